Background: an optimization exercise with open tools, aiming at small area. Do not read the settings as production practice. At most, simulation tests tie the RTL to the original design; equivalence was not proved. Order is by start time. A run may have started before the one above it ended, and the first run may already hold edits. Some runs may be left out. An edit can pass the tests and still lose a function that they never use. Function not checked in run 2: the RTL went through the layout flow alone. No driver is modelled on the clock port, so clocking that relies on it looks cheaper here than on a real chip. Power and IR drop assume default switching activity.

==> config.mk <==
export PLATFORM = sky130hd
export DESIGN_NAME = rgblcd_top
export DESIGN_NICKNAME = rgblcd_top
export VERILOG_FILES = /design/flow/design.v
export SDC_FILE = /design/flow/constraint.sdc
export NUM_CORES = 4
export LEC_CHECK = 0
export CAP_MARGIN = 20
export CORE_MARGIN = 2
export CORE_UTILIZATION = 40
export SLEW_MARGIN = 20
==> constraint.sdc <==
create_clock -name core_clock -period 10.0 [get_ports {clk}]
set_input_delay 2.0000 -clock core_clock [delete_from_list [all_inputs] [get_ports {clk}]]
set_output_delay 2.0000 -clock core_clock [all_outputs]
set_load 0.01 [all_outputs]
==> design.v <==
`timescale 1ns/1ns
module lcd_ctrl
(
	input  wire			clk,			 
	input  wire			rst_n,     		 
	input  wire	[23:0]	lcd_data,		 
	output wire			lcd_clk,   		 
	output wire			lcd_hs,	    	 
	output wire			lcd_vs,	    	 
	output wire			lcd_de,			 
	output wire	[23:0]	lcd_rgb,		 
	output wire	[11:0]	lcd_xpos,		 
	output wire	[11:0]	lcd_ypos		 
);
	parameter H_SYNC = 10	; 		 
	parameter H_BACK = 46	; 		 
	parameter H_DISP = 800	; 		 
	parameter H_FRONT = 210 ; 		 
	parameter H_TOTAL = 1066; 		 
	parameter V_SYNC = 4	; 		 
	parameter V_BACK = 23	; 		 
	parameter V_DISP = 480	; 		 
	parameter V_FRONT = 13	; 		 
	parameter V_TOTAL = 520 ;  		 
localparam	H_AHEAD = 	12'd1;
reg [11:0] hcnt; 
reg [11:0] vcnt;
wire lcd_request;
always @ (posedge clk or negedge rst_n)
begin
	if (!rst_n)
		hcnt <= 12'd0;
	else
	begin
        if(hcnt < H_TOTAL - 1'b1)		 
            hcnt <= hcnt + 1'b1;
        else
            hcnt <= 12'd0;
	end
end 
assign	lcd_hs = (hcnt <= H_SYNC - 1'b1) ? 1'b0 : 1'b1;  
always@(posedge clk or negedge rst_n)
begin
	if (!rst_n)
		vcnt <= 12'b0;
	else if(hcnt == H_TOTAL - 1'b1)	 
		begin
		if(vcnt == V_TOTAL - 1'b1)		 
			vcnt <= 12'd0;
		else
			vcnt <= vcnt + 1'b1;
		end
end
assign	lcd_vs = (vcnt <= V_SYNC - 1'b1) ? 1'b0 : 1'b1;  
assign	lcd_de		=	(hcnt >= H_SYNC + H_BACK  && hcnt < H_SYNC + H_BACK + H_DISP) &&
						(vcnt >= V_SYNC + V_BACK  && vcnt < V_SYNC + V_BACK + V_DISP) 
						? 1'b1 : 1'b0;                    
assign	lcd_rgb 	= 	lcd_de ? lcd_data : 24'h000000;	
assign	lcd_request	=	(hcnt >= H_SYNC + H_BACK - H_AHEAD && hcnt < H_SYNC + H_BACK + H_DISP - H_AHEAD) &&
						(vcnt >= V_SYNC + V_BACK && vcnt < V_SYNC + V_BACK + V_DISP) 
						? 1'b1 : 1'b0;
assign	lcd_xpos	= 	lcd_request ? (hcnt - (H_SYNC + H_BACK - H_AHEAD)) : 12'd0;
assign	lcd_ypos	= 	lcd_request ? (vcnt - (V_SYNC + V_BACK)) : 12'd0;
assign lcd_clk = clk ;
endmodule
`timescale 1ns/1ns
module lcd_data
#(
	parameter H_DISP = 800,
	parameter V_DISP = 480,
	parameter PHASE  = 600_000	 
)
( 
	input  wire	 		clk,	
	input  wire			rst_n,	
	input  wire	[11:0]	lcd_xpos,	 
	input  wire	[11:0]	lcd_ypos,	 
	output reg  [23:0]	lcd_data	 
);
reg [28:0] clk50M_CNT;
always @(posedge clk or negedge rst_n) begin
	if(!rst_n) begin
		clk50M_CNT <= 0;
	end
	else begin
		if (clk50M_CNT==PHASE*8) begin
			clk50M_CNT<=0;
		end
		else 
		clk50M_CNT <= clk50M_CNT+1'b1;
	end
end
always@(posedge clk or negedge rst_n)
begin
	if(!rst_n)
		lcd_data <= 24'h0;
	else
		begin
		if	(clk50M_CNT>PHASE*7)
			lcd_data <= 24'hFF0000;
		else if(clk50M_CNT>PHASE*6)
			lcd_data <= 24'h00FF00;
		else if(clk50M_CNT>PHASE*5)
			lcd_data <= 24'h0000FF;
		else if(clk50M_CNT>PHASE*4)
		begin
		if	(lcd_ypos >= 0 && lcd_ypos < (V_DISP/8)*1  && lcd_xpos < (H_DISP/8)*4)
			lcd_data <= 24'hFF0000;
		else if(lcd_ypos >= (V_DISP/8)*1 && lcd_ypos < (V_DISP/8)*2  && lcd_xpos < (H_DISP/8)*4)
			lcd_data <= 24'h00FF00;
		else if(lcd_ypos >= (V_DISP/8)*2 && lcd_ypos < (V_DISP/8)*3  && lcd_xpos < (H_DISP/8)*4)
			lcd_data <= 24'h0000FF;
		else if(lcd_ypos >= (V_DISP/8)*3 && lcd_ypos < (V_DISP/8)*4  && lcd_xpos < (H_DISP/8)*4)
			lcd_data <= 24'hFFFFFF;
		else if(lcd_ypos >= (V_DISP/8)*4 && lcd_ypos < (V_DISP/8)*5  && lcd_xpos < (H_DISP/8)*4)
			lcd_data <= 24'h000000;
		else if(lcd_ypos >= (V_DISP/8)*5 && lcd_ypos < (V_DISP/8)*6 && lcd_xpos < (H_DISP/8)*4 )
			lcd_data <= 24'hFFFF00;
		else if(lcd_ypos >= (V_DISP/8)*6 && lcd_ypos < (V_DISP/8)*7  && lcd_xpos < (H_DISP/8)*4)
			lcd_data <= 24'hFF00FF;
		else
			lcd_data <= 24'h00FFFF;
		end
		else if(clk50M_CNT>PHASE*3)
		begin begin
		if	(lcd_xpos >= 0 && lcd_xpos < (H_DISP/8)*1)
			lcd_data <= 24'hFF0000;
		else if(lcd_xpos >= (H_DISP/8)*1 && lcd_xpos < (H_DISP/8)*2)
			lcd_data <= 24'h00FF00;
		else if(lcd_xpos >= (H_DISP/8)*2 && lcd_xpos < (H_DISP/8)*3)
			lcd_data <= 24'h0000FF;
		else if(lcd_xpos >= (H_DISP/8)*3 && lcd_xpos < (H_DISP/8)*4)
			lcd_data <= 24'hFFFFFF;
		else if(lcd_xpos >= (H_DISP/8)*4 && lcd_xpos < (H_DISP/8)*5)
			lcd_data <= 24'h000000;
		else if(lcd_xpos >= (H_DISP/8)*5 && lcd_xpos < (H_DISP/8)*6)
			lcd_data <= 24'hFFFF00;
		else if(lcd_xpos >= (H_DISP/8)*6 && lcd_xpos < (H_DISP/8)*7)
			lcd_data <= 24'hFF00FF;
		else
			lcd_data <= 24'h00FFFF;
		end end
		else if(clk50M_CNT>PHASE*2 )
			lcd_data <= {lcd_ypos[7:0], lcd_ypos[7:0], lcd_ypos[7:0]};
		else if(clk50M_CNT>PHASE*1)
			lcd_data <= lcd_xpos * lcd_ypos;
		else
			lcd_data <= 24'h00FFFF;
		end
end
endmodule
module rgblcd_top (
        input           clk,
        input           rst_n,
        output [4:0]  	LCD_R,
        output [5:0]  	LCD_G,
        output [4:0]  	LCD_B,
        output          lcd_de,
        output          lcd_hsync,
        output          lcd_vsync,
        output			lcd_bl
    );
    reg [31:0] bl_cnt;
    always @(posedge clk or negedge rst_n) begin
        if(!rst_n)
            bl_cnt<=0;
        else if(bl_cnt>250000)
            bl_cnt<=0;
        else begin
            bl_cnt<=bl_cnt+1;
        end
    end
   assign lcd_bl = bl_cnt>(250000/10)*4 ;
    wire clk_out = clk;
    parameter para = 8 ;
    wire [23:0] lcd_rgb  ;
    wire [23:0] lcd_data ;
    assign LCD_R[4:0] = lcd_rgb[4+ para*2:para*2];
    assign LCD_G[5:0] = lcd_rgb[5+ para*1:para*1];
    assign LCD_B[4:0] = lcd_rgb[4+ para*0:para*0];
    wire	[11:0]	lcd_xpos;
    wire	[11:0]	lcd_ypos;
    lcd_ctrl lcd_ctrl_inst (
                 .clk        (clk_out)    ,       
                 .rst_n      (rst_n)      ,       
                 .lcd_data   (lcd_data)   ,       
                 .lcd_clk    ()           ,       
                 .lcd_hs     (lcd_hsync)  ,	     
                 .lcd_vs     (lcd_vsync)  ,	     
                 .lcd_de     (lcd_de)     ,	     
                 .lcd_rgb    (lcd_rgb)    ,       
                 .lcd_xpos   (lcd_xpos)   ,       
                 .lcd_ypos   (lcd_ypos)		     
             );
    lcd_data lcd_data_inst(
                 .clk(clk),
                 .rst_n(rst_n),
                 .lcd_xpos(lcd_xpos),	 
                 .lcd_ypos(lcd_ypos),	 
                 .lcd_data(lcd_data)	     
             );
endmodule
==> run.sh <==
#!/bin/bash
# synth_recipe.tcl (not shown) runs the flow's synth.tcl, then flattens the netlist and writes it again
# the make line also repeats each setting of config.mk as NAME=value (left out here)
make -C /OpenROAD-flow-scripts/flow DESIGN_CONFIG=/design/flow/config.mk WORK_HOME=/design/flow/orfs CLKGATE_MAP_FILE= SYNTH_SCRIPT=/design/flow/synth_recipe.tcl finish
==> results of run 1 <==
## metal layers
metal / global-route usage (%) / part of all wire [%] / vias up
met1: 28.7 / 46 / 4305
met2: 32.4 / 46 / 263
met5: 0 / 0 / -
li1: - / - / 4191
met4: 5.67 / 2.6 / 0
met3: 3.12 / 5.5 / 64
## state kept, by name (all words and copies together), names as in the netlist
signal / count
lcd_data_inst.clk50M_CNT: 29
lcd_ctrl_inst.hcnt: 12
bl_cnt: 32
lcd_ctrl_inst.vcnt: 12
lcd_data_inst.lcd_data: 16
## power by group through the flow
stage               sequential, mW  combinational (mW)  clock [mW]
CTS                          0.417              0.0981       0.381
global route                 0.417               0.112       0.395
finish                       0.417              0.0959       0.373
detailed placement           0.425              0.0967           0
global placement             0.424              0.0957           0
floorplan                    0.423              0.0626           0
## path summary, 6_finish.rpt
check | slack, ns | to | start | cells past startpoint
max in group asynchronous | 7.20 | lcd_ctrl_inst.hcnt[11] | rst_n | 2
hold reg to reg | 0.48 | lcd_data_inst.clk50M_CNT[28] | lcd_data_inst.clk50M_CNT[28] | 1
hold / removal | 0.48 | lcd_data_inst.clk50M_CNT[28] | lcd_data_inst.clk50M_CNT[28] | 1
setup reg to reg | 1.68 | lcd_data_inst.lcd_data[19] | lcd_ctrl_inst.hcnt[0] | 23
setup / recovery | 1.68 | lcd_data_inst.lcd_data[19] | lcd_ctrl_inst.hcnt[0] | 23
min in group asynchronous | 1.54 | lcd_data_inst.clk50M_CNT[4] | rst_n | 1
## stage by stage
step / area [um2] / total power [mW] / cells / setup slack [ns] / util, %
floorplan: 10800 / 0.485 / 1288 / 3.24 / -
global placement: 11300 / 0.520 / 1586 / 2.10 / 42.9
detailed placement: 11300 / 0.521 / 1586 / 1.75 / 42.9
CTS: 11600 / 0.896 / 1602 / 1.71 / 44.1
global route: 11600 / 0.924 / 1603 / 1.11 / 44.2
finish: 11600 / 0.885 / 1603 / 1.68 / 44.2
## cells in the mapped netlist, types with 9 or more instances
cell type,count,share of area (%)
and3_1,16,0.93
buf_2,13,0.61
nand4_1,21,1.2
a21oi_1,32,1.5
ha_1,56,6.5
o21ai_0,24,1.1
nor3_1,34,1.6
or3_1,9,0.53
o21a_1,9,0.63
and2_1,26,1.5
nor4_1,9,0.53
nor2_1,137,4.8
o211ai_1,9,0.63
o31ai_1,9,0.63
o21ai_1,12,0.56
nand2_1,136,4.8
inv_1,151,5.3
fa_1,97,18
clkbuf_1,46,1.6
xnor2_1,56,4.6
nand3_1,39,1.8
xor2_1,32,2.6
dfrtp_1,101,24
a31oi_1,12,0.70
a211oi_1,12,0.84
## logic make-up (layout without fill, tap and decap cells)
group	count (synthesis)	count (layout)
buffers and inverters	220	200
AND/OR/NAND/NOR	484	484
AO/OA/AOI/OAI	201	201
adder cells (fa/ha/maj)	153	153
XOR/XNOR	90	90
other	2	35
flip-flops	101	101
multiplexers	4	4
## final cells by class
type | instances | area (um2)
well taps | 335 | 419
repair buffers | 31 | 283
fillers | 2549 | 14600
multi-input cells | 967 | 7450
clock buffers | 10 | 239
flip-flops and latches | 101 | 2530
clock inverters | 6 | 77.6
inverters | 153 | 574
## layout by cell type (no fill, tap or decap), types with 6 or more instances in the layout
| master | instances |
|---|---|
| inv_1 | 151 |
| nor2_1 | 137 |
| nand2_1 | 136 |
| dfrtp_1 | 101 |
| fa_1 | 97 |
| xnor2_1 | 56 |
| ha_1 | 56 |
| nand3_1 | 39 |
| conb_1 | 35 |
| nor3_1 | 34 |
| a21oi_1 | 32 |
| xor2_1 | 32 |
| and2_1 | 26 |
| o21ai_0 | 24 |
| nand4_1 | 21 |
| clkdlybuf4s50_1 | 20 |
| and3_1 | 16 |
| o21ai_1 | 12 |
| a31oi_1 | 12 |
| a211oi_1 | 12 |
| buf_4 | 10 |
| o211ai_1 | 9 |
| nor4_1 | 9 |
| o21a_1 | 9 |
| or3_1 | 9 |
| o31ai_1 | 9 |
| clkbuf_16 | 9 |
| or4_1 | 8 |
| nand2b_1 | 8 |
| nor2b_1 | 8 |
| a21o_1 | 7 |
| nand3b_1 | 7 |
| o221ai_1 | 7 |
| o2111ai_1 | 6 |
==> flow_metrics.tcl, run 1 <==
set metrics [dict create \
    outcome "complete, no violations" \
    cts_max_path_buffers 2 \
    synth-xor-area-share_pct 7.50 \
    drv_cap 0 \
    skew_ns 0.00872 \
    ant_nets 0 \
    power.leakage_nw 5.13 \
    worstPathMaxFanout 22 \
    drive_above_1_share_pct 4.26 \
    synth_top_family_by_area "adder cells" \
    path_cells "ha_1 > a21oi_1 > or4_1 > nand4_2 > nor2_1 > nand2_1 > fa_1 > fa_1 > inv_1 > fa_1 > fa_1 > inv_1 > fa_1 > inv_1 > ha_1 > and2_1 > and3_1 > and3_1 > o2111ai_1 > a21boi_0 > o21a_1 > o311a_1 > o221ai_1" \
    hold_ws_ns 0.477 \
    synth_compound_area_share_pct 13.7 \
    synthArstFlopShare_pct 100 \
    grt_pass1_vias 8852 \
    intPower_mw 0.652 \
    drtPass1Iterations 8 \
    grt_max_degree 76 \
    path_common_cell "fa_1" \
    min_path_type "flop to flop" \
    synth_mux_area_share_pct 0.397 \
    power_switching_share_pct 26.4 \
    crit_path_max_incr_delay_ns 0.87 \
    slowest_stage "nor2_1" \
    core_um2 26200 \
    slew_headroom_pct 30.6 \
    port_buffers 21 \
    synthCells 1255 \
    synth-simple-area-share_pct 22.0 \
    grt_usage_pct 20.3 \
    vdd_drop_max_mv 0.0769 \
    post_cts_buffers 0 \
    grt_overflow 0 \
    synth-edff-count 0 \
    yosys_warnings 3 \
    syn-cell-area_um2 10700 \
    hpwl_um 21000 \
    comb_power_share_pct 10.8 \
    cp_num_buf_inv 3 \
    timing.final.crit_share_pct 83.2 \
    postCtsResizedCells 0 \
    switching_power_mw 0.233 \
    post_synth_fa_ha_maj_area_fraction_pct 24.7 \
    holdBufCountCts 0 \
    rsz0062_at_grt "false" \
    fp.dieW_um 168 \
    synth_cell_types 87 \
    seqPwrFrac_pct 47.1 \
    cp_data_required_time_ns 10.26 \
    drcViolationCount 0 \
    avgViaCountPerCell 5.50 \
    ys.flop_type "dfrtp_1" \
    avgSynthCellArea_um2 8.54 \
    tightest_slew_ns 1.04 \
    ys_seq_area_share_pct 23.6 \
    critical_path_arrival_ns 8.58 \
    clkPwrFrac_pct 42.1 \
    cp-end-kind "flop" \
    power_density_nw_per_um2 76.5 \
    io_pins 22 \
    die-area_um2 28100 \
    area_growth_pct 8.01 \
    wl_per_cell_um 16.8 \
    rows 59 \
    cp-start-kind "flop" \
    wl_um 27000 \
    globalplace.congestion 0.898 \
    clk_latency_ns 0.35 \
    cts_root_buffer "clkbuf_16" \
    hold_violations 0 \
    setup_tns_ns 0 \
    cts_buffers 9 \
    report.final.slew_viol_count 0 \
    grt_first_pass_wirelength_um 46300 \
    fmax_mhz 120 \
    period_needed_ns 8.32 \
    cts.sinks 101 \
    nNetsFinal 1418 \
    start_util_pct 40.9 \
    critical_path_class "flop to flop" \
    postSynthRegisterBits 101 \
    setup_viol 0 \
    antenna_found_initial 0 \
    first_iter_violations 732 \
    cts_tree "yes" \
    chipHeight_um 168 \
    path_clk_slew_ns 0.07 \
    crit_family "adder cells" \
    diodes 0 \
    vias 8823 \
    htreeDepth 3 \
]
==> inputs of run 2 (changes only) <==
==> design.v (replaced) <==
module lcd_ctrl (
    input  wire       clk,
    input  wire       rst_n,
    output reg  [3:0] xhi,
    output reg  [6:0] xlo,
    output reg  [9:0] y,
    output wire       de,
    output wire       hs,
    output wire       vs
);
    wire xlo_end  = xlo[6] & xlo[5] & xlo[1] & xlo[0];           
    wire line_end = xhi[3] & xhi[1] & xlo[6] & xlo[0];           
    always @(posedge clk or negedge rst_n) begin
        if (!rst_n) begin
            xhi <= 4'd10;                                         
            xlo <= 7'd10;
        end else if (line_end) begin
            xhi <= 4'd0;
            xlo <= 7'd0;
        end else if (xlo_end) begin
            xhi <= xhi + 4'd1;
            xlo <= 7'd0;
        end else begin
            xlo <= xlo + 7'd1;
        end
    end
    wire h_end = xhi[3] & xhi[1] & (xlo[6:0] == 7'd9);
    wire frame_end = y[9] & y[2] & y[1] & y[0];                   
    always @(posedge clk or negedge rst_n) begin
        if (!rst_n)
            y <= 10'd493;                                         
        else if (h_end)
            y <= frame_end ? 10'd0 : y + 10'd1;
    end
    wire h_sync = xhi[3] & xhi[1] & ~xlo[6] & ~xlo[5] &
                  ((~xlo[4] & xlo[3] & (xlo[2] | xlo[1])) | (xlo[4] & ~xlo[3] & ~xlo[2]));
    wire v_sync = (y >= 10'd493) & (y <= 10'd496);
    assign hs = ~h_sync;
    assign vs = ~v_sync;
    assign de = ~xhi[3] & (y < 10'd480);
endmodule
module lcd_data (
    input  wire        clk,
    input  wire        rst_n,
    input  wire [3:0]  xhi,
    input  wire [9:0]  y,
    input  wire        de,
    output wire [4:0]  r,
    output wire [5:0]  g,
    output wire [4:0]  b
);
    localparam [19:0] S_LAST  = 20'b10001111111110000001;
    localparam [19:0] S_JUMP  = 20'b00100000000100000010;
    localparam [19:0] S_JUMP0 = 20'b00000000000000000010;
    reg [2:0]  ph;
    reg [19:0] s;
    wire s_last = (s == S_LAST);
    wire s_fb   = ~(s[19] ^ s[16]);
    always @(posedge clk or negedge rst_n) begin
        if (!rst_n) begin
            ph <= 3'd7;                                          
            s  <= S_LAST;
        end else begin
            if (s_last)
                ph <= ph + 3'd1;
            s <= {s[18:0], s_fb} ^ (s_last ? ((ph == 3'd7) ? S_JUMP0 : S_JUMP) : 20'd0);
        end
    end
    reg [18:0] acc;
    always @(posedge clk) begin
        if (xhi[3])
            acc <= 19'd0;
        else
            acc <= acc + {10'd0, y[8:0]};
    end
    wire [2:0] yq = (y >= 10'd420) ? 3'd7 :
                    (y >= 10'd360) ? 3'd6 :
                    (y >= 10'd300) ? 3'd5 :
                    (y >= 10'd240) ? 3'd4 :
                    (y >= 10'd180) ? 3'd3 :
                    (y >= 10'd120) ? 3'd2 :
                    (y >= 10'd60)  ? 3'd1 : 3'd0;
    wire ph0 = (ph == 3'd0);
    wire ph1 = (ph == 3'd1);
    wire ph2 = (ph == 3'd2);
    wire ph3 = (ph == 3'd3);
    wire ph4 = (ph == 3'd4);
    wire ph5 = (ph == 3'd5);
    wire ph6 = (ph == 3'd6);
    wire ph7 = (ph == 3'd7);
    wire [2:0] idx  = ph3 ? xhi[2:0] : (xhi[2] ? 3'd7 : yq);
    wire       bars = ph3 | ph4;
    wire ir = (idx == 3'd0) | (idx == 3'd3) | (idx == 3'd5) | (idx == 3'd6);
    wire ig = (idx == 3'd1) | (idx == 3'd3) | (idx == 3'd5) | (idx == 3'd7);
    wire ib = (idx == 3'd2) | (idx == 3'd3) | (idx == 3'd6) | (idx == 3'd7);
    wire cr = ph7 | (bars & ir);
    wire cg = ph0 | ph6 | (bars & ig);
    wire cb = ph0 | ph5 | (bars & ib);
    wire mul  = de & ph1;
    wire gray = de & ph2;
    assign r = ({5{mul}} & {2'b00, acc[18:16]}) | ({5{gray}} & y[4:0]) | {5{de & cr}};
    assign g = ({6{mul}} & acc[13:8])          | ({6{gray}} & y[5:0]) | {6{de & cg}};
    assign b = ({5{mul}} & acc[4:0])           | ({5{gray}} & y[4:0]) | {5{de & cb}};
endmodule
module rgblcd_top (
        input           clk,
        input           rst_n,
        output [4:0]    LCD_R,
        output [5:0]    LCD_G,
        output [4:0]    LCD_B,
        output          lcd_de,
        output          lcd_hsync,
        output          lcd_vsync,
        output          lcd_bl
    );
    localparam [17:0] R_START  = 18'b101001010110111110;
    localparam [17:0] R_END_LO = 18'b011100001011111111;
    localparam [17:0] R_END_HI = 18'b010100101011011111;
    localparam [17:0] R_JUMP   = 18'b000000010010000000;
    reg        bl;
    reg [17:0] rs;
    wire r_end = (rs == (bl ? R_END_HI : R_END_LO));
    wire r_fb  = ~(rs[17] ^ rs[6]);
    always @(posedge clk or negedge rst_n) begin
        if (!rst_n) begin
            bl <= 1'b0;
            rs <= R_START;
        end else begin
            bl <= bl ^ r_end;
            rs <= {rs[16:0], r_fb} ^ ((r_end & ~bl) ? R_JUMP : 18'd0);
        end
    end
    assign lcd_bl = bl;
    wire [3:0] xhi;
    wire [6:0] xlo;
    wire [9:0] y;
    lcd_ctrl lcd_ctrl_inst (
        .clk   (clk),
        .rst_n (rst_n),
        .xhi   (xhi),
        .xlo   (xlo),
        .y     (y),
        .de    (lcd_de),
        .hs    (lcd_hsync),
        .vs    (lcd_vsync)
    );
    lcd_data lcd_data_inst (
        .clk   (clk),
        .rst_n (rst_n),
        .xhi   (xhi),
        .y     (y),
        .de    (lcd_de),
        .r     (LCD_R),
        .g     (LCD_G),
        .b     (LCD_B)
    );
endmodule
==> run 2 against run 1 <==
Still clean on timing, DRC and antenna. Hold slack worse by 0.11 ns. Count of clock-buffer cells in the layout did not move. Synthesized area shrank 61%. Non-clock buffer count shrank 9. Global-route usage is 4.6 points lower. Sequential share of layout area rose by 21 points. Sequential cell count is 19 lower. Utilization increased by 1.3 points. Critical endpoint is now LCD_R[4].
==> flow_metrics.tcl, run 2 <==
set metrics [dict create \
    setup_tns_ns 0 \
    cts_max_path_buffers 2 \
    place_area_um2 4440 \
    critical_path_class "flop to output pin" \
    cts.sinks 82 \
    cp_data_required_time_ns 8.00 \
    post_cts_buffers 0 \
    r2r-start "lcd_ctrl_inst.y[0]" \
    regMostFlops "lcd_data_inst.s" \
    hold_depth 0 \
    synth-edff-count 0 \
    post_synth_fa_ha_maj_area_fraction_pct 7.08 \
    final_cell_mix "nand2_1, dfstp_2, nor2_1" \
    clk_latency_ns 0.37 \
    holdBufCountCts 0 \
    synth_cell_types 70 \
    skew_ns 0.0147 \
    grt_usage_pct 15.7 \
    outcome "complete, no violations" \
    cp-end-kind "output pin" \
    syn-cell-area_um2 4170 \
    nNetsFinal 445 \
    hold_ws_ns 0.370 \
    tightest_slew_ns 0.743 \
    postCtsResizedCells 0 \
    worstPathMaxFanout 7 \
    core_um2 10200 \
    first_iter_violations 155 \
    vias 2998 \
    io_pins 22 \
    start_util_pct 40.8 \
    path_clk_slew_ns 0.08 \
    critical_path_arrival_ns 3.18 \
    hpwl_um 5770 \
    grt_max_degree 64 \
    setup_viol 0 \
    regArea_um2 2000 \
    synthCells 405 \
    rsz0062_at_grt "false" \
    timing.final.crit_share_pct 51.8 \
    grt_overflow 0 \
    drv_cap 0 \
    synth_top_area_cell "dfstp_2" \
    multi_input_area_um2 1980 \
    largest_registers "lcd_data_inst.s: 20 flops, lcd_data_inst.acc: 19 flops, rs: 18 flops" \
    rows 37 \
    crit_start "lcd_data_inst.ph[2]" \
    cts_root_buffer "clkbuf_8" \
    wl_per_cell_um 14.8 \
    drtPass1Iterations 4 \
    synth_top_family_by_area "simple AND/OR/NAND/NOR gates" \
    fill_cells 950 \
    cts_buffers 9 \
    synthArstFlopShare_pct 76.8 \
    synth_mux_area_share_pct 1.95 \
    ys.flop_type "dfstp_2" \
    netlist_top_cells_count "dfstp_2, nand2_1, nor2_1" \
    synth-xor-area-share_pct 4.41 \
    cts_tree "yes" \
    report.final.slew_viol_count 0 \
    ys_seq_area_share_pct 48.0 \
    postSynthRegisterBits 82 \
    synth_area_leaders "dfstp_2, dfrtp_1, dfxtp_1, ha_1, nand2_1" \
    fp.dieW_um 106 \
    area_growth_pct 11.5 \
    cp-start-kind "flop" \
    avgSynthCellArea_um2 10.3 \
    drive_above_1_share_pct 16.9 \
    globalplace.congestion 0.850 \
    synth-simple-area-share_pct 19.0 \
    worstReg2RegEnd "lcd_data_inst.acc[18]" \
    min_from "lcd_data_inst.s[13]" \
    hold_violations 0 \
    grt_first_pass_wirelength_um 13900 \
    min_path_type "flop to flop" \
    chipHeight_um 106 \
    reg2reg_depth 9 \
    avgViaCountPerCell 5.34 \
    fmax_mhz 193 \
    min_to "lcd_data_inst.s[14]" \
    r2r_setup_slack_ns 7.13 \
    slew_headroom_pct 50.4 \
    htreeDepth 3 \
    largest_reg_flops 20 \
    diodes 0 \
    ant_nets 0 \
    period_needed_ns 5.18 \
    drcViolationCount 0 \
    port_buffers 21 \
    yosys_warnings 3 \
    final_area_um2 4650 \
    grt_pass1_vias 2793 \
    yosysTopAreaCellShare_pct 22.7 \
    wl_um 8310 \
    synth_compound_area_share_pct 15.1 \
    antenna_found_initial 0 \
    die-area_um2 11300 \
]
[run 2: cell types whose count changed in the layout (fill, tap and decap cells not counted), moves of 23 or more]
cell / previous run / this run
nor2_1: 137 / 33
inv_1: 151 / 18
nand3_1: 39 / 7
conb_1: 35 / 0
dfrtp_1: 101 / 27
and2_1: 26 / 3
nand2_1: 136 / 36
fa_1: 97 / 1
xnor2_1: 56 / 11
ha_1: 56 / 22
dfstp_2: 0 / 36
[run 2: metal layers]
layer	wire, um	GRT usage (%)
met1	4220	22.7
met4	172	7.24
met5	0	0
met2	3660	22.8
met3	263	2.82
[run 2: worst max-delay path by stage]
stage	end	slack, ns	cells past startpoint
2_1_floorplan	LCD_R[0]	5.87	8
4_1_cts	LCD_R[4]	4.84	9
6_report	LCD_R[4]	4.82	9
3_5_place_dp	LCD_R[4]	5.23	9
3_3_place_gp	LCD_G[5]	5.32	9
5_1_grt	LCD_R[2]	4.56	9
[run 2: area by class of cell]
class	instances	area share, %
clock buffers	10	2.96
multi-input cells	286	42.6
flip-flops and latches	82	43.1
clock inverters	6	1.59
inverters	19	1.53
repair buffers	22	4.57
well taps	136	3.66
[run 2: worst max-delay path, cell delays in order (launching register included)]
cell and delay (ns):
dfstp_2 0.59, inv_1 0.10, ha_1 0.26, nor3_1 0.21
a21boi_0 0.39, a221o_1 0.25, o211ai_2 0.11, mux2i_2 0.31
nand2_1 0.12, clkdlybuf4s50_1 0.49
[run 2: logic make-up (layout without fill, tap and decap cells)]
logic type,Yosys count,after routing
AND/OR/NAND/NOR,149,149
AO/OA/AOI/OAI,86,86
flip-flops,82,82
buffers and inverters,37,57
adder cells (fa/ha/maj),23,23
XOR/XNOR,21,21
multiplexers,7,7
[run 2: stage by stage]
stage | setup slack [ns] | std cells | util, %
CTS | 4.84 | 561 | 45.4
global placement | 5.32 | 545 | 43.4
floorplan | 5.87 | 405 | -
finish | 4.82 | 561 | 45.4
detailed placement | 5.23 | 545 | 43.4
global route | 4.56 | 561 | 45.4
Power of run 2 is not shown: the default activity estimate is doubtful for this run.
==> inputs of run 3 (changes only) <==
--- a/design.v
+++ b/design.v
@@ -12,2 +12,19 @@
     wire line_end = xhi[3] & xhi[1] & xlo[6] & xlo[0];           
+    wire [7:0] xlo_c;
+    wire [6:0] xlo_inc;
+    wire [4:0] xhi_c;
+    wire [3:0] xhi_inc;
+    assign xlo_c[0] = 1'b1;
+    assign xhi_c[0] = xlo_end;
+    genvar i;
+    generate
+        for (i = 0; i < 7; i = i + 1) begin : g_xlo
+            assign xlo_inc[i]  = xlo[i] ^ xlo_c[i];
+            assign xlo_c[i+1]  = xlo[i] & xlo_c[i];
+        end
+        for (i = 0; i < 4; i = i + 1) begin : g_xhi
+            assign xhi_inc[i]  = xhi[i] ^ xhi_c[i];
+            assign xhi_c[i+1]  = xhi[i] & xhi_c[i];
+        end
+    endgenerate
     always @(posedge clk or negedge rst_n) begin
@@ -16,14 +33,18 @@
             xlo <= 7'd10;
-        end else if (line_end) begin
-            xhi <= 4'd0;
-            xlo <= 7'd0;
-        end else if (xlo_end) begin
-            xhi <= xhi + 4'd1;
-            xlo <= 7'd0;
         end else begin
-            xlo <= xlo + 7'd1;
+            xhi <= xhi_inc & {4{~line_end}};
+            xlo <= xlo_inc & {7{~(line_end | xlo_end)}};
         end
     end
-    wire h_end = xhi[3] & xhi[1] & (xlo[6:0] == 7'd9);
+    wire h_end     = xhi[3] & xhi[1] & (xlo[6:0] == 7'd9);
     wire frame_end = y[9] & y[2] & y[1] & y[0];                   
+    wire [10:0] y_c;
+    wire [9:0]  y_inc;
+    assign y_c[0] = h_end;
+    generate
+        for (i = 0; i < 10; i = i + 1) begin : g_y
+            assign y_inc[i] = y[i] ^ y_c[i];
+            assign y_c[i+1] = y[i] & y_c[i];
+        end
+    endgenerate
     always @(posedge clk or negedge rst_n) begin
@@ -31,4 +52,4 @@
             y <= 10'd493;                                         
-        else if (h_end)
-            y <= frame_end ? 10'd0 : y + 10'd1;
+        else
+            y <= y_inc & {10{~(h_end & frame_end)}};
     end
@@ -58,2 +79,12 @@
     wire s_fb   = ~(s[19] ^ s[16]);
+    wire [3:0] ph_c;
+    wire [2:0] ph_inc;
+    assign ph_c[0] = s_last;
+    genvar i;
+    generate
+        for (i = 0; i < 3; i = i + 1) begin : g_ph
+            assign ph_inc[i] = ph[i] ^ ph_c[i];
+            assign ph_c[i+1] = ph[i] & ph_c[i];
+        end
+    endgenerate
     always @(posedge clk or negedge rst_n) begin
@@ -63,4 +94,3 @@
         end else begin
-            if (s_last)
-                ph <= ph + 3'd1;
+            ph <= ph_inc;
             s <= {s[18:0], s_fb} ^ (s_last ? ((ph == 3'd7) ? S_JUMP0 : S_JUMP) : 20'd0);
@@ -68,9 +98,18 @@
     end
-    reg [18:0] acc;
-    always @(posedge clk) begin
-        if (xhi[3])
-            acc <= 19'd0;
-        else
-            acc <= acc + {10'd0, y[8:0]};
-    end
+    reg  [18:0] acc;
+    wire [19:0] acc_c;
+    wire [18:0] acc_sum;
+    assign acc_c[0] = 1'b0;
+    generate
+        for (i = 0; i < 9; i = i + 1) begin : g_acc_fa
+            assign acc_sum[i]  = acc[i] ^ y[i] ^ acc_c[i];
+            assign acc_c[i+1]  = (acc[i] & y[i]) | (acc_c[i] & (acc[i] ^ y[i]));
+        end
+        for (i = 9; i < 19; i = i + 1) begin : g_acc_ha
+            assign acc_sum[i]  = acc[i] ^ acc_c[i];
+            assign acc_c[i+1]  = acc[i] & acc_c[i];
+        end
+    endgenerate
+    always @(posedge clk)
+        acc <= acc_sum & {19{~xhi[3]}};
     wire [2:0] yq = (y >= 10'd420) ? 3'd7 :
--- a/config.mk
+++ b/config.mk
@@ -7,2 +7,3 @@
 export LEC_CHECK = 0
+export ABC_AREA = 1
 export CAP_MARGIN = 20
==> run 3 against run 2 <==
Hold slack lost 0.0074 ns. Final cell count increased by 1.4%. Sequential share of layout area is 2.7 points higher. Maximum frequency grew 0.82%. Sequential cell count is the same. Worst setup slack better by 0.042 ns. Critical path type is now flop to flop.
==> flow_metrics.tcl, run 3 <==
set metrics [dict create \
    path_common_cell "ha_1" \
    core_um2 9240 \
    cp-start-kind "flop" \
    yosysTopAreaCellShare_pct 24.7 \
    ant_nets 0 \
    cts_buffers 9 \
    die-area_um2 10400 \
    final_area_um2 4370 \
    grt_usage_pct 14.2 \
    syn-cell-area_um2 3820 \
    antenna_found_initial 0 \
    use_met3_pct 3.80 \
    fp.dieW_um 102 \
    ys.flop_type "dfstp_2" \
    grt_overflow 0 \
    nNetsFinal 476 \
    wl_per_cell_um 11.3 \
    cts_max_path_buffers 2 \
    cts_root_buffer "clkbuf_8" \
    cp-end-kind "flop" \
    min_path_type "flop to flop" \
    regArea_um2 2000 \
    wl_um 6460 \
    netlist_top_cells_count "nand2_1, inv_1, nor2_1" \
    final_cell_mix "nand2_1, inv_1, nor2_1" \
    htreeDepth 3 \
    start_util_pct 41.4 \
    first_iter_violations 132 \
    post_cts_buffers 0 \
    drive_above_1_share_pct 14.8 \
    outcome "complete, no violations" \
    synth_top_area_cell "dfstp_2" \
    postSynthRegisterBits 82 \
    fmax_mhz 195 \
    port_buffers 21 \
    avgSynthCellArea_um2 9.42 \
    globalRouteMet1Util_pct 19.9 \
    globalplace.congestion 0.842 \
    layout_commonest_cell "nand2_1" \
    vias 2554 \
    report.final.slew_viol_count 0 \
    slew_headroom_pct 43.5 \
    synth_cell_types 31 \
    regMostFlops "lcd_data_inst.s" \
    cts_tree "yes" \
    ys_seq_area_share_pct 52.3 \
    crit_path_max_incr_delay_ns 0.58 \
    fill_cells 876 \
    rsz0062_at_grt "false" \
    largest_registers "lcd_data_inst.s: 20 flops, lcd_data_inst.acc: 19 flops, rs: 18 flops" \
    diodes 0 \
    yosys_warnings 3 \
    cts.sinks 82 \
    setup_tns_ns 0 \
    rows 35 \
    chipHeight_um 102 \
    drcViolationCount 0 \
    grt_max_degree 64 \
    tightest_slew_ns 0.840 \
    synthCells 406 \
    holdBufCountCts 0 \
    slowest_stage "dfstp_2" \
    worstPathMaxFanout 5 \
    drtPass1Iterations 4 \
    grt_busiest_layer "met2" \
    critical_path_class "flop to flop" \
    path_cells "ha_1 > inv_1 > fa_1 > fa_1 > fa_1 > inv_1 > fa_1 > fa_1 > inv_1 > fa_1 > fa_1 > inv_1 > fa_1 > ha_1 > ha_1 > ha_1 > ha_1 > ha_1 > ha_1 > ha_1 > ha_1 > ha_1 > xnor2_1 > nor2_1" \
    synth_area_leaders "dfstp_2, dfrtp_1, ha_1, dfxtp_1, nand2_1" \
    utilization_pct 47.3 \
    synthArstFlopShare_pct 76.8 \
    yosysMostFrequentCell "nand2_1" \
    path_clk_slew_ns 0.08 \
    setup_viol 0 \
    timing.final.crit_share_pct 51.4 \
    multi_input_area_um2 1510 \
    io_pins 22 \
    final_cells 569 \
    area_growth_pct 14.3 \
    met2_usage_pct 20.9 \
    grt_first_pass_wirelength_um 11500 \
    period_needed_ns 5.14 \
    cp_data_required_time_ns 10.22 \
    grt_pass1_vias 2470 \
    synth-edff-count 0 \
    postCtsResizedCells 0 \
    place_inst 553 \
    hpwl_um 4700 \
    drv_cap 0 \
    skew_ns 0.00857 \
    clk_latency_ns 0.34 \
    critical_path_arrival_ns 5.36 \
    avgViaCountPerCell 4.49 \
    largest_reg_flops 20 \
    place_area_um2 4180 \
    hold_violations 0 \
]
-- run 3: changes by cell type in the layout (fill, tap and decap cells not counted), sizes merged, moves of 7 or more --
cell | before | now
a21oi | 19 | 2
and3 | 7 | 0
fa | 1 | 8
ha | 22 | 31
inv | 21 | 77
nand2 | 37 | 84
nand3 | 7 | 19
nor2 | 33 | 48
nor2b | 14 | 0
nor3 | 12 | 5
-- run 3: metal layers --
layer,part of all wire (%),vias to the layer above
li1,-,1324
met1,52,1186
met2,43,40
met3,3.4,4
met4,0.96,0
met5,0,-
-- run 3: layout make-up --
type	count	area share (%)
sequential	82	45.8
multi-input combinational	243	34.6
inverter	77	6.61
timing repair buffer	22	4.87
tap	129	3.69
clock buffer	10	2.92
clock inverter	6	1.52
-- run 3: worst paths after layout --
| path | start | endpoint | slack [ns] | cells past startpoint |
|---|---|---|---|---|
| worst min register to register | rs[3] | rs[4] | 0.36 | 0 |
| worst min-delay path | rs[3] | rs[4] | 0.36 | 0 |
| worst max register to register | lcd_ctrl_inst.y[0] | lcd_data_inst.acc[18] | 4.86 | 24 |
| worst max-delay path | lcd_ctrl_inst.y[0] | lcd_data_inst.acc[18] | 4.86 | 24 |
| min in group asynchronous | rst_n | lcd_ctrl_inst.y[4] | 1.80 | 2 |
| max in group asynchronous | rst_n | lcd_data_inst.s[18] | 7.69 | 2 |
-- run 3: stage by stage --
step	worst slack, ns	hold WS [ns]
after detailed placement	4.87	0.355
final	4.86	0.363
after floorplan	5.11	0.346
after global placement	4.97	0.355
after CTS	4.83	0.358
after global routing	4.53	0.363
-- run 3: cell families (layout without fill, tap and decap cells) --
family / after synthesis / after routing / share of synthesized area, %
AND/OR/NAND/NOR: 176 / 176 / 20.4
flip-flops: 82 / 82 / 52.3
buffers and inverters: 81 / 115 / 8.15
adder cells (fa/ha/maj): 39 / 39 / 14.3
AO/OA/AOI/OAI: 19 / 19 / 2.68
XOR/XNOR: 9 / 9 / 2.06
-- run 3: critical path, delay by kind of cell (launching register included) --
kind	cells	cell delay (ns)
xor+xnor	1	0.11
buf+inv	4	0.26
fa+ha+maj	18	4.00
simple gates	1	0.05
flops	1	0.58
Power of run 3 is not shown: the default activity estimate is doubtful for this run.
==> inputs of run 4 (changes only) <==
--- a/design.v
+++ b/design.v
@@ -34,8 +34,16 @@
         end else begin
-            xhi <= xhi_inc & {4{~line_end}};
-            xlo <= xlo_inc & {7{~(line_end | xlo_end)}};
+            xhi <= {xhi_inc[3] & ~line_end, xhi_inc[2],
+                    xhi_inc[1] & ~line_end, xhi_inc[0]};
+            xlo <= {xlo_inc[6] & ~(xlo_end | line_end),
+                    xlo_inc[5] & ~xlo_end,
+                    xlo_inc[4:3],
+                    xlo_inc[2] & ~xlo_end,
+                    xlo_inc[1] & ~line_end,
+                    xlo_inc[0]};
         end
     end
-    wire h_end     = xhi[3] & xhi[1] & (xlo[6:0] == 7'd9);
+    wire h_end     = xhi[3] & xhi[1] & ~xlo[6] & ~xlo[5] & ~xlo[4] &
+                     xlo[3] & ~xlo[2] & ~xlo[1] & xlo[0];          
     wire frame_end = y[9] & y[2] & y[1] & y[0];                   
+    wire y_wrap    = h_end & frame_end;
     wire [10:0] y_c;
@@ -53,3 +61,3 @@
         else
-            y <= y_inc & {10{~(h_end & frame_end)}};
+            y <= {y_inc[9] & ~y_wrap, y_inc[8:4], y_inc[3] & ~y_wrap, y_inc[2:0]};
     end
@@ -57,6 +65,8 @@
                   ((~xlo[4] & xlo[3] & (xlo[2] | xlo[1])) | (xlo[4] & ~xlo[3] & ~xlo[2]));
-    wire v_sync = (y >= 10'd493) & (y <= 10'd496);
+    wire v_sync = ~y[9] & y[8] & y[7] & y[6] & y[5] &
+                  ((~y[4] & y[3] & y[2] & (y[1] | y[0])) |
+                   (y[4] & ~y[3] & ~y[2] & ~y[1] & ~y[0]));
     assign hs = ~h_sync;
     assign vs = ~v_sync;
-    assign de = ~xhi[3] & (y < 10'd480);
+    assign de = ~xhi[3] & ~y[9] & ~(y[8] & y[7] & y[6] & y[5]);
 endmodule
@@ -95,3 +105,3 @@
             ph <= ph_inc;
-            s <= {s[18:0], s_fb} ^ (s_last ? ((ph == 3'd7) ? S_JUMP0 : S_JUMP) : 20'd0);
+            s  <= {s[18:0], s_fb} ^ (s_last ? ((ph == 3'd7) ? S_JUMP0 : S_JUMP) : 20'd0);
         end
@@ -114,9 +124,7 @@
         acc <= acc_sum & {19{~xhi[3]}};
-    wire [2:0] yq = (y >= 10'd420) ? 3'd7 :
-                    (y >= 10'd360) ? 3'd6 :
-                    (y >= 10'd300) ? 3'd5 :
-                    (y >= 10'd240) ? 3'd4 :
-                    (y >= 10'd180) ? 3'd3 :
-                    (y >= 10'd120) ? 3'd2 :
-                    (y >= 10'd60)  ? 3'd1 : 3'd0;
+    wire [6:0] yy = y[8:2];
+    wire hr = (yy < 7'd15) | ((yy >= 7'd45) & (yy < 7'd60)) | ((yy >= 7'd75) & (yy < 7'd105));
+    wire hg = ((yy >= 7'd15) & (yy < 7'd30)) | ((yy >= 7'd45) & (yy < 7'd60)) |
+              ((yy >= 7'd75) & (yy < 7'd90)) | (yy >= 7'd105);
+    wire hb = ((yy >= 7'd30) & (yy < 7'd60)) | (yy >= 7'd90);
     wire ph0 = (ph == 3'd0);
@@ -129,10 +137,5 @@
     wire ph7 = (ph == 3'd7);
-    wire [2:0] idx  = ph3 ? xhi[2:0] : (xhi[2] ? 3'd7 : yq);
-    wire       bars = ph3 | ph4;
-    wire ir = (idx == 3'd0) | (idx == 3'd3) | (idx == 3'd5) | (idx == 3'd6);
-    wire ig = (idx == 3'd1) | (idx == 3'd3) | (idx == 3'd5) | (idx == 3'd7);
-    wire ib = (idx == 3'd2) | (idx == 3'd3) | (idx == 3'd6) | (idx == 3'd7);
-    wire cr = ph7 | (bars & ir);
-    wire cg = ph0 | ph6 | (bars & ig);
-    wire cb = ph0 | ph5 | (bars & ib);
+    wire cr = ph7 | (ph3 & ~(xhi[2] ^ xhi[1] ^ xhi[0])) | (ph4 & ~xhi[2] & hr);
+    wire cg = ph0 | ph6 | (ph3 & xhi[0]) | (ph4 & (xhi[2] | hg));
+    wire cb = ph0 | ph5 | (ph3 & xhi[1]) | (ph4 & (xhi[2] | hb));
     wire mul  = de & ph1;
==> flow/run.sh (new file) <==
#!/bin/bash
# Standard ORFS layout, with three changes to how cells are chosen:
#  - synthesis maps logic with an area-oriented ABC script (abc_area.script
#    here) and without the full/half-adder extraction;
#  - input and output ports are buffered with buf_1;
#  - clock tree synthesis uses small clock buffers and no dummy loads.
set -euo pipefail
W=$PWD
rm -rf "$W/scripts_mod"
cp -r "$FLOW_HOME/scripts" "$W/scripts_mod"
cp "$W/flow/abc_area.script" "$W/scripts_mod/abc_area.script"
export SCRIPTS_DIR="$W/scripts_mod"
export ADDER_MAP_FILE=
export BUFFER_PORTS_ARGS="-buffer_cell sky130_fd_sc_hd__buf_1"
export CTS_ARGS="-sink_clustering_enable -repair_clock_nets -dont_use_dummy_load -buf_list {sky130_fd_sc_hd__clkbuf_2 sky130_fd_sc_hd__clkbuf_4 sky130_fd_sc_hd__clkbuf_8}"
bash standard.sh > "$W/standard.log" 2>&1
==> flow/abc_area.script (new file) <==
strash
&get -n
&deepsyn -T 30
&put
amap -m
topo
==> standard.sh (new file) <==
#!/bin/bash
# synth_recipe.tcl (not shown) runs the flow's synth.tcl, then flattens the netlist and writes it again
# the make line also repeats each setting of config.mk as NAME=value (left out here)
make -C /OpenROAD-flow-scripts/flow DESIGN_CONFIG=/design/flow/config.mk WORK_HOME=/design/flow/orfs CLKGATE_MAP_FILE= SYNTH_SCRIPT=/design/flow/synth_recipe.tcl "${@:-finish}"
removed: run.sh
==> run 4 against run 3 <==
Wire length up 2.9%. First-iteration DRC count is 2.3% higher. Register-to-register slack gained 0.67 ns. Hold slack got worse by 0.0067 ns. Synthesized cell count is 15% lower. Count of clock-buffer cells in the layout fell by 1. Final cell count shrank 16%. Critical path type is now flop to output pin. Critical endpoint is now LCD_R[4]. Largest cell class unchanged.
==> flow_metrics.tcl, run 4 <==
set metrics [dict create \
    outcome "complete, no violations" \
    wl_um 6640 \
    port_buffers 21 \
    drive_above_1_share_pct 12.5 \
    antenna_found_initial 0 \
    skew_ns 0.0338 \
    globalplace.congestion 0.850 \
    worstPathMaxFanout 9 \
    netlist_top_cells_count "nor2_1, clkinv_1, dfstp_2" \
    final_cells 480 \
    fmax_mhz 199 \
    clk_latency_ns 0.34 \
    avgSynthCellArea_um2 9.73 \
    grt_pass1_vias 2391 \
    largest_reg_flops 20 \
    rows 33 \
    drcViolationCount 0 \
    hold_violations 0 \
    timing.final.crit_share_pct 50.3 \
    place_area_um2 3570 \
    layout_commonest_cell "nor2_1" \
    nNetsFinal 379 \
    vias 2494 \
    hpwl_um 4810 \
    cts_max_path_buffers 2 \
    place_inst 471 \
    io_pins 22 \
    holdBufCountCts 0 \
    hold_ws_ns 0.356 \
    synth_area_leaders "dfstp_2, dfrtp_1, dfxtp_1, nor2_1, clkinv_1" \
    report.final.slew_viol_count 0 \
    min_path_type "flop to flop" \
    htreeDepth 3 \
    critical_path_arrival_ns 3.03 \
    postSynthRegisterBits 82 \
    post_cts_buffers 0 \
    path_clk_slew_ns 0.07 \
    grt_usage_pct 16.0 \
    ys_seq_area_share_pct 59.8 \
    drtPass1Iterations 4 \
    wl_per_cell_um 13.8 \
    grt_first_pass_wirelength_um 11200 \
    grt_overflow 0 \
    synth_top_area_cell "dfstp_2" \
    core_um2 8180 \
    ys.flop_type "dfstp_2" \
    regMostFlops "lcd_data_inst.s" \
    die-area_um2 9120 \
    fp.dieW_um 95.5 \
    period_needed_ns 5.03 \
    synth-edff-count 0 \
    avgViaCountPerCell 5.20 \
    cp-end-kind "output pin" \
    setup_viol 0 \
    cts_root_buffer "clkbuf_8" \
    postCtsResizedCells 0 \
    first_iter_violations 135 \
    final_cell_mix "nor2_1, clkinv_1, dfstp_2" \
    fill_cells 798 \
    setup_tns_ns 0 \
    cts_buffers 9 \
    largest_registers "lcd_data_inst.s: 20 flops, lcd_data_inst.acc: 19 flops, rs: 18 flops" \
    rsz0062_at_grt "false" \
    chipHeight_um 95.5 \
    yosysMostFrequentCell "nor2_1" \
    slew_headroom_pct 48.5 \
    diodes 0 \
    ant_nets 0 \
    r2r_setup_slack_ns 5.53 \
    drv_cap 0 \
    cts_tree "yes" \
    start_util_pct 41.0 \
    synthCells 344 \
    yosys_warnings 3 \
    final_area_um2 3690 \
    yosysTopAreaCellShare_pct 28.3 \
    cp-start-kind "flop" \
    tightest_slew_ns 0.773 \
    synth_cell_types 31 \
    critical_path_class "flop to output pin" \
    cp_data_required_time_ns 8.00 \
    synthArstFlopShare_pct 76.8 \
    area_growth_pct 10.2 \
    syn-cell-area_um2 3350 \
    grt_max_degree 64 \
    cts.sinks 82 \
]
-- run 4: cell types whose count changed after synthesis, moves of 13 or more --
cell and delta:
clkinv_1 +52, nand2_1 -53, a21oi_1 +15, nand3_1 -13, ha_1 -31, inv_1 -73
-- run 4: final timing paths --
kind                                    start               endpoint  cells after the start
setup / recovery           lcd_ctrl_inst.y[3]               LCD_R[4]                     12
hold / removal             lcd_data_inst.s[9]    lcd_data_inst.s[10]                      0
setup reg to reg           lcd_ctrl_inst.y[0]  lcd_data_inst.acc[18]                     26
hold reg to reg            lcd_data_inst.s[9]    lcd_data_inst.s[10]                      0
max in group asynchronous               rst_n     lcd_ctrl_inst.y[4]                      2
min in group asynchronous               rst_n                     bl                      2
-- run 4: per-layer routing --
metal | track usage [%] | vias up | routed length, um
li1 | - | 1270 | -
met1 | 21.5 | 1175 | 3280
met2 | 25.8 | 44 | 3020
met3 | 3.87 | 5 | 291
met4 | 4.76 | 0 | 45
met5 | 0 | - | 0
-- run 4: area by class of cell --
cell class	instances	area [um2]	share of cell area, %
flip-flops and latches	82	2000	54.2
multi-input cells	209	1150	31.1
inverters	53	199	5.39
well taps	105	131	3.56
clock buffers	9	124	3.36
repair buffers	22	87.6	2.37
-- run 4: cells by family (layout without fill, tap and decap cells) --
group,count (synthesis),after routing,share of synthesized area [%]
flops,82,82,59.8
buf+inv,53,84,5.94
simple gates,120,120,16.2
compound gates,89,89,18.1
-- run 4: worst max-delay path: stages (launching register included) --
cell      delay [ns]
dfstp_2         0.55
clkinv_1        0.19
o21ai_0         0.24
a21oi_1         0.09
nor2_1          0.09
nor2_1          0.06
nor2_1          0.17
o22ai_1         0.11
a21oi_1         0.20
nor3_1          0.06
o21ai_0         0.48
o21ai_0         0.28
buf_1           0.19
-- run 4: per-stage QoR --
stage | setup slack (ns) | util, %
after detailed placement | 5.41 | 43.6
after global routing | 4.67 | 45.1
after floorplan | 5.84 | -
after CTS | 5.05 | 45.1
after global placement | 5.50 | 43.6
final | 4.97 | 45.1
Power of run 4 is not shown: the default activity estimate is doubtful for this run.
==> inputs of run 5 (changes only) <==
--- a/flow/run.sh
+++ b/flow/run.sh
@@ -14,3 +14,3 @@
 export BUFFER_PORTS_ARGS="-buffer_cell sky130_fd_sc_hd__buf_1"
-export CTS_ARGS="-sink_clustering_enable -repair_clock_nets -dont_use_dummy_load -buf_list {sky130_fd_sc_hd__clkbuf_2 sky130_fd_sc_hd__clkbuf_4 sky130_fd_sc_hd__clkbuf_8}"
+export CTS_ARGS="-sink_clustering_enable -repair_clock_nets -dont_use_dummy_load -root_buf sky130_fd_sc_hd__clkbuf_8 -buf_list {sky130_fd_sc_hd__clkbuf_8} -sink_clustering_size 25 -sink_clustering_max_diameter 200"
 bash standard.sh > "$W/standard.log" 2>&1
==> run 5 against run 4 <==
Count of clock-buffer cells in the layout unchanged. Worst setup slack unchanged. Critical path depth unchanged. Highest routed layer unchanged. Synthesized area unchanged. Die area unchanged. Still clean on timing, DRC and antenna.
==> flow_metrics.tcl, run 5 <==
set metrics [dict create \
    globalplace.congestion 0.850 \
    nNetsFinal 379 \
    post_cts_buffers 0 \
    grt_usage_pct 16.0 \
    dpl_worst_slack_ns 5.41 \
    vias 2494 \
    chipHeight_um 95.5 \
    holdBufCountCts 0 \
    diodes 0 \
    fmax_mhz 199 \
    ys_seq_area_share_pct 59.8 \
    drv_cap 0 \
    ant_nets 0 \
    critical_path_arrival_ns 3.03 \
    die-area_um2 9120 \
    antenna_found_initial 0 \
    yosysTopAreaCellShare_pct 28.3 \
    yosysMostFrequentCell "nor2_1" \
    cts_buffers 9 \
    wl_per_cell_um 13.8 \
    postCtsResizedCells 0 \
    report.final.slew_viol_count 0 \
    synth_top_area_cell "dfstp_2" \
    grt_first_pass_wirelength_um 11200 \
    area_growth_pct 10.2 \
    drcViolationCount 0 \
    tightest_slew_ns 0.773 \
    grt_pass1_vias 2391 \
    wl_um 6640 \
    slew_headroom_pct 48.5 \
    cts.sinks 82 \
    fp.dieW_um 95.5 \
    synth_cell_types 31 \
    regMostFlops "lcd_data_inst.s" \
    drtPass1Iterations 4 \
    cts_tree "yes" \
    port_buffers 21 \
    ys.flop_type "dfstp_2" \
    final_cell_mix "nor2_1, clkinv_1, dfstp_2" \
    start_util_pct 41.0 \
    clk_latency_ns 0.34 \
    setup_tns_ns 0 \
    outcome "complete, no violations" \
    hold_violations 0 \
    cp_data_required_time_ns 8.00 \
    setup_viol 0 \
    core_um2 8180 \
    io_pins 22 \
    drive_above_1_share_pct 12.5 \
    skew_ns 0.0338 \
    critical_path_class "flop to output pin" \
    postSynthRegisterBits 82 \
    period_needed_ns 5.03 \
    fill_cells 798 \
    hpwl_um 4810 \
    layout_commonest_cell "nor2_1" \
    synthCells 344 \
    rows 33 \
    min_path_type "flop to flop" \
    synth_area_leaders "dfstp_2, dfrtp_1, dfxtp_1, nor2_1, clkinv_1" \
    largest_reg_flops 20 \
    cp-start-kind "flop" \
    place_inst 471 \
    setup_ws_ns 4.97 \
    rsz0062_at_grt "false" \
    largest_registers "lcd_data_inst.s: 20 flops, lcd_data_inst.acc: 19 flops, rs: 18 flops" \
    synth-edff-count 0 \
    timing.final.crit_share_pct 50.3 \
    r2r_setup_slack_ns 5.53 \
    synthArstFlopShare_pct 76.8 \
    cts_max_path_buffers 2 \
    cts_root_buffer "clkbuf_8" \
    avgViaCountPerCell 5.20 \
    multi_input_area_um2 1150 \
    netlist_top_cells_count "nor2_1, clkinv_1, dfstp_2" \
    worstPathMaxFanout 9 \
    htreeDepth 3 \
    syn-cell-area_um2 3350 \
    path_clk_slew_ns 0.07 \
    grt_overflow 0 \
    first_iter_violations 135 \
    cp-end-kind "output pin" \
    regArea_um2 2000 \
    final_cells 480 \
    avgSynthCellArea_um2 9.73 \
    yosys_warnings 3 \
    grt_max_degree 64 \
]
[run 5: cell counts after synthesis]
No cell type changed its count.
[run 5: path summary, 6_finish.rpt]
kind | startpoint | to | cells after the start
setup / recovery | lcd_ctrl_inst.y[3] | LCD_R[4] | 12
min in group asynchronous | rst_n | bl | 2
max in group asynchronous | rst_n | lcd_ctrl_inst.y[4] | 2
setup reg to reg | lcd_ctrl_inst.y[0] | lcd_data_inst.acc[18] | 26
hold reg to reg | lcd_data_inst.s[9] | lcd_data_inst.s[10] | 0
hold / removal | lcd_data_inst.s[9] | lcd_data_inst.s[10] | 0
[run 5: area by class of cell]
type                            count  area share (%)
Clock buffer                        9            3.36
Tap cell                          105            3.56
Inverter                           53            5.39
Sequential cell                    82            54.2
Timing Repair Buffer               22            2.37
Multi-Input combinational cell    209            31.1
[run 5: metrics by stage]
step           area [um2]  hold WS [ns]  util, %
6_report             3690         0.356     45.1
5_1_grt              3690         0.366     45.1
4_1_cts              3690         0.358     45.1
3_5_place_dp         3570         0.357     43.6
3_3_place_gp         3570         0.353     43.6
2_1_floorplan        3350         0.346        -
[run 5: logic make-up after synthesis]
kind of cell | share of synthesized area (%)
and+or+nand+nor | 16.2
AOI/OAI and AO/OA | 18.1
DFF | 59.8
buffers and inverters | 5.94
[run 5: layer usage]
layer	track usage, %	up-vias	share of wire, %
met2	25.8	44	46
li1	-	1270	-
met3	3.87	5	4.4
met4	4.76	0	0.68
met1	21.5	1175	49
met5	0	-	0
[run 5: worst max-delay path: stages (launching register included)]
cell	delay, ns
dfstp_2	0.55
clkinv_1	0.19
o21ai_0	0.24
a21oi_1	0.09
nor2_1	0.09
nor2_1	0.06
nor2_1	0.17
o22ai_1	0.11
a21oi_1	0.20
nor3_1	0.06
o21ai_0	0.48
o21ai_0	0.28
buf_1	0.19
Power of run 5 is not shown: the default activity estimate is doubtful for this run.
==> inputs of run 6 (changes only) <==
--- a/flow/run.sh
+++ b/flow/run.sh
@@ -14,3 +14,3 @@
 export BUFFER_PORTS_ARGS="-buffer_cell sky130_fd_sc_hd__buf_1"
-export CTS_ARGS="-sink_clustering_enable -repair_clock_nets -dont_use_dummy_load -root_buf sky130_fd_sc_hd__clkbuf_8 -buf_list {sky130_fd_sc_hd__clkbuf_8} -sink_clustering_size 25 -sink_clustering_max_diameter 200"
+export CTS_ARGS="-repair_clock_nets -dont_use_dummy_load -root_buf sky130_fd_sc_hd__clkbuf_16 -buf_list {sky130_fd_sc_hd__clkbuf_16}"
 bash standard.sh > "$W/standard.log" 2>&1
==> run 6 against run 5 <==
Worst setup slack gained 0.0050 ns. Sequential share of layout area is 1.4 points lower. Still clean. Count of clock-buffer cells in the layout is the same. Die area unchanged. Critical path depth did not move. Via count grew 0.88%. Global-route usage increased by 0.44 points. Maximum frequency increased by 0.10%. Non-clock buffer count unchanged.
==> flow_metrics.tcl, run 6 <==
set metrics [dict create \
    outcome "complete, no violations" \
    ys.flop_type "dfstp_2" \
    area_growth_pct 13.3 \
    cts_tree "yes" \
    place_area_um2 3570 \
    die-area_um2 9120 \
    crit_family "compound AO/OA/AOI/OAI gates" \
    yosysMostFrequentCell "nor2_1" \
    start_util_pct 41.0 \
    grt_overflow 0 \
    timing.final.crit_share_pct 50.3 \
    period_needed_ns 5.03 \
    cts.sinks 82 \
    postSynthRegisterBits 82 \
    layout_commonest_cell "nor2_1" \
    final_area_um2 3790 \
    chipHeight_um 95.5 \
    report.final.slew_viol_count 0 \
    fmax_mhz 199 \
    setup_tns_ns 0 \
    drcViolationCount 0 \
    globalplace.congestion 0.850 \
    cts_max_path_buffers 2 \
    skew_ns 0.0226 \
    ys_seq_area_share_pct 59.8 \
    synth_top_area_cell "dfstp_2" \
    diodes 0 \
    hold_ws_ns 0.358 \
    wl_per_cell_um 14.1 \
    synth-edff-count 0 \
    nNetsFinal 379 \
    min_path_type "flop to flop" \
    cp_data_required_time_ns 8.00 \
    grt_pass1_vias 2409 \
    largest_registers "lcd_data_inst.s: 20 flops, lcd_data_inst.acc: 19 flops, rs: 18 flops" \
    clk_latency_ns 0.33 \
    grt_first_pass_wirelength_um 11400 \
    hpwl_um 4810 \
    fill_cells 789 \
    largest_reg_flops 20 \
    holdBufCountCts 0 \
    drtPass1Iterations 4 \
    first_iter_violations 135 \
    place_inst 471 \
    critical_path_class "flop to output pin" \
    worstPathMaxFanout 9 \
    postCtsResizedCells 0 \
    regMostFlops "lcd_data_inst.s" \
    slowest_stage "dfstp_2" \
    post_cts_buffers 0 \
    port_buffers 21 \
    drv_cap 0 \
    regArea_um2 2000 \
    fp.dieW_um 95.5 \
    final_cell_mix "nor2_1, clkinv_1, dfstp_2" \
    synthArstFlopShare_pct 76.8 \
    yosysTopAreaCellShare_pct 28.3 \
    netlist_top_cells_count "nor2_1, clkinv_1, dfstp_2" \
    multi_input_area_um2 1150 \
    vias 2516 \
    synthCells 344 \
    avgViaCountPerCell 5.24 \
    drive_above_1_share_pct 12.5 \
    critical_path_arrival_ns 3.03 \
    io_pins 22 \
    final_cells 480 \
    grt_usage_pct 16.4 \
    crit_path_max_incr_delay_ns 0.55 \
    tightest_slew_ns 0.775 \
    cp-end-kind "output pin" \
    antenna_found_initial 0 \
    cts_root_buffer "clkbuf_16" \
    synth_cell_types 31 \
    cts_buffers 9 \
    path_cells "clkinv_1 > o21ai_0 > a21oi_1 > nor2_1 > nor2_1 > nor2_1 > o22ai_1 > a21oi_1 > nor3_1 > o21ai_0 > o21ai_0 > buf_1" \
    setup_viol 0 \
    slew_headroom_pct 48.4 \
    core_um2 8180 \
    rows 33 \
    path_clk_slew_ns 0.05 \
    syn-cell-area_um2 3350 \
    yosys_warnings 3 \
    avgSynthCellArea_um2 9.73 \
    grt_max_degree 64 \
    hold_violations 0 \
    ant_nets 0 \
    htreeDepth 3 \
    cp_num_buf_inv 2 \
    synth_area_leaders "dfstp_2, dfrtp_1, dfxtp_1, nor2_1, clkinv_1" \
    wl_um 6790 \
    rsz0062_at_grt "false" \
    cp-start-kind "flop" \
]
==> run 6: kinds of logic after synthesis <==
logic type	count (synthesis)	share of synthesized area, %
compound gates	89	18.1
flops	82	59.8
buf+inv	53	5.94
simple gates	120	16.2
==> run 6: cell type report <==
| type | instances | area share, % |
|---|---|---|
| timing repair buffer | 22 | 2.31 |
| tap | 105 | 3.46 |
| multi-input combinational | 209 | 30.3 |
| sequential | 82 | 52.8 |
| inverter | 53 | 5.25 |
| clock buffer | 9 | 5.94 |
==> run 6: per-stage QoR <==
step                setup slack, ns  util (%)
floorplan                      5.84         -
global placement               5.50      43.6
detailed placement             5.41      43.6
CTS                            5.07      46.4
global route                   4.68      46.4
finish                         4.97      46.4
==> run 6: final timing paths <==
check | start | slack, ns | end | depth (start not counted)
hold reg to reg | lcd_data_inst.s[9] | 0.36 | lcd_data_inst.s[10] | 0
min in group asynchronous | rst_n | 1.81 | bl | 2
max in group asynchronous | rst_n | 7.64 | lcd_ctrl_inst.y[4] | 2
hold / removal | lcd_data_inst.s[9] | 0.36 | lcd_data_inst.s[10] | 0
setup / recovery | lcd_ctrl_inst.y[3] | 4.97 | LCD_R[4] | 12
setup reg to reg | lcd_ctrl_inst.y[0] | 5.51 | lcd_data_inst.acc[18] | 26
==> run 6: layer usage <==
layer	vias to the layer above	global-route usage, %	wire (um)
met2	44	26.2	3090
met1	1198	21.7	3370
li1	1268	-	-
met3	6	3.40	253
met5	-	0	0
met4	0	7.26	76
Power of run 6 is not shown: the default activity estimate is doubtful for this run.
==> inputs of run 7 (changes only) <==
--- a/flow/run.sh
+++ b/flow/run.sh
@@ -14,3 +14,3 @@
 export BUFFER_PORTS_ARGS="-buffer_cell sky130_fd_sc_hd__buf_1"
-export CTS_ARGS="-repair_clock_nets -dont_use_dummy_load -root_buf sky130_fd_sc_hd__clkbuf_16 -buf_list {sky130_fd_sc_hd__clkbuf_16}"
+export CTS_ARGS="-sink_clustering_enable -repair_clock_nets -dont_use_dummy_load -root_buf sky130_fd_sc_hd__clkbuf_8 -buf_list {sky130_fd_sc_hd__clkbuf_8} -sink_clustering_size 50 -sink_clustering_max_diameter 300"
 bash standard.sh > "$W/standard.log" 2>&1
==> run 7 against run 6 <==
Non-clock buffer count unchanged. Hold slack got worse by 0.0026 ns. Critical path type unchanged. Still clean on timing, DRC and antenna. Clock skew up 0.011 ns. Utilization decreased by 1.2 points. Synthesized area stayed put.
==> flow_metrics.tcl, run 7 <==
set metrics [dict create \
    cts_tree "yes" \
    skew_ns 0.0338 \
    postCtsResizedCells 0 \
    report.final.slew_viol_count 0 \
    antenna_found_initial 0 \
    hold_violations 0 \
    grt_pass1_vias 2391 \
    setup_tns_ns 0 \
    cts_max_path_buffers 2 \
    grt_first_pass_wirelength_um 11200 \
    wl_um 6640 \
    first_iter_violations 135 \
    yosys_warnings 3 \
    crit_path_max_incr_delay_ns 0.55 \
    synth-xor-area-share_pct 0 \
    critical_path_arrival_ns 3.03 \
    avgSynthCellArea_um2 9.73 \
    layout_commonest_cell "nor2_1" \
    yosysMostFrequentCell "nor2_1" \
    final_cell_mix "nor2_1, clkinv_1, dfstp_2" \
    use_met3_pct 3.87 \
    nNetsFinal 379 \
    drcViolationCount 0 \
    outcome "complete, no violations" \
    postSynthRegisterBits 82 \
    synth_mux_area_share_pct 0 \
    grt_max_degree 64 \
    grt_usage_pct 16.0 \
    synth-simple-area-share_pct 16.2 \
    syn-cell-area_um2 3350 \
    ys_seq_area_share_pct 59.8 \
    synth_compound_area_share_pct 18.1 \
    grt_busiest_layer "met2" \
    r2r-start "lcd_ctrl_inst.y[0]" \
    grt_overflow 0 \
    post_cts_buffers 0 \
    timing.final.crit_share_pct 50.3 \
    synthCells 344 \
    worstPathMaxFanout 9 \
    cp_data_required_time_ns 8.00 \
    start_util_pct 41.0 \
    yosysTopAreaCellShare_pct 28.3 \
    drive_above_1_share_pct 12.5 \
    min_path_type "flop to flop" \
    setup_viol 0 \
    rows 33 \
    cp-start-kind "flop" \
    crit_end "LCD_R[4]" \
    fmax_mhz 199 \
    globalplace.congestion 0.850 \
    period_needed_ns 5.03 \
    hpwl_um 4810 \
    met2_usage_pct 25.8 \
    holdBufCountCts 0 \
    htreeDepth 3 \
    io_pins 22 \
    cts_buffers 9 \
    slowest_stage "dfstp_2" \
    port_buffers 21 \
    synth-edff-count 0 \
    slew_headroom_pct 48.5 \
    ant_nets 0 \
    netlist_top_cells_count "nor2_1, clkinv_1, dfstp_2" \
    cp-end-kind "output pin" \
    place_inst 471 \
    largest_reg_flops 20 \
    diodes 0 \
    core_um2 8180 \
    vias 2494 \
    rsz0062_at_grt "false" \
    reg2reg_depth 26 \
    regMostFlops "lcd_data_inst.s" \
    fill_cells 798 \
    worstReg2RegEnd "lcd_data_inst.acc[18]" \
    post_synth_fa_ha_maj_area_fraction_pct 0 \
    die-area_um2 9120 \
    r2r_setup_slack_ns 5.53 \
    synth_top_area_cell "dfstp_2" \
    area_growth_pct 10.2 \
    drtPass1Iterations 4 \
    fp.dieW_um 95.5 \
    avgViaCountPerCell 5.20 \
    path_cells "clkinv_1 > o21ai_0 > a21oi_1 > nor2_1 > nor2_1 > nor2_1 > o22ai_1 > a21oi_1 > nor3_1 > o21ai_0 > o21ai_0 > buf_1" \
    synth_cell_types 31 \
    largest_registers "lcd_data_inst.s: 20 flops, lcd_data_inst.acc: 19 flops, rs: 18 flops" \
    drv_cap 0 \
    critical_path_class "flop to output pin" \
    synthArstFlopShare_pct 76.8 \
    synth_area_leaders "dfstp_2, dfrtp_1, dfxtp_1, nor2_1, clkinv_1" \
    ys.flop_type "dfstp_2" \
    tightest_slew_ns 0.773 \
    crit_start "lcd_ctrl_inst.y[3]" \
    wl_per_cell_um 13.8 \
    synth_top_family_by_area "compound AO/OA/AOI/OAI gates" \
    cts_root_buffer "clkbuf_8" \
    chipHeight_um 95.5 \
    path_clk_slew_ns 0.07 \
    globalRouteMet1Util_pct 21.5 \
    final_cells 480 \
    clk_latency_ns 0.34 \
    cts.sinks 82 \
]
==> run 7: kinds of logic (layout without fill, tap and decap cells) <==
group | Yosys count | in the layout
compound gates | 89 | 89
simple gates | 120 | 120
flops | 82 | 82
buf+inv | 53 | 84
==> run 7: through the flow <==
step / util [%] / instance area (um2) / worst slack (ns) / hold WS (ns)
after global placement: 43.6 / 3570 / 5.50 / 0.353
after floorplan: - / 3350 / 5.84 / 0.346
after global routing: 45.1 / 3690 / 4.67 / 0.366
final: 45.1 / 3690 / 4.97 / 0.356
after detailed placement: 43.6 / 3570 / 5.41 / 0.357
after CTS: 45.1 / 3690 / 5.05 / 0.358
==> run 7: layout make-up <==
class	instances	area, um2	share of cell area (%)
well taps	105	131	3.56
flip-flops and latches	82	2000	54.2
repair buffers	22	87.6	2.37
clock buffers	9	124	3.36
inverters	53	199	5.39
multi-input cells	209	1150	31.1
==> run 7: per-layer routing <==
metal  share of wire, %  vias to the layer above
li1                   -                     1270
met1                 49                     1175
met2                 46                       44
met3                4.4                        5
met4               0.68                        0
met5                  0                        -
==> run 7: worst min path at each step <==
stage                          endpoint  cells past startpoint  slack, ns               start
detailed placement                rs[3]                      0       0.36               rs[2]
global placement                 rs[14]                      0       0.35              rs[13]
floorplan            lcd_data_inst.s[5]                      0       0.35  lcd_data_inst.s[4]
finish              lcd_data_inst.s[10]                      0       0.36  lcd_data_inst.s[9]
CTS                 lcd_data_inst.s[10]                      0       0.36  lcd_data_inst.s[9]
global route        lcd_data_inst.s[10]                      0       0.37  lcd_data_inst.s[9]
==> run 7: critical path: cells and delay by family (launching register included) <==
kind | cells | cell delay (ns)
buf+inv | 2 | 0.38
compound gates | 6 | 1.40
flops | 1 | 0.55
simple gates | 4 | 0.38
Power of run 7 is not shown: the default activity estimate is doubtful for this run.
==> inputs of run 8 (changes only) <==
--- a/flow/run.sh
+++ b/flow/run.sh
@@ -14,3 +14,3 @@
 export BUFFER_PORTS_ARGS="-buffer_cell sky130_fd_sc_hd__buf_1"
-export CTS_ARGS="-sink_clustering_enable -repair_clock_nets -dont_use_dummy_load -root_buf sky130_fd_sc_hd__clkbuf_8 -buf_list {sky130_fd_sc_hd__clkbuf_8} -sink_clustering_size 50 -sink_clustering_max_diameter 300"
+export CTS_ARGS="-sink_clustering_enable -repair_clock_nets -dont_use_dummy_load -root_buf sky130_fd_sc_hd__clkbuf_8 -buf_list {sky130_fd_sc_hd__clkbuf_16} -sink_clustering_size 50 -sink_clustering_max_diameter 300"
 bash standard.sh > "$W/standard.log" 2>&1
==> run 8 against run 7 <==
Still clean on timing, DRC and antenna. Utilization is the same. Hold slack is the same. Critical path depth is the same. Wire length is the same. Count of clock-buffer cells in the layout is the same.
==> flow_metrics.tcl, run 8 <==
set metrics [dict create \
    outcome "complete, no violations" \
    setup_tns_ns 0 \
    synthArstFlopShare_pct 76.8 \
    drive_above_1_share_pct 12.5 \
    fmax_mhz 199 \
    drv_cap 0 \
    cts_tree "yes" \
    cts_max_path_buffers 2 \
    drtPass1Iterations 4 \
    yosys_warnings 3 \
    path_cells "clkinv_1 > o21ai_0 > a21oi_1 > nor2_1 > nor2_1 > nor2_1 > o22ai_1 > a21oi_1 > nor3_1 > o21ai_0 > o21ai_0 > buf_1" \
    synth-edff-count 0 \
    synth_compound_area_share_pct 18.1 \
    netlist_top_cells_count "nor2_1, clkinv_1, dfstp_2" \
    first_iter_violations 135 \
    start_util_pct 41.0 \
    cts.sinks 82 \
    vias 2494 \
    cts_buffers 9 \
    ys_seq_area_share_pct 59.8 \
    cp_data_required_time_ns 8.00 \
    postSynthRegisterBits 82 \
    critical_path_class "flop to output pin" \
    yosysMostFrequentCell "nor2_1" \
    setup_viol 0 \
    critical_path_arrival_ns 3.03 \
    avgSynthCellArea_um2 9.73 \
    report.final.slew_viol_count 0 \
    largest_registers "lcd_data_inst.s: 20 flops, lcd_data_inst.acc: 19 flops, rs: 18 flops" \
    cp_num_buf_inv 2 \
    grt_first_pass_wirelength_um 11200 \
    hold_violations 0 \
    setup_ws_ns 4.97 \
    clk_latency_ns 0.34 \
    ant_nets 0 \
    ys.flop_type "dfstp_2" \
    cp-end-kind "output pin" \
    min_path_type "flop to flop" \
    diodes 0 \
    avgViaCountPerCell 5.20 \
    fill_cells 798 \
    crit_family "compound AO/OA/AOI/OAI gates" \
    area_growth_pct 10.2 \
    nNetsFinal 379 \
    period_needed_ns 5.03 \
    io_pins 22 \
    path_clk_slew_ns 0.07 \
    rows 33 \
    synthCells 344 \
    syn-cell-area_um2 3350 \
    port_buffers 21 \
    htreeDepth 3 \
    synth_top_area_cell "dfstp_2" \
    antenna_found_initial 0 \
    synth_cell_types 31 \
    drcViolationCount 0 \
    synth-simple-area-share_pct 16.2 \
    wl_um 6640 \
    chipHeight_um 95.5 \
    tightest_slew_ns 0.773 \
    yosysTopAreaCellShare_pct 28.3 \
    worstPathMaxFanout 9 \
    grt_usage_pct 16.0 \
    grt_pass1_vias 2391 \
    post_synth_fa_ha_maj_area_fraction_pct 0 \
    grt_overflow 0 \
    layout_commonest_cell "nor2_1" \
    crit_path_max_incr_delay_ns 0.55 \
    core_um2 8180 \
    dpl_worst_slack_ns 5.41 \
    globalplace.congestion 0.850 \
    post_cts_buffers 0 \
    slew_headroom_pct 48.5 \
    wl_per_cell_um 13.8 \
    skew_ns 0.0338 \
    postCtsResizedCells 0 \
    hpwl_um 4810 \
    final_cell_mix "nor2_1, clkinv_1, dfstp_2" \
    synth_top_family_by_area "compound AO/OA/AOI/OAI gates" \
    die-area_um2 9120 \
    largest_reg_flops 20 \
    timing.final.crit_share_pct 50.3 \
    regMostFlops "lcd_data_inst.s" \
    fp.dieW_um 95.5 \
    grt_max_degree 64 \
    holdBufCountCts 0 \
    synth_area_leaders "dfstp_2, dfrtp_1, dfxtp_1, nor2_1, clkinv_1" \
    rsz0062_at_grt "false" \
    cp-start-kind "flop" \
    synth_mux_area_share_pct 0 \
    synth-xor-area-share_pct 0 \
    cts_root_buffer "clkbuf_8" \
    slowest_stage "dfstp_2" \
]
run 8: cell counts in the layout (fill, tap and decap cells not counted):
Identical to the previous run, type by type.
run 8: logic make-up (layout without fill, tap and decap cells):
logic type	Yosys count	in the layout
and+or+nand+nor	120	120
AOI/OAI and AO/OA	89	89
buffers and inverters	53	84
DFF	82	82
run 8: metal layers:
metal | wire length [um] | track usage (%) | up-vias
met5 | 0 | 0 | -
met4 | 45 | 4.76 | 0
met3 | 291 | 3.87 | 5
met2 | 3020 | 25.8 | 44
met1 | 3280 | 21.5 | 1175
li1 | - | - | 1270
run 8: final cells by class:
class	count	area [um2]	share of cell area (%)
Inverter	53	199	5.39
Sequential cell	82	2000	54.2
Clock buffer	9	124	3.36
Multi-Input combinational cell	209	1150	31.1
Tap cell	105	131	3.56
Timing Repair Buffer	22	87.6	2.37
run 8: final timing paths:
check,from,end,slack [ns],cells past startpoint
worst min-delay path,lcd_data_inst.s[9],lcd_data_inst.s[10],0.36,0
min in group asynchronous,rst_n,bl,1.79,2
worst max-delay path,lcd_ctrl_inst.y[3],LCD_R[4],4.97,12
max in group asynchronous,rst_n,lcd_ctrl_inst.y[4],7.65,2
worst max register to register,lcd_ctrl_inst.y[0],lcd_data_inst.acc[18],5.53,26
worst min register to register,lcd_data_inst.s[9],lcd_data_inst.s[10],0.36,0
run 8: worst register-to-register path, delay by kind of cell (launching register included):
kind            cells  cell delay (ns)
simple gates       17             2.44
compound gates      9             1.36
flops               1             0.59
run 8: through the flow:
stage / instance area (um2) / utilization [%] / hold WS (ns) / cells
6_report: 3690 / 45.1 / 0.356 / 480
4_1_cts: 3690 / 45.1 / 0.358 / 480
3_3_place_gp: 3570 / 43.6 / 0.353 / 471
5_1_grt: 3690 / 45.1 / 0.366 / 480
3_5_place_dp: 3570 / 43.6 / 0.357 / 471
2_1_floorplan: 3350 / - / 0.346 / 344
Power of run 8 is not shown: the default activity estimate is doubtful for this run.
==> inputs of run 9 (changes only) <==
--- a/design.v
+++ b/design.v
@@ -1,7 +1,11 @@
-module lcd_ctrl (
+module lcd_ctrl #(
+    parameter [3:0] XHI_P = 4'd0,
+    parameter [6:0] XLO_P = 7'd0,
+    parameter [9:0] Y_P   = 10'd0
+) (
     input  wire       clk,
     input  wire       rst_n,
-    output reg  [3:0] xhi,
-    output reg  [6:0] xlo,
-    output reg  [9:0] y,
+    output wire [3:0] xhi,
+    output wire [6:0] xlo,
+    output wire [9:0] y,
     output wire       de,
@@ -10,2 +14,8 @@
 );
+    reg [3:0] xhi_q;
+    reg [6:0] xlo_q;
+    reg [9:0] y_q;
+    assign xhi = xhi_q ^ XHI_P;
+    assign xlo = xlo_q ^ XLO_P;
+    assign y   = y_q ^ Y_P;
     wire xlo_end  = xlo[6] & xlo[5] & xlo[1] & xlo[0];           
@@ -31,8 +41,8 @@
         if (!rst_n) begin
-            xhi <= 4'd10;                                         
-            xlo <= 7'd10;
+            xhi_q <= 4'd10 ^ XHI_P;                               
+            xlo_q <= 7'd10 ^ XLO_P;
         end else begin
-            xhi <= {xhi_inc[3] & ~line_end, xhi_inc[2],
+            xhi_q <= XHI_P ^ {xhi_inc[3] & ~line_end, xhi_inc[2],
                     xhi_inc[1] & ~line_end, xhi_inc[0]};
-            xlo <= {xlo_inc[6] & ~(xlo_end | line_end),
+            xlo_q <= XLO_P ^ {xlo_inc[6] & ~(xlo_end | line_end),
                     xlo_inc[5] & ~xlo_end,
@@ -59,5 +69,5 @@
         if (!rst_n)
-            y <= 10'd493;                                         
+            y_q <= 10'd493 ^ Y_P;                                 
         else
-            y <= {y_inc[9] & ~y_wrap, y_inc[8:4], y_inc[3] & ~y_wrap, y_inc[2:0]};
+            y_q <= Y_P ^ {y_inc[9] & ~y_wrap, y_inc[8:4], y_inc[3] & ~y_wrap, y_inc[2:0]};
     end
@@ -72,3 +82,7 @@
 endmodule
-module lcd_data (
+module lcd_data #(
+    parameter [2:0]  PH_P  = 3'd0,
+    parameter [19:0] S_P   = 20'd0,
+    parameter [18:1] ACC_P = 18'd0
+) (
     input  wire        clk,
@@ -76,2 +90,3 @@
     input  wire [3:0]  xhi,
+    input  wire        x0,
     input  wire [9:0]  y,
@@ -85,4 +100,6 @@
     localparam [19:0] S_JUMP0 = 20'b00000000000000000010;
-    reg [2:0]  ph;
-    reg [19:0] s;
+    reg  [2:0]  ph_q;
+    reg  [19:0] s_q;
+    wire [2:0]  ph = ph_q ^ PH_P;
+    wire [19:0] s  = s_q ^ S_P;
     wire s_last = (s == S_LAST);
@@ -101,15 +118,18 @@
         if (!rst_n) begin
-            ph <= 3'd7;                                          
-            s  <= S_LAST;
+            ph_q <= 3'd7 ^ PH_P;                                 
+            s_q  <= S_LAST ^ S_P;
         end else begin
-            ph <= ph_inc;
-            s  <= {s[18:0], s_fb} ^ (s_last ? ((ph == 3'd7) ? S_JUMP0 : S_JUMP) : 20'd0);
-        end
-    end
-    reg  [18:0] acc;
-    wire [19:0] acc_c;
-    wire [18:0] acc_sum;
-    assign acc_c[0] = 1'b0;
-    generate
-        for (i = 0; i < 9; i = i + 1) begin : g_acc_fa
+            ph_q <= ph_inc ^ PH_P;
+            s_q  <= S_P ^ {s[18:0], s_fb} ^ (s_last ? ((ph == 3'd7) ? S_JUMP0 : S_JUMP) : 20'd0);
+        end
+    end
+    wire        p0 = x0 & y[0];
+    reg  [18:1] acc_q;
+    wire [18:1] acc_r = acc_q ^ ACC_P;
+    wire [18:0] acc = {acc_r, p0};
+    wire [19:1] acc_c;
+    wire [18:1] acc_sum;
+    assign acc_c[1] = p0;
+    generate
+        for (i = 1; i < 9; i = i + 1) begin : g_acc_fa
             assign acc_sum[i]  = acc[i] ^ y[i] ^ acc_c[i];
@@ -123,3 +143,3 @@
     always @(posedge clk)
-        acc <= acc_sum & {19{~xhi[3]}};
+        acc_q <= ACC_P ^ (acc_sum & {18{~xhi[3]}});
     wire [6:0] yy = y[8:2];
@@ -140,7 +160,30 @@
     wire cb = ph0 | ph5 | (ph3 & xhi[1]) | (ph4 & (xhi[2] | hb));
-    wire mul  = de & ph1;
-    wire gray = de & ph2;
-    assign r = ({5{mul}} & {2'b00, acc[18:16]}) | ({5{gray}} & y[4:0]) | {5{de & cr}};
-    assign g = ({6{mul}} & acc[13:8])          | ({6{gray}} & y[5:0]) | {6{de & cg}};
-    assign b = ({5{mul}} & acc[4:0])           | ({5{gray}} & y[4:0]) | {5{de & cb}};
+    lcd_out lcd_out_inst (
+        .mul  (de & ph1),
+        .gray (de & ph2),
+        .cr   (de & cr),
+        .cg   (de & cg),
+        .cb   (de & cb),
+        .acc  (acc),
+        .y    (y[5:0]),
+        .r    (r),
+        .g    (g),
+        .b    (b)
+    );
+endmodule
+module lcd_out (
+    input  wire        mul,
+    input  wire        gray,
+    input  wire        cr,
+    input  wire        cg,
+    input  wire        cb,
+    input  wire [18:0] acc,
+    input  wire [5:0]  y,
+    output wire [4:0]  r,
+    output wire [5:0]  g,
+    output wire [4:0]  b
+);
+    assign r = ({5{mul}} & {2'b00, acc[18:16]}) | ({5{gray}} & y[4:0]) | {5{cr}};
+    assign g = ({6{mul}} & acc[13:8])          | ({6{gray}} & y[5:0]) | {6{cg}};
+    assign b = ({5{mul}} & acc[4:0])           | ({5{gray}} & y[4:0]) | {5{cb}};
 endmodule
@@ -161,4 +204,6 @@
     localparam [17:0] R_JUMP   = 18'b000000010010000000;
-    reg        bl;
-    reg [17:0] rs;
+    localparam [17:0] RS_P = 18'd0;
+    reg         bl;
+    reg  [17:0] rs_q;
+    wire [17:0] rs = rs_q ^ RS_P;
     wire r_end = (rs == (bl ? R_END_HI : R_END_LO));
@@ -168,6 +213,6 @@
             bl <= 1'b0;
-            rs <= R_START;
+            rs_q <= R_START ^ RS_P;
         end else begin
             bl <= bl ^ r_end;
-            rs <= {rs[16:0], r_fb} ^ ((r_end & ~bl) ? R_JUMP : 18'd0);
+            rs_q <= RS_P ^ {rs[16:0], r_fb} ^ ((r_end & ~bl) ? R_JUMP : 18'd0);
         end
@@ -178,3 +223,7 @@
     wire [9:0] y;
-    lcd_ctrl lcd_ctrl_inst (
+    lcd_ctrl #(
+        .XHI_P (4'd0),
+        .XLO_P (7'd0),
+        .Y_P   (10'd0)
+    ) lcd_ctrl_inst (
         .clk   (clk),
@@ -188,3 +237,7 @@
     );
-    lcd_data lcd_data_inst (
+    lcd_data #(
+        .PH_P  (3'd0),
+        .S_P   (20'd0),
+        .ACC_P (18'd0)
+    ) lcd_data_inst (
         .clk   (clk),
@@ -192,2 +245,3 @@
         .xhi   (xhi),
+        .x0    (xlo[0]),
         .y     (y),
--- a/flow/run.sh
+++ b/flow/run.sh
@@ -14,3 +14,3 @@
 export BUFFER_PORTS_ARGS="-buffer_cell sky130_fd_sc_hd__buf_1"
-export CTS_ARGS="-sink_clustering_enable -repair_clock_nets -dont_use_dummy_load -root_buf sky130_fd_sc_hd__clkbuf_8 -buf_list {sky130_fd_sc_hd__clkbuf_16} -sink_clustering_size 50 -sink_clustering_max_diameter 300"
+export CTS_ARGS="-sink_clustering_enable -repair_clock_nets -dont_use_dummy_load -buf_list {sky130_fd_sc_hd__clkbuf_2 sky130_fd_sc_hd__clkbuf_4 sky130_fd_sc_hd__clkbuf_8}"
 bash standard.sh > "$W/standard.log" 2>&1
==> flow/abc_area.script (replaced) <==
strash
&get -n
&deepsyn -J 100 -T 300
&put
dch -f
amap -m
topo
==> run 9 against run 8 <==
Count of clock-buffer cells in the layout unchanged. Non-clock buffer count increased by 1. Register-to-register slack improved by 0.33 ns. Via count is 3.8% lower. Die area is 1.8% lower. Critical path depth is 2 lower. Synthesized area fell by 1.9%. Critical endpoint is now LCD_R[2]. Largest cell class unchanged.
==> flow_metrics.tcl, run 9 <==
set metrics [dict create \
    outcome "complete, no violations" \
    worstReg2RegEnd "lcd_data_inst.acc_q[18]" \
    chipHeight_um 94.6 \
    post_synth_fa_ha_maj_area_fraction_pct 0 \
    setup_viol 0 \
    synth_mux_area_share_pct 0 \
    dpl_worst_slack_ns 5.53 \
    drv_cap 0 \
    final_cells 476 \
    drcViolationCount 0 \
    synth-edff-count 0 \
    synth_area_leaders "dfstp_2, dfrtp_1, dfxtp_1, nor2_1, clkinv_1" \
    globalplace.congestion 0.798 \
    cts_tree "yes" \
    critical_path_arrival_ns 2.89 \
    cp_data_required_time_ns 8.00 \
    postSynthRegisterBits 81 \
    synth_compound_area_share_pct 17.8 \
    io_pins 22 \
    cp-end-kind "output pin" \
    grt_pass1_vias 2225 \
    crit_start "lcd_ctrl_inst.y_q[7]" \
    period_needed_ns 4.89 \
    avgSynthCellArea_um2 9.69 \
    skew_ns 0.0207 \
    cts_root_buffer "clkbuf_8" \
    first_iter_violations 100 \
    use_met3_pct 2.87 \
    worstPathMaxFanout 7 \
    hold_violations 0 \
    cts.sinks 81 \
    layout_commonest_cell "nor2_1" \
    largest_registers "lcd_data_inst.s_q: 20 flops, lcd_data_inst.acc_q: 18 flops, rs_q: 18 flops" \
    wl_per_cell_um 12.7 \
    vias 2400 \
    regMostFlops "lcd_data_inst.s_q" \
    hpwl_um 4390 \
    netlist_top_cells_count "nor2_1, clkinv_1, dfstp_2" \
    start_util_pct 40.6 \
    core_um2 8090 \
    met2_usage_pct 21.9 \
    fill_cells 833 \
    min_from "rs_q[7]" \
    path_clk_slew_ns 0.08 \
    synth_cell_types 33 \
    report.final.slew_viol_count 0 \
    final_cell_mix "nor2_1, clkinv_1, dfstp_2" \
    ys_seq_area_share_pct 60.3 \
    grt_first_pass_wirelength_um 10400 \
    fp.dieW_um 94.6 \
    r2r-start "lcd_ctrl_inst.y_q[0]" \
    antenna_found_initial 0 \
    grt_max_degree 64 \
    die-area_um2 8950 \
    drtPass1Iterations 4 \
    postCtsResizedCells 0 \
    drive_above_1_share_pct 12.9 \
    ant_nets 0 \
    synth-simple-area-share_pct 16.5 \
    synth_top_family_by_area "compound AO/OA/AOI/OAI gates" \
    setup_ws_ns 5.11 \
    holdBufCountCts 0 \
    grt_overflow 0 \
    rsz0062_at_grt "false" \
    port_buffers 21 \
    syn-cell-area_um2 3290 \
    yosysTopAreaCellShare_pct 28.8 \
    synthCells 339 \
    avgViaCountPerCell 5.04 \
    reg2reg_depth 27 \
    setup_tns_ns 0 \
    rows 33 \
    timing.final.crit_share_pct 48.9 \
    diodes 0 \
    yosysMostFrequentCell "nor2_1" \
    yosys_warnings 3 \
    place_inst 467 \
    globalRouteMet1Util_pct 21.6 \
    slew_headroom_pct 45.3 \
    cp-start-kind "flop" \
    post_cts_buffers 0 \
    grt_busiest_layer "met2" \
    htreeDepth 3 \
    largest_reg_flops 20 \
    fmax_mhz 205 \
    r2r_setup_slack_ns 5.86 \
    hold_depth 0 \
    ys.flop_type "dfstp_2" \
    cts_buffers 9 \
    wl_um 6030 \
    min_to "rs_q[8]" \
    synth-xor-area-share_pct 0 \
    cts_max_path_buffers 2 \
    nNetsFinal 375 \
    area_growth_pct 10.7 \
    min_path_type "flop to flop" \
    synthArstFlopShare_pct 77.8 \
    clk_latency_ns 0.35 \
    tightest_slew_ns 0.814 \
    synth_top_area_cell "dfstp_2" \
    critical_path_class "flop to output pin" \
    grt_usage_pct 15.2 \
]
run 9: worst max-delay path by stage:
| stage | to | slack [ns] | depth (start not counted) |
|---|---|---|---|
| after floorplan | LCD_R[0] | 5.46 | 7 |
| final | LCD_R[2] | 5.11 | 10 |
| after CTS | LCD_R[3] | 5.16 | 12 |
| after global placement | LCD_R[0] | 5.63 | 13 |
| after global routing | LCD_R[0] | 4.76 | 10 |
| after detailed placement | LCD_R[3] | 5.53 | 12 |
run 9: cell type report:
class                           instances  area, um2  area share, %
Inverter                               47        176           4.85
Timing Repair Buffer                   23       95.1           2.62
Clock buffer                            9        124           3.41
Multi-Input combinational cell        211       1130           31.0
Tap cell                              105        131           3.61
Sequential cell                        81       1980           54.5
run 9: worst max-delay path, stage by stage (launching register included):
cell      delay [ns]
dfstp_2         0.40
clkinv_1        0.11
nor4_1          0.08
nor3_1          0.67
nand3_1         0.21
nor4_1          0.30
a31oi_1         0.07
a31oi_1         0.39
nor2_1          0.07
o21ai_0         0.08
buf_1           0.16
run 9: per-stage QoR:
stage,hold slack [ns],instance area (um2),util [%]
global route,0.354,3640,44.9
finish,0.355,3640,44.9
floorplan,0.346,3290,-
detailed placement,0.355,3510,43.4
CTS,0.350,3640,44.9
global placement,0.356,3510,43.4
run 9: cell families (layout without fill, tap and decap cells):
kind of cell,count (synthesis),count (layout)
AOI/OAI and AO/OA,88,88
DFF,81,81
buffers and inverters,47,79
and+or+nand+nor,123,123
run 9: metal layers:
metal  vias to the layer above  part of all wire, %
met4                         0                  2.9
li1                       1243                    -
met1                      1120                   51
met3                        14                  2.1
met2                        23                   44
met5                         -                    0
Power of run 9 is not shown: the default activity estimate is doubtful for this run.
==> inputs of run 10 (changes only) <==
--- a/design.v
+++ b/design.v
@@ -204,3 +204,3 @@
     localparam [17:0] R_JUMP   = 18'b000000010010000000;
-    localparam [17:0] RS_P = 18'd0;
+    localparam [17:0] RS_P = 18'b101001010110111110;
     reg         bl;
@@ -224,5 +224,5 @@
     lcd_ctrl #(
-        .XHI_P (4'd0),
-        .XLO_P (7'd0),
-        .Y_P   (10'd0)
+        .XHI_P (4'd10),
+        .XLO_P (7'd10),
+        .Y_P   (10'd493)
     ) lcd_ctrl_inst (
@@ -238,4 +238,4 @@
     lcd_data #(
-        .PH_P  (3'd0),
-        .S_P   (20'd0),
+        .PH_P  (3'd7),
+        .S_P   (20'b10001111111110000001),
         .ACC_P (18'd0)
--- a/flow/run.sh
+++ b/flow/run.sh
@@ -14,3 +14,3 @@
 export BUFFER_PORTS_ARGS="-buffer_cell sky130_fd_sc_hd__buf_1"
-export CTS_ARGS="-sink_clustering_enable -repair_clock_nets -dont_use_dummy_load -buf_list {sky130_fd_sc_hd__clkbuf_2 sky130_fd_sc_hd__clkbuf_4 sky130_fd_sc_hd__clkbuf_8}"
+export CTS_ARGS="-sink_clustering_enable -repair_clock_nets -dont_use_dummy_load -root_buf sky130_fd_sc_hd__clkbuf_8 -buf_list {sky130_fd_sc_hd__clkbuf_8} -sink_clustering_size 40 -sink_clustering_max_diameter 300 -sink_clustering_levels 1"
 bash standard.sh > "$W/standard.log" 2>&1
==> run 10 against run 9 <==
Sequential cell count stayed put. Synthesized area is 0.61% lower. Clock skew is 0.0052 ns lower. Maximum frequency is 3.4% lower. Critical path type unchanged. Cell area is 0.65% lower. Highest routed layer unchanged.
==> flow_metrics.tcl, run 10 <==
set metrics [dict create \
    postCtsResizedCells 0 \
    path_cells "clkinv_1 > nor3_1 > nand2_1 > o32ai_1 > a211o_1 > buf_1" \
    drive_above_1_share_pct 3.18 \
    nNetsFinal 381 \
    ys.flop_type "dfrtp_1" \
    hpwl_um 4490 \
    grt_first_pass_wirelength_um 10800 \
    place_inst 470 \
    fp.dieW_um 94.4 \
    hold_violations 0 \
    ys_seq_area_share_pct 59.3 \
    crit_family "compound AO/OA/AOI/OAI gates" \
    cp_data_required_time_ns 8.00 \
    synth_area_leaders "dfrtp_1, dfxtp_1, clkinv_1, nor2_1, o21ai_0" \
    slowest_stage "o32ai_1" \
    io_pins 22 \
    cts.sinks 81 \
    cp-start-kind "flop" \
    critical_path_arrival_ns 3.06 \
    yosys_warnings 3 \
    report.final.slew_viol_count 0 \
    first_iter_violations 88 \
    final_cells 479 \
    regMostFlops "lcd_data_inst.s_q" \
    wl_um 6180 \
    clk_latency_ns 0.35 \
    wl_per_cell_um 12.9 \
    cp_num_buf_inv 2 \
    globalplace.congestion 0.836 \
    holdBufCountCts 0 \
    place_area_um2 3490 \
    largest_registers "lcd_data_inst.s_q: 20 flops, lcd_data_inst.acc_q: 18 flops, rs_q: 18 flops" \
    grt_usage_pct 15.7 \
    start_util_pct 41.8 \
    worstPathMaxFanout 17 \
    setup_viol 0 \
    fmax_mhz 198 \
    synth_top_area_cell "dfrtp_1" \
    synth_cell_types 31 \
    rsz0062_at_grt "false" \
    post_cts_buffers 0 \
    vias 2443 \
    yosysMostFrequentCell "dfrtp_1" \
    die-area_um2 8900 \
    critical_path_class "flop to output pin" \
    chipHeight_um 94.4 \
    cts_root_buffer "clkbuf_8" \
    ant_nets 0 \
    avgViaCountPerCell 5.10 \
    grt_pass1_vias 2335 \
    cts_max_path_buffers 2 \
    largest_reg_flops 20 \
    area_growth_pct 10.6 \
    timing.final.crit_share_pct 50.6 \
    crit_path_max_incr_delay_ns 0.72 \
    setup_tns_ns 0 \
    synthCells 345 \
    path_clk_slew_ns 0.08 \
    antenna_found_initial 0 \
    diodes 0 \
    netlist_top_cells_count "dfrtp_1, clkinv_1, nor2_1" \
    port_buffers 21 \
    cp-end-kind "output pin" \
    postSynthRegisterBits 81 \
    drv_cap 0 \
    synthArstFlopShare_pct 77.8 \
    outcome "complete, no violations" \
    drtPass1Iterations 4 \
    cts_tree "yes" \
    final_cell_mix "dfrtp_1, clkinv_1, nor2_1" \
    skew_ns 0.0156 \
    slew_headroom_pct 48.0 \
    grt_overflow 0 \
    rows 32 \
    layout_commonest_cell "dfrtp_1" \
    syn-cell-area_um2 3270 \
    final_area_um2 3610 \
    htreeDepth 3 \
    period_needed_ns 5.06 \
    grt_max_degree 64 \
    cts_buffers 9 \
    synth-edff-count 0 \
    avgSynthCellArea_um2 9.47 \
    core_um2 7810 \
    tightest_slew_ns 0.780 \
    min_path_type "flop to flop" \
    yosysTopAreaCellShare_pct 48.3 \
    drcViolationCount 0 \
]
## run 10: changes by cell type after synthesis, sizes merged, moves of 3 or more
cell    before  now
nor3        10   14
o21ai       15   25
clkinv      47   52
a211o       10   13
nor2        58   48
or2          4    7
nand3        6    2
dfstp       36    0
nand4        5    2
dfrtp       27   63
o21a         7    3
## run 10: worst paths after layout
path / from / to / slack (ns) / cells after the start
min in group asynchronous: rst_n / bl / 1.81 / 2
hold / removal: lcd_data_inst.s_q[2] / lcd_data_inst.s_q[3] / 0.37 / 0
max in group asynchronous: rst_n / lcd_ctrl_inst.y_q[4] / 7.65 / 2
setup / recovery: lcd_ctrl_inst.xhi_q[3] / LCD_B[1] / 4.94 / 6
setup reg to reg: lcd_ctrl_inst.xlo_q[0] / lcd_data_inst.acc_q[18] / 5.63 / 28
hold reg to reg: lcd_data_inst.s_q[2] / lcd_data_inst.s_q[3] / 0.37 / 0
## run 10: cell families (layout without fill, tap and decap cells)
kind of cell           count (synthesis)  count (layout)  share of synthesized area (%)
AND/OR/NAND/NOR                      120             120                           16.7
buffers and inverters                 52              84                           5.98
AO/OA/AOI/OAI                         92              92                           18.0
flip-flops                            81              81                           59.3
## run 10: routing by layer
layer	vias to the layer above	share of wire [%]	global-route usage (%)
li1	1251	-	-
met1	1157	52	22.0
met2	23	44	23.3
met3	12	2.3	3.19
met4	0	1.9	7.61
met5	-	0	0
## run 10: stage by stage
stage          utilization, %  hold slack [ns]  setup slack, ns
2_1_floorplan               -            0.346             5.47
3_3_place_gp             44.7            0.352             5.47
3_5_place_dp             44.7            0.355             5.29
4_1_cts                  46.3            0.374             4.91
5_1_grt                  46.3            0.385             4.73
6_report                 46.3            0.371             4.94
## run 10: cell type report
type | count | area [um2]
repair buffers | 23 | 95.1
inverters | 52 | 195
flip-flops and latches | 81 | 1940
well taps | 102 | 128
fillers | 758 | 4200
clock buffers | 9 | 124
multi-input cells | 212 | 1130
Power of run 10 is not shown: the default activity estimate is doubtful for this run.
==> inputs of run 11 (changes only) <==
--- a/flow/run.sh
+++ b/flow/run.sh
@@ -14,3 +14,3 @@
 export BUFFER_PORTS_ARGS="-buffer_cell sky130_fd_sc_hd__buf_1"
-export CTS_ARGS="-sink_clustering_enable -repair_clock_nets -dont_use_dummy_load -root_buf sky130_fd_sc_hd__clkbuf_8 -buf_list {sky130_fd_sc_hd__clkbuf_8} -sink_clustering_size 40 -sink_clustering_max_diameter 300 -sink_clustering_levels 1"
+export CTS_ARGS="-repair_clock_nets -dont_use_dummy_load -root_buf sky130_fd_sc_hd__clkbuf_8 -buf_list {sky130_fd_sc_hd__clkbuf_8} -distance_between_buffers 400 -branching_point_buffers_distance 400"
 bash standard.sh > "$W/standard.log" 2>&1
==> run 11 against run 10 <==
Still clean. Critical path depth is the same. Non-clock buffer count unchanged. Final cell count is the same. Largest cell class unchanged.
==> flow_metrics.tcl, run 11 <==
set metrics [dict create \
    crit_family "compound AO/OA/AOI/OAI gates" \
    cts_max_path_buffers 2 \
    io_pins 22 \
    grt_first_pass_wirelength_um 10800 \
    reg2reg_depth 28 \
    drive_above_1_share_pct 3.18 \
    hold_depth 0 \
    crit_path_max_incr_delay_ns 0.72 \
    post_cts_buffers 0 \
    drtPass1Iterations 4 \
    min_to "lcd_data_inst.s_q[3]" \
    holdBufCountCts 0 \
    min_path_type "flop to flop" \
    cts.sinks 81 \
    cp_num_buf_inv 2 \
    synthCells 345 \
    r2r-start "lcd_ctrl_inst.xlo_q[0]" \
    syn-cell-area_um2 3270 \
    slowest_stage "o32ai_1" \
    regMostFlops "lcd_data_inst.s_q" \
    cts_buffers 9 \
    path_clk_slew_ns 0.08 \
    timing.final.crit_share_pct 50.6 \
    diodes 0 \
    setup_viol 0 \
    synth-edff-count 0 \
    chipHeight_um 94.4 \
    start_util_pct 41.8 \
    core_um2 7810 \
    cp_data_required_time_ns 8.00 \
    critical_path_arrival_ns 3.06 \
    grt_max_degree 64 \
    drcViolationCount 0 \
    synth_cell_types 31 \
    vias 2443 \
    final_area_um2 3610 \
    synthArstFlopShare_pct 77.8 \
    clk_latency_ns 0.35 \
    htreeDepth 3 \
    ys_seq_area_share_pct 59.3 \
    synth_area_leaders "dfrtp_1, dfxtp_1, clkinv_1, nor2_1, o21ai_0" \
    outcome "complete, no violations" \
    hold_violations 0 \
    port_buffers 21 \
    largest_reg_flops 20 \
    netlist_top_cells_count "dfrtp_1, clkinv_1, nor2_1" \
    yosysTopAreaCellShare_pct 48.3 \
    wl_per_cell_um 12.9 \
    ant_nets 0 \
    antenna_found_initial 0 \
    yosys_warnings 3 \
    report.final.slew_viol_count 0 \
    tightest_slew_ns 0.780 \
    postCtsResizedCells 0 \
    min_from "lcd_data_inst.s_q[2]" \
    path_cells "clkinv_1 > nor3_1 > nand2_1 > o32ai_1 > a211o_1 > buf_1" \
    fmax_mhz 198 \
    area_growth_pct 10.6 \
    nNetsFinal 381 \
    grt_overflow 0 \
    cts_tree "yes" \
    globalplace.congestion 0.836 \
    grt_usage_pct 15.7 \
    largest_registers "lcd_data_inst.s_q: 20 flops, lcd_data_inst.acc_q: 18 flops, rs_q: 18 flops" \
    synth_top_area_cell "dfrtp_1" \
    cp-end-kind "output pin" \
    rsz0062_at_grt "false" \
    postSynthRegisterBits 81 \
    worstPathMaxFanout 17 \
    period_needed_ns 5.06 \
    cts_root_buffer "clkbuf_8" \
    fp.dieW_um 94.4 \
    first_iter_violations 88 \
    wl_um 6180 \
    final_cell_mix "dfrtp_1, clkinv_1, nor2_1" \
    setup_tns_ns 0 \
    avgViaCountPerCell 5.10 \
    place_area_um2 3490 \
    slew_headroom_pct 48.0 \
    cp-start-kind "flop" \
    drv_cap 0 \
    critical_path_class "flop to output pin" \
    avgSynthCellArea_um2 9.47 \
    hpwl_um 4490 \
    r2r_setup_slack_ns 5.63 \
    grt_pass1_vias 2335 \
    ys.flop_type "dfrtp_1" \
    layout_commonest_cell "dfrtp_1" \
    skew_ns 0.0156 \
    worstReg2RegEnd "lcd_data_inst.acc_q[18]" \
    yosysMostFrequentCell "dfrtp_1" \
    rows 32 \
    die-area_um2 8900 \
]
run 11: cell counts in the layout (fill, tap and decap cells not counted):
No cell type changed its count.
run 11: worst reg2reg max path: cells and delay by family (launching register included):
| kind | cells | cell delay (ns) |
|---|---|---|
| buffers and inverters | 1 | 0.17 |
| DFF | 1 | 0.39 |
| and+or+nand+nor | 18 | 2.85 |
| AOI/OAI and AO/OA | 9 | 0.87 |
run 11: how the worst max path moves through the flow:
stage,from,depth (start not counted),slack [ns],to
finish,lcd_ctrl_inst.xhi_q[3],6,4.94,LCD_B[1]
global route,lcd_ctrl_inst.xhi_q[3],6,4.73,LCD_B[2]
CTS,lcd_ctrl_inst.xhi_q[3],6,4.91,LCD_B[1]
detailed placement,lcd_ctrl_inst.xhi_q[3],6,5.29,LCD_B[1]
global placement,lcd_ctrl_inst.xhi_q[3],6,5.47,LCD_B[1]
floorplan,lcd_ctrl_inst.xhi_q[3],6,5.47,LCD_G[5]
run 11: cell type report:
class,instances,area (um2)
Clock buffer,9,124
Fill cell,758,4200
Inverter,52,195
Multi-Input combinational cell,212,1130
Sequential cell,81,1940
Tap cell,102,128
Timing Repair Buffer,23,95.1
run 11: metrics by stage:
stage	setup slack (ns)	std cells	util [%]	hold WS (ns)
after floorplan	5.47	345	-	0.346
after global placement	5.47	470	44.7	0.352
after detailed placement	5.29	470	44.7	0.355
after CTS	4.91	479	46.3	0.374
after global routing	4.73	479	46.3	0.385
final	4.94	479	46.3	0.371
run 11: cells by family after synthesis:
group,after synthesis,share of synthesized area (%)
AOI/OAI and AO/OA,92,18.0
buffers and inverters,52,5.98
DFF,81,59.3
and+or+nand+nor,120,16.7
run 11: per-layer routing:
metal	vias to the layer above	track usage, %	part of all wire [%]
li1	1251	-	-
met1	1157	22.0	52
met2	23	23.3	44
met3	12	3.19	2.3
met4	0	7.61	1.9
met5	-	0	0
Power of run 11 is not shown: the default activity estimate is doubtful for this run.
==> inputs of run 12 (changes only) <==
--- a/flow/run.sh
+++ b/flow/run.sh
@@ -5,3 +5,4 @@
 #  - input and output ports are buffered with buf_1;
-#  - clock tree synthesis uses small clock buffers and no dummy loads.
+#  - clock tree synthesis uses no dummy loads, and afterwards each clock
+#    buffer is made as small as the clock pins' slew allows (cts_down.tcl).
 set -euo pipefail
@@ -14,3 +15,5 @@
 export BUFFER_PORTS_ARGS="-buffer_cell sky130_fd_sc_hd__buf_1"
-export CTS_ARGS="-repair_clock_nets -dont_use_dummy_load -root_buf sky130_fd_sc_hd__clkbuf_8 -buf_list {sky130_fd_sc_hd__clkbuf_8} -distance_between_buffers 400 -branching_point_buffers_distance 400"
+export CTS_ARGS="-sink_clustering_enable -repair_clock_nets -dont_use_dummy_load -buf_list {sky130_fd_sc_hd__clkbuf_8}"
+export FLOW_WORK="$W"
+export POST_CTS_TCL="$W/flow/cts_down.tcl"
 bash standard.sh > "$W/standard.log" 2>&1
==> flow/cts_down.tcl (new file) <==
# After clock tree synthesis: give each clock buffer the smallest clock
# buffer that keeps every clock pin's slew under CLK_SLEW_TARGET (ns).
set target 0.095
if { [info exists ::env(CLK_SLEW_TARGET)] } { set target $::env(CLK_SLEW_TARGET) }
set log [open $::env(FLOW_WORK)/cts_down.log w]

proc clock_pin_max_slew {} {
  set worst 0.0
  foreach net [get_nets -hierarchical *clk*] {
    foreach pin [get_pins -of_objects $net -filter "direction == input"] {
      foreach prop {slew_max_rise slew_max_fall} {
        set s [get_property $pin $prop]
        if { $s > $worst } { set worst $s }
      }
    }
  }
  return $worst
}

estimate_parasitics -placement
puts $log "start: worst clock pin slew [clock_pin_max_slew]"
foreach cell [get_cells -filter "ref_name =~ sky130_fd_sc_hd__clkbuf_*"] {
  set name [get_full_name $cell]
  if { ![string match "clkbuf_*" $name] } { continue }
  set orig [get_property $cell ref_name]
  foreach smaller {sky130_fd_sc_hd__clkbuf_2 sky130_fd_sc_hd__clkbuf_4} {
    if { $smaller == $orig } { break }
    replace_cell $cell $smaller
    estimate_parasitics -placement
    set s [clock_pin_max_slew]
    if { $s <= $target } {
      puts $log "$name: $orig -> $smaller (worst slew $s)"
      set orig $smaller
      break
    }
    replace_cell $cell $orig
    estimate_parasitics -placement
  }
}
puts $log "end: worst clock pin slew [clock_pin_max_slew]"
close $log
detailed_placement
check_placement -verbose
==> run 12 against run 11 <==
First-iteration DRC count unchanged. Register-to-register slack barely moved. Via count unchanged. Maximum frequency is the same. Count of clock-buffer cells in the layout stayed put. Wire length did not move. Hold slack unchanged. Largest cell class unchanged. Highest routed layer unchanged.
==> flow_metrics.tcl, run 12 <==
set metrics [dict create \
    netlist_top_cells_count "dfrtp_1, clkinv_1, nor2_1" \
    cp-end-kind "output pin" \
    nNetsFinal 381 \
    largest_registers "lcd_data_inst.s_q: 20 flops, lcd_data_inst.acc_q: 18 flops, rs_q: 18 flops" \
    regMostFlops "lcd_data_inst.s_q" \
    fmax_mhz 198 \
    yosysTopAreaCellShare_pct 48.3 \
    drcViolationCount 0 \
    min_path_type "flop to flop" \
    chipHeight_um 94.4 \
    cp_data_required_time_ns 8.00 \
    antenna_found_initial 0 \
    synth-edff-count 0 \
    fp.dieW_um 94.4 \
    setup_viol 0 \
    timing.final.crit_share_pct 50.6 \
    period_needed_ns 5.06 \
    outcome "complete, no violations" \
    io_pins 22 \
    yosysMostFrequentCell "dfrtp_1" \
    rows 32 \
    synth_top_area_cell "dfrtp_1" \
    hold_ws_ns 0.371 \
    critical_path_class "flop to output pin" \
    grt_max_degree 64 \
    grt_overflow 0 \
    largest_reg_flops 20 \
    skew_ns 0.0156 \
    cp-start-kind "flop" \
    slew_headroom_pct 48.0 \
    synth_cell_types 31 \
    die-area_um2 8900 \
    core_um2 7810 \
    drv_cap 0 \
    rsz0062_at_grt "false" \
    syn-cell-area_um2 3270 \
    cts_tree "yes" \
    setup_tns_ns 0 \
    layout_commonest_cell "dfrtp_1" \
    report.final.slew_viol_count 0 \
    clk_latency_ns 0.35 \
    grt_first_pass_wirelength_um 10800 \
    critical_path_arrival_ns 3.06 \
    wl_um 6180 \
    diodes 0 \
    cts.sinks 81 \
    grt_pass1_vias 2335 \
    worstPathMaxFanout 17 \
    drive_above_1_share_pct 3.18 \
    synth_area_leaders "dfrtp_1, dfxtp_1, clkinv_1, nor2_1, o21ai_0" \
    avgSynthCellArea_um2 9.47 \
    hpwl_um 4490 \
    area_growth_pct 10.6 \
    ys.flop_type "dfrtp_1" \
    globalplace.congestion 0.836 \
    wl_per_cell_um 12.9 \
    hold_violations 0 \
    start_util_pct 41.8 \
    avgViaCountPerCell 5.10 \
    yosys_warnings 3 \
    synthCells 345 \
    grt_usage_pct 15.7 \
    synthArstFlopShare_pct 77.8 \
    place_area_um2 3490 \
    port_buffers 21 \
    vias 2443 \
    drtPass1Iterations 4 \
    path_clk_slew_ns 0.08 \
    ant_nets 0 \
    ys_seq_area_share_pct 59.3 \
    final_area_um2 3610 \
    final_cell_mix "dfrtp_1, clkinv_1, nor2_1" \
    tightest_slew_ns 0.780 \
    first_iter_violations 88 \
    postSynthRegisterBits 81 \
]
-- run 12: cell counts in the layout (fill, tap and decap cells not counted) --
Identical to the previous run, type by type.
-- run 12: logic make-up (layout without fill, tap and decap cells) --
logic type             Yosys count  in the layout  synth area share (%)
buffers and inverters           52             84                  5.98
DFF                             81             81                  59.3
and+or+nand+nor                120            120                  16.7
AOI/OAI and AO/OA               92             92                  18.0
-- run 12: worst paths after layout --
path,cells after the start,end,startpoint,slack (ns)
max in group asynchronous,2,lcd_ctrl_inst.y_q[4],rst_n,7.65
min in group asynchronous,2,bl,rst_n,1.81
hold / removal,0,lcd_data_inst.s_q[3],lcd_data_inst.s_q[2],0.37
hold reg to reg,0,lcd_data_inst.s_q[3],lcd_data_inst.s_q[2],0.37
setup / recovery,6,LCD_B[1],lcd_ctrl_inst.xhi_q[3],4.94
setup reg to reg,28,lcd_data_inst.acc_q[18],lcd_ctrl_inst.xlo_q[0],5.63
-- run 12: layout make-up --
type / instances / area (um2)
well taps: 102 / 128
multi-input cells: 212 / 1130
fillers: 758 / 4200
clock buffers: 9 / 124
repair buffers: 23 / 95.1
inverters: 52 / 195
flip-flops and latches: 81 / 1940
-- run 12: critical path: stages (launching register included) --
cell and delay (ns):
dfrtp_1 0.39, clkinv_1 0.45, nor3_1 0.62, nand2_1 0.21
o32ai_1 0.72, a211o_1 0.19, buf_1 0.15
-- run 12: per-layer routing --
metal	global-route usage (%)	part of all wire (%)	wire length (um)
met1	22.0	52	3210
met2	23.3	44	2700
met3	3.19	2.3	143
met4	7.61	1.9	119
met5	0	0	0
-- run 12: metrics by stage --
| stage | setup slack, ns | instances | util [%] |
|---|---|---|---|
| 2_1_floorplan | 5.47 | 345 | - |
| 3_3_place_gp | 5.47 | 470 | 44.7 |
| 3_5_place_dp | 5.29 | 470 | 44.7 |
| 5_1_grt | 4.73 | 479 | 46.3 |
| 6_report | 4.94 | 479 | 46.3 |
Power of run 12 is not shown: the default activity estimate is doubtful for this run.
==> inputs of run 13 (changes only) <==
==> flow/cts_down.tcl (replaced) <==
# After clock tree synthesis: give each clock buffer the smallest clock
# buffer that keeps every clock pin's slew under CLK_SLEW_TARGET (ns).
set target 0.110
if { [info exists ::env(CLK_SLEW_TARGET)] } { set target $::env(CLK_SLEW_TARGET) }
set log [open $::env(FLOW_WORK)/cts_down.log w]

# worst slew at the flip-flops' clock pins, and at the clock buffers' inputs
proc clock_slews {} {
  set ff 0.0
  set buf 0.0
  foreach net [get_nets -hierarchical clk*] {
    foreach pin [get_pins -of_objects $net -filter "direction == input"] {
      foreach prop {slew_max_rise slew_max_fall} {
        set s [get_property $pin $prop]
        if { [get_property $pin lib_pin_name] == "CLK" } {
          if { $s > $ff } { set ff $s }
        } elseif { $s > $buf } { set buf $s }
      }
    }
  }
  return [list $ff $buf]
}

proc slews_ok { target } {
  lassign [clock_slews] ff buf
  return [expr { $ff <= $target && $buf <= 0.25 }]
}

estimate_parasitics -placement
puts $log "start: worst clock slews (flip-flop, buffer) [clock_slews]"
# leaf buffers (driving the flip-flops) first, the root last
set cells [lsort -decreasing -command {apply {{a b} {
  string compare [get_full_name $a] [get_full_name $b] }}} \
  [get_cells -filter "ref_name =~ sky130_fd_sc_hd__clkbuf_*"]]
foreach cell $cells {
  set name [get_full_name $cell]
  if { ![string match "clkbuf_*" $name] } { continue }
  set orig [get_property $cell ref_name]
  foreach smaller {sky130_fd_sc_hd__clkbuf_1 sky130_fd_sc_hd__clkbuf_2 sky130_fd_sc_hd__clkbuf_4} {
    if { $smaller == $orig } { break }
    replace_cell $cell $smaller
    estimate_parasitics -placement
    if { [slews_ok $target] } {
      puts $log "$name: $orig -> $smaller, slews [clock_slews]"
      set orig $smaller
      break
    }
    replace_cell $cell $orig
    estimate_parasitics -placement
  }
}
puts $log "end: worst clock slews (flip-flop, buffer) [clock_slews]"
close $log
detailed_placement
check_placement -verbose
==> run 13 against run 12 <==
Still clean on timing, DRC and antenna. Die area is the same. First-iteration DRC count down 11%. Synthesized cell count did not move. Cell area is 1.0% lower. Wire length decreased by 0.45%. Count of clock-buffer cells in the layout unchanged. Maximum frequency decreased by 1.1%. Highest routed layer unchanged.
==> flow_metrics.tcl, run 13 <==
set metrics [dict create \
    fill_cells 768 \
    rows 32 \
    crit_start "lcd_ctrl_inst.xhi_q[3]" \
    netlist_top_cells_count "dfrtp_1, clkinv_1, nor2_1" \
    ant_nets 0 \
    yosysTopAreaCellShare_pct 48.3 \
    hpwl_um 4490 \
    grt_pass1_vias 2322 \
    fp.dieW_um 94.4 \
    postSynthRegisterBits 81 \
    slew_headroom_pct 48.2 \
    diodes 0 \
    setup_tns_ns 0 \
    start_util_pct 41.8 \
    grt_usage_pct 15.7 \
    yosysMostFrequentCell "dfrtp_1" \
    outcome "complete, no violations" \
    nNetsFinal 381 \
    cp-end-kind "output pin" \
    yosys_warnings 3 \
    tightest_slew_ns 0.777 \
    grt_first_pass_wirelength_um 10800 \
    place_area_um2 3490 \
    antenna_found_initial 0 \
    worstPathMaxFanout 17 \
    synthCells 345 \
    layout_commonest_cell "dfrtp_1" \
    synth_area_leaders "dfrtp_1, dfxtp_1, clkinv_1, nor2_1, o21ai_0" \
    chipHeight_um 94.4 \
    wl_per_cell_um 12.8 \
    drcViolationCount 0 \
    r2r_setup_slack_ns 5.63 \
    drive_above_1_share_pct 3.18 \
    port_buffers 21 \
    ys_seq_area_share_pct 59.3 \
    avgViaCountPerCell 5.09 \
    largest_registers "lcd_data_inst.s_q: 20 flops, lcd_data_inst.acc_q: 18 flops, rs_q: 18 flops" \
    rsz0062_at_grt "false" \
    path_clk_slew_ns 0.10 \
    regMostFlops "lcd_data_inst.s_q" \
    clk_latency_ns 0.41 \
    synth_top_area_cell "dfrtp_1" \
    fmax_mhz 195 \
    crit_end "LCD_B[1]" \
    cp_data_required_time_ns 8.00 \
    final_cell_mix "dfrtp_1, clkinv_1, nor2_1" \
    setup_viol 0 \
    ys.flop_type "dfrtp_1" \
    cp-start-kind "flop" \
    final_area_um2 3570 \
    vias 2437 \
    synth_cell_types 31 \
    drtPass1Iterations 4 \
    globalplace.congestion 0.836 \
    core_um2 7810 \
    grt_max_degree 64 \
    cts.sinks 81 \
    synthArstFlopShare_pct 77.8 \
    avgSynthCellArea_um2 9.47 \
    report.final.slew_viol_count 0 \
    first_iter_violations 78 \
    largest_reg_flops 20 \
    area_growth_pct 9.46 \
    synth-edff-count 0 \
    grt_overflow 0 \
    syn-cell-area_um2 3270 \
    io_pins 22 \
    critical_path_class "flop to output pin" \
    reg2reg_depth 28 \
    critical_path_arrival_ns 3.12 \
    skew_ns 0.0247 \
    drv_cap 0 \
    min_path_type "flop to flop" \
    regArea_um2 1940 \
    wl_um 6150 \
    period_needed_ns 5.12 \
    multi_input_area_um2 1130 \
    hold_violations 0 \
    die-area_um2 8900 \
    worstReg2RegEnd "lcd_data_inst.acc_q[18]" \
    cts_tree "yes" \
    timing.final.crit_share_pct 51.2 \
    r2r-start "lcd_ctrl_inst.xlo_q[0]" \
]
run 13: worst max-delay path, cell delays in order (launching register included):
cell and delay [ns]:
dfrtp_1 0.40, clkinv_1 0.45, nor3_1 0.60, nand2_1 0.21
o32ai_1 0.71, a211o_1 0.19, buf_1 0.15
run 13: worst min-delay path by stage:
stage / slack (ns) / cells past startpoint / start / end
finish: 0.36 / 0 / rs_q[7] / rs_q[8]
global route: 0.36 / 0 / rs_q[7] / rs_q[8]
detailed placement: 0.35 / 0 / rs_q[4] / rs_q[5]
global placement: 0.35 / 0 / rs_q[2] / rs_q[3]
floorplan: 0.35 / 0 / lcd_data_inst.s_q[5] / lcd_data_inst.s_q[6]
run 13: area by class of cell:
class / instances / share of cell area [%]
flip-flops and latches: 81 / 54.2
multi-input cells: 212 / 31.7
inverters: 52 / 5.46
well taps: 102 / 3.57
repair buffers: 23 / 2.66
clock buffers: 9 / 2.42
run 13: cell families after synthesis:
kind of cell	after synthesis	synth area share (%)
buf+inv	52	5.98
simple gates	120	16.7
compound gates	92	18.0
flops	81	59.3
run 13: through the flow:
stage                     worst slack (ns)  utilization [%]  instances  hold slack (ns)
after floorplan                       5.47                -        345            0.346
final                                 4.88             45.8        479            0.359
after global routing                  4.64             45.8        479            0.359
after global placement                5.47             44.7        470            0.352
after detailed placement              5.29             44.7        470            0.355
run 13: per-layer routing:
layer	track usage, %	wire [um]	up-vias
met4	7.49	99	0
met2	23.3	2740	15
met3	2.95	115	8
met5	0	0	-
li1	-	-	1254
met1	22.2	3200	1160
Power of run 13 is not shown: the default activity estimate is doubtful for this run.
==> inputs of run 14 (changes only) <==
==> flow/run.sh (replaced) <==
#!/bin/bash
# Standard ORFS layout, with three changes to how cells are chosen:
#  - synthesis maps logic without the full/half-adder extraction, with
#    several area-oriented ABC recipes (abc_recipe_*.script here), keeping
#    the smallest result (abc_best.tcl);
#  - input and output ports are buffered with buf_1;
#  - clock tree synthesis uses no dummy loads, and afterwards each clock
#    buffer is made as small as the clock pins' slew allows (cts_down.tcl).
set -euo pipefail
W=$PWD
rm -rf "$W/scripts_mod"
cp -r "$FLOW_HOME/scripts" "$W/scripts_mod"
sed -i 's|^\( *\)log_cmd abc {\*}\$abc_args$|\1source $::env(FLOW_WORK)/flow/abc_best.tcl|' "$W/scripts_mod/synth.tcl"
grep -q 'abc_best.tcl' "$W/scripts_mod/synth.tcl"
export SCRIPTS_DIR="$W/scripts_mod"
export FLOW_WORK="$W"
export ADDER_MAP_FILE=
export BUFFER_PORTS_ARGS="-buffer_cell sky130_fd_sc_hd__buf_1"
export CTS_ARGS="-sink_clustering_enable -repair_clock_nets -dont_use_dummy_load -buf_list {sky130_fd_sc_hd__clkbuf_8}"
export POST_CTS_TCL="$W/flow/cts_down.tcl"
bash standard.sh > "$W/standard.log" 2>&1
==> flow/abc_best.tcl (new file) <==
# Technology mapping: map the logic with each ABC recipe
# (abc_recipe_*.script beside this file) and keep the one whose netlist has
# the smallest cell area. Sourced by synth.tcl in place of its abc call.
set my_abc_rest [lrange $abc_args 2 end]
design -save my_pre_abc
set my_best_area 1e18
set my_best ""
foreach my_recipe [lsort [glob $::env(FLOW_WORK)/flow/abc_recipe_*.script]] {
  design -load my_pre_abc
  abc -script $my_recipe {*}$my_abc_rest
  set my_stat [tee -q -s result.string stat {*}$lib_args]
  if { [regexp {Chip area for module [^:]*: ([0-9.]+)} $my_stat -> my_area] } {
    puts "abc recipe [file tail $my_recipe]: area $my_area"
    if { $my_area < $my_best_area } {
      set my_best_area $my_area
      set my_best $my_recipe
    }
  }
}
puts "abc recipe chosen: [file tail $my_best] (area $my_best_area)"
design -load my_pre_abc
log_cmd abc -script $my_best {*}$my_abc_rest
==> flow/abc_recipe_1.script (new file) <==
strash
&get -n
&deepsyn -J 100 -T 300
&put
dch -f
amap -m
topo
==> flow/abc_recipe_3.script (new file) <==
strash
&get -n
&deepsyn -J 100 -T 300
&put
dch -f
amap -m -A 8
topo
==> flow/abc_recipe_4.script (new file) <==
strash
&get -n
&deepsyn -J 100 -T 300
&put
dch -f
amap -m
topo
&get -n
&deepsyn -J 100 -T 300
&put
dch -f
amap -m
topo
removed: flow/abc_area.script
==> run 14 against run 13 <==
Global-route usage is the same. Sequential cell count is the same. Register-to-register slack is essentially flat. Sequential share of layout area is the same. Critical path type unchanged. Critical endpoint unchanged.
==> flow_metrics.tcl, run 14 <==
set metrics [dict create \
    outcome "complete, no violations" \
    skew_ns 0.0247 \
    yosysMostFrequentCell "dfrtp_1" \
    worstPathMaxFanout 17 \
    final_area_um2 3570 \
    start_util_pct 41.8 \
    hold_ws_ns 0.359 \
    grt_max_degree 64 \
    area_growth_pct 9.46 \
    drv_cap 0 \
    cp-start-kind "flop" \
    place_area_um2 3490 \
    setup_tns_ns 0 \
    core_um2 7810 \
    yosys_warnings 3 \
    tightest_slew_ns 0.777 \
    chipHeight_um 94.4 \
    grt_pass1_vias 2322 \
    fill_cells 768 \
    port_buffers 21 \
    drtPass1Iterations 4 \
    final_cells 479 \
    vias 2437 \
    diodes 0 \
    synthArstFlopShare_pct 77.8 \
    synth_area_leaders "dfrtp_1, dfxtp_1, clkinv_1, nor2_1, o21ai_0" \
    syn-cell-area_um2 3270 \
    period_needed_ns 5.12 \
    drive_above_1_share_pct 3.18 \
    min_path_type "flop to flop" \
    cts.sinks 81 \
    wl_per_cell_um 12.8 \
    postSynthRegisterBits 81 \
    ant_nets 0 \
    first_iter_violations 78 \
    wl_um 6150 \
    yosysTopAreaCellShare_pct 48.3 \
    hold_violations 0 \
    setup_viol 0 \
    rsz0062_at_grt "false" \
    fp.dieW_um 94.4 \
    layout_commonest_cell "dfrtp_1" \
    largest_reg_flops 20 \
    critical_path_class "flop to output pin" \
    synth-edff-count 0 \
    path_clk_slew_ns 0.10 \
    cts_tree "yes" \
    cp-end-kind "output pin" \
    antenna_found_initial 0 \
    place_inst 470 \
    io_pins 22 \
    globalplace.congestion 0.836 \
    die-area_um2 8900 \
    fmax_mhz 195 \
    cp_data_required_time_ns 8.00 \
    drcViolationCount 0 \
    avgSynthCellArea_um2 9.47 \
    hpwl_um 4490 \
    rows 32 \
    regMostFlops "lcd_data_inst.s_q" \
    slew_headroom_pct 48.2 \
    report.final.slew_viol_count 0 \
    critical_path_arrival_ns 3.12 \
    synth_top_area_cell "dfrtp_1" \
    timing.final.crit_share_pct 51.2 \
    grt_overflow 0 \
    grt_usage_pct 15.7 \
    final_cell_mix "dfrtp_1, clkinv_1, nor2_1" \
    nNetsFinal 381 \
    synthCells 345 \
    largest_registers "lcd_data_inst.s_q: 20 flops, lcd_data_inst.acc_q: 18 flops, rs_q: 18 flops" \
    grt_first_pass_wirelength_um 10800 \
    ys_seq_area_share_pct 59.3 \
    clk_latency_ns 0.41 \
    avgViaCountPerCell 5.09 \
    ys.flop_type "dfrtp_1" \
    synth_cell_types 31 \
    netlist_top_cells_count "dfrtp_1, clkinv_1, nor2_1" \
]
[run 14: cell counts after synthesis]
Identical to the previous run, type by type.
[run 14: through the flow]
step                      utilization, %  setup WS [ns]
final                               45.8           4.88
after global placement              44.7           5.47
after detailed placement            44.7           5.29
after floorplan                        -           5.47
after global routing                45.8           4.64
[run 14: logic make-up after synthesis]
logic type             share of synthesized area, %
AOI/OAI and AO/OA                              18.0
buffers and inverters                          5.98
DFF                                            59.3
and+or+nand+nor                                16.7
[run 14: final cells by class]
cell class	instances	area (um2)	share of cell area, %
multi-input combinational	212	1130	31.7
clock buffer	9	86.3	2.42
tap	102	128	3.57
inverter	52	195	5.46
sequential	81	1940	54.2
timing repair buffer	23	95.1	2.66
[run 14: layer usage]
metal	vias to the layer above	routed length (um)	track usage [%]
met5	-	0	0
met4	0	99	7.49
li1	1254	-	-
met3	8	115	2.95
met1	1160	3200	22.2
met2	15	2740	23.3
[run 14: worst paths after layout]
path | slack (ns) | start | cells after the start | endpoint
min | 0.36 | rs_q[7] | 0 | rs_q[8]
min in group asynchronous | 1.75 | rst_n | 2 | rs_q[1]
max reg2reg | 5.63 | lcd_ctrl_inst.xlo_q[0] | 28 | lcd_data_inst.acc_q[18]
min reg2reg | 0.36 | rs_q[7] | 0 | rs_q[8]
max | 4.88 | lcd_ctrl_inst.xhi_q[3] | 6 | LCD_B[1]
max in group asynchronous | 7.72 | rst_n | 2 | lcd_ctrl_inst.y_q[0]
[run 14: critical path, cell delays in order, from the launching register on]
cell and delay [ns]:
dfrtp_1 0.40, clkinv_1 0.45, nor3_1 0.60, nand2_1 0.21, o32ai_1 0.71, a211o_1 0.19, buf_1 0.15
Power of run 14 is not shown: the default activity estimate is doubtful for this run.
==> inputs of run 15 (changes only) <==
--- a/config.mk
+++ b/config.mk
@@ -10,3 +10,4 @@
 export CORE_MARGIN = 2
-export CORE_UTILIZATION = 40
+export CORE_UTILIZATION = 70
+export PLACE_DENSITY = 0.85
 export SLEW_MARGIN = 20
==> run 15 against run 14 <==
Still clean on timing, DRC and antenna. Non-clock buffer count is the same. Count of clock-buffer cells in the layout is the same. Final cell count shrank 10%. Critical path type unchanged.
==> flow_metrics.tcl, run 15 <==
set metrics [dict create \
    ys_seq_area_share_pct 59.3 \
    synth-edff-count 0 \
    cts.sinks 81 \
    drcViolationCount 0 \
    largest_registers "lcd_data_inst.s_q: 20 flops, lcd_data_inst.acc_q: 18 flops, rs_q: 18 flops" \
    synthCells 345 \
    cp-end-kind "output pin" \
    path_clk_slew_ns 0.10 \
    globalplace.congestion 0.849 \
    worstPathMaxFanout 17 \
    port_buffers 21 \
    rsz0062_at_grt "false" \
    largest_reg_flops 20 \
    grt_usage_pct 28.1 \
    drv_cap 0 \
    crit_path_max_incr_delay_ns 0.69 \
    synth-simple-area-share_pct 16.7 \
    synth_top_family_by_area "compound AO/OA/AOI/OAI gates" \
    slowest_stage "o32ai_1" \
    die-area_um2 5230 \
    syn-cell-area_um2 3270 \
    cts_tree "yes" \
    drive_above_1_share_pct 3.18 \
    r2r_setup_slack_ns 5.53 \
    hold_violations 0 \
    chipHeight_um 72.3 \
    critical_path_class "flop to output pin" \
    io_pins 22 \
    critical_path_arrival_ns 3.05 \
    first_iter_violations 181 \
    start_util_pct 74.0 \
    avgSynthCellArea_um2 9.47 \
    timing.final.crit_share_pct 50.5 \
    synth_cell_types 31 \
    synthArstFlopShare_pct 77.8 \
    rows 24 \
    grt_first_pass_wirelength_um 11000 \
    place_area_um2 3430 \
    final_area_um2 3510 \
    yosysMostFrequentCell "dfrtp_1" \
    outcome "complete, no violations" \
    regMostFlops "lcd_data_inst.s_q" \
    nNetsFinal 381 \
    fp.dieW_um 72.3 \
    area_growth_pct 7.55 \
    diodes 0 \
    final_cell_mix "dfrtp_1, clkinv_1, nor2_1" \
    setup_viol 0 \
    crit_family "compound AO/OA/AOI/OAI gates" \
    path_cells "clkinv_1 > nor3_1 > nand2_1 > o32ai_1 > a211o_1 > buf_1" \
    layout_commonest_cell "dfrtp_1" \
    hpwl_um 4770 \
    postSynthRegisterBits 81 \
    antenna_found_initial 0 \
    hold_ws_ns 0.342 \
    grt_pass1_vias 2488 \
    wl_per_cell_um 15.3 \
    cp_num_buf_inv 2 \
    cp-start-kind "flop" \
    drtPass1Iterations 5 \
    ant_nets 0 \
    setup_tns_ns 0 \
    ys.flop_type "dfrtp_1" \
    vias 2556 \
    clk_latency_ns 0.41 \
    yosysTopAreaCellShare_pct 48.3 \
    post_synth_fa_ha_maj_area_fraction_pct 0 \
    fmax_mhz 198 \
    min_path_type "flop to flop" \
    core_um2 4410 \
    wl_um 6570 \
    tightest_slew_ns 0.774 \
    period_needed_ns 5.05 \
    grt_overflow 0 \
    synth-xor-area-share_pct 0 \
    cp_data_required_time_ns 8.00 \
    report.final.slew_viol_count 0 \
    synth_compound_area_share_pct 18.0 \
    grt_max_degree 64 \
    netlist_top_cells_count "dfrtp_1, clkinv_1, nor2_1" \
    slew_headroom_pct 48.3 \
    skew_ns 0.0302 \
    yosys_warnings 3 \
    synth_mux_area_share_pct 0 \
    synth_area_leaders "dfrtp_1, dfxtp_1, clkinv_1, nor2_1, o21ai_0" \
    synth_top_area_cell "dfrtp_1" \
    avgViaCountPerCell 5.96 \
]
==> run 15: worst paths after layout <==
| kind | startpoint | end | cells after the start |
|---|---|---|---|
| max in group asynchronous | rst_n | rs_q[9] | 2 |
| min in group asynchronous | rst_n | lcd_data_inst.s_q[12] | 2 |
| min reg2reg | rs_q[7] | rs_q[8] | 0 |
| max reg2reg | lcd_ctrl_inst.xlo_q[0] | lcd_data_inst.acc_q[18] | 28 |
| max | lcd_ctrl_inst.xhi_q[3] | LCD_B[0] | 6 |
| min | rs_q[7] | rs_q[8] | 0 |
==> run 15: cell type report <==
class	count	area (um2)
fill	287	902
timing repair buffer	23	95.1
clock buffer	9	86.3
tap	52	65.1
sequential	81	1940
inverter	52	195
multi-input combinational	212	1130
==> run 15: kinds of logic (layout without fill, tap and decap cells) <==
kind of cell,Yosys count,after routing
AO/OA/AOI/OAI,92,92
AND/OR/NAND/NOR,120,120
buffers and inverters,52,84
flip-flops,81,81
==> run 15: per-stage QoR <==
| stage | setup WS, ns | std cells | util, % |
|---|---|---|---|
| floorplan | 5.47 | 345 | - |
| global placement | 5.57 | 420 | 77.6 |
| detailed placement | 5.43 | 420 | 77.6 |
| global route | 4.65 | 429 | 79.6 |
| finish | 4.95 | 429 | 79.6 |
==> run 15: metal layers <==
metal  vias to the layer above  global-route usage, %  share of wire, %
li1                       1266                      -                 -
met1                      1182                   36.0                44
met2                        88                   46.5                49
met3                        20                   9.17               5.3
met4                         0                   7.55               2.1
met5                         -                      0                 0
Power of run 15 is not shown: the default activity estimate is doubtful for this run.
==> inputs of run 16 (changes only) <==
--- a/config.mk
+++ b/config.mk
@@ -10,4 +10,4 @@
 export CORE_MARGIN = 2
-export CORE_UTILIZATION = 70
-export PLACE_DENSITY = 0.85
+export CORE_UTILIZATION = 60
+export PLACE_DENSITY = 0.75
 export SLEW_MARGIN = 20
==> run 16 against run 15 <==
Still clean. Count of clock-buffer cells in the layout unchanged. Worst setup slack got worse by 0.073 ns. Sequential cell count did not move. Via count decreased by 1.7%. Critical path depth unchanged. Synthesized area is the same. Die area grew 16%. Critical endpoint is now LCD_B[2].
==> flow_metrics.tcl, run 16 <==
set metrics [dict create \
    hold_ws_ns 0.369 \
    worstPathMaxFanout 17 \
    rsz0062_at_grt "false" \
    setup_viol 0 \
    synthArstFlopShare_pct 77.8 \
    grt_first_pass_wirelength_um 11200 \
    tightest_slew_ns 0.756 \
    globalplace.congestion 0.912 \
    path_clk_slew_ns 0.08 \
    vias 2512 \
    ant_nets 0 \
    die-area_um2 6050 \
    yosysTopAreaCellShare_pct 48.3 \
    area_growth_pct 8.43 \
    io_pins 22 \
    yosys_warnings 3 \
    critical_path_arrival_ns 3.12 \
    grt_max_degree 64 \
    reg2reg_depth 28 \
    diodes 0 \
    cp-start-kind "flop" \
    postSynthRegisterBits 81 \
    report.final.slew_viol_count 0 \
    synth_area_leaders "dfrtp_1, dfxtp_1, clkinv_1, nor2_1, o21ai_0" \
    crit_path_max_incr_delay_ns 0.67 \
    cts_tree "yes" \
    worst-path-stages 6 \
    final_cell_mix "dfrtp_1, clkinv_1, nor2_1" \
    cp-end-kind "output pin" \
    crit_family "simple AND/OR/NAND/NOR gates" \
    rows 26 \
    nNetsFinal 381 \
    avgViaCountPerCell 5.62 \
    synth_cell_types 31 \
    cp_data_required_time_ns 8.00 \
    drive_above_1_share_pct 3.18 \
    netlist_top_cells_count "dfrtp_1, clkinv_1, nor2_1" \
    grt_usage_pct 23.9 \
    layout_commonest_cell "dfrtp_1" \
    hold_depth 0 \
    drcViolationCount 0 \
    start_util_pct 63.1 \
    clk_latency_ns 0.42 \
    drtPass1Iterations 4 \
    largest_registers "lcd_data_inst.s_q: 20 flops, lcd_data_inst.acc_q: 18 flops, rs_q: 18 flops" \
    critical_path_class "flop to output pin" \
    synth_top_area_cell "dfrtp_1" \
    r2r_setup_slack_ns 5.58 \
    min_path_type "flop to flop" \
    antenna_found_initial 0 \
    hpwl_um 4460 \
    regMostFlops "lcd_data_inst.s_q" \
    synthCells 345 \
    slowest_stage "o32ai_1" \
    chipHeight_um 77.8 \
    drv_cap 0 \
    wl_per_cell_um 13.8 \
    cts.sinks 81 \
    fp.dieW_um 77.8 \
    timing.final.crit_share_pct 51.2 \
    path_cells "clkinv_1 > nor3_1 > nand2_1 > o32ai_1 > a211o_1 > buf_1" \
    ys.flop_type "dfrtp_1" \
    first_iter_violations 157 \
    outcome "complete, no violations" \
    slew_headroom_pct 49.5 \
    wl_um 6180 \
    setup_tns_ns 0 \
    grt_overflow 0 \
    period_needed_ns 5.12 \
    synth-edff-count 0 \
    port_buffers 21 \
    avgSynthCellArea_um2 9.47 \
    cp_num_buf_inv 2 \
    skew_ns 0.0232 \
    hold_violations 0 \
    syn-cell-area_um2 3270 \
    grt_pass1_vias 2423 \
    core_um2 5170 \
    ys_seq_area_share_pct 59.3 \
    fmax_mhz 195 \
    largest_reg_flops 20 \
    yosysMostFrequentCell "dfrtp_1" \
]
## run 16: logic make-up after synthesis
group           synth area share, %
flops                          59.3
compound gates                 18.0
simple gates                   16.7
buf+inv                        5.98
## run 16: per-stage QoR
step	instances	util, %	setup WS (ns)	area, um2
finish	447	68.5	4.88	3540
global route	447	68.5	4.62	3540
detailed placement	438	66.7	5.39	3450
global placement	438	66.7	5.52	3450
floorplan	345	-	5.47	3270
## run 16: worst register-to-register path: cells and delay by family, from the launching register on
family | cells | cell delay [ns]
buf+inv | 1 | 0.15
flops | 1 | 0.39
compound gates | 9 | 0.86
simple gates | 18 | 2.94
## run 16: routing by layer
| metal | GRT usage (%) | vias up | part of all wire, % |
|---|---|---|---|
| met4 | 7.50 | 0 | 2.0 |
| met1 | 31.9 | 1200 | 46 |
| met3 | 7.67 | 12 | 4.3 |
| li1 | - | 1248 | - |
| met5 | 0 | - | 0 |
| met2 | 37.3 | 52 | 48 |
## run 16: layout make-up
class | count | area (um2)
Clock buffer | 9 | 92.6
Fill cell | 422 | 1630
Inverter | 52 | 195
Multi-Input combinational cell | 212 | 1130
Sequential cell | 81 | 1940
Tap cell | 70 | 87.6
Timing Repair Buffer | 23 | 95.1
## run 16: final timing paths
check,start,endpoint
hold reg to reg,lcd_data_inst.s_q[11],lcd_data_inst.s_q[12]
max in group asynchronous,rst_n,rs_q[7]
setup reg to reg,lcd_ctrl_inst.xlo_q[0],lcd_data_inst.acc_q[18]
min in group asynchronous,rst_n,lcd_data_inst.s_q[5]
setup / recovery,lcd_ctrl_inst.xhi_q[3],LCD_B[2]
hold / removal,lcd_data_inst.s_q[11],lcd_data_inst.s_q[12]
Power of run 16 is not shown: the default activity estimate is doubtful for this run.
==> inputs of run 17 (changes only) <==
--- a/design.v
+++ b/design.v
@@ -200,22 +200,2 @@
     );
-    localparam [17:0] R_START  = 18'b101001010110111110;
-    localparam [17:0] R_END_LO = 18'b011100001011111111;
-    localparam [17:0] R_END_HI = 18'b010100101011011111;
-    localparam [17:0] R_JUMP   = 18'b000000010010000000;
-    localparam [17:0] RS_P = 18'b101001010110111110;
-    reg         bl;
-    reg  [17:0] rs_q;
-    wire [17:0] rs = rs_q ^ RS_P;
-    wire r_end = (rs == (bl ? R_END_HI : R_END_LO));
-    wire r_fb  = ~(rs[17] ^ rs[6]);
-    always @(posedge clk or negedge rst_n) begin
-        if (!rst_n) begin
-            bl <= 1'b0;
-            rs_q <= R_START ^ RS_P;
-        end else begin
-            bl <= bl ^ r_end;
-            rs_q <= RS_P ^ {rs[16:0], r_fb} ^ ((r_end & ~bl) ? R_JUMP : 18'd0);
-        end
-    end
-    assign lcd_bl = bl;
     wire [3:0] xhi;
@@ -223,2 +203,21 @@
     wire [9:0] y;
+    localparam [16:0] R_START = 17'b01100000010000100;
+    localparam [16:0] R_RISE  = 17'b10011000011001110;   
+    localparam [16:0] R_END   = 17'b10110000001001010;   
+    localparam [16:0] R_JUMP  = 17'b00000000000010001;
+    reg         bl;
+    reg  [16:0] rs;
+    wire r_end  = (rs == R_END);
+    wire r_rise = (rs == R_RISE);
+    wire r_fb   = ~(rs[16] ^ rs[13]);
+    always @(posedge clk or negedge rst_n) begin
+        if (!rst_n) begin
+            bl <= 1'b0;
+            rs <= R_START;
+        end else begin
+            bl <= (r_rise & ~xlo[0]) | (bl & ~(r_end & xlo[0]));
+            rs <= {rs[15:0], r_fb} ^ (r_end ? R_JUMP : 17'd0);
+        end
+    end
+    assign lcd_bl = bl;
     lcd_ctrl #(
--- a/config.mk
+++ b/config.mk
@@ -10,4 +10,3 @@
 export CORE_MARGIN = 2
-export CORE_UTILIZATION = 60
-export PLACE_DENSITY = 0.75
+export CORE_UTILIZATION = 40
 export SLEW_MARGIN = 20
==> run 17 against run 16 <==
First-iteration DRC count fell by 31%. Utilization shrank 23 points. Clock skew grew 0.0083 ns. Hold slack worse by 0.0017 ns. Die area increased by 44%. Via count down 3.9%. Critical endpoint is now LCD_B[0]. Largest cell class unchanged. Highest routed layer unchanged.
==> flow_metrics.tcl, run 17 <==
set metrics [dict create \
    outcome "complete, no violations" \
    r2r-start "lcd_ctrl_inst.y_q[2]" \
    cts.sinks 80 \
    cp-start-kind "flop" \
    clk_latency_ns 0.40 \
    yosysMostFrequentCell "dfrtp_1" \
    cp_num_buf_inv 2 \
    synth_area_leaders "dfrtp_1, dfxtp_1, nor2_1, clkinv_1, o21ai_0" \
    final_area_um2 3490 \
    path_clk_slew_ns 0.10 \
    fp.dieW_um 93.3 \
    final_cell_mix "dfrtp_1, nor2_1, clkinv_1" \
    syn-cell-area_um2 3190 \
    cp_data_required_time_ns 8.00 \
    synth_cell_types 36 \
    timing.final.crit_share_pct 51.2 \
    largest_registers "lcd_data_inst.s_q: 20 flops, lcd_data_inst.acc_q: 18 flops, rs: 17 flops" \
    critical_path_class "flop to output pin" \
    layout_commonest_cell "dfrtp_1" \
    grt_usage_pct 16.1 \
    path_cells "clkinv_1 > nor3_1 > nand2b_1 > or3_1 > nor2_1 > a311o_1 > buf_1" \
    drcViolationCount 0 \
    die-area_um2 8710 \
    fmax_mhz 195 \
    first_iter_violations 108 \
    wl_per_cell_um 13.3 \
    postSynthRegisterBits 80 \
    wl_um 6160 \
    grt_max_degree 63 \
    synth-simple-area-share_pct 17.0 \
    synth_mux_area_share_pct 0 \
    drv_cap 0 \
    skew_ns 0.0315 \
    place_area_um2 3410 \
    synth-xor-area-share_pct 0 \
    avgViaCountPerCell 5.20 \
    largest_reg_flops 20 \
    regMostFlops "lcd_data_inst.s_q" \
    diodes 0 \
    setup_viol 0 \
    drtPass1Iterations 4 \
    synth_top_area_cell "dfrtp_1" \
    fill_cells 786 \
    synth_compound_area_share_pct 18.5 \
    regArea_um2 1920 \
    cts_tree "yes" \
    ys.flop_type "dfrtp_1" \
    min_from "rs[10]" \
    hpwl_um 4540 \
    rsz0062_at_grt "false" \
    netlist_top_cells_count "dfrtp_1, nor2_1, clkinv_1" \
    nNetsFinal 366 \
    cp-end-kind "output pin" \
    slew_headroom_pct 48.7 \
    ant_nets 0 \
    synth_top_family_by_area "compound AO/OA/AOI/OAI gates" \
    area_growth_pct 9.44 \
    tightest_slew_ns 0.769 \
    globalplace.congestion 0.847 \
    setup_ws_ns 4.88 \
    synth-edff-count 0 \
    io_pins 22 \
    avgSynthCellArea_um2 9.65 \
    antenna_found_initial 0 \
    worstPathMaxFanout 17 \
    multi_input_area_um2 1130 \
    vias 2413 \
    post_synth_fa_ha_maj_area_fraction_pct 0 \
    critical_path_arrival_ns 3.12 \
    crit_family "simple AND/OR/NAND/NOR gates" \
    period_needed_ns 5.12 \
    grt_pass1_vias 2303 \
    port_buffers 21 \
    grt_overflow 0 \
    rows 32 \
    synthArstFlopShare_pct 77.5 \
    report.final.slew_viol_count 0 \
    slowest_stage "nor3_1" \
    start_util_pct 41.3 \
    drive_above_1_share_pct 4.14 \
    grt_first_pass_wirelength_um 10900 \
    yosys_warnings 3 \
    crit_start "lcd_ctrl_inst.xhi_q[3]" \
    chipHeight_um 93.3 \
    core_um2 7730 \
    min_path_type "flop to flop" \
    synthCells 331 \
    ys_seq_area_share_pct 60.0 \
    setup_tns_ns 0 \
    hold_violations 0 \
    dpl_worst_slack_ns 5.35 \
    yosysTopAreaCellShare_pct 45.5 \
    crit_path_max_incr_delay_ns 0.62 \
]
-- run 17: layout make-up --
class	instances	area share (%)
Sequential cell	80	54.9
Multi-Input combinational cell	213	32.4
Inverter	38	4.08
Tap cell	102	3.65
Timing Repair Buffer	22	2.51
Clock buffer	9	2.47
-- run 17: final timing paths --
| path | to | slack (ns) | cells after the start |
|---|---|---|---|
| hold / removal | rs[11] | 0.37 | 0 |
| max in group asynchronous | lcd_data_inst.s_q[9] | 7.71 | 2 |
| setup / recovery | LCD_B[0] | 4.88 | 7 |
| min in group asynchronous | rs[6] | 1.76 | 2 |
| hold reg to reg | rs[11] | 0.37 | 0 |
| setup reg to reg | lcd_data_inst.acc_q[18] | 5.73 | 28 |
-- run 17: kinds of logic (layout without fill, tap and decap cells) --
kind of cell    Yosys count  after routing
simple gates            121            121
compound gates           92             92
flops                    80             80
buf+inv                  38             69
-- run 17: layer usage --
metal,wire (um),GRT usage [%],vias to the layer above
li1,-,-,1231
met1,3180,23.1,1143
met2,2670,23.2,28
met3,216,4.83,11
met4,103,5.64,0
met5,0,0,-
-- run 17: metrics by stage --
step                      instances  hold slack [ns]  utilization, %
after global routing            464            0.383            45.2
after floorplan                 331            0.346               -
final                           464            0.367            45.2
after detailed placement        455            0.355            44.1
after global placement          455            0.354            44.1
-- run 17: worst reg2reg max path: cells and delay by family (launching register included) --
family,cells,cell delay [ns]
AND/OR/NAND/NOR,17,2.51
buffers and inverters,1,0.22
flip-flops,1,0.51
AO/OA/AOI/OAI,10,0.94
Power of run 17 is not shown: the default activity estimate is doubtful for this run.
==> inputs of run 18 (changes only) <==
--- a/design.v
+++ b/design.v
@@ -85,3 +85,3 @@
     parameter [19:0] S_P   = 20'd0,
-    parameter [18:1] ACC_P = 18'd0
+    parameter [18:2] ACC_P = 17'd0
 ) (
@@ -91,2 +91,3 @@
     input  wire        x0,
+    input  wire        x1,
     input  wire [9:0]  y,
@@ -125,11 +126,12 @@
     end
-    wire        p0 = x0 & y[0];
-    reg  [18:1] acc_q;
-    wire [18:1] acc_r = acc_q ^ ACC_P;
-    wire [18:0] acc = {acc_r, p0};
-    wire [19:1] acc_c;
-    wire [18:1] acc_sum;
-    assign acc_c[1] = p0;
-    generate
-        for (i = 1; i < 9; i = i + 1) begin : g_acc_fa
+    wire [1:0]  plo = {(x1 & y[0]) ^ (x0 & y[1]), x0 & y[0]};
+    wire        c2  = (plo[1] & y[1]) | (((plo[1] ^ y[1])) & plo[0] & y[0]);
+    reg  [18:2] acc_q;
+    wire [18:2] acc_r = acc_q ^ ACC_P;
+    wire [18:0] acc = {acc_r, plo};
+    wire [19:2] acc_c;
+    wire [18:2] acc_sum;
+    assign acc_c[2] = c2;
+    generate
+        for (i = 2; i < 9; i = i + 1) begin : g_acc_fa
             assign acc_sum[i]  = acc[i] ^ y[i] ^ acc_c[i];
@@ -143,3 +145,3 @@
     always @(posedge clk)
-        acc_q <= ACC_P ^ (acc_sum & {18{~xhi[3]}});
+        acc_q <= ACC_P ^ (acc_sum & {17{~xhi[3]}});
     wire [6:0] yy = y[8:2];
@@ -239,3 +241,3 @@
         .S_P   (20'b10001111111110000001),
-        .ACC_P (18'd0)
+        .ACC_P (17'd0)
     ) lcd_data_inst (
@@ -245,2 +247,3 @@
         .x0    (xlo[0]),
+        .x1    (xlo[1]),
         .y     (y),
==> run 18 against run 17 <==
Sequential cell count decreased by 1. Cell area down 0.54%. Sequential share of layout area decreased by 0.28 points. Synthesized cell count stayed put. Global-route usage up 0.26 points. Utilization shrank 0.24 points. Maximum frequency down 9.9%. Still clean. Register-to-register slack gained 0.33 ns. Worst setup slack worse by 0.56 ns. Critical path depth did not move. Hold slack worse by 0.0067 ns.
==> flow_metrics.tcl, run 18 <==
set metrics [dict create \
    worstReg2RegEnd "lcd_data_inst.acc_q[18]" \
    r2r-start "lcd_ctrl_inst.y_q[2]" \
    port_buffers 21 \
    hpwl_um 4600 \
    largest_registers "lcd_data_inst.s_q: 20 flops, lcd_data_inst.acc_q: 17 flops, rs: 17 flops" \
    area_growth_pct 9.20 \
    place_area_um2 3400 \
    yosys_warnings 3 \
    grt_overflow 0 \
    regMostFlops "lcd_data_inst.s_q" \
    cp-start-kind "flop" \
    rsz0062_at_grt "false" \
    hold_depth 0 \
    netlist_top_cells_count "dfrtp_1, nor2_1, clkinv_1" \
    vias 2392 \
    synthCells 331 \
    syn-cell-area_um2 3180 \
    fmax_mhz 176 \
    antenna_found_initial 0 \
    avgSynthCellArea_um2 9.62 \
    grt_pass1_vias 2310 \
    diodes 0 \
    avgViaCountPerCell 5.16 \
    tightest_slew_ns 1.06 \
    synth_top_area_cell "dfrtp_1" \
    slowest_stage "nor3_1" \
    drv_cap 0 \
    grt_first_pass_wirelength_um 10900 \
    outcome "complete, no violations" \
    timing.final.crit_share_pct 56.8 \
    io_pins 22 \
    drive_above_1_share_pct 4.14 \
    postSynthRegisterBits 79 \
    hold_ws_ns 0.360 \
    synthArstFlopShare_pct 78.5 \
    largest_reg_flops 20 \
    cp_num_buf_inv 3 \
    critical_path_arrival_ns 3.68 \
    crit_family "simple AND/OR/NAND/NOR gates" \
    report.final.slew_viol_count 0 \
    yosysMostFrequentCell "dfrtp_1" \
    final_cell_mix "dfrtp_1, nor2_1, clkinv_1" \
    utilization_pct 45.0 \
    hold_violations 0 \
    layout_commonest_cell "dfrtp_1" \
    wl_per_cell_um 13.5 \
    first_iter_violations 181 \
    synth-edff-count 0 \
    start_util_pct 41.2 \
    skew_ns 0.0432 \
    period_needed_ns 5.68 \
    synth_cell_types 34 \
    critical_path_class "flop to output pin" \
    min_to "rs[12]" \
    clk_latency_ns 0.42 \
    fp.dieW_um 93.2 \
    grt_max_degree 63 \
    slew_headroom_pct 29.0 \
    drcViolationCount 0 \
    chipHeight_um 93.2 \
    core_um2 7730 \
    wl_um 6250 \
    setup_viol 0 \
    synth_area_leaders "dfrtp_1, dfxtp_1, nor2_1, clkinv_1, o21ai_0" \
    cp_data_required_time_ns 8.00 \
    reg2reg_depth 26 \
    globalplace.congestion 0.899 \
    min_path_type "flop to flop" \
    crit_path_max_incr_delay_ns 0.87 \
    die-area_um2 8690 \
    cts_tree "yes" \
    worstPathMaxFanout 18 \
    drtPass1Iterations 4 \
    cts.sinks 79 \
    nNetsFinal 366 \
    grt_usage_pct 16.4 \
    path_cells "clkinv_1 > nor3_1 > nand2_1 > nor3_1 > clkinv_1 > o21ai_0 > buf_1" \
    rows 32 \
    setup_tns_ns 0 \
    ys_seq_area_share_pct 59.6 \
    min_from "rs[11]" \
    cp-end-kind "output pin" \
    ant_nets 0 \
    final_area_um2 3480 \
    ys.flop_type "dfrtp_1" \
    path_clk_slew_ns 0.09 \
    yosysTopAreaCellShare_pct 45.6 \
    r2r_setup_slack_ns 6.06 \
]
[run 18: cell types whose count changed in the layout (fill, tap and decap cells not counted), moves of 2 or more]
cell	delta
a211o_1	-4
nand3_1	-4
clkinv_1	+5
or4_1	+2
a21oi_1	-5
or2_0	+2
a211oi_1	-2
and3_1	+2
o21a_1	+3
[run 18: how the worst max path moves through the flow]
stage | startpoint | endpoint | slack, ns | cells after the start
after detailed placement | lcd_ctrl_inst.xhi_q[3] | LCD_B[3] | 4.75 | 7
after floorplan | lcd_ctrl_inst.xhi_q[3] | LCD_B[3] | 5.43 | 6
after global routing | lcd_ctrl_inst.xhi_q[3] | LCD_B[1] | 4.00 | 8
final | lcd_ctrl_inst.xhi_q[3] | LCD_B[3] | 4.32 | 7
after global placement | lcd_ctrl_inst.xhi_q[3] | LCD_B[3] | 4.93 | 7
[run 18: through the flow]
stage,std cells,setup slack (ns)
global placement,455,4.93
global route,464,4.00
floorplan,331,5.43
finish,464,4.32
detailed placement,455,4.75
[run 18: layout make-up]
type	instances	area [um2]
fillers	734	4250
flip-flops and latches	79	1900
multi-input cells	209	1120
inverters	43	161
well taps	102	128
repair buffers	22	87.6
clock buffers	9	77.6
[run 18: cell families after synthesis]
family / after synthesis / synth area share, %
AND/OR/NAND/NOR: 122 / 17.7
buffers and inverters: 43 / 5.07
flip-flops: 79 / 59.6
AO/OA/AOI/OAI: 87 / 17.6
[run 18: layer usage]
| layer | up-vias | GRT usage, % | routed length (um) |
|---|---|---|---|
| met5 | - | 0 | 0 |
| met4 | 0 | 8.09 | 136 |
| met3 | 11 | 3.06 | 243 |
| met2 | 45 | 26.0 | 2960 |
| met1 | 1116 | 21.6 | 2920 |
| li1 | 1220 | - | - |
Power of run 18 is not shown: the default activity estimate is doubtful for this run.

==> port drivers added, routing unchanged <==
Ports are ideal in the flow. The routed layouts listed here were re-timed in OpenROAD. Step 1 sets driving cells, clkbuf_16 on the clock port and buf_2 on the other inputs (assumed; they add their load-dependent delay and slew). Step 2 moves the port delays by t, midway between the first and last clock arrival at a register: inputs arrive t later, outputs are due t later. That takes back most of the time a late clock gives input paths. Three values: ideal ports, drivers, drivers and shift; two values: the first two.
run | t, ns | slack for setup (ns) | worst setup path at the end | slew at the worst register clock pin (ns) | worst data-port slew with drivers (ns)
run 1 | 0.391 | 1.678 / 1.678 / 1.678 | register to register | 0.08 / 0.08 | 0.03
run 2 | 0.390 | 4.820 / 4.788 / 5.178 | register to output | 0.09 / 0.09 | 0.02
run 3 | 0.365 | 4.862 / 4.862 / 4.862 | register to register | 0.08 / 0.08 | 0.02
run 4 | 0.357 | 4.969 / 4.939 / 5.296 | register to output | 0.09 / 0.09 | 0.03
run 5 | 0.357 | 4.969 / 4.939 / 5.296 | register to output | 0.09 / 0.09 | 0.03
run 6 | 0.357 | 4.974 / 4.936 / 5.293 | register to output | 0.06 / 0.06 | 0.03
run 7 | 0.357 | 4.969 / 4.939 / 5.296 | register to output | 0.09 / 0.09 | 0.03
run 8 | 0.357 | 4.969 / 4.939 / 5.296 | register to output | 0.09 / 0.09 | 0.03
run 9 | 0.369 | 5.112 / 5.081 / 5.450 | register to output | 0.08 / 0.08 | 0.03
run 10 | 0.365 | 4.940 / 4.911 / 5.276 | register to output | 0.08 / 0.08 | 0.03
run 11 | 0.365 | 4.940 / 4.911 / 5.276 | register to output | 0.08 / 0.08 | 0.03
run 12 | 0.365 | 4.940 / 4.911 / 5.276 | register to output | 0.08 / 0.08 | 0.03
run 13 | 0.421 | 4.885 / 4.857 / 5.279 | register to output | 0.10 / 0.10 | 0.03
run 14 | 0.421 | 4.885 / 4.857 / 5.279 | register to output | 0.10 / 0.10 | 0.03
run 15 | 0.425 | 4.949 / 4.922 / 5.347 | register to output | 0.10 / 0.10 | 0.03
run 16 | 0.433 | 4.876 / 4.847 / 5.280 | register to output | 0.09 / 0.09 | 0.03
run 17 | 0.414 | 4.882 / 4.856 / 5.270 | register to output | 0.10 / 0.10 | 0.03
run 18 | 0.422 | 4.320 / 4.293 / 4.716 | register to output | 0.10 / 0.10 | 0.03
After both steps setup and hold are still met in every run listed.
